This design comes from an exercise in tuning for small area and a short achievable clock period on the open sky130 flow, not from production work.
Where RTL was checked, it was by simulation tests only, not by an equivalence proof against the original.
Runs are listed by start time; runs that overlapped did not see each other's results, and the first one shown may already differ from the original design.
Some runs may be left out. An edit can pass the tests and still lose a function that they never use.
Only the layout flow was run in runs 13, 14 and 22; the RTL was not checked for function there.
In runs 14 to 22 the design's own scripts or RTL, not TritonCTS, make the clock network.
No driver is modelled on the clock port, so clock power and skew are understated where the tree is cut down; a real chip needs a root buffer or a tree.

==> flow/design.v <==
module spi_slave_interface(MOSI, SS_n, tx_data, tx_valid, clk, rst_n, MISO, rx_data, rx_valid);
	parameter IDLE = 3'b000, CHK_CMD = 3'b001, WRITE = 3'b010, READ_ADD = 3'b011, READ_DATA = 3'b100;
	input MOSI, SS_n, tx_valid, clk, rst_n;
	input [7:0] tx_data;
	output reg MISO, rx_valid;
	output reg [9:0] rx_data;
	reg [2:0] cs, ns;
	reg read;
	reg [3:0] counter;
	always @(posedge clk) begin
		if(~rst_n) begin
			cs <= IDLE;
		end
		else begin
			cs <= ns;
		end
	end
	always @(*) begin
		case(cs)
			IDLE:
				if(SS_n) begin
					ns = IDLE;
				end
				else begin
					ns = CHK_CMD;
				end
			CHK_CMD:
				if(SS_n) begin
					ns = IDLE;
				end
				else if(~SS_n && MOSI && ~read) begin
					ns = READ_ADD;
				end
				else if(~SS_n && MOSI && read) begin
					ns = READ_DATA;
				end
				else begin
					ns = WRITE;
				end
			READ_ADD:
				if(SS_n) begin
					ns = IDLE;
				end
				else begin
					ns = READ_ADD;
				end
			READ_DATA:
				if(SS_n) begin
					ns = IDLE;
				end
				else begin
					ns = READ_DATA;
				end
			WRITE:
				if(SS_n) begin
					ns = IDLE;
				end
				else begin
					ns = WRITE;
				end
			default: ns = IDLE;
		endcase
	end
	always @(posedge clk) begin
		if(~rst_n) begin
			read <= 0;
			MISO <= 0;
			rx_valid <= 0;
			rx_data <= 0;
			counter <= 9;
		end
		else begin
			if(cs == WRITE) begin
				rx_valid <= 0;
				rx_data[counter] <= MOSI;
				counter <= counter -1;
				if(counter == 4'b0000) begin
					rx_valid <= 1;
					counter <= 9;
				end
			end
			else if(cs == READ_ADD) begin
				rx_valid <= 0;
				rx_data[counter] <= MOSI;
				counter <= counter -1;
				if(counter == 4'b0000) begin
					rx_valid <= 1;
					counter <= 9;
					read <= 1;
				end
			end
			else if(cs == READ_DATA) begin
				if(tx_valid) begin
					MISO <= tx_data[counter];
					counter <= counter -1;
					if(counter == 4'b0000) begin
						counter <= 9;
					end
				end
				else begin
					rx_valid <= 0;
					rx_data[counter] <= MOSI;
					counter <= counter -1;
					if(counter == 4'b0000) begin
						rx_valid <= 1;
						counter <= 7;
						read <= 0;
					end
				end
			end
		end
	end
endmodule
module ram(din, rx_valid, clk, rst_n, dout, tx_valid);
	parameter MEM_DEPTH = 256, ADDR_SIZE = 8;
	input [9:0] din;
	input rx_valid, clk, rst_n;
	output [7:0] dout;
	output tx_valid;
	reg [7:0] mem [MEM_DEPTH-1:0];
	reg [ADDR_SIZE-1:0] write_addr, read_addr;
	reg [7:0] dout_r;
	reg tx_valid_r;
	wire rd_cmd = rx_valid && (din[9:8] == 2'b11);
	assign dout = rd_cmd ? mem[read_addr] : dout_r;
	assign tx_valid = rx_valid ? rd_cmd : tx_valid_r;
	always @(posedge clk) begin
		if(rx_valid && (din[9:8] == 2'b01)) begin
			mem[write_addr] <= din[7:0];
		end
	end
	always @(posedge clk) begin
		if(~rst_n) begin
			dout_r <= 0;
			tx_valid_r <= 0;
			write_addr <= 0;
			read_addr <= 0;
		end
		else begin
			if(rx_valid) begin
				if(din[9:8] == 2'b00) begin
					write_addr <= din[7:0];
					tx_valid_r <= 0;
				end
				else if(din[9:8] == 2'b01) begin
					tx_valid_r <= 0;
				end
				else if(din[9:8] == 2'b10) begin
					read_addr <= din[7:0];
					tx_valid_r <= 0;
				end
				else if (din[9:8] == 2'b11) begin
					dout_r <= mem[read_addr];
					tx_valid_r <= 1;
				end
			end
		end
	end
endmodule
module spi(MOSI, SS_n, clk, rst_n, MISO);
	input MOSI, SS_n, clk, rst_n;
	output MISO;
	wire [9:0] rx_data;
	wire rx_valid, tx_valid;
	wire [7:0] tx_data;
	spi_slave_interface slave(.MOSI(MOSI), .SS_n(SS_n), .tx_data(tx_data), .tx_valid(tx_valid), .clk(clk), .rst_n(rst_n), .MISO(MISO), .rx_data(rx_data), .rx_valid(rx_valid));
	ram mem(.din(rx_data), .rx_valid(rx_valid), .clk(clk), .rst_n(rst_n), .dout(tx_data), .tx_valid(tx_valid));
endmodule
==> flow/run.sh <==
#!/bin/bash
# synth_recipe.tcl (not shown) runs the flow's synth.tcl, then flattens the netlist and writes it again
# the make line also repeats each setting of config.mk as NAME=value (left out here)
make -C /OpenROAD-flow-scripts/flow DESIGN_CONFIG=/design/flow/config.mk WORK_HOME=/design/flow/orfs CLKGATE_MAP_FILE= SYNTH_SCRIPT=/design/flow/synth_recipe.tcl finish
==> flow/config.mk <==
export PLATFORM = sky130hd
export DESIGN_NAME = spi
export DESIGN_NICKNAME = spi
export VERILOG_FILES = /design/flow/design.v
export SDC_FILE = /design/flow/constraint.sdc
export NUM_CORES = 4
export LEC_CHECK = 0
export CAP_MARGIN = 20
export CORE_MARGIN = 2
export CORE_UTILIZATION = 40
export SLEW_MARGIN = 20
==> flow/constraint.sdc <==
create_clock -name core_clock -period 5.5 [get_ports {clk}]
set_input_delay 1.1000 -clock core_clock [delete_from_list [all_inputs] [get_ports {clk}]]
set_output_delay 1.1000 -clock core_clock [all_outputs]
set_load 0.01 [all_outputs]
==> results of run 1 <==
==> worst min-delay path, cell delays in order (launching register included) <==
cell and delay [ns]:
sky130_fd_sc_hd__dfxtp_1 0.31, sky130_fd_sc_hd__mux2i_1 0.06, sky130_fd_sc_hd__nor2_1 0.10
==> path summary, 6_finish.rpt <==
path | from | to | depth (start not counted)
max | flip-flop | slave.MISO | 10
min | mem.read_addr[7] | mem.read_addr[7] | 2
max reg2reg | flip-flop | slave.MISO | 10
min reg2reg | mem.read_addr[7] | mem.read_addr[7] | 2
==> routing by layer <==
metal / wire [microns] / vias to the layer above
li1: - / 17500
met3: 21600 / 450
met4: 9420 / 2
met2: 107000 / 2183
met5: 12 / -
met1: 94100 / 23000
==> sequential cells by signal, indices dropped and copies added (netlist names), 3 cells and up, named ones only <==
register / flops
mem.dout_r: 8
slave.rx_data: 10
slave.cs: 3
slave.counter: 4
mem.read_addr: 8
mem.mem: 2048
mem.write_addr: 8
==> synth_stat cells (14+ instances only) <==
cell,count
sky130_fd_sc_hd__buf_6,33
sky130_fd_sc_hd__a211oi_1,14
sky130_fd_sc_hd__dfxtp_1,53
sky130_fd_sc_hd__a221oi_1,15
sky130_fd_sc_hd__buf_8,15
sky130_fd_sc_hd__o22ai_1,62
sky130_fd_sc_hd__o21ai_0,37
sky130_fd_sc_hd__nor3_1,43
sky130_fd_sc_hd__buf_4,36
sky130_fd_sc_hd__mux4_1,27
sky130_fd_sc_hd__nand2_1,107
sky130_fd_sc_hd__mux2i_1,287
sky130_fd_sc_hd__edfxtp_1,2048
sky130_fd_sc_hd__nand4_1,23
sky130_fd_sc_hd__mux4_2,379
sky130_fd_sc_hd__clkbuf_1,79
sky130_fd_sc_hd__nor2_1,367
sky130_fd_sc_hd__nor2b_1,25
sky130_fd_sc_hd__a22oi_1,58
sky130_fd_sc_hd__nand3_1,66
sky130_fd_sc_hd__buf_2,58
sky130_fd_sc_hd__a21oi_1,58
sky130_fd_sc_hd__o221ai_1,52
sky130_fd_sc_hd__inv_1,14
==> metrics by stage <==
stage          worst slack (ns)  instance area, sq um  utilization  hold WS (ns)  std cells
3_3_place_gp              0.477                 85800        0.418         0.479       6753
4_1_cts                    1.17                 92800        0.452         0.511       7151
3_5_place_dp               1.19                 85800        0.418         0.496       6755
6_report                   1.07                 92900        0.453         0.512       7160
2_1_floorplan              1.21                 82800            -         0.459       4187
5_1_grt                   0.992                 92900        0.453         0.530       7158
==> cells by family after synthesis <==
group / after synthesis / share of synthesized area
flops: 2101 / 0.756
simple gates: 706 / 0.0379
mux: 703 / 0.148
compound gates: 399 / 0.0348
buf+inv: 272 / 0.0228
fa+ha+maj: 4 / 0.000605
xor+xnor: 2 / 0.000212
==> cell type report <==
type,count,area [sq um],share of cell area
flip-flops and latches,2101,62600,0.674
multi-input cells,1814,18400,0.198
clock buffers,255,5510,0.0593
well taps,2688,3360,0.0362
repair buffers,143,1510,0.0163
clock inverters,141,1460,0.0158
inverters,16,61.3,0.000660
diodes,2,5.00,0.0000539
==> reports/metrics.csv, run 1 <==
stage,metric,value,unit
worst_setup_path,timing.critical_path.slowest_cell_delay,0.84,ns
sta,rsz0062_at_grt,false,
global_route,grt_pass1_wl,327000,microns
sta,max-slew-margin-rel,0.110,
yosys,yosys.area.top_type,sky130_fd_sc_hd__edfxtp_1,
sta,period_needed,4.43,ns
layout,final_cell_mix,"2,048 x sky130_fd_sc_hd__edfxtp_1, 379 x sky130_fd_sc_hd__mux4_2, 357 x sky130_fd_sc_hd__nor2_1",
place,io_buffer_count,4,
layout,layout.cells.most_common,sky130_fd_sc_hd__edfxtp_1,
global_route,grt_start_max_net_pins,196,
die,io_pins,5,
worst_setup_path,critical_path_peak_fanout,30,
detailed_routing,first_iter_violations,5701,
yosys,synth_async_sr_flop_share,0,
worst_setup_path,critPathBufInv,1,
yosys,cell_types_occupying_the_most_area_after_synthesis,"sky130_fd_sc_hd__edfxtp_1 74%, sky130_fd_sc_hd__mux4_2 10%, sky130_fd_sc_hd__mux2i_1 3.5%",
yosys,post_synth_num_cell_types,81,
clocking,clock-sinks,2101,
place,weighted_congestion_at_the_end_of_routability_driven_global_placement,0.898,
global_route,globalRoute.totalOverflow,0,
detailed_routing,drc_errors,0,
global_route,grt_use_met3,0.0456,
worst_setup_path,crit_required,6.25,ns
yosys,synthesis.yosys.warnings,2,
die,initial_utilization,0.403,
die,dieWidth,459,microns
yosys,post-synth-top-area-fraction,0.743,
global_route,gr-usage-met2,0.336,
sta,timing_max_transition_violations_final,0,
yosys,synth_seq_area_share,0.756,
layout,fillers,17200,
die,design.die.area,211000,sq um
yosys,postSynthCellCount,4187,
clocking,cts_tree,done,
worst_setup_path,cp_top_family,compound AO/OA/AOI/OAI gates,
place,dp.final_hpwl,144000,microns
worst_setup_path,crit_path_end_kind,flip-flop,
layout,syn_to_final_growth,12.3,%
sta,finalSetupTns,0,ns
clocking,cts_buffers,210,
worst_setup_path,crit_slowest_cell,sky130_fd_sc_hd__and2_2,
worst_setup_path,r2r_setup_slack,1.07,ns
clocking,post_cts_resize_count,0,
worst_hold_path,holdCritPathClass,flip-flop to flip-flop,
detailed_routing,route.detailed.wl_per_inst,32.4,microns
clocking,cts.htree.levels,4,
global_route,grt_pass1_vias,41700,
detailed_routing,dr.pass1.iters,6,
sta,worst_slew_pin_slew,1.30,ns
clocking,worstSkewPairLatency,0.87,ns
global_route,number_of_antenna_violations_at_the_first_check_in_global_routing,9,
yosys,yosys_register_bits,2101,
detailed_routing,drt-vias-per-instance,6.02,
clocking,clk_pin_slew_worst_paths,0.06,ns
sta,max_freq,226,MHz
clocking,cts.hold.buffers_added,0,
global_route,overall_global_routing_usage,0.218,
global_route,globalRoute.busiestLayer,met2,
clocking,postCtsSetupBuffers,0,
detailed_routing,postRouteWirelength,232000,microns
yosys,synth.avg_cell_area,19.8,sq um
status,run_status,finished clean,
worst_setup_path,start_kind,flip-flop,
yosys,most_used_flip_flop_cell_after_synthesis,sky130_fd_sc_hd__edfxtp_1,
layout,post_route_cells_drive_above_1_share,0.196,
global_route,gr-usage-met1,0.307,
detailed_routing,postRouteAntennaNets,0,
sta,fin_crit_sh,0.805,
yosys,synth_enable_flop_cells,2048,
clocking,ctsRootBufferMaster,sky130_fd_sc_hd__clkbuf_16,
layout,final_net_count,4294,
yosys,netlist_area,82800,sq um
sta,report.final.hold_viol_count,0,
worst_setup_path,crit_chain,buf_4 -> and2_2 -> a22oi_1 -> a31oi_1 -> a21oi_1 -> o21ai_0 -> nor4_1 -> a211oi_1 -> a21o_1 -> nand4_1,
sta,worst_clock_skew,0.0527,ns
die,placement_rows,166,
sta,timing.final.setup_violations,0,
die,die_height,459,microns
clocking,cts.path.max_buffers,3,
yosys,syn-num-nets,4195,
worst_setup_path,crit_type,flip-flop to flip-flop,
worst_setup_path,crit_arrival,5.18,ns
flow_run,maxcap_violations,0,
die,core-area,205000,sq um
detailed_routing,via_count,43100,
Power of run 1 is not shown: the default activity estimate is doubtful for this run.
==> run 2: changes to the inputs <==
==> flow/design.v (replaced) <==
module spi_slave_interface(MOSI, SS_n, clk, rst_n, MISO, wr_addr, wr_data, rd_addr, rd_data);
	input MOSI, SS_n, clk, rst_n;
	output reg MISO;
	output reg [7:0] wr_addr, wr_data, rd_addr;
	input [7:0] rd_data;
	reg [4:0] cnt;
	reg [8:0] sh;
	reg at11;
	reg [7:0] waddr;
	wire [7:0] byte_in = {sh[6:0], MOSI};
	always @(posedge clk) begin
		sh <= {sh[7:0], MOSI};
		if (~rst_n || SS_n) cnt <= 0;
		else cnt <= cnt + 1'b1;
		at11 <= rst_n && ~SS_n && (cnt == 5'd10);
		MISO <= rd_data[3'd3 - cnt[2:0]];
	end
	always @(posedge clk) begin
		if (~rst_n) waddr <= 0;
		else if (at11 && sh[8:7] == 2'b00) waddr <= byte_in;
	end
	always @(posedge clk) begin
		if (at11 && sh[8:7] == 2'b01) begin
			wr_addr <= waddr;
			wr_data <= byte_in;
		end
		if (at11 && sh[8:7] == 2'b10) rd_addr <= byte_in;
	end
endmodule
module ram(clk, rst_n, wr_addr, wr_data, rd_addr, rd_data);
	input clk, rst_n;
	input [7:0] wr_addr, wr_data, rd_addr;
	output reg [7:0] rd_data;
	reg [2:0] ph;
	reg [7:0] tap;
	wire wr_hit = (ph == wr_addr[2:0]);
	wire rd_hit = (ph - 3'd2 == rd_addr[2:0]);
	always @(posedge clk) begin
		ph <= ph + 1'b1;	 
	end
	genvar j, r;
	generate
		for (j = 0; j < 8; j = j + 1) begin : plane
			wire [31:0] f0;
			for (r = 0; r < 32; r = r + 1) begin : rg
				reg [7:0] f;
				always @(posedge clk) begin
					f[7:1] <= f[6:0];
					f[0] <= (wr_hit && wr_addr[7:3] == r) ? wr_data[j] : f[7];
				end
				assign f0[r] = f[0];
			end
			always @(posedge clk) begin
				tap[j] <= f0[rd_addr[7:3]];
				if (rd_hit) rd_data[j] <= tap[j];
			end
		end
	endgenerate
endmodule
module spi(MOSI, SS_n, clk, rst_n, MISO);
	input MOSI, SS_n, clk, rst_n;
	output MISO;
	wire [7:0] wr_addr, wr_data, rd_addr, rd_data;
	spi_slave_interface slave(.MOSI(MOSI), .SS_n(SS_n), .clk(clk), .rst_n(rst_n), .MISO(MISO),
		.wr_addr(wr_addr), .wr_data(wr_data), .rd_addr(rd_addr), .rd_data(rd_data));
	ram mem(.clk(clk), .rst_n(rst_n), .wr_addr(wr_addr), .wr_data(wr_data), .rd_addr(rd_addr), .rd_data(rd_data));
endmodule
==> run 2 against run 1 <==
Net effect: via count shrank 57%; non-clock buffer count down 122; synthesized cell count is 38% lower; die area fell by 41%; still clean on timing, DRC and antenna; critical path type is now flip-flop to output port; wire length fell by 67%; clock skew is 0.029 ns lower.
==> reports/metrics.csv, run 2 <==
stage,metric,value,unit,change
worst_setup_path,critPathBufInv,1,,unchanged
sta,fin_crit_sh,0.498,,was 0.805
flow_run,maxcap_violations,0,,unchanged
global_route,grt_start_max_net_pins,65,,was 196
clocking,cts.htree.levels,4,,unchanged
die,placement_rows,127,,was 166
global_route,number_of_antenna_violations_at_the_first_check_in_global_routing,5,,was 9
yosys,yosys.cell_count.top_type,sky130_fd_sc_hd__dfxtp_1,,was sky130_fd_sc_hd__edfxtp_1
worst_setup_path,crit_path_end_kind,output port,,was flip-flop
layout,fin_cells,4509,,"was 7,160"
yosys,yosys.area.top_type,sky130_fd_sc_hd__dfxtp_1,,was sky130_fd_sc_hd__edfxtp_1
sta,timing.final.setup_violations,0,,unchanged
place,weighted_congestion_at_the_end_of_routability_driven_global_placement,0.765,,was 0.898
detailed_routing,drt-vias-per-instance,4.08,,was 6.02
die,initial_utilization,0.404,,was 0.403
die,die_height,352,microns,was 459 microns
detailed_routing,dr.pass1.iters,5,,was 6
sta,max-slew-margin-rel,0.275,,was 0.110
worst_setup_path,crit_arrival,1.64,ns,was 5.18 ns
yosys,postSynthCellCount,2614,,"was 4,187"
layout,max_flop_register,mem.plane.rg.f,,was mem.mem
layout,final_util,0.469,,was 0.453
sta,report.final.hold_viol_count,0,,unchanged
clocking,clk_pin_slew_worst_paths,0.06,ns,about the same
detailed_routing,drc_errors,0,,unchanged
clocking,ctsRootBufferMaster,sky130_fd_sc_hd__clkbuf_16,,unchanged
worst_setup_path,crit_chain,clkdlybuf4s50_1,,was buf_4 -> and2_2 -> a22oi_1 -> a31oi_1 -> a21oi_1 -> o21ai_0 -> nor4_1 -> a211oi_1 -> a21o_1 -> nand4_1
clocking,post_cts_resize_count,0,,unchanged
global_route,globalRoute.totalOverflow,0,,unchanged
clocking,cts.path.max_buffers,3,,unchanged
place,dp_worst_setup_slack,2.82,ns,was 1.19 ns
place,dp_cells,4196,,"was 6,755"
clocking,cts.hold.buffers_added,0,,unchanged
layout,number_of_flip_flops_in_the_largest_register,2048,,unchanged
layout,syn_to_final_growth,16.1,%,was 12.3%
detailed_routing,via_count,18400,,"was 43,100"
global_route,overall_global_routing_usage,0.125,,was 0.218
sta,worst_slew_pin_slew,1.09,ns,was 1.30 ns
yosys,ys_top_cells_by_count,"2,083 x sky130_fd_sc_hd__dfxtp_1, 260 x sky130_fd_sc_hd__mux2_2, 82 x sky130_fd_sc_hd__mux4_2",,"was 2,048 x sky130_fd_sc_hd__edfxtp_1, 379 x sky130_fd_sc_hd__mux4_2, 367 x sky130_fd_sc_hd__nor2_1"
detailed_routing,postRouteWirelength,76300,microns,"was 232,000 microns"
status,run_status,finished clean,,unchanged
yosys,post_synth_num_cell_types,32,,was 81
layout,final_net_count,2771,,"was 4,294"
layout,post_route_cells_drive_above_1_share,0.223,,was 0.196
clocking,clock-sinks,2115,,"was 2,101"
die,core-area,120000,sq um,"was 205,000 sq um"
place,dp.final_hpwl,46300,microns,"was 144,000 microns"
yosys,synth_async_sr_flop_share,0,,unchanged
yosys,synthesis.yosys.warnings,2,,unchanged
worst_hold_path,holdCritPathClass,flip-flop to flip-flop,,unchanged
die,dieWidth,352,microns,was 459 microns
worst_setup_path,crit_required,4.40,ns,was 6.25 ns
layout,layout.cells.most_common,sky130_fd_sc_hd__dfxtp_1,,was sky130_fd_sc_hd__edfxtp_1
worst_setup_path,cp_top_family,buffers and inverters,,was compound AO/OA/AOI/OAI gates
clocking,worstSkewPairLatency,0.76,ns,was 0.87 ns
place,io_buffer_count,4,,unchanged
global_route,grt_pass1_wl,117000,microns,"was 327,000 microns"
yosys,netlist_area,48400,sq um,"was 82,800 sq um"
detailed_routing,first_iter_violations,1007,,"was 5,701"
layout,final_cell_mix,"2,083 x sky130_fd_sc_hd__dfxtp_1, 260 x sky130_fd_sc_hd__mux2_2, 187 x sky130_fd_sc_hd__clkbuf_16",,"was 2,048 x sky130_fd_sc_hd__edfxtp_1, 379 x sky130_fd_sc_hd__mux4_2, 357 x sky130_fd_sc_hd__nor2_1"
sta,rsz0062_at_grt,false,,unchanged
worst_setup_path,timing.critical_path.slowest_cell_delay,0.58,ns,was 0.84 ns
worst_setup_path,crit_slowest_cell,sky130_fd_sc_hd__clkdlybuf4s50_1,,was sky130_fd_sc_hd__and2_2
yosys,synth.avg_cell_area,18.5,sq um,was 19.8 sq um
layout,fillers,9958,,"was 17,200"
die,io_pins,5,,unchanged
sta,timing.final.ws_setup,2.76,ns,was 1.07 ns
yosys,most_used_flip_flop_cell_after_synthesis,sky130_fd_sc_hd__dfxtp_1,,was sky130_fd_sc_hd__edfxtp_1
yosys,yosys_register_bits,2115,,"was 2,101"
worst_setup_path,critical_path_peak_fanout,1,,was 30
yosys,cell_types_occupying_the_most_area_after_synthesis,"sky130_fd_sc_hd__dfxtp_1 86%, sky130_fd_sc_hd__mux2_2 6.0%, sky130_fd_sc_hd__mux4_2 3.8%",,"was sky130_fd_sc_hd__edfxtp_1 74%, sky130_fd_sc_hd__mux4_2 10%, sky130_fd_sc_hd__mux2i_1 3.5%"
yosys,post-synth-top-area-fraction,0.861,,was 0.743
sta,period_needed,2.74,ns,was 4.43 ns
sta,worst_clock_skew,0.0237,ns,was 0.0527 ns
clocking,cts_buffers,177,,was 210
sta,max_freq,365,MHz,was 226 MHz
worst_setup_path,crit_type,flip-flop to output port,,was flip-flop to flip-flop
detailed_routing,route.detailed.wl_per_inst,16.9,microns,was 32.4 microns
clocking,postCtsSetupBuffers,0,,unchanged
sta,finalSetupTns,0,ns,unchanged
yosys,syn-num-nets,2621,,"was 4,195"
detailed_routing,postRouteAntennaNets,0,,unchanged
clocking,cts_tree,done,,unchanged
worst_setup_path,start_kind,flip-flop,,unchanged
global_route,grt_pass1_vias,19300,,"was 41,700"
die,design.die.area,124000,sq um,"was 211,000 sq um"
yosys,synth_seq_area_share,0.881,,was 0.756
layout,largestRegisters,"mem.plane.rg.f x2048, slave.sh x9",,"was mem.mem x2048, slave.rx_data x10"
yosys,synth_enable_flop_cells,32,,"was 2,048"
sta,timing_max_transition_violations_final,0,,unchanged
-- run 2: final cells by class --
| class | count | area [sq um] | share of cell area |
|---|---|---|---|
| clock buffer | 260 | 5290 | 0.0942 |
| timing repair buffer | 21 | 168 | 0.00298 |
| antenna | 2 | 5.00 | 0.0000890 |
| multi-input combinational | 447 | 5550 | 0.0988 |
| tap | 1612 | 2020 | 0.0359 |
| sequential | 2115 | 42700 | 0.759 |
| clock inverter | 50 | 513 | 0.00913 |
| inverter | 2 | 7.51 | 0.000134 |
-- run 2: stage by stage --
stage	cell area (sq um)	hold slack (ns)
after floorplan	48400	0.310
after global placement	50400	0.310
after detailed placement	50400	0.312
after CTS	56200	0.310
after global routing	56200	0.318
final	56200	0.317
-- run 2: worst paths after layout --
| kind | from | end | slack (ns) | cells past startpoint |
|---|---|---|---|---|
| worst max-delay path | slave.MISO | MISO | 2.76 | 1 |
| worst min register to register | mem.plane[5].rg[26].f[4] | mem.plane[5].rg[26].f[5] | 0.32 | 0 |
| worst max register to register | slave.rd_addr[4] | mem.tap[7] | 2.85 | 4 |
| worst min-delay path | mem.plane[5].rg[26].f[4] | mem.plane[5].rg[26].f[5] | 0.32 | 0 |
-- run 2: cells by family (layout without fill, tap and decap cells) --
group           Yosys count  after routing  synth area share
compound gates            1              1          0.000103
xor+xnor                 12             12           0.00217
fa+ha+maj                 3              3          0.000775
buf+inv                  52            333           0.00434
flops                  2115           2115             0.881
mux                     355            355             0.101
other cells               0              2                 0
simple gates             76             76            0.0101
-- run 2: metal layers --
metal  track usage  routed length, microns  up-vias
met3        0.0292                    3400      132
met4        0.0476                    1840        0
met2         0.180                   32300      320
met5             0                       0        -
met1         0.181                   38800     9047
li1              -                       -     8909
Power of run 2 is not shown: the default activity estimate is doubtful for this run.
==> run 3: changes to the inputs <==
--- a/flow/config.mk
+++ b/flow/config.mk
@@ -8,4 +8,5 @@
 export CAP_MARGIN = 20
 export CORE_MARGIN = 2
 export CORE_UTILIZATION = 40
+export SETUP_SLACK_MARGIN = 3.5
 export SLEW_MARGIN = 20
==> run 3 against run 2 <==
Net effect: still clean; via count increased by 1.4%; global-route usage is 0.25 points higher; setup slack improved by 0.43 ns; count of clock-buffer cells in the layout shrank 12; maximum frequency increased by 19%; core utilization grew 1.4 points; clock skew fell by 0.0052 ns; critical path depth increased by 4.
==> reports/metrics.csv, run 3 <==
stage,metric,value,unit,change
status,run_status,finished clean,,unchanged
worst_setup_path,crit_type,flip-flop to flip-flop,,was flip-flop to output port
layout,layout.cells.most_common,sky130_fd_sc_hd__dfxtp_1,,unchanged
clocking,cts.path.max_buffers,3,,unchanged
clocking,ctsRootBufferMaster,sky130_fd_sc_hd__clkbuf_16,,unchanged
worst_setup_path,timing.critical_path.slowest_cell_delay,0.59,ns,was 0.58 ns
global_route,overall_global_routing_usage,0.127,,was 0.125
yosys,yosys_register_bits,2115,,unchanged
sta,max-slew-margin-rel,0.256,,was 0.275
worst_setup_path,crit_path_end_kind,flip-flop,,was output port
yosys,netlist_area,48400,sq um,unchanged
detailed_routing,dr.pass1.iters,5,,unchanged
detailed_routing,first_iter_violations,1029,,"was 1,007"
yosys,ys_top_cells_by_count,"2,083 x sky130_fd_sc_hd__dfxtp_1, 260 x sky130_fd_sc_hd__mux2_2, 82 x sky130_fd_sc_hd__mux4_2",,unchanged
die,placement_rows,127,,unchanged
yosys,synth_seq_area_share,0.881,,unchanged
detailed_routing,drc_errors,0,,unchanged
sta,fin_crit_sh,0.419,,was 0.498
die,design.die.area,124000,sq um,unchanged
sta,timing.final.setup_violations,0,,unchanged
global_route,grt_pass1_wl,120000,microns,"was 117,000 microns"
detailed_routing,via_count,18700,,"was 18,400"
die,initial_utilization,0.404,,unchanged
clocking,worstSkewPairLatency,0.77,ns,was 0.76 ns
yosys,post_synth_num_cell_types,32,,unchanged
layout,fillers,9719,,"was 9,958"
worst_setup_path,crit_arrival,2.95,ns,was 1.64 ns
sta,worst_slew_pin_slew,1.12,ns,was 1.09 ns
layout,number_of_flip_flops_in_the_largest_register,2048,,unchanged
clocking,cts_tree,done,,unchanged
worst_setup_path,critPathBufInv,2,,was 1
worst_setup_path,cp_common_cell,sky130_fd_sc_hd__mux4_2,,
clocking,clock-sinks,2115,,unchanged
detailed_routing,route.detailed.wl_per_inst,17.2,microns,was 16.9 microns
global_route,grt_start_max_net_pins,65,,unchanged
yosys,cell_types_occupying_the_most_area_after_synthesis,"sky130_fd_sc_hd__dfxtp_1 86%, sky130_fd_sc_hd__mux2_2 6.0%, sky130_fd_sc_hd__mux4_2 3.8%",,unchanged
detailed_routing,postRouteAntennaNets,0,,unchanged
sta,finalSetupTns,0,ns,unchanged
flow_run,maxcap_violations,0,,unchanged
detailed_routing,drt-vias-per-instance,4.09,,was 4.08
yosys,syn-num-nets,2621,,unchanged
sta,report.final.hold_viol_count,0,,unchanged
layout,post_route_cells_drive_above_1_share,0.254,,was 0.223
global_route,number_of_antenna_violations_at_the_first_check_in_global_routing,2,,was 5
yosys,synthesis.yosys.warnings,2,,unchanged
place,dp.final_hpwl,46100,microns,"was 46,300 microns"
worst_setup_path,crit_chain,buf_6 -> buf_16 -> mux4_2 -> mux4_2 -> mux2_4,,was clkdlybuf4s50_1
sta,timing_max_transition_violations_final,0,,unchanged
clocking,cts_buffers,176,,was 177
yosys,postSynthCellCount,2614,,unchanged
sta,worst_clock_skew,0.0184,ns,was 0.0237 ns
worst_setup_path,start_kind,flip-flop,,unchanged
die,die_height,352,microns,unchanged
sta,max_freq,434,MHz,was 365 MHz
worst_setup_path,cp_top_family,multiplexers,,was buffers and inverters
yosys,synth_async_sr_flop_share,0,,unchanged
yosys,post-synth-top-area-fraction,0.861,,unchanged
yosys,yosys.cell_count.top_type,sky130_fd_sc_hd__dfxtp_1,,unchanged
yosys,yosys.area.top_type,sky130_fd_sc_hd__dfxtp_1,,unchanged
layout,final_cell_mix,"2,080 x sky130_fd_sc_hd__dfxtp_1, 188 x sky130_fd_sc_hd__mux2_2, 182 x sky130_fd_sc_hd__clkbuf_16",,"was 2,083 x sky130_fd_sc_hd__dfxtp_1, 260 x sky130_fd_sc_hd__mux2_2, 187 x sky130_fd_sc_hd__clkbuf_16"
worst_setup_path,critical_path_peak_fanout,8,,was 1
die,core-area,120000,sq um,unchanged
clocking,clk_pin_slew_worst_paths,0.07,ns,was 0.06 ns
layout,max_flop_register,mem.plane.rg.f,,unchanged
place,weighted_congestion_at_the_end_of_routability_driven_global_placement,0.772,,was 0.765
sta,rsz0062_at_grt,true,,was false
die,dieWidth,352,microns,unchanged
yosys,most_used_flip_flop_cell_after_synthesis,sky130_fd_sc_hd__dfxtp_1,,unchanged
layout,largestRegisters,"mem.plane.rg.f x2048, slave.sh x9",,unchanged
sta,period_needed,2.30,ns,was 2.74 ns
global_route,globalRoute.totalOverflow,0,,unchanged
layout,syn_to_final_growth,19.5,%,was 16.1%
yosys,synth.avg_cell_area,18.5,sq um,unchanged
clocking,cts.htree.levels,4,,unchanged
layout,final_net_count,2817,,"was 2,771"
layout,fin_cells,4566,,"was 4,509"
die,io_pins,5,,unchanged
worst_setup_path,crit_required,6.15,ns,was 4.40 ns
detailed_routing,postRouteWirelength,78600,microns,"was 76,300 microns"
global_route,grt_pass1_vias,20000,,"was 19,300"
yosys,synth_enable_flop_cells,32,,unchanged
place,io_buffer_count,4,,unchanged
place,dp_cells,4196,,unchanged
clocking,cts.hold.buffers_added,0,,unchanged
worst_setup_path,crit_slowest_cell,sky130_fd_sc_hd__mux4_2,,was sky130_fd_sc_hd__clkdlybuf4s50_1
worst_hold_path,holdCritPathClass,flip-flop to flip-flop,,unchanged
==> run 3: final timing paths <==
check                           startpoint                  endpoint  slack [ns]  depth (start not counted)
setup reg to reg          slave.rd_addr[4]                mem.tap[7]        3.20                          5
setup / recovery          slave.rd_addr[4]                mem.tap[7]        3.20                          5
hold reg to reg   mem.plane[3].rg[21].f[1]  mem.plane[3].rg[21].f[2]        0.32                          0
hold / removal    mem.plane[3].rg[21].f[1]  mem.plane[3].rg[21].f[2]        0.32                          0
==> run 3: kinds of logic (layout without fill, tap and decap cells) <==
kind of cell             Yosys count  in the layout  synth area share
multiplexers                     355            355             0.101
AO/OA/AOI/OAI                      1              1          0.000103
AND/OR/NAND/NOR                   76             76            0.0101
buffers and inverters             52            390           0.00434
XOR/XNOR                          12             12           0.00217
other                              0              2                 0
adder cells (fa/ha/maj)            3              3          0.000775
flip-flops                      2115           2115             0.881
==> run 3: cell type report <==
cell class / count / area, sq um / area share
flip-flops and latches: 2115 / 42700 / 0.738
multi-input cells: 447 / 6180 / 0.107
clock buffers: 248 / 5160 / 0.0892
well taps: 1612 / 2020 / 0.0349
repair buffers: 68 / 936 / 0.0162
clock inverters: 72 / 877 / 0.0152
inverters: 2 / 7.51 / 0.000130
diodes: 2 / 5.00 / 0.0000865
==> run 3: worst reg2reg max path, stage by stage, from the launching register on <==
cell and delay (ns):
sky130_fd_sc_hd__edfxtp_1 0.42, sky130_fd_sc_hd__buf_6 0.19, sky130_fd_sc_hd__buf_16 0.18, sky130_fd_sc_hd__mux4_2 0.52
sky130_fd_sc_hd__mux4_2 0.59, sky130_fd_sc_hd__mux2_4 0.30
==> run 3: timing repair <==
action | in CTS | in global routing
pin swaps | 18 | 7
setup endpoints to repair | 257 | 241
gates cloned | 3 | 2
gates resized for setup | 128 | 46
setup buffers | 34 | 9
==> run 3: through the flow <==
stage           util  worst slack (ns)  cell area (sq um)  hold WS (ns)
2_1_floorplan      -              3.51              48500         0.310
4_1_cts        0.479              3.14              57500         0.313
6_report       0.482              3.20              57800         0.316
3_5_place_dp   0.420              2.33              50400         0.312
3_3_place_gp   0.420              2.39              50400         0.309
5_1_grt        0.482              3.14              57800         0.320
==> run 3: routing by layer <==
layer,up-vias,track usage,routed length [microns]
met3,133,0.0339,3840
met1,9222,0.180,38900
li1,9000,-,-
met5,-,0,0
met2,312,0.190,34400
met4,0,0.0408,1450
Power of run 3 is not shown: the default activity estimate is doubtful for this run.
==> run 4: changes to the inputs <==
--- a/flow/config.mk
+++ b/flow/config.mk
@@ -8,5 +8,7 @@
 export CAP_MARGIN = 20
 export CORE_MARGIN = 2
 export CORE_UTILIZATION = 40
+export CTS_CLUSTER_DIAMETER = 60
+export CTS_CLUSTER_SIZE = 36
 export SETUP_SLACK_MARGIN = 3.5
 export SLEW_MARGIN = 20
==> run 4 against run 3 <==
Net effect: maximum frequency is 1.4% lower; global-route usage is 0.74 points lower; die area stayed put; flip-flop and latch count stayed put; setup slack worse by 0.033 ns; highest routed layer unchanged; still clean on timing, DRC and antenna; hold slack better by 0.0021 ns; count of clock-buffer cells in the layout is 157 lower; critical path depth is 1 higher; clock skew is 0.0071 ns higher; via count is 4.5% lower; wire length is 4.4% lower.
==> reports/metrics.csv, run 4 <==
stage,metric,value,unit,change
status,run_status,finished clean,,unchanged
place,io_buffer_count,4,,unchanged
detailed_routing,postRouteWirelength,75100,microns,"was 78,600 microns"
detailed_routing,via_count,17800,,"was 18,700"
die,placement_rows,127,,unchanged
yosys,post-synth-top-area-fraction,0.861,,unchanged
clocking,cts.path.max_buffers,3,,unchanged
worst_hold_path,hold-path-cell-count,0,,unchanged
layout,layout.cells.most_common,sky130_fd_sc_hd__dfxtp_1,,unchanged
sta,rsz0062_at_grt,true,,unchanged
layout,fillers,10100,,"was 9,719"
yosys,synth.area.mux_share,0.101,,unchanged
die,die_height,352,microns,unchanged
yosys,synth_enable_flop_cells,32,,unchanged
global_route,grt_pass1_wl,114000,microns,"was 120,000 microns"
detailed_routing,drt-vias-per-instance,4.08,,was 4.09
sta,finalSetupTns,0,ns,unchanged
global_route,number_of_antenna_violations_at_the_first_check_in_global_routing,2,,unchanged
sta,timing.final.setup_violations,0,,unchanged
sta,max-slew-margin-rel,0.253,,was 0.256
layout,post_route_cells_drive_above_1_share,0.209,,was 0.254
yosys,synth.avg_cell_area,18.5,sq um,unchanged
die,core-area,120000,sq um,unchanged
worst_setup_path,crit_arrival,2.90,ns,was 2.95 ns
clocking,ctsRootBufferMaster,sky130_fd_sc_hd__clkbuf_16,,unchanged
clocking,worstSkewPairLatency,0.67,ns,was 0.77 ns
place,dp.final_hpwl,46100,microns,unchanged
yosys,synth_xor_area_frac,0.00217,,unchanged
global_route,grt_pass1_vias,18600,,"was 20,000"
die,design.die.area,124000,sq um,unchanged
sta,worst_slew_pin_slew,1.12,ns,about the same
layout,number_of_flip_flops_in_the_largest_register,2048,,unchanged
global_route,overall_global_routing_usage,0.120,,was 0.127
worst_setup_path,crit_slowest_cell,sky130_fd_sc_hd__mux4_2,,unchanged
yosys,synth_async_sr_flop_share,0,,unchanged
die,io_pins,5,,unchanged
yosys,syn-num-nets,2621,,unchanged
yosys,synthesis.yosys.warnings,2,,unchanged
worst_setup_path,critical_path_peak_fanout,8,,unchanged
clocking,cts_buffers,77,,was 176
yosys,largest_family_of_logic_cells_by_synthesized_area,multiplexers,,unchanged
die,dieWidth,352,microns,unchanged
yosys,yosys.area.top_type,sky130_fd_sc_hd__dfxtp_1,,unchanged
worst_setup_path,crit_type,flip-flop to flip-flop,,unchanged
yosys,adder_cell_share_of_the_synthesized_area,0.000775,,unchanged
place,placed_cell_area,50400,sq um,unchanged
yosys,post_synth_num_cell_types,32,,unchanged
place,weighted_congestion_at_the_end_of_routability_driven_global_placement,0.772,,unchanged
sta,fin_crit_sh,0.425,,was 0.419
worst_setup_path,crit_path_end_kind,flip-flop,,unchanged
layout,syn_to_final_growth,11.8,%,was 19.5%
flow_run,maxcap_violations,0,,unchanged
worst_hold_path,holdCritPathClass,flip-flop to flip-flop,,unchanged
layout,fin_cells,4372,,"was 4,566"
yosys,postSynthCellCount,2614,,unchanged
detailed_routing,dr.pass1.iters,6,,was 5
worst_setup_path,start_kind,flip-flop,,unchanged
yosys,yosys_register_bits,2115,,unchanged
layout,max_flop_register,mem.plane.rg.f,,unchanged
sta,hold-worst-slack,0.318,ns,was 0.316 ns
detailed_routing,first_iter_violations,1131,,"was 1,029"
yosys,synth-simple-area-share,0.0101,,unchanged
yosys,yosys.cell_count.top_type,sky130_fd_sc_hd__dfxtp_1,,unchanged
place,dp_cells,4196,,unchanged
yosys,most_used_flip_flop_cell_after_synthesis,sky130_fd_sc_hd__dfxtp_1,,unchanged
yosys,synth_seq_area_share,0.881,,unchanged
yosys,ys_top_cells_by_count,"2,083 x sky130_fd_sc_hd__dfxtp_1, 260 x sky130_fd_sc_hd__mux2_2, 82 x sky130_fd_sc_hd__mux4_2",,unchanged
global_route,grt_start_max_net_pins,65,,unchanged
yosys,netlist_area,48400,sq um,unchanged
detailed_routing,wl_met2,32200,microns,"was 34,400 microns"
sta,period_needed,2.34,ns,was 2.30 ns
worst_setup_path,crit_required,6.06,ns,was 6.15 ns
layout,final_net_count,2719,,"was 2,817"
clocking,cts_tree,done,,unchanged
detailed_routing,postRouteAntennaNets,0,,unchanged
yosys,cell_types_occupying_the_most_area_after_synthesis,"sky130_fd_sc_hd__dfxtp_1 86%, sky130_fd_sc_hd__mux2_2 6.0%, sky130_fd_sc_hd__mux4_2 3.8%",,unchanged
sta,report.final.hold_viol_count,0,,unchanged
layout,stdcell_area,54100,sq um,"was 57,800 sq um"
detailed_routing,route.detailed.wl_per_inst,17.2,microns,about the same
yosys,synth-compound-area-share,0.000103,,unchanged
global_route,globalRoute.totalOverflow,0,,unchanged
sta,max_freq,428,MHz,was 434 MHz
detailed_routing,dr_wl_met3,2390,microns,was 3840 microns
worst_setup_path,crit_chain,buf_6 -> buf_12 -> buf_12 -> mux4_2 -> mux4_2 -> mux2_4,,was buf_6 -> buf_16 -> mux4_2 -> mux4_2 -> mux2_4
layout,largestRegisters,"mem.plane.rg.f x2048, slave.sh x9",,unchanged
clocking,cts.htree.levels,3,,was 4
clocking,clock-sinks,2115,,unchanged
layout,final_cell_mix,"2,079 x sky130_fd_sc_hd__dfxtp_1, 195 x sky130_fd_sc_hd__mux2_2, 82 x sky130_fd_sc_hd__mux4_2, 82 x sky130_fd_sc_hd__clkbuf_16, 70 x sky130_fd_sc_hd__mux2_4",,"was 2,080 x sky130_fd_sc_hd__dfxtp_1, 188 x sky130_fd_sc_hd__mux2_2, 182 x sky130_fd_sc_hd__clkbuf_16"
detailed_routing,wirelength_met1,39200,microns,"was 38,900 microns"
sta,worst_clock_skew,0.0256,ns,was 0.0184 ns
detailed_routing,drc_errors,0,,unchanged
worst_setup_path,timing.critical_path.slowest_cell_delay,0.58,ns,was 0.59 ns
die,initial_utilization,0.404,,unchanged
sta,timing_max_transition_violations_final,0,,unchanged
worst_setup_path,r2r_cells,6,,was 5
detailed_routing,top_layer_used,met4,,unchanged
clocking,clk_pin_slew_worst_paths,0.12,ns,was 0.07 ns
[run 4: cell counts after synthesis]
Identical to the previous run, type by type.
[run 4: stage by stage]
stage,util,worst slack (ns)
2_1_floorplan,-,3.51
3_3_place_gp,0.420,2.39
3_5_place_dp,0.420,2.33
4_1_cts,0.449,3.18
5_1_grt,0.451,3.14
6_report,0.451,3.16
[run 4: final cells by class]
cell class / instances / area (sq um) / share of cell area
tap: 1612 / 2020 / 0.0373
sequential: 2115 / 42700 / 0.788
antenna: 2 / 5.00 / 0.0000925
clock inverter: 34 / 473 / 0.00874
timing repair buffer: 69 / 875 / 0.0162
inverter: 2 / 7.51 / 0.000139
multi-input combinational: 447 / 6040 / 0.112
clock buffer: 91 / 2050 / 0.0379
[run 4: cells by family after synthesis]
logic type	count (synthesis)
flops	2115
xor+xnor	12
simple gates	76
buf+inv	52
fa+ha+maj	3
compound gates	1
mux	355
[run 4: path summary, 6_finish.rpt]
| kind | from | endpoint | slack (ns) |
|---|---|---|---|
| hold / removal | mem.plane[7].rg[2].f[6] | mem.plane[7].rg[2].f[7] | 0.32 |
| hold reg to reg | mem.plane[7].rg[2].f[6] | mem.plane[7].rg[2].f[7] | 0.32 |
| setup reg to reg | slave.rd_addr[4] | mem.tap[3] | 3.16 |
| setup / recovery | slave.rd_addr[4] | mem.tap[3] | 3.16 |
[run 4: metal layers]
layer / GRT usage / vias to the layer above
li1: - / 8715
met1: 0.180 / 8838
met2: 0.179 / 204
met3: 0.0178 / 72
met4: 0.0354 / 0
met5: 0 / -
[run 4: worst max-delay path, delay by kind of cell (launching register included)]
kind     cells  cell delay (ns)
mux          3             1.44
flops        1             0.40
buf+inv      3             0.38
[run 4: timing repair]
| action | CTS | global route |
|---|---|---|
| setup endpoints to repair | 262 | 218 |
| resized for setup | 115 | 31 |
| pin swaps | 18 | 3 |
| cloned | 3 | 2 |
| hold endpoints to repair | 0 | 0 |
| buffers inserted | 37 | 7 |
| hold buffers | 0 | 0 |
Power of run 4 is not shown: the default activity estimate is doubtful for this run.
==> run 5: changes to the inputs <==
--- a/flow/config.mk
+++ b/flow/config.mk
@@ -8,7 +8,7 @@
 export CAP_MARGIN = 20
 export CORE_MARGIN = 2
 export CORE_UTILIZATION = 40
-export CTS_CLUSTER_DIAMETER = 60
-export CTS_CLUSTER_SIZE = 36
+export CTS_CLUSTER_DIAMETER = 100
+export CTS_CLUSTER_SIZE = 30
 export SETUP_SLACK_MARGIN = 3.5
 export SLEW_MARGIN = 20
==> run 5 against run 4 <==
Net effect: sequential share of layout area rose by 0.21 points; area after synthesis is the same; register-to-register slack better by 0.02 ns; clock skew decreased by 0.0018 ns; critical path type unchanged; hold slack better by 0.0062 ns; still clean.
==> reports/metrics.csv, run 5 <==
stage,metric,value,unit,change
yosys,synth_seq_area_share,0.881,,unchanged
yosys,post_synth_num_cell_types,32,,unchanged
clocking,clk_pin_slew_worst_paths,0.11,ns,was 0.12 ns
detailed_routing,first_iter_violations,1102,,"was 1,131"
global_route,grt_start_max_net_pins,65,,unchanged
layout,number_of_flip_flops_in_the_largest_register,2048,,unchanged
flow_run,maxcap_violations,0,,unchanged
global_route,grt_pass1_wl,114000,microns,about the same
sta,period_needed,2.32,ns,was 2.34 ns
detailed_routing,postRouteAntennaNets,0,,unchanged
clocking,ctsRootBufferMaster,sky130_fd_sc_hd__clkbuf_16,,unchanged
place,io_buffer_count,4,,unchanged
yosys,synth_enable_flop_cells,32,,unchanged
sta,max_freq,431,MHz,was 428 MHz
worst_setup_path,r2r_setup_slack,3.18,ns,was 3.16 ns
sta,timing.final.setup_violations,0,,unchanged
worst_setup_path,worst_r2r_startpoint,slave.rd_addr[4],,unchanged
detailed_routing,drt-vias-per-instance,4.11,,was 4.08
detailed_routing,via_count,17800,,unchanged
place,placed_cell_area,50400,sq um,unchanged
layout,layout.cells.most_common,sky130_fd_sc_hd__dfxtp_1,,unchanged
detailed_routing,dr.pass1.iters,4,,was 6
yosys,synthesis.yosys.warnings,2,,unchanged
clocking,cts_buffers,80,,was 77
layout,post_route_cells_drive_above_1_share,0.202,,was 0.209
worst_setup_path,crit_path_end_kind,flip-flop,,unchanged
yosys,yosys.area.top_type,sky130_fd_sc_hd__dfxtp_1,,unchanged
status,run_status,finished clean,,unchanged
yosys,netlist_area,48400,sq um,unchanged
layout,multiInputGateArea,6200,sq um,was 6040 sq um
sta,worst_clock_skew,0.0238,ns,was 0.0256 ns
place,dp.final_hpwl,46100,microns,unchanged
layout,final_net_count,2730,,"was 2,719"
die,dieWidth,352,microns,unchanged
worst_setup_path,critical_path_peak_fanout,8,,unchanged
worst_setup_path,crit_type,flip-flop to flip-flop,,unchanged
worst_setup_path,timing.critical_path.to,mem.tap[5],,was mem.tap[3]
die,design.die.area,124000,sq um,unchanged
place,weighted_congestion_at_the_end_of_routability_driven_global_placement,0.772,,unchanged
global_route,globalRoute.totalOverflow,0,,unchanged
yosys,yosys.cell_count.top_type,sky130_fd_sc_hd__dfxtp_1,,unchanged
clocking,cts.htree.levels,3,,unchanged
die,placement_rows,127,,unchanged
place,dp_worst_setup_slack,2.33,ns,unchanged
global_route,grt_pass1_vias,18600,,about the same
die,die_height,352,microns,unchanged
layout,fillers,10100,,about the same
worst_setup_path,startpoint_of_the_most_critical_setup_path,slave.rd_addr[4],,unchanged
worst_hold_path,holdCritPathClass,flip-flop to flip-flop,,unchanged
global_route,overall_global_routing_usage,0.120,,about the same
global_route,number_of_antenna_violations_at_the_first_check_in_global_routing,3,,was 2
sta,worst_slew_pin_slew,0.942,ns,was 1.12 ns
yosys,synth.avg_cell_area,18.5,sq um,unchanged
sta,fin_crit_sh,0.422,,was 0.425
sta,hold-worst-slack,0.324,ns,was 0.318 ns
yosys,most_used_flip_flop_cell_after_synthesis,sky130_fd_sc_hd__dfxtp_1,,unchanged
die,io_pins,5,,unchanged
yosys,synth_async_sr_flop_share,0,,unchanged
worst_setup_path,start_kind,flip-flop,,unchanged
yosys,yosys_register_bits,2115,,unchanged
layout,largestRegisters,"mem.plane.rg.f x2048, slave.sh x9",,unchanged
layout,final_cell_mix,"2,080 x sky130_fd_sc_hd__dfxtp_1, 192 x sky130_fd_sc_hd__mux2_2, 83 x sky130_fd_sc_hd__clkbuf_16",,"was 2,079 x sky130_fd_sc_hd__dfxtp_1, 195 x sky130_fd_sc_hd__mux2_2, 82 x sky130_fd_sc_hd__mux4_2, 82 x sky130_fd_sc_hd__clkbuf_16, 70 x sky130_fd_sc_hd__mux2_4"
layout,syn_to_final_growth,11.5,%,was 11.8%
detailed_routing,postRouteWirelength,75200,microns,"was 75,100 microns"
layout,seqCellArea,42700,sq um,about the same
sta,report.final.hold_viol_count,0,,unchanged
sta,timing.final.ws_setup,3.18,ns,was 3.16 ns
sta,finalSetupTns,0,ns,unchanged
yosys,cell_types_occupying_the_most_area_after_synthesis,"sky130_fd_sc_hd__dfxtp_1 86%, sky130_fd_sc_hd__mux2_2 6.0%, sky130_fd_sc_hd__mux4_2 3.8%",,unchanged
clocking,clock-sinks,2115,,unchanged
worst_setup_path,crit_arrival,2.87,ns,was 2.90 ns
clocking,cts_tree,done,,unchanged
clocking,worstSkewPairLatency,0.67,ns,about the same
sta,max-slew-margin-rel,0.372,,was 0.253
layout,stdcell_area,54000,sq um,"was 54,100 sq um"
yosys,postSynthCellCount,2614,,unchanged
yosys,syn-num-nets,2621,,unchanged
yosys,ys_top_cells_by_count,"2,083 x sky130_fd_sc_hd__dfxtp_1, 260 x sky130_fd_sc_hd__mux2_2, 82 x sky130_fd_sc_hd__mux4_2",,unchanged
detailed_routing,drc_errors,0,,unchanged
sta,timing_max_transition_violations_final,0,,unchanged
clocking,cts.path.max_buffers,3,,unchanged
layout,max_flop_register,mem.plane.rg.f,,unchanged
yosys,post-synth-top-area-fraction,0.861,,unchanged
die,core-area,120000,sq um,unchanged
sta,rsz0062_at_grt,true,,unchanged
detailed_routing,route.detailed.wl_per_inst,17.3,microns,was 17.2 microns
worst_setup_path,crit_required,6.05,ns,was 6.06 ns
worst_setup_path,r2r_cells,5,,was 6
die,initial_utilization,0.404,,unchanged
worst_setup_path,rr_endpoint,mem.tap[5],,was mem.tap[3]
## run 5: cell count changes in the layout (fill, tap and decap cells not counted), moves of 4 or more
cell,before,now
sky130_fd_sc_hd__nand2_8,2,12
sky130_fd_sc_hd__nand2_2,9,1
sky130_fd_sc_hd__clkinv_8,7,0
sky130_fd_sc_hd__inv_6,6,0
sky130_fd_sc_hd__buf_6,9,14
sky130_fd_sc_hd__inv_8,6,1
sky130_fd_sc_hd__buf_12,16,20
sky130_fd_sc_hd__clkbuf_1,10,6
## run 5: stage by stage
step | cells | utilization
final | 4343 | 0.450
after global routing | 4342 | 0.450
after CTS | 4326 | 0.446
after detailed placement | 4196 | 0.420
after global placement | 4196 | 0.420
after floorplan | 2614 | -
## run 5: repair_timing
| action | CTS | global route |
|---|---|---|
| setup buffers | 38 | 13 |
| gates resized for setup | 130 | 49 |
| hold buffers | 0 | 0 |
| cloned | 3 | 2 |
| pin swaps | 20 | 10 |
| setup endpoints to repair | 257 | 237 |
## run 5: area by class of cell
cell class / count / area share
clock buffer: 87 / 0.0380
tap: 1612 / 0.0374
timing repair buffer: 77 / 0.0191
antenna: 1 / 0.0000463
inverter: 2 / 0.000139
multi-input combinational: 447 / 0.115
clock inverter: 2 / 0.000348
sequential: 2115 / 0.790
## run 5: cell families (layout without fill, tap and decap cells)
logic type	count (synthesis)	count (layout)	synth area share
multiplexers	355	355	0.101
AND/OR/NAND/NOR	76	76	0.0101
XOR/XNOR	12	12	0.00217
other	0	1	0
buffers and inverters	52	168	0.00434
flip-flops	2115	2115	0.881
adder cells (fa/ha/maj)	3	3	0.000775
AO/OA/AOI/OAI	1	1	0.000103
## run 5: critical path, stage by stage (launching register included)
cell and delay (ns):
sky130_fd_sc_hd__edfxtp_1 0.45, sky130_fd_sc_hd__buf_12 0.15, sky130_fd_sc_hd__buf_12 0.15, sky130_fd_sc_hd__mux4_2 0.56, sky130_fd_sc_hd__mux4_2 0.58, sky130_fd_sc_hd__mux2_4 0.29
## run 5: worst min path at each step
stage | to | slack [ns] | from | cells past startpoint
final | mem.plane[2].rg[18].f[5] | 0.32 | mem.plane[2].rg[18].f[4] | 0
after global routing | mem.plane[7].rg[13].f[6] | 0.33 | mem.plane[7].rg[13].f[5] | 0
after global placement | mem.plane[4].rg[30].f[6] | 0.31 | mem.plane[4].rg[30].f[5] | 0
after floorplan | mem.plane[0].rg[0].f[2] | 0.31 | mem.plane[0].rg[0].f[1] | 0
after CTS | mem.plane[5].rg[24].f[7] | 0.32 | mem.plane[5].rg[24].f[6] | 0
after detailed placement | mem.plane[4].rg[11].f[7] | 0.31 | mem.plane[4].rg[11].f[6] | 0
## run 5: per-layer routing
| layer | share of wire | vias to the layer above | global-route usage |
|---|---|---|---|
| met2 | 0.43 | 218 | 0.180 |
| met5 | 0 | - | 0 |
| met1 | 0.51 | 8831 | 0.180 |
| met3 | 0.041 | 88 | 0.0193 |
| met4 | 0.019 | 0 | 0.0347 |
| li1 | - | 8692 | - |
Power of run 5 is not shown: the default activity estimate is doubtful for this run.
==> run 6: changes to the inputs <==
--- a/flow/design.v
+++ b/flow/design.v
@@ -32,7 +32,7 @@
 	input [7:0] wr_addr, wr_data, rd_addr;
 	output reg [7:0] rd_data;
 	reg [2:0] ph;
-	reg [7:0] tap;
+	reg [1:0] half [0:7];
 	wire wr_hit = (ph == wr_addr[2:0]);
 	wire rd_hit = (ph - 3'd2 == rd_addr[2:0]);
 	always @(posedge clk) begin
@@ -51,8 +51,9 @@
 				assign f0[r] = f[0];
 			end
 			always @(posedge clk) begin
-				tap[j] <= f0[rd_addr[7:3]];
-				if (rd_hit) rd_data[j] <= tap[j];
+				half[j][0] <= f0[{1'b0, rd_addr[6:3]}];
+				half[j][1] <= f0[{1'b1, rd_addr[6:3]}];
+				if (rd_hit) rd_data[j] <= half[j][rd_addr[7]];
 			end
 		end
 	endgenerate
--- a/flow/config.mk
+++ b/flow/config.mk
@@ -7,8 +7,9 @@
 export LEC_CHECK = 0
 export CAP_MARGIN = 20
 export CORE_MARGIN = 2
-export CORE_UTILIZATION = 40
+export CORE_UTILIZATION = 65
 export CTS_CLUSTER_DIAMETER = 100
 export CTS_CLUSTER_SIZE = 30
+export PLACE_DENSITY = 0.75
 export SETUP_SLACK_MARGIN = 3.5
 export SLEW_MARGIN = 20
==> run 6 against run 5 <==
Net effect: hold slack worse by 0.018 ns; area after synthesis up 0.43%; die area down 38%; global-route usage up 7.6 points; highest routed layer unchanged; largest cell class unchanged.
==> reports/metrics.csv, run 6 <==
stage,metric,value,unit,change
layout,final_net_count,2771,,"was 2,730"
worst_setup_path,start_kind,flip-flop,,unchanged
yosys,synth.avg_cell_area,18.2,sq um,was 18.5 sq um
clocking,cts.path.max_buffers,3,,unchanged
clocking,cts_tree,done,,unchanged
die,initial_utilization,0.655,,was 0.404
detailed_routing,drc_errors,0,,unchanged
detailed_routing,via_count,18300,,"was 17,800"
worst_hold_path,timing.hold.worst_endpoint,mem.plane[6].rg[16].f[3],,was mem.plane[2].rg[18].f[5]
clocking,cts.htree.levels,3,,unchanged
die,io_pins,5,,unchanged
clocking,ctsRootBufferMaster,sky130_fd_sc_hd__clkbuf_16,,unchanged
layout,number_of_flip_flops_in_the_largest_register,2048,,unchanged
layout,final_cell_mix,"2,090 x sky130_fd_sc_hd__dfxtp_1, 221 x sky130_fd_sc_hd__mux2_2, 81 x sky130_fd_sc_hd__clkbuf_16",,"was 2,080 x sky130_fd_sc_hd__dfxtp_1, 192 x sky130_fd_sc_hd__mux2_2, 83 x sky130_fd_sc_hd__clkbuf_16"
yosys,netlist_area,48600,sq um,"was 48,400 sq um"
worst_setup_path,r2r_cells,3,,was 5
status,run_status,finished clean,,unchanged
layout,largestRegisters,"mem.plane.rg.f x2048, mem.half x16, slave.sh x9",,"was mem.plane.rg.f x2048, slave.sh x9"
yosys,syn-num-nets,2672,,"was 2,621"
die,design.die.area,77000,sq um,"was 124,000 sq um"
sta,max-slew-margin-rel,0.335,,was 0.372
worst_hold_path,holdCritPathClass,flip-flop to flip-flop,,unchanged
yosys,post_synth_num_cell_types,36,,was 32
worst_setup_path,rr_endpoint,mem.plane[4].rg[16].f[0],,was mem.tap[5]
detailed_routing,postRouteWirelength,76400,microns,"was 75,200 microns"
layout,syn_to_final_growth,9.17,%,was 11.5%
die,placement_rows,100,,was 127
sta,rsz0062_at_grt,true,,unchanged
global_route,number_of_antenna_violations_at_the_first_check_in_global_routing,1,,was 3
global_route,globalRoute.totalOverflow,0,,unchanged
global_route,grt_pass1_vias,19000,,"was 18,600"
worst_setup_path,crit_arrival,2.79,ns,was 2.87 ns
clocking,worstSkewPairLatency,0.67,ns,about the same
place,dp.final_hpwl,43400,microns,"was 46,100 microns"
detailed_routing,dr.pass1.iters,7,,was 4
sta,worst_clock_skew,0.0390,ns,was 0.0238 ns
global_route,grt_pass1_wl,114000,microns,about the same
clocking,cts.hold.buffers_added,0,,unchanged
sta,finalSetupTns,0,ns,unchanged
place,io_buffer_count,4,,unchanged
layout,layout.cells.most_common,sky130_fd_sc_hd__dfxtp_1,,unchanged
worst_setup_path,crit_path_end_kind,flip-flop,,unchanged
die,die_height,278,microns,was 352 microns
global_route,overall_global_routing_usage,0.196,,was 0.120
flow_run,maxcap_violations,0,,unchanged
sta,timing_max_transition_violations_final,0,,unchanged
place,weighted_congestion_at_the_end_of_routability_driven_global_placement,0.754,,was 0.772
worst_setup_path,crit_type,flip-flop to flip-flop,,unchanged
yosys,synth_async_sr_flop_share,0,,unchanged
yosys,cell_types_occupying_the_most_area_after_synthesis,"sky130_fd_sc_hd__dfxtp_1 86%, sky130_fd_sc_hd__mux2_2 6.1%, sky130_fd_sc_hd__mux4_2 3.1%",,"was sky130_fd_sc_hd__dfxtp_1 86%, sky130_fd_sc_hd__mux2_2 6.0%, sky130_fd_sc_hd__mux4_2 3.8%"
sta,report.final.hold_viol_count,0,,unchanged
yosys,post-synth-top-area-fraction,0.861,,about the same
yosys,postSynthCellCount,2665,,"was 2,614"
sta,worst_slew_pin_slew,0.998,ns,was 0.942 ns
yosys,synth_seq_area_share,0.881,,about the same
detailed_routing,first_iter_violations,1136,,"was 1,102"
die,dieWidth,278,microns,was 352 microns
worst_hold_path,hp-start,mem.plane[6].rg[16].f[2],,was mem.plane[2].rg[18].f[4]
worst_setup_path,critical_path_peak_fanout,8,,unchanged
worst_hold_path,hold-path-cell-count,0,,unchanged
yosys,yosys_register_bits,2123,,"was 2,115"
yosys,yosys.area.top_type,sky130_fd_sc_hd__dfxtp_1,,unchanged
worst_setup_path,r2r_setup_slack,3.25,ns,was 3.18 ns
clocking,cts_buffers,80,,unchanged
yosys,synth_enable_flop_cells,32,,unchanged
global_route,grt_start_max_net_pins,33,,was 65
worst_setup_path,worst_r2r_startpoint,slave.wr_addr[7],,was slave.rd_addr[4]
clocking,clock-sinks,2123,,"was 2,115"
detailed_routing,route.detailed.wl_per_inst,20.4,microns,was 17.3 microns
layout,max_flop_register,mem.plane.rg.f,,unchanged
worst_setup_path,crit_required,6.05,ns,about the same
yosys,yosys.cell_count.top_type,sky130_fd_sc_hd__dfxtp_1,,unchanged
sta,max_freq,445,MHz,was 431 MHz
layout,final_util,0.716,,was 0.450
sta,timing.final.setup_violations,0,,unchanged
clocking,clk_pin_slew_worst_paths,0.11,ns,about the same
sta,fin_crit_sh,0.408,,was 0.422
yosys,synthesis.yosys.warnings,3,,was 2
die,core-area,74200,sq um,"was 120,000 sq um"
detailed_routing,postRouteAntennaNets,0,,unchanged
layout,post_route_cells_drive_above_1_share,0.198,,was 0.202
sta,period_needed,2.25,ns,was 2.32 ns
layout,fillers,4300,,"was 10,100"
detailed_routing,drt-vias-per-instance,4.88,,was 4.11
yosys,ys_top_cells_by_count,"2,091 x sky130_fd_sc_hd__dfxtp_1, 264 x sky130_fd_sc_hd__mux2_2, 66 x sky130_fd_sc_hd__mux4_2",,"was 2,083 x sky130_fd_sc_hd__dfxtp_1, 260 x sky130_fd_sc_hd__mux2_2, 82 x sky130_fd_sc_hd__mux4_2"
yosys,most_used_flip_flop_cell_after_synthesis,sky130_fd_sc_hd__dfxtp_1,,unchanged
-- run 6: changes by cell type after synthesis, sizes merged, moves of 4 or more --
cell / before / now
a22oi: 0 / 32
clkbuf: 37 / 41
dfxtp: 2083 / 2091
mux4: 82 / 66
nand2: 20 / 33
nand3: 3 / 8
nor2b: 8 / 15
nor3: 1 / 5
-- run 6: kinds of logic after synthesis --
family | synth area share
buffers and inverters | 0.00443
XOR/XNOR | 0.00208
adder cells (fa/ha/maj) | 0.000772
multiplexers | 0.0936
flip-flops | 0.881
AO/OA/AOI/OAI | 0.00504
AND/OR/NAND/NOR | 0.0135
-- run 6: worst max-delay path by stage --
stage	start	endpoint	slack [ns]	cells after the start
floorplan	slave.wr_addr[1]	mem.plane[0].rg[3].f[0]	3.59	4
global placement	slave.rd_addr[3]	mem.half[0][0]	2.88	4
detailed placement	slave.rd_addr[3]	mem.half[0][0]	2.85	4
CTS	slave.wr_addr[7]	mem.plane[1].rg[20].f[0]	3.27	3
global route	slave.wr_addr[7]	mem.plane[4].rg[16].f[0]	3.16	3
finish	slave.wr_addr[7]	mem.plane[4].rg[16].f[0]	3.25	3
-- run 6: final cells by class --
class / instances / area [sq um] / area share
tap: 969 / 1210 / 0.0228
clock buffer: 87 / 2050 / 0.0386
multi-input combinational: 487 / 6060 / 0.114
clock inverter: 5 / 43.8 / 0.000825
antenna: 2 / 5.00 / 0.0000943
timing repair buffer: 70 / 888 / 0.0167
inverter: 2 / 7.51 / 0.000141
sequential: 2123 / 42800 / 0.807
-- run 6: metrics by stage --
step | hold WS (ns) | setup WS [ns] | std cells | cell area, sq um
2_1_floorplan | 0.310 | 3.59 | 2665 | 48600
3_3_place_gp | 0.309 | 2.88 | 3601 | 49800
3_5_place_dp | 0.312 | 2.85 | 3601 | 49800
4_1_cts | 0.298 | 3.27 | 3727 | 52600
5_1_grt | 0.303 | 3.16 | 3744 | 53100
6_report | 0.306 | 3.25 | 3745 | 53100
-- run 6: critical path, cell delays in order, from the launching register on --
cell	delay, ns
sky130_fd_sc_hd__edfxtp_1	0.64
sky130_fd_sc_hd__nor3b_2	0.53
sky130_fd_sc_hd__nand3_1	0.51
sky130_fd_sc_hd__mux2_2	0.44
-- run 6: per-layer routing --
layer	share of wire	global-route usage	wire, microns
met5	0	0	0
met4	0.017	0.0580	1320
met3	0.042	0.0324	3180
met1	0.48	0.285	37000
met2	0.46	0.307	34900
-- run 6: repair_timing --
item | 4_1_cts | 5_1_grt
resized for setup | 44 | 84
setup buffers | 33 | 16
setup endpoints to repair | 273 | 246
cloned | 1 | 0
pin swaps | 17 | 17
Power of run 6 is not shown: the default activity estimate is doubtful for this run.
==> run 7: changes to the inputs <==
--- a/flow/config.mk
+++ b/flow/config.mk
@@ -7,9 +7,8 @@
 export LEC_CHECK = 0
 export CAP_MARGIN = 20
 export CORE_MARGIN = 2
-export CORE_UTILIZATION = 65
+export CORE_UTILIZATION = 40
 export CTS_CLUSTER_DIAMETER = 100
 export CTS_CLUSTER_SIZE = 30
-export PLACE_DENSITY = 0.75
 export SETUP_SLACK_MARGIN = 3.5
 export SLEW_MARGIN = 20
==> run 7 against run 6 <==
Net effect: still clean on timing, DRC and antenna; sequential share of layout area decreased by 2.0 points; via count down 0.80%; synthesized cell count is the same; core utilization decreased by 26 points; cell area is 2.6% higher; hold slack got worse by 0.0042 ns; die area up 61%; maximum frequency rose by 1.9%; critical path type is now flip-flop to output port.
==> reports/metrics.csv, run 7 <==
stage,metric,value,unit,change
global_route,grt_pass1_wl,117000,microns,"was 114,000 microns"
detailed_routing,postRouteAntennaNets,0,,unchanged
layout,max_flop_register,mem.plane.rg.f,,unchanged
worst_setup_path,crit_chain,buf_6,,was nor3b_2 -> nand3_1 -> mux2_2
place,io_buffer_count,4,,unchanged
layout,multiInputGateArea,6240,sq um,was 6060 sq um
yosys,synth_enable_flop_cells,32,,unchanged
sta,timing.final.setup_violations,0,,unchanged
detailed_routing,first_iter_violations,1103,,"was 1,136"
yosys,cell_types_occupying_the_most_area_after_synthesis,"sky130_fd_sc_hd__dfxtp_1 86%, sky130_fd_sc_hd__mux2_2 6.1%, sky130_fd_sc_hd__mux4_2 3.1%",,unchanged
detailed_routing,drc_errors,0,,unchanged
global_route,globalRoute.totalOverflow,0,,unchanged
die,dieWidth,353,microns,was 278 microns
place,weighted_congestion_at_the_end_of_routability_driven_global_placement,0.732,,was 0.754
worst_setup_path,critical_path_peak_fanout,1,,was 8
global_route,overall_global_routing_usage,0.122,,was 0.196
sta,rsz0062_at_grt,true,,unchanged
sta,worst_slew_pin_slew,0.995,ns,was 0.998 ns
worst_setup_path,timing.critical_path.slowest_cell_delay,0.33,ns,was 0.64 ns
sta,hold-worst-slack,0.302,ns,was 0.306 ns
yosys,yosys.area.top_type,sky130_fd_sc_hd__dfxtp_1,,unchanged
die,initial_utilization,0.404,,was 0.655
yosys,netlist_area,48600,sq um,unchanged
layout,number_of_flip_flops_in_the_largest_register,2048,,unchanged
worst_hold_path,hold-path-cell-count,0,,unchanged
clocking,cts.path.max_buffers,3,,unchanged
layout,post_route_cells_drive_above_1_share,0.206,,was 0.198
worst_setup_path,crit_required,4.40,ns,was 6.05 ns
flow_run,maxcap_violations,0,,unchanged
place,dp.final_hpwl,43800,microns,"was 43,400 microns"
yosys,yosys.cell_count.top_type,sky130_fd_sc_hd__dfxtp_1,,unchanged
worst_setup_path,r2r_setup_slack,3.40,ns,was 3.25 ns
global_route,grt_start_max_net_pins,33,,unchanged
worst_hold_path,timing.hold.worst_endpoint,mem.plane[4].rg[6].f[4],,was mem.plane[6].rg[16].f[3]
clocking,clock-sinks,2123,,unchanged
sta,max_freq,454,MHz,was 445 MHz
worst_setup_path,rr_endpoint,mem.half[0][1],,was mem.plane[4].rg[16].f[0]
detailed_routing,route.detailed.wl_per_inst,17.5,microns,was 20.4 microns
place,placed_cell_area,50600,sq um,"was 49,800 sq um"
sta,worst_clock_skew,0.0433,ns,was 0.0390 ns
die,design.die.area,124000,sq um,"was 77,000 sq um"
worst_setup_path,r2r_cells,6,,was 3
worst_setup_path,crit_slowest_cell,sky130_fd_sc_hd__dfxtp_2,,was sky130_fd_sc_hd__edfxtp_1
clocking,worstSkewPairLatency,0.68,ns,was 0.67 ns
clocking,clk_pin_slew_worst_paths,0.10,ns,was 0.11 ns
sta,finalSetupTns,0,ns,unchanged
worst_setup_path,timing.critical_path.depth,1,,was 3
global_route,grt_pass1_vias,19000,,about the same
layout,layout.cells.most_common,sky130_fd_sc_hd__dfxtp_1,,unchanged
yosys,synth.avg_cell_area,18.2,sq um,unchanged
clocking,ctsRootBufferMaster,sky130_fd_sc_hd__clkbuf_16,,unchanged
worst_hold_path,hp-start,mem.plane[4].rg[6].f[3],,was mem.plane[6].rg[16].f[2]
yosys,synth_seq_area_share,0.881,,unchanged
worst_setup_path,crit_arrival,1.10,ns,was 2.79 ns
yosys,syn-num-nets,2672,,unchanged
yosys,synthesis.yosys.warnings,3,,unchanged
worst_setup_path,critPathBufInv,1,,was 0
die,placement_rows,127,,was 100
layout,seqCellArea,42800,sq um,about the same
clocking,cts_tree,done,,unchanged
sta,max-slew-margin-rel,0.337,,was 0.335
worst_setup_path,crit_path_end_kind,output port,,was flip-flop
detailed_routing,via_count,18100,,"was 18,300"
worst_hold_path,holdCritPathClass,flip-flop to flip-flop,,unchanged
layout,final_cell_mix,"2,088 x sky130_fd_sc_hd__dfxtp_1, 187 x sky130_fd_sc_hd__mux2_2, 85 x sky130_fd_sc_hd__clkbuf_16",,"was 2,090 x sky130_fd_sc_hd__dfxtp_1, 221 x sky130_fd_sc_hd__mux2_2, 81 x sky130_fd_sc_hd__clkbuf_16"
detailed_routing,dr.pass1.iters,4,,was 7
die,core-area,120000,sq um,"was 74,200 sq um"
global_route,number_of_antenna_violations_at_the_first_check_in_global_routing,1,,unchanged
sta,period_needed,2.20,ns,was 2.25 ns
layout,largestRegisters,"mem.plane.rg.f x2048, mem.half x16, slave.sh x9",,unchanged
layout,syn_to_final_growth,12.0,%,was 9.17%
detailed_routing,postRouteWirelength,77100,microns,"was 76,400 microns"
die,io_pins,5,,unchanged
yosys,post-synth-top-area-fraction,0.861,,unchanged
yosys,yosys_register_bits,2123,,unchanged
yosys,ys_top_cells_by_count,"2,091 x sky130_fd_sc_hd__dfxtp_1, 264 x sky130_fd_sc_hd__mux2_2, 66 x sky130_fd_sc_hd__mux4_2",,unchanged
clocking,cts_buffers,81,,was 80
yosys,postSynthCellCount,2665,,unchanged
die,die_height,353,microns,was 278 microns
yosys,post_synth_num_cell_types,36,,unchanged
layout,final_net_count,2793,,"was 2,771"
layout,stdcell_area,54500,sq um,"was 53,100 sq um"
worst_setup_path,worst_r2r_startpoint,slave.rd_addr[3],,was slave.wr_addr[7]
detailed_routing,drt-vias-per-instance,4.11,,was 4.88
worst_setup_path,start_kind,flip-flop,,unchanged
sta,timing_max_transition_violations_final,0,,unchanged
sta,fin_crit_sh,0.401,,was 0.408
layout,fillers,10100,,"was 4,300"
worst_setup_path,cp_top_family,flip-flops,,was simple AND/OR/NAND/NOR gates
status,run_status,finished clean,,unchanged
yosys,synth_async_sr_flop_share,0,,unchanged
clocking,cts.htree.levels,3,,unchanged
yosys,most_used_flip_flop_cell_after_synthesis,sky130_fd_sc_hd__dfxtp_1,,unchanged
sta,report.final.hold_viol_count,0,,unchanged
worst_setup_path,crit_type,flip-flop to output port,,was flip-flop to flip-flop
run 7: repair_timing:
action	in CTS	in global routing
gates resized for setup	87	100
setup endpoints to repair	273	249
hold buffers	0	0
pin swaps	22	22
cloned	3	1
buffers inserted	34	33
run 7: cell families after synthesis:
kind of cell / synth area share
mux: 0.0936
simple gates: 0.0135
fa+ha+maj: 0.000772
buf+inv: 0.00443
flops: 0.881
compound gates: 0.00504
xor+xnor: 0.00208
run 7: layout make-up:
class / instances / share of cell area
Antenna cell: 1 / 0.0000459
Clock buffer: 90 / 0.0390
Clock inverter: 4 / 0.00131
Inverter: 2 / 0.000138
Multi-Input combinational cell: 487 / 0.115
Sequential cell: 2123 / 0.786
Tap cell: 1612 / 0.0370
Timing Repair Buffer: 91 / 0.0217
run 7: worst max path at each step:
stage	to	start	slack, ns
detailed placement	mem.plane[0].rg[0].f[0]	slave.wr_addr[7]	2.58
global placement	mem.plane[3].rg[0].f[0]	slave.wr_addr[7]	2.59
finish	MISO	slave.MISO	3.30
floorplan	mem.plane[0].rg[3].f[0]	slave.wr_addr[1]	3.59
CTS	MISO	slave.MISO	3.23
global route	MISO	slave.MISO	3.24
run 7: metal layers:
layer | share of wire | wire length [microns] | vias to the layer above | global-route usage
met5 | 0 | 0 | - | 0
met4 | 0.022 | 1700 | 0 | 0.0390
met3 | 0.031 | 2360 | 98 | 0.0195
met2 | 0.44 | 34100 | 191 | 0.190
met1 | 0.51 | 39000 | 8970 | 0.175
li1 | - | - | 8884 | -
run 7: metrics by stage:
| stage | util | setup slack [ns] | std cells |
|---|---|---|---|
| after CTS | 0.447 | 3.23 | 4375 |
| after detailed placement | 0.421 | 2.58 | 4244 |
| after floorplan | - | 3.59 | 2665 |
| final | 0.453 | 3.30 | 4410 |
| after global routing | 0.453 | 3.24 | 4409 |
| after global placement | 0.421 | 2.59 | 4244 |
Power of run 7 is not shown: the default activity estimate is doubtful for this run.
==> run 8: changes to the inputs <==
--- a/flow/config.mk
+++ b/flow/config.mk
@@ -10,5 +10,5 @@
 export CORE_UTILIZATION = 40
 export CTS_CLUSTER_DIAMETER = 100
 export CTS_CLUSTER_SIZE = 30
-export SETUP_SLACK_MARGIN = 3.5
+export SETUP_SLACK_MARGIN = 3.2
 export SLEW_MARGIN = 20
==> run 8 against run 7 <==
Net effect: still clean; critical path type is now flip-flop to flip-flop; core utilization fell by 1.1 points; largest cell class unchanged; via count down 1.8%; critical endpoint is now mem.plane[0].rg[13].f[0]; critical path depth grew 3.
==> reports/metrics.csv, run 8 <==
stage,metric,value,unit,change
worst_setup_path,timing.critical_path.slowest_cell_delay,0.52,ns,was 0.33 ns
sta,finalSetupTns,0,ns,unchanged
sta,max-slew-margin-rel,0.272,,was 0.337
place,dp.final_hpwl,43800,microns,unchanged
yosys,ys_top_cells_by_count,"2,091 x sky130_fd_sc_hd__dfxtp_1, 264 x sky130_fd_sc_hd__mux2_2, 66 x sky130_fd_sc_hd__mux4_2",,unchanged
layout,multiInputGateArea,5730,sq um,was 6240 sq um
die,core-area,120000,sq um,unchanged
sta,worst_slew_pin_slew,1.09,ns,was 0.995 ns
worst_setup_path,crit_type,flip-flop to flip-flop,,was flip-flop to output port
worst_hold_path,holdCritPathClass,flip-flop to flip-flop,,unchanged
layout,syn_to_final_growth,9.38,%,was 12.0%
layout,final_cell_mix,"2,091 x sky130_fd_sc_hd__dfxtp_1, 264 x sky130_fd_sc_hd__mux2_2, 84 x sky130_fd_sc_hd__clkbuf_16",,"was 2,088 x sky130_fd_sc_hd__dfxtp_1, 187 x sky130_fd_sc_hd__mux2_2, 85 x sky130_fd_sc_hd__clkbuf_16"
global_route,overall_global_routing_usage,0.119,,was 0.122
clocking,cts_tree,done,,unchanged
yosys,most_used_flip_flop_cell_after_synthesis,sky130_fd_sc_hd__dfxtp_1,,unchanged
sta,fin_crit_sh,0.418,,was 0.401
detailed_routing,postRouteWirelength,74100,microns,"was 77,100 microns"
layout,seqCellArea,42800,sq um,about the same
yosys,cell_types_occupying_the_most_area_after_synthesis,"sky130_fd_sc_hd__dfxtp_1 86%, sky130_fd_sc_hd__mux2_2 6.1%, sky130_fd_sc_hd__mux4_2 3.1%",,unchanged
place,io_buffer_count,4,,unchanged
status,run_status,finished clean,,unchanged
clocking,cts.hold.buffers_added,0,,unchanged
worst_setup_path,crit_required,6.05,ns,was 4.40 ns
yosys,yosys.area.top_type,sky130_fd_sc_hd__dfxtp_1,,unchanged
sta,report.final.hold_viol_count,0,,unchanged
worst_setup_path,cp_top_family,simple AND/OR/NAND/NOR gates,,was flip-flops
yosys,synth_enable_flop_cells,32,,unchanged
global_route,grt_pass1_wl,114000,microns,"was 117,000 microns"
yosys,post-synth-top-area-fraction,0.861,,unchanged
layout,number_of_flip_flops_in_the_largest_register,2048,,unchanged
yosys,yosys_register_bits,2123,,unchanged
detailed_routing,drc_errors,0,,unchanged
clocking,clk_pin_slew_worst_paths,0.11,ns,was 0.10 ns
worst_setup_path,crit_arrival,2.85,ns,was 1.10 ns
yosys,synthesis.yosys.warnings,3,,unchanged
layout,layout.cells.most_common,sky130_fd_sc_hd__dfxtp_1,,unchanged
die,placement_rows,127,,unchanged
detailed_routing,first_iter_violations,948,,"was 1,103"
detailed_routing,drt-vias-per-instance,4.09,,was 4.11
worst_setup_path,crit_slowest_cell,sky130_fd_sc_hd__edfxtp_1,,was sky130_fd_sc_hd__dfxtp_2
yosys,synth_seq_area_share,0.881,,unchanged
clocking,cts_buffers,81,,unchanged
yosys,synth.avg_cell_area,18.2,sq um,unchanged
global_route,globalRoute.totalOverflow,0,,unchanged
global_route,grt_start_max_net_pins,33,,unchanged
worst_setup_path,start_kind,flip-flop,,unchanged
sta,timing_max_transition_violations_final,0,,unchanged
detailed_routing,via_count,17800,,"was 18,100"
clocking,worstSkewPairLatency,0.68,ns,about the same
die,die_height,353,microns,unchanged
yosys,postSynthCellCount,2665,,unchanged
sta,max_freq,435,MHz,was 454 MHz
die,dieWidth,353,microns,unchanged
worst_setup_path,critical_path_peak_fanout,8,,was 1
global_route,number_of_antenna_violations_at_the_first_check_in_global_routing,0,,was 1
clocking,ctsRootBufferMaster,sky130_fd_sc_hd__clkbuf_16,,unchanged
place,weighted_congestion_at_the_end_of_routability_driven_global_placement,0.732,,unchanged
layout,fillers,10300,,"was 10,100"
flow_run,maxcap_violations,0,,unchanged
yosys,syn-num-nets,2672,,unchanged
sta,period_needed,2.30,ns,was 2.20 ns
clocking,cts.htree.levels,3,,unchanged
yosys,post_synth_num_cell_types,36,,unchanged
die,initial_utilization,0.404,,unchanged
yosys,yosys.cell_count.top_type,sky130_fd_sc_hd__dfxtp_1,,unchanged
global_route,grt_pass1_vias,18800,,"was 19,000"
clocking,cts.path.max_buffers,3,,unchanged
detailed_routing,dr.pass1.iters,4,,unchanged
yosys,synth_async_sr_flop_share,0,,unchanged
sta,timing.final.setup_violations,0,,unchanged
die,io_pins,5,,unchanged
sta,worst_clock_skew,0.0435,ns,was 0.0433 ns
die,design.die.area,124000,sq um,unchanged
layout,largestRegisters,"mem.plane.rg.f x2048, mem.half x16, slave.sh x9",,unchanged
layout,max_flop_register,mem.plane.rg.f,,unchanged
detailed_routing,postRouteAntennaNets,0,,unchanged
worst_setup_path,crit_chain,nand2b_1 -> nor2_1 -> nand2_1 -> mux2_2,,was buf_6
worst_setup_path,crit_path_end_kind,flip-flop,,was output port
sta,rsz0062_at_grt,true,,unchanged
worst_setup_path,critPathBufInv,0,,was 1
layout,final_net_count,2738,,"was 2,793"
detailed_routing,route.detailed.wl_per_inst,17.0,microns,was 17.5 microns
layout,post_route_cells_drive_above_1_share,0.178,,was 0.206
clocking,clock-sinks,2123,,unchanged
yosys,netlist_area,48600,sq um,unchanged
[run 8: final cells by class]
type	count	share of cell area
Sequential cell	2123	0.805
Inverter	2	0.000141
Clock inverter	4	0.00134
Tap cell	1612	0.0379
Antenna cell	1	0.0000470
Clock buffer	90	0.0399
Timing Repair Buffer	36	0.00781
Multi-Input combinational cell	487	0.108
[run 8: worst reg2reg max path: stages, from the launching register on]
cell and delay (ns):
sky130_fd_sc_hd__edfxtp_1 0.52, sky130_fd_sc_hd__nand2b_1 0.24, sky130_fd_sc_hd__nor2_1 0.48, sky130_fd_sc_hd__nand2_1 0.52, sky130_fd_sc_hd__mux2_2 0.43
[run 8: per-layer routing]
metal | track usage | vias up | routed length, microns
met5 | 0 | - | 0
met4 | 0.0349 | 0 | 1430
met3 | 0.0196 | 90 | 2270
met2 | 0.187 | 175 | 32900
met1 | 0.171 | 8782 | 37500
li1 | - | 8767 | -
[run 8: worst paths after layout]
check / from / end / slack [ns] / depth (start not counted)
worst max-delay path: slave.wr_addr[4] / mem.plane[0].rg[13].f[0] / 3.20 / 4
worst min-delay path: mem.plane[4].rg[6].f[3] / mem.plane[4].rg[6].f[4] / 0.30 / 0
worst max register to register: slave.wr_addr[4] / mem.plane[0].rg[13].f[0] / 3.20 / 4
worst min register to register: mem.plane[4].rg[6].f[3] / mem.plane[4].rg[6].f[4] / 0.30 / 0
[run 8: logic make-up after synthesis]
group                      after synthesis  share of synthesized area
DFF                                   2123                      0.881
AOI/OAI and AO/OA                       33                    0.00504
muxes                                  339                     0.0936
xor gates and xnor gates                 9                    0.00208
and+or+nand+nor                        103                     0.0135
buffers and inverters                   55                    0.00443
adders and majority gates                3                   0.000772
[run 8: per-stage QoR]
step,util,hold slack [ns],setup slack (ns),instances,instance area [sq um]
finish,0.442,0.302,3.20,4355,53200
floorplan,-,0.310,3.59,2665,48600
global placement,0.421,0.310,2.59,4244,50600
global route,0.442,0.298,3.16,4354,53200
detailed placement,0.421,0.312,2.58,4244,50600
CTS,0.441,0.302,3.05,4348,53000
[run 8: timing repair]
item,in CTS,in global routing
hold endpoints to repair,0,0
gates resized for setup,20,14
setup buffers,10,6
pin swaps,6,5
setup endpoints to repair,246,187
Power of run 8 is not shown: the default activity estimate is doubtful for this run.
==> run 9: changes to the inputs <==
==> flow/design.v (replaced) <==
module spi_slave_interface(MOSI, SS_n, clk, rst_n, MISO, word, waddr, ld_wd, ld_ra, rd_data);
	input MOSI, SS_n, clk, rst_n;
	output reg MISO;
	output [7:0] word;
	output reg [7:0] waddr;
	output ld_wd, ld_ra;
	input [7:0] rd_data;
	reg [4:0] cnt;
	reg [8:0] sh;
	reg at11;
	assign word = {sh[6:0], MOSI};
	assign ld_wd = at11 && sh[8:7] == 2'b01;
	assign ld_ra = at11 && sh[8:7] == 2'b10;
	always @(posedge clk) begin
		sh <= {sh[7:0], MOSI};
		if (~rst_n || SS_n) cnt <= 0;
		else cnt <= cnt + 1'b1;
		at11 <= rst_n && ~SS_n && (cnt == 5'd10);
		MISO <= rd_data[3'd3 - cnt[2:0]];
	end
	always @(posedge clk) begin
		if (~rst_n) waddr <= 0;
		else if (at11 && sh[8:7] == 2'b00) waddr <= word;
	end
endmodule
module ram(clk, word, waddr, ld_wd, ld_ra, rd_data);
	input clk;
	input [7:0] word, waddr;
	input ld_wd, ld_ra;
	output reg [7:0] rd_data;
	reg [7:0] wa, wd, ra;
	reg [3:0] ph;
	reg wr_hit;
	reg [1:0] half [0:7];
	wire [7:0] wa_n = ld_wd ? waddr : wa;
	wire [3:0] ph_rd = ph - 4'd2;
	wire rd_hit = (ph_rd[2:0] == ra[2:0]);
	always @(posedge clk) begin
		ph <= ph + 1'b1;	 
		wa <= wa_n;
		if (ld_wd) wd <= word;
		if (ld_ra) ra <= word;
		wr_hit <= (ph[2:0] + 3'd1 == wa_n[2:0]);
	end
	genvar j, r;
	generate
		for (j = 0; j < 8; j = j + 1) begin : plane
			wire [31:0] f0;
			wire wbit = wd[j] ^ ph[3];
			for (r = 0; r < 32; r = r + 1) begin : rg
				reg [7:0] f;
				always @(posedge clk) begin
					f[7:1] <= f[6:0];
					f[0] <= (wr_hit && wa[7:3] == r) ? wbit : ~f[7];
				end
				assign f0[r] = f[0];
			end
			always @(posedge clk) begin
				half[j][0] <= f0[{1'b0, ra[6:3]}];
				half[j][1] <= f0[{1'b1, ra[6:3]}];
				if (rd_hit) rd_data[j] <= half[j][ra[7]] ^ ph_rd[3];
			end
		end
	endgenerate
endmodule
module spi(MOSI, SS_n, clk, rst_n, MISO);
	input MOSI, SS_n, clk, rst_n;
	output MISO;
	wire [7:0] word, waddr, rd_data;
	wire ld_wd, ld_ra;
	spi_slave_interface slave(.MOSI(MOSI), .SS_n(SS_n), .clk(clk), .rst_n(rst_n), .MISO(MISO),
		.word(word), .waddr(waddr), .ld_wd(ld_wd), .ld_ra(ld_ra), .rd_data(rd_data));
	ram mem(.clk(clk), .word(word), .waddr(waddr), .ld_wd(ld_wd), .ld_ra(ld_ra), .rd_data(rd_data));
endmodule
--- a/flow/config.mk
+++ b/flow/config.mk
@@ -10,5 +10,5 @@
 export CORE_UTILIZATION = 40
 export CTS_CLUSTER_DIAMETER = 100
 export CTS_CLUSTER_SIZE = 30
-export SETUP_SLACK_MARGIN = 3.2
+export SETUP_SLACK_MARGIN = 3.8
 export SLEW_MARGIN = 20
==> run 9 against run 8 <==
Net effect: still clean on timing, DRC and antenna; flip-flop and latch count rose by 2; synthesized cell count up 0.86%; cell count increased by 2.4%; cell area rose by 2.9%; area after synthesis down 0.21%; maximum frequency rose by 3.1%; via count rose by 4.5%.
==> reports/metrics.csv, run 9 <==
stage,metric,value,unit,change
detailed_routing,route.detailed.wl_per_inst,18.6,microns,was 17.0 microns
place,dp.final_hpwl,47200,microns,"was 43,800 microns"
die,dieWidth,352,microns,was 353 microns
worst_setup_path,worst_r2r_startpoint,mem.ra[3],,was slave.wr_addr[4]
die,placement_rows,127,,unchanged
worst_setup_path,timing.critical_path.slowest_cell_delay,0.36,ns,was 0.52 ns
layout,final_cell_mix,"2,094 x sky130_fd_sc_hd__dfxtp_1, 270 x sky130_fd_sc_hd__mux2i_1, 84 x sky130_fd_sc_hd__clkbuf_16",,"was 2,091 x sky130_fd_sc_hd__dfxtp_1, 264 x sky130_fd_sc_hd__mux2_2, 84 x sky130_fd_sc_hd__clkbuf_16"
layout,largestRegisters,"mem.plane.rg.f x2048, mem.half x16, slave.sh x9",,unchanged
layout,max_flop_register,mem.plane.rg.f,,unchanged
status,run_status,finished clean,,unchanged
die,io_pins,5,,unchanged
clocking,clock-sinks,2125,,"was 2,123"
detailed_routing,drt-vias-per-instance,4.18,,was 4.09
layout,fillers,10100,,"was 10,300"
yosys,synth_async_sr_flop_share,0,,unchanged
yosys,synth.avg_cell_area,18.1,sq um,was 18.2 sq um
global_route,number_of_antenna_violations_at_the_first_check_in_global_routing,3,,was 0
sta,worst_slew_pin_slew,0.969,ns,was 1.09 ns
sta,worst_clock_skew,0.0290,ns,was 0.0435 ns
die,core-area,120000,sq um,about the same
clocking,ctsRootBufferMaster,sky130_fd_sc_hd__clkbuf_16,,unchanged
worst_setup_path,critPathBufInv,1,,was 0
detailed_routing,dr.pass1.iters,4,,unchanged
worst_hold_path,holdCritPathClass,flip-flop to flip-flop,,unchanged
sta,timing.final.setup_violations,0,,unchanged
sta,max-slew-margin-rel,0.354,,was 0.272
die,die_height,352,microns,was 353 microns
global_route,overall_global_routing_usage,0.131,,was 0.119
yosys,synth_enable_flop_cells,29,,was 32
worst_setup_path,crit_type,flip-flop to output port,,was flip-flop to flip-flop
layout,multiInputGateArea,6030,sq um,was 5730 sq um
yosys,cell_types_occupying_the_most_area_after_synthesis,"sky130_fd_sc_hd__dfxtp_1 86%, sky130_fd_sc_hd__mux2i_1 5.6%, sky130_fd_sc_hd__mux4_2 3.1%",,"was sky130_fd_sc_hd__dfxtp_1 86%, sky130_fd_sc_hd__mux2_2 6.1%, sky130_fd_sc_hd__mux4_2 3.1%"
worst_setup_path,r2r_setup_slack,3.63,ns,was 3.20 ns
place,io_buffer_count,4,,unchanged
clocking,cts_tree,done,,unchanged
worst_setup_path,crit_required,4.40,ns,was 6.05 ns
worst_setup_path,critical_path_peak_fanout,1,,was 8
yosys,synthesis.yosys.warnings,3,,unchanged
clocking,clk_pin_slew_worst_paths,0.10,ns,was 0.11 ns
global_route,grt_pass1_vias,18900,,"was 18,800"
yosys,yosys.area.top_type,sky130_fd_sc_hd__dfxtp_1,,unchanged
yosys,ys_top_cells_by_count,"2,096 x sky130_fd_sc_hd__dfxtp_1, 272 x sky130_fd_sc_hd__mux2i_1, 66 x sky130_fd_sc_hd__mux4_2",,"was 2,091 x sky130_fd_sc_hd__dfxtp_1, 264 x sky130_fd_sc_hd__mux2_2, 66 x sky130_fd_sc_hd__mux4_2"
clocking,worstSkewPairLatency,0.67,ns,was 0.68 ns
clocking,cts.hold.buffers_added,0,,unchanged
layout,stdcell_area,54700,sq um,"was 53,200 sq um"
detailed_routing,drc_errors,0,,unchanged
worst_setup_path,cp_top_family,flip-flops,,was simple AND/OR/NAND/NOR gates
detailed_routing,first_iter_violations,1261,,was 948
yosys,most_used_flip_flop_cell_after_synthesis,sky130_fd_sc_hd__dfxtp_1,,unchanged
sta,rsz0062_at_grt,true,,unchanged
yosys,netlist_area,48500,sq um,"was 48,600 sq um"
worst_setup_path,startpoint_of_the_most_critical_setup_path,slave.MISO,,was slave.wr_addr[4]
worst_setup_path,crit_chain,buf_6,,was nand2b_1 -> nor2_1 -> nand2_1 -> mux2_2
yosys,synth_seq_area_share,0.883,,was 0.881
sta,report.final.hold_viol_count,0,,unchanged
sta,max_freq,449,MHz,was 435 MHz
yosys,syn-num-nets,2697,,"was 2,672"
clocking,cts.path.max_buffers,3,,unchanged
layout,number_of_flip_flops_in_the_largest_register,2048,,unchanged
worst_setup_path,start_kind,flip-flop,,unchanged
global_route,grt_start_max_net_pins,33,,unchanged
sta,finalSetupTns,0,ns,unchanged
layout,layout.cells.most_common,sky130_fd_sc_hd__dfxtp_1,,unchanged
layout,post_route_cells_drive_above_1_share,0.129,,was 0.178
detailed_routing,postRouteAntennaNets,0,,unchanged
place,placed_cell_area,50600,sq um,about the same
sta,period_needed,2.23,ns,was 2.30 ns
layout,fin_cells,4459,,"was 4,355"
yosys,yosys.cell_count.top_type,sky130_fd_sc_hd__dfxtp_1,,unchanged
yosys,postSynthCellCount,2688,,"was 2,665"
layout,syn_to_final_growth,12.8,%,was 9.38%
sta,timing_max_transition_violations_final,0,,unchanged
global_route,grt_pass1_wl,122000,microns,"was 114,000 microns"
yosys,yosys_register_bits,2125,,"was 2,123"
clocking,cts_buffers,80,,was 81
layout,seqCellArea,42800,sq um,about the same
global_route,globalRoute.totalOverflow,0,,unchanged
detailed_routing,via_count,18600,,"was 17,800"
yosys,post_synth_num_cell_types,39,,was 36
place,dp_cells,4265,,"was 4,244"
clocking,cts.htree.levels,3,,unchanged
layout,final_net_count,2843,,"was 2,738"
worst_setup_path,crit_slowest_cell,sky130_fd_sc_hd__dfxtp_2,,was sky130_fd_sc_hd__edfxtp_1
die,initial_utilization,0.404,,about the same
sta,fin_crit_sh,0.405,,was 0.418
detailed_routing,postRouteWirelength,83100,microns,"was 74,100 microns"
flow_run,maxcap_violations,0,,unchanged
yosys,post-synth-top-area-fraction,0.865,,was 0.861
worst_setup_path,crit_arrival,1.13,ns,was 2.85 ns
worst_hold_path,hp-start,mem.plane[0].rg[17].f[3],,was mem.plane[4].rg[6].f[3]
worst_setup_path,crit_path_end_kind,output port,,was flip-flop
place,weighted_congestion_at_the_end_of_routability_driven_global_placement,0.774,,was 0.732
die,design.die.area,124000,sq um,about the same
run 9: cell types whose count changed after synthesis, sizes merged, moves of 5 or more:
cell,before,now
buf,12,17
dfxtp,2091,2096
mux2,265,4
mux2i,8,272
nand3,8,2
xnor2,4,20
run 9: path summary, 6_finish.rpt:
kind / endpoint / cells past startpoint
setup / recovery: MISO / 1
hold / removal: mem.plane[0].rg[17].f[4] / 0
setup reg to reg: mem.half[6][1] / 8
hold reg to reg: mem.plane[0].rg[17].f[4] / 0
run 9: cell families (layout without fill, tap and decap cells):
logic type                 after synthesis  count (layout)  synth area share
other                                    0               1                 0
buffers and inverters                   63             221           0.00575
xor gates and xnor gates                27              27           0.00503
and+or+nand+nor                         94              94            0.0127
AOI/OAI and AO/OA                       32              32           0.00495
adders and majority gates                5               5           0.00129
muxes                                  342             342            0.0877
DFF                                   2125            2125             0.883
run 9: routing by layer:
layer | global-route usage | part of all wire | vias up
li1 | - | - | 9001
met1 | 0.194 | 0.51 | 9277
met2 | 0.199 | 0.44 | 253
met3 | 0.0216 | 0.036 | 89
met4 | 0.0328 | 0.015 | 0
met5 | 0 | 0 | -
run 9: through the flow:
stage / hold slack [ns] / util / setup WS [ns]
3_3_place_gp: 0.310 / 0.421 / 2.98
6_report: 0.318 / 0.455 / 3.27
5_1_grt: 0.327 / 0.455 / 3.20
2_1_floorplan: 0.310 / - / 3.81
3_5_place_dp: 0.312 / 0.421 / 3.02
4_1_cts: 0.322 / 0.452 / 3.20
run 9: timing repair:
| item | CTS | global route |
|---|---|---|
| gates resized for setup | 111 | 41 |
| endpoints found under the setup margin | 290 | 200 |
| pin swaps | 36 | 32 |
| buffers inserted | 66 | 22 |
| gates cloned | 10 | 1 |
| hold endpoints to repair | 0 | 0 |
run 9: layout make-up:
cell class                      count  area share
Antenna cell                        1   0.0000457
Clock buffer                       91      0.0389
Clock inverter                      3    0.000595
Inverter                            5    0.000343
Multi-Input combinational cell    500       0.110
Sequential cell                  2125       0.783
Tap cell                         1612      0.0369
Timing Repair Buffer              122      0.0302
Power of run 9 is not shown: the default activity estimate is doubtful for this run.
==> run 10: changes to the inputs <==
--- a/flow/config.mk
+++ b/flow/config.mk
@@ -10,5 +10,5 @@
 export CORE_UTILIZATION = 40
 export CTS_CLUSTER_DIAMETER = 100
 export CTS_CLUSTER_SIZE = 30
-export SETUP_SLACK_MARGIN = 3.8
+export SETUP_SLACK_MARGIN = 3.5
 export SLEW_MARGIN = 20
==> run 10 against run 9 <==
Net effect: cell area decreased by 1.9%; flip-flop and latch count did not move; maximum frequency up 0.66%; sequential share of layout area rose by 1.6 points; die area did not move; setup slack better by 0.014 ns; register-to-register slack worse by 0.17 ns; count of clock-buffer cells in the layout fell by 2; critical path depth stayed put; non-clock buffer count is 57 lower; clock skew increased by 0.0083 ns; core utilization down 0.89 points.
==> reports/metrics.csv, run 10 <==
stage,metric,value,unit,change
status,run_status,finished clean,,unchanged
worst_setup_path,rr_endpoint,mem.half[2][1],,was mem.half[6][1]
yosys,synthesis.yosys.warnings,3,,unchanged
layout,max_flop_register,mem.plane.rg.f,,unchanged
sta,worst_slew_pin_slew,0.719,ns,was 0.969 ns
die,core-area,120000,sq um,unchanged
flow_run,maxcap_violations,0,,unchanged
detailed_routing,first_iter_violations,987,,"was 1,261"
worst_setup_path,crit_required,4.40,ns,about the same
layout,multiInputGateArea,5760,sq um,was 6030 sq um
worst_setup_path,timing.critical_path.slowest_cell_delay,0.34,ns,was 0.36 ns
clocking,cts_buffers,81,,was 80
worst_setup_path,crit_arrival,1.11,ns,was 1.13 ns
clocking,cts.htree.levels,3,,unchanged
layout,largestRegisters,"mem.plane.rg.f x2048, mem.half x16, slave.sh x9",,unchanged
worst_hold_path,hold-path-cell-count,0,,unchanged
yosys,post-synth-top-area-fraction,0.865,,unchanged
global_route,globalRoute.totalOverflow,0,,unchanged
detailed_routing,dr.pass1.iters,4,,unchanged
yosys,ys_top_cells_by_count,"2,096 x sky130_fd_sc_hd__dfxtp_1, 272 x sky130_fd_sc_hd__mux2i_1, 66 x sky130_fd_sc_hd__mux4_2",,unchanged
worst_setup_path,crit_type,flip-flop to output port,,unchanged
worst_setup_path,r2r_setup_slack,3.46,ns,was 3.63 ns
global_route,number_of_antenna_violations_at_the_first_check_in_global_routing,0,,was 3
global_route,grt_pass1_wl,116000,microns,"was 122,000 microns"
die,dieWidth,352,microns,unchanged
yosys,cell_types_occupying_the_most_area_after_synthesis,"sky130_fd_sc_hd__dfxtp_1 86%, sky130_fd_sc_hd__mux2i_1 5.6%, sky130_fd_sc_hd__mux4_2 3.1%",,unchanged
yosys,postSynthCellCount,2688,,unchanged
sta,report.final.hold_viol_count,0,,unchanged
global_route,gr-usage-met2,0.190,,was 0.199
yosys,yosys.area.top_type,sky130_fd_sc_hd__dfxtp_1,,unchanged
worst_setup_path,r2r_cells,6,,was 8
worst_setup_path,crit_path_end_kind,output port,,unchanged
detailed_routing,postRouteWirelength,76000,microns,"was 83,100 microns"
die,initial_utilization,0.404,,unchanged
layout,post_route_cells_drive_above_1_share,0.105,,was 0.129
yosys,synth_seq_area_share,0.883,,unchanged
global_route,grt_use_met3,0.0190,,was 0.0216
sta,rsz0062_at_grt,true,,unchanged
global_route,grt_start_max_net_pins,37,,was 33
yosys,syn-num-nets,2697,,unchanged
worst_setup_path,cp_top_family,flip-flops,,unchanged
worst_setup_path,crit_chain,buf_6,,unchanged
layout,syn_to_final_growth,10.6,%,was 12.8%
detailed_routing,drt-vias-per-instance,4.11,,was 4.18
place,io_buffer_count,4,,unchanged
worst_hold_path,hp-start,mem.plane[3].rg[21].f[4],,was mem.plane[0].rg[17].f[3]
die,io_pins,5,,unchanged
global_route,overall_global_routing_usage,0.123,,was 0.131
worst_hold_path,timing.hold.worst_endpoint,mem.plane[3].rg[21].f[5],,was mem.plane[0].rg[17].f[4]
worst_setup_path,crit_slowest_cell,sky130_fd_sc_hd__dfxtp_2,,unchanged
yosys,yosys.cell_count.top_type,sky130_fd_sc_hd__dfxtp_1,,unchanged
worst_setup_path,critical_path_peak_fanout,1,,unchanged
worst_setup_path,start_kind,flip-flop,,unchanged
detailed_routing,postRouteAntennaNets,0,,unchanged
layout,final_net_count,2787,,"was 2,843"
clocking,ctsRootBufferMaster,sky130_fd_sc_hd__clkbuf_16,,unchanged
detailed_routing,drc_errors,0,,unchanged
clocking,clk_pin_slew_worst_paths,0.11,ns,was 0.10 ns
layout,final_util,0.447,,was 0.455
place,dp.final_hpwl,45200,microns,"was 47,200 microns"
sta,worst_clock_skew,0.0373,ns,was 0.0290 ns
layout,final_cell_mix,"2,094 x sky130_fd_sc_hd__dfxtp_1, 272 x sky130_fd_sc_hd__mux2i_1, 83 x sky130_fd_sc_hd__clkbuf_16",,"was 2,094 x sky130_fd_sc_hd__dfxtp_1, 270 x sky130_fd_sc_hd__mux2i_1, 84 x sky130_fd_sc_hd__clkbuf_16"
sta,finalSetupTns,0,ns,unchanged
clocking,clock-sinks,2125,,unchanged
yosys,yosys_register_bits,2125,,unchanged
clocking,cts.hold.buffers_added,0,,unchanged
sta,period_needed,2.21,ns,was 2.23 ns
yosys,post_synth_num_cell_types,39,,unchanged
layout,antenna_cells,0,,was 1
global_route,globalRoute.busiestLayer,met2,,unchanged
layout,layout.cells.most_common,sky130_fd_sc_hd__dfxtp_1,,unchanged
yosys,synth_async_sr_flop_share,0,,unchanged
global_route,grt_pass1_vias,18900,,about the same
worst_setup_path,critPathBufInv,1,,unchanged
sta,fin_crit_sh,0.402,,was 0.405
sta,timing_max_transition_violations_final,0,,unchanged
detailed_routing,via_count,18100,,"was 18,600"
die,placement_rows,127,,unchanged
yosys,synth.avg_cell_area,18.1,sq um,unchanged
worst_setup_path,worst_r2r_startpoint,mem.ra[3],,unchanged
sta,max_freq,452,MHz,was 449 MHz
clocking,cts_tree,done,,unchanged
global_route,gr-usage-met1,0.176,,was 0.194
sta,max-slew-margin-rel,0.518,,was 0.354
yosys,synth_enable_flop_cells,29,,unchanged
clocking,cts.path.max_buffers,3,,unchanged
sta,timing.final.setup_violations,0,,unchanged
yosys,netlist_area,48500,sq um,unchanged
detailed_routing,route.detailed.wl_per_inst,17.3,microns,was 18.6 microns
die,die_height,352,microns,unchanged
place,weighted_congestion_at_the_end_of_routability_driven_global_placement,0.751,,was 0.774
die,design.die.area,124000,sq um,unchanged
yosys,most_used_flip_flop_cell_after_synthesis,sky130_fd_sc_hd__dfxtp_1,,unchanged
worst_hold_path,holdCritPathClass,flip-flop to flip-flop,,unchanged
clocking,worstSkewPairLatency,0.68,ns,was 0.67 ns
layout,number_of_flip_flops_in_the_largest_register,2048,,unchanged
layout,seqCellArea,42800,sq um,unchanged
layout,fillers,10200,,"was 10,100"
[run 10: metrics by stage]
stage / hold slack, ns / cells / setup slack, ns / area (sq um)
after floorplan: 0.310 / 2688 / 3.65 / 48500
after global placement: 0.310 / 4264 / 2.84 / 50500
after detailed placement: 0.312 / 4264 / 2.90 / 50500
after CTS: 0.309 / 4383 / 3.15 / 53300
after global routing: 0.317 / 4402 / 3.23 / 53700
final: 0.310 / 4402 / 3.29 / 53700
[run 10: cells by family after synthesis]
group / count (synthesis) / synth area share
AO/OA/AOI/OAI: 32 / 0.00495
XOR/XNOR: 27 / 0.00503
adder cells (fa/ha/maj): 5 / 0.00129
buffers and inverters: 63 / 0.00575
flip-flops: 2125 / 0.883
multiplexers: 342 / 0.0877
AND/OR/NAND/NOR: 94 / 0.0127
[run 10: final cells by class]
type                    instances  share of cell area
multi-input cells             500               0.107
repair buffers                 65              0.0160
flip-flops and latches       2125               0.798
clock inverters                 6             0.00126
clock buffers                  89              0.0391
inverters                       5            0.000350
well taps                    1612              0.0376
[run 10: worst max-delay path by stage]
| stage | start | to | slack [ns] | cells past startpoint |
|---|---|---|---|---|
| final | slave.MISO | MISO | 3.29 | 1 |
| after global routing | slave.MISO | MISO | 3.23 | 1 |
| after CTS | mem.wa[4] | mem.plane[1].rg[13].f[0] | 3.15 | 3 |
| after detailed placement | mem.ra[3] | mem.half[3][1] | 2.90 | 4 |
| after global placement | mem.ra[3] | mem.half[3][1] | 2.84 | 4 |
| after floorplan | mem.ph[1] | mem.rd_data[0] | 3.65 | 4 |
[run 10: metal layers]
metal  vias to the layer above  part of all wire
met5                         -                 0
met4                         0             0.026
met3                       100             0.025
met2                       165              0.44
met1                      8945              0.51
li1                       8866                 -
[run 10: what timing repair did]
| action | CTS | global route |
|---|---|---|
| buffers inserted | 21 | 19 |
| cloned | 3 | 0 |
| gates resized for setup | 54 | 25 |
| setup endpoints to repair | 269 | 218 |
| pin swaps | 10 | 13 |
Power of run 10 is not shown: the default activity estimate is doubtful for this run.
==> run 11: changes to the inputs <==
==> flow/flow/run.sh (new file) <==
#!/bin/bash
# The standard layout, except that the top of the clock tree is rebuilt after
# CTS: the clock port drives four buffers, one per region of the die, and each
# of those drives the leaf buffers of its region (see retree.tcl). Every tool's
# output goes to a log file of its own in this folder.
set -euo pipefail
R=orfs/results/sky130hd/spi/base
bash standard.sh cts > log_1_std_to_cts.txt 2>&1
cat > retree_run.tcl <<TCL
read_db $R/4_cts.odb
set NQ 4
source flow/retree.tcl
detailed_placement
check_placement
write_db $R/4_cts.odb
TCL
openroad -no_init -exit retree_run.tcl > log_2_retree.txt 2>&1
bash standard.sh finish > log_3_std_finish.txt 2>&1
==> flow/flow/retree.tcl (new file) <==
# Replace the top of the clock tree (the root buffer and the level below it)
# by NQ buffers driven straight from the clock port, each driving the leaf
# buffers of one region of the die.
if {![info exists NQ]} { set NQ 4 }
set block [ord::get_db_block]
set clkport [$block findBTerm clk]
set clknet [$clkport getNet]
proc in_loads {net} {
  set r {}
  foreach it [$net getITerms] { if {[[$it getMTerm] getIoType] eq "INPUT"} { lappend r $it } }
  return $r
}
proc out_of {inst} {
  foreach it [$inst getITerms] { if {[[$it getMTerm] getIoType] eq "OUTPUT"} { return $it } }
  return ""
}
set top {}
set topnets {}
set leaves {}
set dummies {}
foreach r [in_loads $clknet] {
  set ri [$r getInst]
  lappend top $ri
  set rn [[out_of $ri] getNet]
  lappend topnets $rn
  foreach m [in_loads $rn] {
    set mi [$m getInst]
    set mo [out_of $mi]
    if {$mo eq "" || [$mo getNet] eq "NULL"} { lappend dummies $mi; continue }
    lappend top $mi
    set mn [$mo getNet]
    lappend topnets $mn
    foreach l [in_loads $mn] {
      set li [$l getInst]
      set lo [out_of $li]
      if {$lo eq "" || [$lo getNet] eq "NULL"} { lappend dummies $li; continue }
      lappend leaves $l
    }
  }
}
puts "retree: top buffers [llength $top], leaves [llength $leaves], dummy loads [llength $dummies]"
# split the leaves into NQ groups: NQ=4 by the medians of x then y within each half
proc xy {it} { set b [[$it getInst] getBBox]; return [list [expr {([$b xMin]+[$b xMax])/2}] [expr {([$b yMin]+[$b yMax])/2}]] }
proc split2 {its axis} {
  set s [lsort -integer -index 1 [lmap it $its { list $it [lindex [xy $it] $axis] }]]
  set h [expr {[llength $s]/2}]
  return [list [lmap p [lrange $s 0 [expr {$h-1}]] {lindex $p 0}] [lmap p [lrange $s $h end] {lindex $p 0}]]
}
set groups [list $leaves]
set axis 0
while {[llength $groups] < $NQ} {
  set ng {}
  foreach g $groups { foreach h [split2 $g $axis] { lappend ng $h } }
  set groups $ng
  set axis [expr {1-$axis}]
}
# disconnect and remove the old top of the tree
foreach it [concat $leaves] { $it disconnect }
foreach i [concat $top $dummies] { odb::dbInst_destroy $i }
foreach n $topnets { if {[$n getITermCount] == 0 && [$n getBTermCount] == 0} { odb::dbNet_destroy $n } }
set master [[ord::get_db] findMaster sky130_fd_sc_hd__clkbuf_16]
set k 0
foreach g $groups {
  set sx 0; set sy 0
  foreach it $g { lassign [xy $it] x y; incr sx $x; incr sy $y }
  set cx [expr {$sx/[llength $g]}]; set cy [expr {$sy/[llength $g]}]
  set inst [odb::dbInst_create $block $master "clkbuf_region_${k}_clk"]
  $inst setLocation $cx $cy
  $inst setPlacementStatus PLACED
  set net [odb::dbNet_create $block "clknet_region_${k}_clk"]
  $net setSigType CLOCK
  [$inst findITerm A] connect $clknet
  [$inst findITerm X] connect $net
  foreach it $g { $it connect $net }
  puts "retree: region $k: [llength $g] leaves, buffer at [expr {$cx/1000.0}] [expr {$cy/1000.0}]"
  incr k
}
==> flow/standard.sh (new file) <==
#!/bin/bash
# synth_recipe.tcl (not shown) runs the flow's synth.tcl, then flattens the netlist and writes it again
# the make line also repeats each setting of config.mk as NAME=value (left out here)
make -C /OpenROAD-flow-scripts/flow DESIGN_CONFIG=/design/flow/config.mk WORK_HOME=/design/flow/orfs CLKGATE_MAP_FILE= SYNTH_SCRIPT=/design/flow/synth_recipe.tcl "${@:-finish}"
removed: flow/run.sh
==> run 11 against run 10 <==
Net effect: count of clock-buffer cells in the layout down 11; wire length down 0.24%; cell area down 0.40%; critical path depth unchanged; cell count down 0.25%; setup slack better by 0.16 ns.
==> reports/metrics.csv, run 11 <==
stage,metric,value,unit,change
worst_setup_path,r2r_setup_slack,3.48,ns,was 3.46 ns
worst_setup_path,crit_required,4.40,ns,about the same
die,placement_rows,127,,unchanged
detailed_routing,route.detailed.wl_per_inst,17.3,microns,about the same
worst_setup_path,crit_arrival,0.95,ns,was 1.11 ns
worst_setup_path,critical_path_peak_fanout,1,,unchanged
worst_setup_path,crit_path_end_kind,output port,,unchanged
sta,worst_slew_pin_slew,0.715,ns,was 0.719 ns
place,weighted_congestion_at_the_end_of_routability_driven_global_placement,0.751,,unchanged
yosys,yosys.area.top_type,sky130_fd_sc_hd__dfxtp_1,,unchanged
die,core-area,120000,sq um,unchanged
worst_setup_path,start_kind,flip-flop,,unchanged
clocking,cts_tree,done,,unchanged
sta,report.final.hold_viol_count,0,,unchanged
clocking,clk_pin_slew_worst_paths,0.10,ns,was 0.11 ns
clocking,clock-sinks,2125,,unchanged
layout,final_cell_mix,"2,094 x sky130_fd_sc_hd__dfxtp_1, 272 x sky130_fd_sc_hd__mux2i_1, 76 x sky130_fd_sc_hd__clkbuf_16",,"was 2,094 x sky130_fd_sc_hd__dfxtp_1, 272 x sky130_fd_sc_hd__mux2i_1, 83 x sky130_fd_sc_hd__clkbuf_16"
sta,max_freq,487,MHz,was 452 MHz
die,design.die.area,124000,sq um,unchanged
global_route,overall_global_routing_usage,0.121,,was 0.123
layout,final_net_count,2781,,"was 2,787"
clocking,worstSkewPairLatency,0.52,ns,was 0.68 ns
global_route,globalRoute.totalOverflow,0,,unchanged
yosys,ys_top_cells_by_count,"2,096 x sky130_fd_sc_hd__dfxtp_1, 272 x sky130_fd_sc_hd__mux2i_1, 66 x sky130_fd_sc_hd__mux4_2",,unchanged
yosys,yosys_register_bits,2125,,unchanged
worst_hold_path,hold-path-cell-count,0,,unchanged
place,io_buffer_count,4,,unchanged
sta,timing_max_transition_violations_final,0,,unchanged
worst_setup_path,critPathBufInv,1,,unchanged
layout,antenna_cells,0,,unchanged
clocking,ctsRootBufferMaster,sky130_fd_sc_hd__clkbuf_16,,unchanged
yosys,post-synth-top-area-fraction,0.865,,unchanged
layout,final_util,0.445,,was 0.447
layout,layout.cells.most_common,sky130_fd_sc_hd__dfxtp_1,,unchanged
global_route,globalRoute.busiestLayer,met2,,unchanged
yosys,synth_enable_flop_cells,29,,unchanged
yosys,synth_async_sr_flop_share,0,,unchanged
global_route,grt_pass1_wl,116000,microns,about the same
sta,rsz0062_at_grt,true,,unchanged
layout,post_route_cells_drive_above_1_share,0.101,,was 0.105
worst_setup_path,timing.critical_path.slowest_cell_delay,0.34,ns,about the same
global_route,grt_use_met3,0.0179,,was 0.0190
worst_setup_path,crit_type,flip-flop to output port,,unchanged
sta,timing.final.setup_violations,0,,unchanged
place,dp.final_hpwl,45200,microns,unchanged
yosys,postSynthCellCount,2688,,unchanged
layout,largestRegisters,"mem.plane.rg.f x2048, mem.half x16, slave.sh x9",,unchanged
worst_setup_path,timing.critical_path.depth,1,,unchanged
worst_setup_path,crit_slowest_cell,sky130_fd_sc_hd__dfxtp_2,,unchanged
clocking,cts.htree.levels,3,,unchanged
yosys,netlist_area,48500,sq um,unchanged
worst_setup_path,startpoint_of_the_most_critical_setup_path,slave.MISO,,unchanged
yosys,synth_seq_area_share,0.883,,unchanged
yosys,synth.avg_cell_area,18.1,sq um,unchanged
yosys,syn-num-nets,2697,,unchanged
detailed_routing,dr.pass1.iters,4,,unchanged
layout,syn_to_final_growth,10.1,%,was 10.6%
status,run_status,finished clean,,unchanged
worst_setup_path,cp_top_family,flip-flops,,unchanged
sta,max-slew-margin-rel,0.521,,was 0.518
yosys,synthesis.yosys.warnings,3,,unchanged
worst_setup_path,crit_chain,buf_6,,unchanged
die,dieWidth,352,microns,unchanged
worst_hold_path,timing.hold.worst_endpoint,mem.plane[1].rg[23].f[4],,was mem.plane[3].rg[21].f[5]
flow_run,maxcap_violations,0,,unchanged
layout,number_of_flip_flops_in_the_largest_register,2048,,unchanged
die,io_pins,5,,unchanged
detailed_routing,first_iter_violations,1028,,was 987
detailed_routing,via_count,18000,,"was 18,100"
worst_hold_path,hp-start,mem.plane[1].rg[23].f[3],,was mem.plane[3].rg[21].f[4]
layout,fillers,10300,,"was 10,200"
global_route,grt_start_max_net_pins,37,,unchanged
clocking,cts.path.max_buffers,3,,unchanged
clocking,cts_buffers,81,,unchanged
yosys,post_synth_num_cell_types,39,,unchanged
yosys,most_used_flip_flop_cell_after_synthesis,sky130_fd_sc_hd__dfxtp_1,,unchanged
yosys,cell_types_occupying_the_most_area_after_synthesis,"sky130_fd_sc_hd__dfxtp_1 86%, sky130_fd_sc_hd__mux2i_1 5.6%, sky130_fd_sc_hd__mux4_2 3.1%",,unchanged
global_route,grt_pass1_vias,18800,,"was 18,900"
global_route,gr-usage-met1,0.176,,about the same
worst_setup_path,rr_endpoint,mem.half[2][1],,unchanged
detailed_routing,drt-vias-per-instance,4.10,,was 4.11
layout,max_flop_register,mem.plane.rg.f,,unchanged
global_route,gr-usage-met2,0.190,,about the same
yosys,yosys.cell_count.top_type,sky130_fd_sc_hd__dfxtp_1,,unchanged
worst_setup_path,r2r_cells,6,,unchanged
sta,fin_crit_sh,0.373,,was 0.402
die,initial_utilization,0.404,,unchanged
detailed_routing,postRouteWirelength,75900,microns,"was 76,000 microns"
global_route,number_of_antenna_violations_at_the_first_check_in_global_routing,0,,unchanged
detailed_routing,drc_errors,0,,unchanged
clocking,cts.hold.buffers_added,0,,unchanged
sta,worst_clock_skew,0.0312,ns,was 0.0373 ns
die,die_height,352,microns,unchanged
sta,finalSetupTns,0,ns,unchanged
worst_setup_path,worst_r2r_startpoint,mem.ra[3],,unchanged
detailed_routing,postRouteAntennaNets,0,,unchanged
worst_hold_path,holdCritPathClass,flip-flop to flip-flop,,unchanged
sta,period_needed,2.05,ns,was 2.21 ns
[run 11: logic make-up (layout without fill, tap and decap cells)]
group	Yosys count	in the layout	share of synthesized area
flip-flops	2125	2125	0.883
multiplexers	342	342	0.0877
AND/OR/NAND/NOR	94	94	0.0127
buffers and inverters	63	154	0.00575
AO/OA/AOI/OAI	32	32	0.00495
XOR/XNOR	27	27	0.00503
adder cells (fa/ha/maj)	5	5	0.00129
[run 11: per-stage QoR]
stage | setup WS (ns) | hold WS (ns) | area (sq um) | instances
floorplan | 3.65 | 0.310 | 48500 | 2688
global placement | 2.84 | 0.310 | 50500 | 4264
detailed placement | 2.90 | 0.312 | 50500 | 4264
CTS | 3.15 | 0.309 | 53300 | 4383
global route | 3.37 | 0.325 | 53400 | 4391
finish | 3.45 | 0.319 | 53400 | 4391
[run 11: area by class of cell]
cell class / count / area (sq um) / area share
inverter: 5 / 18.8 / 0.000351
clock inverter: 3 / 41.3 / 0.000773
multi-input combinational: 500 / 5740 / 0.107
timing repair buffer: 64 / 862 / 0.0161
buffer: 4 / 100 / 0.00187
tap: 1612 / 2020 / 0.0377
clock buffer: 78 / 1820 / 0.0341
sequential: 2125 / 42800 / 0.802
[run 11: layer usage]
layer	wire [microns]	vias to the layer above
li1	-	8843
met1	38500	8884
met2	33300	164
met3	2060	96
met4	1990	0
met5	0	-
[run 11: worst register-to-register path: stages (launching register included)]
cell                       delay (ns)
sky130_fd_sc_hd__edfxtp_1        0.39
sky130_fd_sc_hd__buf_6           0.11
sky130_fd_sc_hd__buf_12          0.12
sky130_fd_sc_hd__buf_12          0.15
sky130_fd_sc_hd__mux4_2          0.60
sky130_fd_sc_hd__a22oi_2         0.40
sky130_fd_sc_hd__nand2_1         0.13
[run 11: worst max-delay path by stage]
stage	endpoint	slack [ns]
after floorplan	mem.rd_data[0]	3.65
after global placement	mem.half[3][1]	2.84
after detailed placement	mem.half[3][1]	2.90
after CTS	mem.plane[1].rg[13].f[0]	3.15
after global routing	mem.half[0][1]	3.37
final	MISO	3.45
[run 11: repair_timing]
action / 4_1_cts / 5_1_grt
endpoints found under the hold margin: 0 / 0
endpoints found under the setup margin: 269 / 200
resized for setup: 54 / 22
setup buffers: 21 / 18
pin swaps: 10 / 16
cloned: 3 / 0
Power of run 11 is not shown: the default activity estimate is doubtful for this run.
==> run 12: changes to the inputs <==
--- a/flow/config.mk
+++ b/flow/config.mk
@@ -8,7 +8,7 @@
 export CAP_MARGIN = 20
 export CORE_MARGIN = 2
 export CORE_UTILIZATION = 40
-export CTS_CLUSTER_DIAMETER = 100
-export CTS_CLUSTER_SIZE = 30
+export CTS_CLUSTER_DIAMETER = 80
+export CTS_CLUSTER_SIZE = 20
 export SETUP_SLACK_MARGIN = 3.5
 export SLEW_MARGIN = 20
==> run 12 against run 11 <==
Net effect: area after synthesis unchanged; non-clock buffer count up 16; count of clock-buffer cells in the layout up 39; maximum frequency down 2.8%; critical path type unchanged; hold slack better by 0.0027 ns; register-to-register slack worse by 0.07 ns; first-iteration DRC count down 9.2%; die area unchanged; core utilization up 0.84 points; cell count up 1.3%; global-route usage up 0.13 points; sequential share of layout area down 1.5 points.
==> reports/metrics.csv, run 12 <==
stage,metric,value,unit,change
status,run_status,finished clean,,unchanged
detailed_routing,postRouteWirelength,76800,microns,"was 75,900 microns"
yosys,post_synth_num_cell_types,39,,unchanged
detailed_routing,drt-vias-per-instance,4.11,,was 4.10
layout,final_cell_mix,"2,094 x sky130_fd_sc_hd__dfxtp_1, 272 x sky130_fd_sc_hd__mux2i_1, 114 x sky130_fd_sc_hd__clkbuf_16",,"was 2,094 x sky130_fd_sc_hd__dfxtp_1, 272 x sky130_fd_sc_hd__mux2i_1, 76 x sky130_fd_sc_hd__clkbuf_16"
sta,period_needed,2.11,ns,was 2.05 ns
worst_hold_path,hold-path-cell-count,0,,unchanged
yosys,most_used_flip_flop_cell_after_synthesis,sky130_fd_sc_hd__dfxtp_1,,unchanged
die,die_height,352,microns,unchanged
yosys,postSynthCellCount,2688,,unchanged
yosys,yosys_register_bits,2125,,unchanged
sta,max-slew-margin-rel,0.238,,was 0.521
sta,fin_crit_sh,0.384,,was 0.373
worst_setup_path,start_kind,flip-flop,,unchanged
worst_setup_path,r2r_cells,6,,unchanged
clocking,cts_buffers,117,,was 81
clocking,cts.path.max_buffers,3,,unchanged
sta,worst_clock_skew,0.0244,ns,was 0.0312 ns
die,placement_rows,127,,unchanged
global_route,number_of_antenna_violations_at_the_first_check_in_global_routing,0,,unchanged
sta,finalSetupTns,0,ns,unchanged
yosys,synth_seq_area_share,0.883,,unchanged
sta,worst_slew_pin_slew,1.14,ns,was 0.715 ns
worst_setup_path,timing.critical_path.slowest_cell_delay,0.33,ns,was 0.34 ns
layout,largestRegisters,"mem.plane.rg.f x2048, mem.half x16, slave.sh x9",,unchanged
place,io_buffer_count,4,,unchanged
worst_setup_path,worst_r2r_startpoint,mem.ra[3],,unchanged
yosys,syn-num-nets,2697,,unchanged
die,design.die.area,124000,sq um,unchanged
place,dp.final_hpwl,45200,microns,unchanged
flow_run,maxcap_violations,0,,unchanged
layout,post_route_cells_drive_above_1_share,0.116,,was 0.101
worst_setup_path,critPathBufInv,1,,unchanged
worst_setup_path,crit_arrival,1.01,ns,was 0.95 ns
layout,syn_to_final_growth,12.2,%,was 10.1%
die,dieWidth,352,microns,unchanged
die,io_pins,5,,unchanged
sta,timing.final.setup_violations,0,,unchanged
clocking,cts.hold.buffers_added,0,,unchanged
yosys,cell_types_occupying_the_most_area_after_synthesis,"sky130_fd_sc_hd__dfxtp_1 86%, sky130_fd_sc_hd__mux2i_1 5.6%, sky130_fd_sc_hd__mux4_2 3.1%",,unchanged
yosys,yosys.area.top_type,sky130_fd_sc_hd__dfxtp_1,,unchanged
sta,rsz0062_at_grt,true,,unchanged
clocking,clock-sinks,2125,,unchanged
global_route,grt_start_max_net_pins,37,,unchanged
worst_setup_path,crit_path_end_kind,output port,,unchanged
worst_hold_path,holdCritPathClass,flip-flop to flip-flop,,unchanged
detailed_routing,postRouteAntennaNets,0,,unchanged
detailed_routing,drc_errors,0,,unchanged
die,initial_utilization,0.404,,unchanged
global_route,grt_pass1_vias,19300,,"was 18,800"
die,core-area,120000,sq um,unchanged
yosys,yosys.cell_count.top_type,sky130_fd_sc_hd__dfxtp_1,,unchanged
layout,antenna_cells,0,,unchanged
sta,max_freq,473,MHz,was 487 MHz
layout,number_of_flip_flops_in_the_largest_register,2048,,unchanged
worst_setup_path,crit_type,flip-flop to output port,,unchanged
sta,report.final.hold_viol_count,0,,unchanged
yosys,synth.avg_cell_area,18.1,sq um,unchanged
place,weighted_congestion_at_the_end_of_routability_driven_global_placement,0.751,,unchanged
yosys,synth_enable_flop_cells,29,,unchanged
layout,layout.cells.most_common,sky130_fd_sc_hd__dfxtp_1,,unchanged
clocking,ctsRootBufferMaster,sky130_fd_sc_hd__clkbuf_16,,unchanged
worst_hold_path,timing.hold.worst_endpoint,mem.plane[5].rg[16].f[6],,was mem.plane[1].rg[23].f[4]
clocking,cts_tree,done,,unchanged
yosys,synthesis.yosys.warnings,3,,unchanged
worst_setup_path,critical_path_peak_fanout,1,,unchanged
worst_setup_path,r2r_setup_slack,3.41,ns,was 3.48 ns
global_route,overall_global_routing_usage,0.123,,was 0.121
worst_hold_path,hp-start,mem.plane[5].rg[16].f[5],,was mem.plane[1].rg[23].f[3]
detailed_routing,dr.pass1.iters,4,,unchanged
clocking,cts.htree.levels,3,,unchanged
layout,final_net_count,2833,,"was 2,781"
worst_setup_path,crit_chain,buf_6,,unchanged
yosys,netlist_area,48500,sq um,unchanged
worst_setup_path,cp_top_family,flip-flops,,unchanged
yosys,synth_async_sr_flop_share,0,,unchanged
clocking,clk_pin_slew_worst_paths,0.08,ns,was 0.10 ns
detailed_routing,via_count,18300,,"was 18,000"
yosys,ys_top_cells_by_count,"2,096 x sky130_fd_sc_hd__dfxtp_1, 272 x sky130_fd_sc_hd__mux2i_1, 66 x sky130_fd_sc_hd__mux4_2",,unchanged
worst_setup_path,crit_slowest_cell,sky130_fd_sc_hd__dfxtp_2,,unchanged
yosys,post-synth-top-area-fraction,0.865,,unchanged
global_route,grt_pass1_wl,118000,microns,"was 116,000 microns"
clocking,worstSkewPairLatency,0.58,ns,was 0.52 ns
layout,fillers,10200,,"was 10,300"
global_route,globalRoute.totalOverflow,0,,unchanged
sta,timing_max_transition_violations_final,0,,unchanged
layout,max_flop_register,mem.plane.rg.f,,unchanged
detailed_routing,route.detailed.wl_per_inst,17.3,microns,about the same
worst_setup_path,crit_required,4.40,ns,about the same
detailed_routing,first_iter_violations,933,,"was 1,028"
worst_setup_path,rr_endpoint,mem.half[2][1],,unchanged
-- run 12: cell types whose count changed in the layout (fill, tap and decap cells not counted), sizes merged --
cell,delta
clkbuf,+41
buf,+15
bufbuf,-1
clkinv,+1
clkinvlp,+1
-- run 12: final cells by class --
type                            count  area, sq um  share of cell area
Buffer                              4          100             0.00184
Clock buffer                      117         2740              0.0502
Clock inverter                      5         46.3            0.000850
Inverter                            5         18.8            0.000345
Multi-Input combinational cell    500         5730               0.105
Sequential cell                  2125        42800               0.787
Tap cell                         1612         2020              0.0370
Timing Repair Buffer               80          972              0.0179
-- run 12: cell families (layout without fill, tap and decap cells) --
logic type               Yosys count  after routing  synth area share
AO/OA/AOI/OAI                     32             32           0.00495
XOR/XNOR                          27             27           0.00503
adder cells (fa/ha/maj)            5              5           0.00129
buffers and inverters             63            211           0.00575
flip-flops                      2125           2125             0.883
multiplexers                     342            342            0.0877
AND/OR/NAND/NOR                   94             94            0.0127
-- run 12: metal layers --
layer / share of wire / vias to the layer above / global-route usage
met5: 0 / - / 0
met4: 0.029 / 0 / 0.0355
met3: 0.035 / 123 / 0.0202
met2: 0.44 / 202 / 0.190
met1: 0.50 / 8974 / 0.177
li1: - / 8983 / -
-- run 12: repair_timing --
item | in CTS | in global routing
cloned | 2 | 1
hold endpoints to repair | 0 | 0
gates resized for setup | 52 | 20
pin swaps | 17 | 15
endpoints found under the setup margin | 264 | 174
buffers inserted | 23 | 32
-- run 12: how the worst max path moves through the flow --
stage / start / end / slack (ns) / depth (start not counted)
2_1_floorplan: mem.ph[1] / mem.rd_data[0] / 3.65 / 4
3_3_place_gp: mem.ra[3] / mem.half[3][1] / 2.84 / 4
3_5_place_dp: mem.ra[3] / mem.half[3][1] / 2.90 / 4
4_1_cts: mem.wa[4] / mem.plane[7].rg[13].f[0] / 3.16 / 3
5_1_grt: slave.MISO / MISO / 3.34 / 1
6_report: slave.MISO / MISO / 3.39 / 1
-- run 12: stage by stage --
stage | setup WS [ns] | cell area [sq um] | util | hold WS [ns] | std cells
2_1_floorplan | 3.65 | 48500 | - | 0.310 | 2688
3_3_place_gp | 2.84 | 50500 | 0.421 | 0.310 | 4264
3_5_place_dp | 2.90 | 50500 | 0.421 | 0.312 | 4264
4_1_cts | 3.16 | 54200 | 0.451 | 0.307 | 4426
5_1_grt | 3.34 | 54500 | 0.453 | 0.326 | 4448
6_report | 3.39 | 54500 | 0.453 | 0.322 | 4448
Power of run 12 is not shown: the default activity estimate is doubtful for this run.
==> run 13: changes to the inputs <==
--- a/flow/design.v
+++ b/flow/design.v
@@ -32,6 +32,7 @@
 	reg [3:0] ph;
 	reg wr_hit;
 	reg [1:0] half [0:7];
+	reg [3:0] rsel [0:1];
 	wire [7:0] wa_n = ld_wd ? waddr : wa;
 	wire [3:0] ph_rd = ph - 4'd2;
 	wire rd_hit = (ph_rd[2:0] == ra[2:0]);
@@ -40,6 +41,8 @@
 		wa <= wa_n;
 		if (ld_wd) wd <= word;
 		if (ld_ra) ra <= word;
+		rsel[0] <= ra[6:3];
+		rsel[1] <= ra[6:3];
 		wr_hit <= (ph[2:0] + 3'd1 == wa_n[2:0]);
 	end
 	genvar j, r;
@@ -56,8 +59,8 @@
 				assign f0[r] = f[0];
 			end
 			always @(posedge clk) begin
-				half[j][0] <= f0[{1'b0, ra[6:3]}];
-				half[j][1] <= f0[{1'b1, ra[6:3]}];
+				half[j][0] <= f0[{1'b0, rsel[j/4]}];
+				half[j][1] <= f0[{1'b1, rsel[j/4]}];
 				if (rd_hit) rd_data[j] <= half[j][ra[7]] ^ ph_rd[3];
 			end
 		end
--- a/flow/flow/retree.tcl
+++ b/flow/flow/retree.tcl
@@ -2,6 +2,8 @@
 # by NQ buffers driven straight from the clock port, each driving the leaf
 # buffers of one region of the die.
 if {![info exists NQ]} { set NQ 4 }
+if {![info exists REGION_CELL]} { set REGION_CELL {sky130_fd_sc_hd__clkbuf_16 A X} }
+if {![info exists LEAF_CELL]} { set LEAF_CELL {} }
 set block [ord::get_db_block]
 set clkport [$block findBTerm clk]
 set clknet [$clkport getNet]
@@ -58,7 +60,8 @@
 foreach it [concat $leaves] { $it disconnect }
 foreach i [concat $top $dummies] { odb::dbInst_destroy $i }
 foreach n $topnets { if {[$n getITermCount] == 0 && [$n getBTermCount] == 0} { odb::dbNet_destroy $n } }
-set master [[ord::get_db] findMaster sky130_fd_sc_hd__clkbuf_16]
+lassign $REGION_CELL rcell rin rout
+set master [[ord::get_db] findMaster $rcell]
 set k 0
 foreach g $groups {
   set sx 0; set sy 0
@@ -69,9 +72,31 @@
   $inst setPlacementStatus PLACED
   set net [odb::dbNet_create $block "clknet_region_${k}_clk"]
   $net setSigType CLOCK
-  [$inst findITerm A] connect $clknet
-  [$inst findITerm X] connect $net
+  [$inst findITerm $rin] connect $clknet
+  [$inst findITerm $rout] connect $net
   foreach it $g { $it connect $net }
   puts "retree: region $k: [llength $g] leaves, buffer at [expr {$cx/1000.0}] [expr {$cy/1000.0}]"
   incr k
 }
+
+# optionally rebuild the leaf buffers in another cell
+if {[llength $LEAF_CELL]} {
+  lassign $LEAF_CELL lcell lin lout
+  set lm [[ord::get_db] findMaster $lcell]
+  set n 0
+  foreach it $leaves {
+    set old [$it getInst]
+    set in [$it getNet]
+    set out [[out_of $old] getNet]
+    lassign [$old getLocation] x y
+    set nm [$old getName]
+    odb::dbInst_destroy $old
+    set new [odb::dbInst_create $block $lm $nm]
+    $new setLocation $x $y
+    $new setPlacementStatus PLACED
+    [$new findITerm $lin] connect $in
+    [$new findITerm $lout] connect $out
+    incr n
+  }
+  puts "retree: rebuilt $n leaves as $lcell"
+}
--- a/flow/config.mk
+++ b/flow/config.mk
@@ -8,7 +8,7 @@
 export CAP_MARGIN = 20
 export CORE_MARGIN = 2
 export CORE_UTILIZATION = 40
-export CTS_CLUSTER_DIAMETER = 80
-export CTS_CLUSTER_SIZE = 20
+export CTS_CLUSTER_DIAMETER = 100
+export CTS_CLUSTER_SIZE = 30
 export SETUP_SLACK_MARGIN = 3.5
 export SLEW_MARGIN = 20
==> run 13 against run 12 <==
Net effect: still clean; critical path depth is the same; flip-flop and latch count grew 4; first-iteration DRC count grew 7.0%; critical path type unchanged.
==> reports/metrics.csv, run 13 <==
stage,metric,value,unit,change
status,run_status,finished clean,,unchanged
worst_setup_path,timing.critical_path.slowest_cell_delay,0.33,ns,about the same
layout,syn_to_final_growth,9.77,%,was 12.2%
detailed_routing,postRouteAntennaNets,0,,unchanged
detailed_routing,route.detailed.wl_per_inst,17.4,microns,was 17.3 microns
yosys,ys_top_cells_by_count,"2,100 x sky130_fd_sc_hd__dfxtp_1, 272 x sky130_fd_sc_hd__mux2i_1, 66 x sky130_fd_sc_hd__mux4_2",,"was 2,096 x sky130_fd_sc_hd__dfxtp_1, 272 x sky130_fd_sc_hd__mux2i_1, 66 x sky130_fd_sc_hd__mux4_2"
clocking,clk_pin_slew_worst_paths,0.10,ns,was 0.08 ns
clocking,cts.htree.levels,3,,unchanged
layout,final_net_count,2777,,"was 2,833"
worst_hold_path,holdCritPathClass,flip-flop to flip-flop,,unchanged
sta,timing.final.ws_setup,3.44,ns,was 3.39 ns
layout,largestRegisters,"mem.plane.rg.f x2048, mem.half x16, slave.sh x9",,unchanged
place,weighted_congestion_at_the_end_of_routability_driven_global_placement,0.768,,was 0.751
place,dp.final_hpwl,45700,microns,"was 45,200 microns"
die,io_pins,5,,unchanged
worst_setup_path,cp_top_family,flip-flops,,unchanged
layout,fin_cells,4389,,"was 4,448"
worst_setup_path,start_kind,flip-flop,,unchanged
place,io_buffer_count,4,,unchanged
clocking,cts_buffers,82,,was 117
yosys,most_used_flip_flop_cell_after_synthesis,sky130_fd_sc_hd__dfxtp_1,,unchanged
die,die_height,353,microns,was 352 microns
detailed_routing,drt-vias-per-instance,4.14,,was 4.11
die,core-area,120000,sq um,about the same
yosys,netlist_area,48600,sq um,"was 48,500 sq um"
layout,final_cell_mix,"2,096 x sky130_fd_sc_hd__dfxtp_1, 272 x sky130_fd_sc_hd__mux2i_1, 77 x sky130_fd_sc_hd__clkbuf_16",,"was 2,094 x sky130_fd_sc_hd__dfxtp_1, 272 x sky130_fd_sc_hd__mux2i_1, 114 x sky130_fd_sc_hd__clkbuf_16"
sta,period_needed,2.06,ns,was 2.11 ns
yosys,synthesis.yosys.warnings,4,,was 3
detailed_routing,dr.pass1.iters,4,,unchanged
sta,fin_crit_sh,0.375,,was 0.384
sta,timing.final.setup_violations,0,,unchanged
clocking,ctsRootBufferMaster,sky130_fd_sc_hd__clkbuf_16,,unchanged
global_route,overall_global_routing_usage,0.123,,about the same
sta,worst_clock_skew,0.0307,ns,was 0.0244 ns
global_route,globalRoute.totalOverflow,0,,unchanged
worst_setup_path,crit_required,4.40,ns,about the same
yosys,post-synth-top-area-fraction,0.865,,about the same
clocking,cts_tree,done,,unchanged
global_route,number_of_antenna_violations_at_the_first_check_in_global_routing,2,,was 0
detailed_routing,first_iter_violations,998,,was 933
yosys,synth_async_sr_flop_share,0,,unchanged
yosys,synth_seq_area_share,0.883,,about the same
global_route,grt_start_max_net_pins,35,,was 37
worst_setup_path,critPathBufInv,1,,unchanged
yosys,synth.avg_cell_area,18.1,sq um,about the same
yosys,postSynthCellCount,2692,,"was 2,688"
sta,report.final.hold_viol_count,0,,unchanged
yosys,cell_types_occupying_the_most_area_after_synthesis,"sky130_fd_sc_hd__dfxtp_1 86%, sky130_fd_sc_hd__mux2i_1 5.6%, sky130_fd_sc_hd__mux4_2 3.1%",,unchanged
sta,finalSetupTns,0,ns,unchanged
die,dieWidth,353,microns,was 352 microns
global_route,grt_pass1_vias,18800,,"was 19,300"
sta,timing_max_transition_violations_final,0,,unchanged
place,placed_cell_area,50700,sq um,"was 50,500 sq um"
yosys,yosys.area.top_type,sky130_fd_sc_hd__dfxtp_1,,unchanged
worst_setup_path,critical_path_peak_fanout,1,,unchanged
worst_setup_path,crit_arrival,0.96,ns,was 1.01 ns
yosys,post_synth_num_cell_types,39,,unchanged
layout,number_of_flip_flops_in_the_largest_register,2048,,unchanged
layout,max_flop_register,mem.plane.rg.f,,unchanged
place,dp_cells,4271,,"was 4,264"
sta,max-slew-margin-rel,0.361,,was 0.238
layout,post_route_cells_drive_above_1_share,0.0933,,was 0.116
yosys,yosys_register_bits,2129,,"was 2,125"
worst_setup_path,crit_path_end_kind,output port,,unchanged
worst_setup_path,crit_type,flip-flop to output port,,unchanged
global_route,grt_pass1_wl,117000,microns,"was 118,000 microns"
die,placement_rows,127,,unchanged
clocking,cts.path.max_buffers,3,,unchanged
layout,layout.cells.most_common,sky130_fd_sc_hd__dfxtp_1,,unchanged
flow_run,maxcap_violations,0,,unchanged
yosys,syn-num-nets,2701,,"was 2,697"
layout,stdcell_area,53400,sq um,"was 54,500 sq um"
detailed_routing,via_count,18200,,"was 18,300"
die,initial_utilization,0.404,,about the same
sta,rsz0062_at_grt,true,,unchanged
die,design.die.area,124000,sq um,about the same
worst_setup_path,crit_chain,buf_6,,unchanged
detailed_routing,postRouteWirelength,76500,microns,"was 76,800 microns"
yosys,yosys.cell_count.top_type,sky130_fd_sc_hd__dfxtp_1,,unchanged
worst_setup_path,crit_slowest_cell,sky130_fd_sc_hd__dfxtp_2,,unchanged
sta,max_freq,485,MHz,was 473 MHz
layout,antenna_cells,0,,unchanged
clocking,clock-sinks,2129,,"was 2,125"
clocking,cts.hold.buffers_added,0,,unchanged
sta,worst_slew_pin_slew,0.957,ns,was 1.14 ns
yosys,synth_enable_flop_cells,29,,unchanged
place,dp_worst_setup_slack,3.01,ns,was 2.90 ns
detailed_routing,drc_errors,0,,unchanged
clocking,worstSkewPairLatency,0.53,ns,was 0.58 ns
-- run 13: cell count changes in the layout (fill, tap and decap cells not counted), moves of 3 or more --
| cell | previous run | this run |
|---|---|---|
| sky130_fd_sc_hd__clkbuf_16 | 114 | 77 |
| sky130_fd_sc_hd__buf_4 | 46 | 28 |
| sky130_fd_sc_hd__a22oi_1 | 20 | 29 |
| sky130_fd_sc_hd__a22oi_2 | 12 | 3 |
| sky130_fd_sc_hd__buf_6 | 5 | 2 |
| sky130_fd_sc_hd__xnor2_2 | 2 | 5 |
| sky130_fd_sc_hd__xnor2_4 | 6 | 3 |
-- run 13: kinds of logic (layout without fill, tap and decap cells) --
kind of cell    after synthesis  count (layout)  synth area share
flops                      2129            2129             0.883
mux                         342             342            0.0875
simple gates                 94              94            0.0127
buf+inv                      63             148           0.00574
compound gates               32              32           0.00494
xor+xnor                     27              27           0.00502
fa+ha+maj                     5               5           0.00129
-- run 13: worst register-to-register path: cells and delay by family, from the launching register on --
family	cells	cell delay, ns
DFF	1	0.48
muxes	1	0.23
and+or+nand+nor	3	1.15
-- run 13: layout make-up --
cell class | instances | area, sq um
well taps | 1612 | 2020
plain buffers | 4 | 100
flip-flops and latches | 2129 | 42900
clock buffers | 80 | 1850
repair buffers | 55 | 703
inverters | 5 | 18.8
clock inverters | 4 | 96.3
multi-input cells | 500 | 5650
fillers | 10300 | 66900
-- run 13: metal layers --
metal / vias to the layer above / routed length, microns / global-route usage
li1: 8853 / - / -
met1: 9010 / 40000 / 0.184
met2: 187 / 32500 / 0.187
met3: 99 / 2380 / 0.0184
met4: 2 / 1640 / 0.0312
met5: - / 8 / 0
-- run 13: what timing repair did --
action,CTS,global route
pin swaps,11,5
gates resized for setup,26,13
buffers inserted,25,5
setup endpoints to repair,237,87
endpoints found under the hold margin,0,0
-- run 13: through the flow --
stage,hold WS [ns],util
5_1_grt,0.322,0.444
3_5_place_dp,0.312,0.421
6_report,0.314,0.444
2_1_floorplan,0.310,-
4_1_cts,0.320,0.444
3_3_place_gp,0.310,0.421
-- run 13: final timing paths --
check / startpoint / to / slack (ns) / cells past startpoint
worst max-delay path: slave.MISO / MISO / 3.44 / 1
worst min-delay path: mem.plane[6].rg[5].f[4] / mem.plane[6].rg[5].f[5] / 0.31 / 0
worst min register to register: mem.plane[6].rg[5].f[4] / mem.plane[6].rg[5].f[5] / 0.31 / 0
worst max register to register: mem.wa[3] / mem.plane[5].rg[16].f[0] / 3.48 / 4
Power of run 13 is not shown: the default activity estimate is doubtful for this run.
==> run 14: changes to the inputs <==
--- a/flow/flow/run.sh
+++ b/flow/flow/run.sh
@@ -9,6 +9,8 @@
 cat > retree_run.tcl <<TCL
 read_db $R/4_cts.odb
 set NQ 4
+set REGION_CELL {sky130_fd_sc_hd__buf_16 A X}
+set LEAF_CELL {sky130_fd_sc_hd__buf_12 A X}
 source flow/retree.tcl
 detailed_placement
 check_placement
==> run 14 against run 13 <==
Net effect: global-route usage about the same; wire length barely moved; clock skew down 0.00054 ns; sequential share of layout area rose by 0.55 points; first-iteration DRC count stayed put; highest routed layer unchanged; maximum frequency rose by 2.3%; die area unchanged; critical endpoint unchanged; area after synthesis unchanged.
==> reports/metrics.csv, run 14 <==
stage,metric,value,unit,change
status,run_status,finished clean,,unchanged
yosys,cell_types_occupying_the_most_area_after_synthesis,"sky130_fd_sc_hd__dfxtp_1 86%, sky130_fd_sc_hd__mux2i_1 5.6%, sky130_fd_sc_hd__mux4_2 3.1%",,unchanged
worst_setup_path,r2r_setup_slack,3.50,ns,was 3.48 ns
detailed_routing,drc_errors,0,,unchanged
layout,fillers,10300,,about the same
layout,final_cell_mix,"2,096 x sky130_fd_sc_hd__dfxtp_1, 272 x sky130_fd_sc_hd__mux2i_1, 95 x sky130_fd_sc_hd__buf_12",,"was 2,096 x sky130_fd_sc_hd__dfxtp_1, 272 x sky130_fd_sc_hd__mux2i_1, 77 x sky130_fd_sc_hd__clkbuf_16"
worst_hold_path,timing.hold.worst_endpoint,mem.plane[5].rg[9].f[4],,was mem.plane[6].rg[5].f[5]
sta,fin_crit_sh,0.367,,was 0.375
die,die_height,353,microns,unchanged
die,initial_utilization,0.404,,unchanged
global_route,globalRoute.totalOverflow,0,,unchanged
worst_setup_path,startpoint_of_the_most_critical_setup_path,slave.MISO,,unchanged
sta,max-slew-margin-rel,0.351,,was 0.361
clocking,clock-sinks,2129,,unchanged
flow_run,maxcap_violations,0,,unchanged
place,io_buffer_count,4,,unchanged
yosys,syn-num-nets,2701,,unchanged
layout,largestRegisters,"mem.plane.rg.f x2048, mem.half x16, slave.sh x9",,unchanged
sta,max_freq,496,MHz,was 485 MHz
worst_hold_path,hp-start,mem.plane[5].rg[9].f[3],,was mem.plane[6].rg[5].f[4]
yosys,synthesis.yosys.warnings,4,,unchanged
detailed_routing,dr.pass1.iters,5,,was 4
global_route,grt_start_max_net_pins,35,,unchanged
yosys,synth_seq_area_share,0.883,,unchanged
sta,period_needed,2.02,ns,was 2.06 ns
yosys,synth.avg_cell_area,18.1,sq um,unchanged
detailed_routing,postRouteAntennaNets,0,,unchanged
layout,final_net_count,2777,,unchanged
sta,worst_clock_skew,0.0302,ns,was 0.0307 ns
die,core-area,120000,sq um,unchanged
yosys,ys_top_cells_by_count,"2,100 x sky130_fd_sc_hd__dfxtp_1, 272 x sky130_fd_sc_hd__mux2i_1, 66 x sky130_fd_sc_hd__mux4_2",,unchanged
global_route,number_of_antenna_violations_at_the_first_check_in_global_routing,2,,unchanged
worst_setup_path,crit_slowest_cell,sky130_fd_sc_hd__dfxtp_2,,unchanged
layout,layout.cells.most_common,sky130_fd_sc_hd__dfxtp_1,,unchanged
worst_setup_path,rr_endpoint,mem.half[7][1],,was mem.plane[5].rg[16].f[0]
detailed_routing,route.detailed.wl_per_inst,17.4,microns,about the same
yosys,post-synth-top-area-fraction,0.865,,unchanged
worst_setup_path,worst_r2r_startpoint,mem.rsel[0][0],,was mem.wa[3]
worst_setup_path,critical_path_peak_fanout,1,,unchanged
yosys,yosys_register_bits,2129,,unchanged
yosys,post_synth_num_cell_types,39,,unchanged
clocking,worstSkewPairLatency,0.46,ns,was 0.53 ns
die,placement_rows,127,,unchanged
detailed_routing,first_iter_violations,998,,unchanged
worst_hold_path,hold-path-cell-count,0,,unchanged
worst_setup_path,crit_path_end_kind,output port,,unchanged
worst_setup_path,crit_required,4.40,ns,about the same
worst_setup_path,crit_arrival,0.92,ns,was 0.96 ns
place,weighted_congestion_at_the_end_of_routability_driven_global_placement,0.768,,unchanged
global_route,overall_global_routing_usage,0.123,,about the same
layout,number_of_flip_flops_in_the_largest_register,2048,,unchanged
yosys,synth_enable_flop_cells,29,,unchanged
die,io_pins,5,,unchanged
sta,rsz0062_at_grt,true,,unchanged
sta,timing.final.setup_violations,0,,unchanged
sta,finalSetupTns,0,ns,unchanged
layout,antenna_cells,0,,unchanged
die,design.die.area,124000,sq um,unchanged
global_route,grt_pass1_vias,18800,,about the same
worst_hold_path,holdCritPathClass,flip-flop to flip-flop,,unchanged
worst_setup_path,crit_chain,buf_6,,unchanged
worst_setup_path,r2r_cells,4,,unchanged
worst_setup_path,cp_top_family,flip-flops,,unchanged
clocking,cts.hold.buffers_added,0,,unchanged
yosys,synth_async_sr_flop_share,0,,unchanged
yosys,most_used_flip_flop_cell_after_synthesis,sky130_fd_sc_hd__dfxtp_1,,unchanged
layout,post_route_cells_drive_above_1_share,0.0933,,unchanged
sta,worst_slew_pin_slew,0.972,ns,was 0.957 ns
worst_setup_path,timing.critical_path.depth,1,,unchanged
yosys,yosys.area.top_type,sky130_fd_sc_hd__dfxtp_1,,unchanged
yosys,netlist_area,48600,sq um,unchanged
yosys,yosys.cell_count.top_type,sky130_fd_sc_hd__dfxtp_1,,unchanged
detailed_routing,via_count,18000,,"was 18,200"
layout,syn_to_final_growth,9.02,%,was 9.77%
global_route,grt_pass1_wl,117000,microns,about the same
worst_setup_path,start_kind,flip-flop,,unchanged
yosys,postSynthCellCount,2692,,unchanged
sta,timing_max_transition_violations_final,0,,unchanged
clocking,clk_pin_slew_worst_paths,0.11,ns,was 0.10 ns
sta,report.final.hold_viol_count,0,,unchanged
place,dp.final_hpwl,45700,microns,unchanged
detailed_routing,postRouteWirelength,76500,microns,about the same
worst_setup_path,critPathBufInv,1,,unchanged
worst_setup_path,timing.critical_path.slowest_cell_delay,0.33,ns,about the same
layout,max_flop_register,mem.plane.rg.f,,unchanged
die,dieWidth,353,microns,unchanged
worst_setup_path,crit_type,flip-flop to output port,,unchanged
detailed_routing,drt-vias-per-instance,4.10,,was 4.14
-- run 14: logic make-up (layout without fill, tap and decap cells) --
family | after synthesis | in the layout | share of synthesized area
xor+xnor | 27 | 27 | 0.00502
fa+ha+maj | 5 | 5 | 0.00129
compound gates | 32 | 32 | 0.00494
simple gates | 94 | 94 | 0.0127
buf+inv | 63 | 148 | 0.00574
flops | 2129 | 2129 | 0.883
mux | 342 | 342 | 0.0875
-- run 14: how the worst max path moves through the flow --
stage / to / slack (ns)
floorplan: mem.rd_data[0] / 3.65
global placement: mem.half[5][0] / 2.98
detailed placement: mem.half[5][0] / 3.01
CTS: MISO / 3.23
global route: mem.plane[3].rg[28].f[0] / 3.41
finish: MISO / 3.48
-- run 14: area by class of cell --
type	count	area (sq um)	area share
clock inverters	4	96.3	0.00182
well taps	1612	2020	0.0381
flip-flops and latches	2129	42900	0.810
plain buffers	77	1570	0.0297
inverters	5	18.8	0.000354
multi-input cells	500	5640	0.106
repair buffers	55	703	0.0133
clock buffers	7	26.3	0.000496
-- run 14: timing repair --
action                                 in CTS  in global routing
setup endpoints to repair                 237                 94
pin swaps                                  11                  5
buffers inserted                           25                  5
endpoints found under the hold margin       0                  0
gates resized for setup                    26                 12
-- run 14: layer usage --
metal,vias to the layer above,wire (microns),GRT usage
met2,181,32500,0.186
li1,8857,-,-
met3,89,2670,0.0182
met5,-,13,0
met4,2,1510,0.0315
met1,8886,39800,0.185
-- run 14: metrics by stage --
| stage | hold WS [ns] | setup WS [ns] | util | area (sq um) | std cells |
|---|---|---|---|---|---|
| floorplan | 0.310 | 3.65 | - | 48600 | 2692 |
| global placement | 0.310 | 2.98 | 0.421 | 50600 | 4270 |
| detailed placement | 0.312 | 3.01 | 0.421 | 50700 | 4271 |
| CTS | 0.320 | 3.23 | 0.444 | 53400 | 4393 |
| global route | 0.322 | 3.41 | 0.441 | 53000 | 4389 |
| finish | 0.318 | 3.48 | 0.441 | 53000 | 4389 |
Power of run 14 is not shown: the default activity estimate is doubtful for this run.
==> run 15: changes to the inputs <==
==> flow/design.v (replaced) <==
module spi_slave_interface(MOSI, SS_n, clk, rst_n, MISO, word, ld_wa, ld_wd, ld_ra, rd_data);
	input MOSI, SS_n, clk, rst_n;
	output reg MISO;
	output [7:0] word;
	output ld_wa, ld_wd, ld_ra;
	input [7:0] rd_data;
	reg [4:0] cnt;
	reg [8:0] sh;
	reg at11;
	assign word = {sh[6:0], MOSI};
	assign ld_wa = at11 && rst_n && sh[8:7] == 2'b00;
	assign ld_wd = at11 && rst_n && sh[8:7] == 2'b01;
	assign ld_ra = at11 && rst_n && sh[8:7] == 2'b10;
	always @(posedge clk) begin
		sh <= {sh[7:0], MOSI};
		if (~rst_n || SS_n) cnt <= 0;
		else cnt <= cnt + 1'b1;
		at11 <= rst_n && ~SS_n && (cnt == 5'd10);
		MISO <= rd_data[3'd3 - cnt[2:0]];
	end
endmodule
module ram(clk, rst_n, word, ld_wa, ld_wd, ld_ra, rd_data);
	input clk, rst_n;
	input [7:0] word;
	input ld_wa, ld_wd, ld_ra;
	output reg [7:0] rd_data;
	reg [7:0] wa_hi;
	reg [3:0] wa_mid, wr_mid;
	reg [2:0] wa_lo;
	reg wa_zero, wr_on;
	reg [7:0] wd, ra;
	reg [3:0] ph;
	reg [1:0] half [0:7];
	reg [3:0] rsel [0:1];
	wire ld_a = ld_wa || (ld_wd && wa_zero);
	wire [7:0] a_new = ld_wa ? word : 8'd0;
	wire [7:0] wa_hi_n = ld_a ? (8'd1 << a_new[7:5]) : wa_hi;
	wire [3:0] wa_mid_n = ld_a ? (4'd1 << a_new[4:3]) : wa_mid;
	wire [2:0] wa_lo_n = ld_a ? a_new[2:0] : wa_lo;
	wire wr_on_n = ld_wd ? 1'b1 : ld_wa ? 1'b0 : wr_on;
	wire [3:0] ph_rd = ph - 4'd2;
	wire rd_hit = (ph_rd[2:0] == ra[2:0]);
	always @(posedge clk) begin
		ph <= ph + 1'b1;	 
		wa_hi <= wa_hi_n;
		wa_mid <= wa_mid_n;
		wa_lo <= wa_lo_n;
		wr_on <= wr_on_n;
		if (~rst_n) wa_zero <= 1'b1;
		else if (ld_wa || ld_wd) wa_zero <= 1'b0;
		if (ld_wd) wd <= word;
		wr_mid <= (wr_on_n && ph[2:0] + 3'd1 == wa_lo_n) ? wa_mid_n : 4'd0;
		if (ld_ra) ra <= word;
		rsel[0] <= ra[6:3];
		rsel[1] <= ra[6:3];
	end
	genvar j, r;
	generate
		for (j = 0; j < 8; j = j + 1) begin : plane
			wire [31:0] f0;
			wire wbit = wd[j] ^ ph[3];
			for (r = 0; r < 32; r = r + 1) begin : rg
				reg [7:0] f;
				always @(posedge clk) begin
					f[7:1] <= f[6:0];
					f[0] <= (wa_hi[r / 4] && wr_mid[r % 4]) ? wbit : ~f[7];
				end
				assign f0[r] = f[0];
			end
			always @(posedge clk) begin
				half[j][0] <= f0[{1'b0, rsel[j / 4]}];
				half[j][1] <= f0[{1'b1, rsel[j / 4]}];
				if (rd_hit) rd_data[j] <= half[j][ra[7]] ^ ph_rd[3];
			end
		end
	endgenerate
endmodule
module spi(MOSI, SS_n, clk, rst_n, MISO);
	input MOSI, SS_n, clk, rst_n;
	output MISO;
	wire [7:0] word, rd_data;
	wire ld_wa, ld_wd, ld_ra;
	spi_slave_interface slave(.MOSI(MOSI), .SS_n(SS_n), .clk(clk), .rst_n(rst_n), .MISO(MISO),
		.word(word), .ld_wa(ld_wa), .ld_wd(ld_wd), .ld_ra(ld_ra), .rd_data(rd_data));
	ram mem(.clk(clk), .rst_n(rst_n), .word(word), .ld_wa(ld_wa), .ld_wd(ld_wd), .ld_ra(ld_ra), .rd_data(rd_data));
endmodule
==> run 15 against run 14 <==
Net effect: via count increased by 4.4%; first-iteration DRC count increased by 21%; synthesized cell count increased by 9.5%; flip-flop and latch count increased by 4; sequential share of layout area increased by 1.2 points; cell area decreased by 1.2%; hold slack improved by 0.0084 ns; still clean on timing, DRC and antenna; maximum frequency increased by 0.47%; highest routed layer is now met4; critical endpoint unchanged; clock skew decreased by 0.0053 ns; area after synthesis decreased by 0.18%; wire length decreased by 4.5%; critical path depth unchanged.
==> reports/metrics.csv, run 15 <==
stage,metric,value,unit,change
yosys,yosys.area.top_type,sky130_fd_sc_hd__dfxtp_1,,unchanged
worst_setup_path,start_kind,flip-flop,,unchanged
yosys,post-synth-top-area-fraction,0.867,,was 0.865
worst_setup_path,worst_r2r_startpoint,mem.rsel[0][0],,unchanged
sta,worst_clock_skew,0.0249,ns,was 0.0302 ns
global_route,grt_pass1_wl,110000,microns,"was 117,000 microns"
die,dieWidth,352,microns,was 353 microns
worst_setup_path,crit_chain,buf_6,,unchanged
flow_run,maxcap_violations,0,,unchanged
worst_setup_path,rr_endpoint,mem.half[0][0],,was mem.half[7][1]
die,io_pins,5,,unchanged
global_route,number_of_antenna_violations_at_the_first_check_in_global_routing,2,,unchanged
sta,max_freq,498,MHz,was 496 MHz
worst_setup_path,timing.critical_path.slowest_cell_delay,0.33,ns,about the same
die,placement_rows,127,,unchanged
global_route,grt_start_max_net_pins,39,,was 35
global_route,globalRoute.totalOverflow,0,,unchanged
worst_setup_path,crit_arrival,0.91,ns,was 0.92 ns
layout,syn_to_final_growth,7.88,%,was 9.02%
yosys,synth_enable_flop_cells,32,,was 29
yosys,synthesis.yosys.warnings,4,,unchanged
worst_hold_path,timing.hold.worst_endpoint,mem.plane[7].rg[19].f[3],,was mem.plane[5].rg[9].f[4]
worst_setup_path,critPathBufInv,1,,unchanged
sta,rsz0062_at_grt,true,,unchanged
detailed_routing,via_count,18800,,"was 18,000"
clocking,clk_pin_slew_worst_paths,0.12,ns,was 0.11 ns
yosys,most_used_flip_flop_cell_after_synthesis,sky130_fd_sc_hd__dfxtp_1,,unchanged
layout,layout.cells.most_common,sky130_fd_sc_hd__dfxtp_1,,unchanged
die,die_height,352,microns,was 353 microns
detailed_routing,dr.pass1.iters,5,,unchanged
place,io_buffer_count,4,,unchanged
worst_setup_path,cp_top_family,flip-flops,,unchanged
layout,antenna_cells,0,,unchanged
sta,timing_max_transition_violations_final,0,,unchanged
layout,max_flop_register,mem.plane.rg.f,,unchanged
worst_hold_path,hold-path-cell-count,0,,unchanged
clocking,clock-sinks,2133,,"was 2,129"
worst_setup_path,crit_slowest_cell,sky130_fd_sc_hd__dfxtp_2,,unchanged
global_route,grt_pass1_vias,18100,,"was 18,800"
yosys,synth_async_sr_flop_share,0,,unchanged
worst_setup_path,crit_required,4.40,ns,about the same
place,dp.final_hpwl,43600,microns,"was 45,700 microns"
place,weighted_congestion_at_the_end_of_routability_driven_global_placement,0.758,,was 0.768
detailed_routing,drc_errors,0,,unchanged
yosys,yosys.cell_count.top_type,sky130_fd_sc_hd__dfxtp_1,,unchanged
sta,report.final.hold_viol_count,0,,unchanged
layout,final_cell_mix,"2,098 x sky130_fd_sc_hd__dfxtp_1, 264 x sky130_fd_sc_hd__nor2_1, 258 x sky130_fd_sc_hd__a21oi_1",,"was 2,096 x sky130_fd_sc_hd__dfxtp_1, 272 x sky130_fd_sc_hd__mux2i_1, 95 x sky130_fd_sc_hd__buf_12"
yosys,ys_top_cells_by_count,"2,101 x sky130_fd_sc_hd__dfxtp_1, 264 x sky130_fd_sc_hd__nor2_1, 258 x sky130_fd_sc_hd__a21oi_1",,"was 2,100 x sky130_fd_sc_hd__dfxtp_1, 272 x sky130_fd_sc_hd__mux2i_1, 66 x sky130_fd_sc_hd__mux4_2"
yosys,synth.avg_cell_area,16.5,sq um,was 18.1 sq um
worst_hold_path,hp-start,mem.plane[7].rg[19].f[2],,was mem.plane[5].rg[9].f[3]
detailed_routing,drt-vias-per-instance,4.09,,was 4.10
die,initial_utilization,0.404,,about the same
detailed_routing,postRouteAntennaNets,0,,unchanged
layout,final_net_count,2988,,"was 2,777"
global_route,overall_global_routing_usage,0.116,,was 0.123
sta,period_needed,2.01,ns,was 2.02 ns
sta,worst_slew_pin_slew,0.851,ns,was 0.972 ns
sta,fin_crit_sh,0.365,,was 0.367
sta,finalSetupTns,0,ns,unchanged
detailed_routing,postRouteWirelength,73000,microns,"was 76,500 microns"
layout,post_route_cells_drive_above_1_share,0.0636,,was 0.0933
yosys,yosys_register_bits,2133,,"was 2,129"
yosys,post_synth_num_cell_types,43,,was 39
yosys,netlist_area,48500,sq um,"was 48,600 sq um"
layout,largestRegisters,"mem.plane.rg.f x2048, mem.half x16, slave.sh x9",,unchanged
worst_setup_path,crit_type,flip-flop to output port,,unchanged
yosys,syn-num-nets,2958,,"was 2,701"
worst_setup_path,crit_path_end_kind,output port,,unchanged
yosys,cell_types_occupying_the_most_area_after_synthesis,"sky130_fd_sc_hd__dfxtp_1 87%, sky130_fd_sc_hd__a21oi_1 2.7%, sky130_fd_sc_hd__mux4_2 2.3%",,"was sky130_fd_sc_hd__dfxtp_1 86%, sky130_fd_sc_hd__mux2i_1 5.6%, sky130_fd_sc_hd__mux4_2 3.1%"
layout,number_of_flip_flops_in_the_largest_register,2048,,unchanged
detailed_routing,route.detailed.wl_per_inst,15.9,microns,was 17.4 microns
sta,timing.final.setup_violations,0,,unchanged
die,design.die.area,124000,sq um,about the same
worst_setup_path,critical_path_peak_fanout,1,,unchanged
clocking,worstSkewPairLatency,0.48,ns,was 0.46 ns
worst_setup_path,r2r_setup_slack,3.53,ns,was 3.50 ns
yosys,synth_seq_area_share,0.887,,was 0.883
worst_hold_path,holdCritPathClass,flip-flop to flip-flop,,unchanged
detailed_routing,first_iter_violations,1204,,was 998
worst_setup_path,r2r_cells,3,,was 4
status,run_status,finished clean,,unchanged
sta,max-slew-margin-rel,0.431,,was 0.351
die,core-area,120000,sq um,about the same
yosys,postSynthCellCount,2949,,"was 2,692"
[run 15: timing repair]
action,4_1_cts,5_1_grt
hold buffers,0,0
resized for setup,18,20
buffers inserted,9,5
endpoints found under the setup margin,111,54
gates cloned,0,1
pin swaps,4,6
[run 15: logic make-up after synthesis]
logic type / count (synthesis) / share of synthesized area
DFF: 2133 / 0.887
and+or+nand+nor: 333 / 0.0275
AOI/OAI and AO/OA: 271 / 0.0287
muxes: 91 / 0.0424
buffers and inverters: 90 / 0.00874
xor gates and xnor gates: 26 / 0.00469
adders and majority gates: 5 / 0.00129
[run 15: worst max path at each step]
stage / startpoint / to / slack [ns] / depth (start not counted)
2_1_floorplan: rst_n / mem.wr_mid[1] / 3.25 / 6
3_3_place_gp: rst_n / mem.wr_mid[1] / 2.32 / 6
3_5_place_dp: rst_n / mem.wr_mid[0] / 2.30 / 6
4_1_cts: slave.MISO / MISO / 3.24 / 1
5_1_grt: slave.MISO / MISO / 3.44 / 1
6_report: slave.MISO / MISO / 3.49 / 1
[run 15: routing by layer]
metal,wire [microns],track usage,vias to the layer above,part of all wire
li1,-,-,9519,-
met1,39200,0.179,9003,0.54
met2,30000,0.171,189,0.41
met3,2250,0.0179,100,0.031
met4,1520,0.0253,0,0.021
met5,0,0,-,0
[run 15: cell type report]
cell class | instances | area (sq um)
fill | 10600 | 67800
sequential | 2133 | 43000
multi-input combinational | 726 | 5260
tap | 1612 | 2020
buffer | 76 | 1550
timing repair buffer | 34 | 377
clock buffer | 8 | 40.0
clock inverter | 3 | 32.5
inverter | 8 | 30.0
[run 15: through the flow]
stage / util / hold slack, ns / std cells / worst slack [ns] / cell area [sq um]
3_5_place_dp: 0.420 / 0.312 / 4498 / 2.30 / 50500
3_3_place_gp: 0.420 / 0.310 / 4498 / 2.32 / 50500
6_report: 0.436 / 0.326 / 4600 / 3.49 / 52300
5_1_grt: 0.436 / 0.332 / 4600 / 3.44 / 52300
2_1_floorplan: - / 0.310 / 2949 / 3.25 / 48500
4_1_cts: 0.440 / 0.316 / 4605 / 3.24 / 52800
Power of run 15 is not shown: the default activity estimate is doubtful for this run.
==> run 16: changes to the inputs <==
--- a/flow/config.mk
+++ b/flow/config.mk
@@ -7,7 +7,7 @@
 export LEC_CHECK = 0
 export CAP_MARGIN = 20
 export CORE_MARGIN = 2
-export CORE_UTILIZATION = 40
+export CORE_UTILIZATION = 60
 export CTS_CLUSTER_DIAMETER = 100
 export CTS_CLUSTER_SIZE = 30
 export SETUP_SLACK_MARGIN = 3.5
==> run 16 against run 15 <==
Net effect: critical path depth unchanged; global-route usage increased by 7.3 points; cell count decreased by 12%; hold slack got worse by 0.022 ns; largest cell class unchanged.
==> reports/metrics.csv, run 16 <==
stage,metric,value,unit,change
clocking,worstSkewPairLatency,0.47,ns,was 0.48 ns
yosys,cell_types_occupying_the_most_area_after_synthesis,"sky130_fd_sc_hd__dfxtp_1 87%, sky130_fd_sc_hd__a21oi_1 2.7%, sky130_fd_sc_hd__mux4_2 2.3%",,unchanged
worst_setup_path,crit_arrival,0.91,ns,about the same
global_route,number_of_antenna_violations_at_the_first_check_in_global_routing,4,,was 2
yosys,syn-num-nets,2958,,unchanged
worst_setup_path,timing.critical_path.slowest_cell_delay,0.34,ns,was 0.33 ns
yosys,postSynthCellCount,2949,,unchanged
yosys,yosys.area.top_type,sky130_fd_sc_hd__dfxtp_1,,unchanged
worst_setup_path,critPathBufInv,1,,unchanged
worst_setup_path,cp_top_family,flip-flops,,unchanged
yosys,ys_top_cells_by_count,"2,101 x sky130_fd_sc_hd__dfxtp_1, 264 x sky130_fd_sc_hd__nor2_1, 258 x sky130_fd_sc_hd__a21oi_1",,unchanged
detailed_routing,route.detailed.wl_per_inst,19.4,microns,was 15.9 microns
flow_run,maxcap_violations,0,,unchanged
sta,timing.final.setup_violations,0,,unchanged
die,dieWidth,288,microns,was 352 microns
sta,report.final.hold_viol_count,0,,unchanged
layout,antenna_cells,0,,unchanged
layout,max_flop_register,mem.plane.rg.f,,unchanged
sta,period_needed,2.01,ns,about the same
worst_setup_path,crit_chain,buf_6,,unchanged
global_route,globalRoute.totalOverflow,0,,unchanged
yosys,yosys.cell_count.top_type,sky130_fd_sc_hd__dfxtp_1,,unchanged
worst_hold_path,holdCritPathClass,flip-flop to flip-flop,,unchanged
place,weighted_congestion_at_the_end_of_routability_driven_global_placement,0.774,,was 0.758
yosys,synthesis.yosys.warnings,4,,unchanged
detailed_routing,dr.pass1.iters,5,,unchanged
yosys,post-synth-top-area-fraction,0.867,,unchanged
yosys,post_synth_num_cell_types,43,,unchanged
sta,timing_max_transition_violations_final,0,,unchanged
detailed_routing,via_count,19200,,"was 18,800"
clocking,cts.hold.buffers_added,0,,unchanged
layout,final_net_count,2997,,"was 2,988"
die,placement_rows,104,,was 127
global_route,grt_start_max_net_pins,33,,was 39
layout,layout.cells.most_common,sky130_fd_sc_hd__dfxtp_1,,unchanged
worst_setup_path,crit_required,4.40,ns,about the same
global_route,overall_global_routing_usage,0.189,,was 0.116
layout,number_of_flip_flops_in_the_largest_register,2048,,unchanged
worst_setup_path,crit_path_end_kind,output port,,unchanged
yosys,most_used_flip_flop_cell_after_synthesis,sky130_fd_sc_hd__dfxtp_1,,unchanged
sta,fin_crit_sh,0.366,,was 0.365
global_route,grt_pass1_wl,116000,microns,"was 110,000 microns"
yosys,synth.avg_cell_area,16.5,sq um,unchanged
die,io_pins,5,,unchanged
yosys,netlist_area,48500,sq um,unchanged
yosys,synth_enable_flop_cells,32,,unchanged
yosys,synth_async_sr_flop_share,0,,unchanged
global_route,grt_pass1_vias,18700,,"was 18,100"
clocking,clock-sinks,2133,,unchanged
die,core-area,80300,sq um,"was 120,000 sq um"
detailed_routing,postRouteWirelength,78800,microns,"was 73,000 microns"
die,design.die.area,83200,sq um,"was 124,000 sq um"
sta,max-slew-margin-rel,0.442,,was 0.431
clocking,clk_pin_slew_worst_paths,0.11,ns,was 0.12 ns
status,run_status,finished clean,,unchanged
die,initial_utilization,0.604,,was 0.404
worst_setup_path,start_kind,flip-flop,,unchanged
worst_setup_path,crit_slowest_cell,sky130_fd_sc_hd__dfxtp_2,,unchanged
layout,post_route_cells_drive_above_1_share,0.0675,,was 0.0636
sta,worst_clock_skew,0.0267,ns,was 0.0249 ns
detailed_routing,first_iter_violations,1154,,"was 1,204"
sta,worst_slew_pin_slew,0.834,ns,was 0.851 ns
detailed_routing,drc_errors,0,,unchanged
worst_setup_path,crit_type,flip-flop to output port,,unchanged
layout,syn_to_final_growth,6.74,%,was 7.88%
layout,largestRegisters,"mem.plane.rg.f x2048, mem.half x16, slave.sh x9",,unchanged
place,io_buffer_count,4,,unchanged
place,dp.final_hpwl,45900,microns,"was 43,600 microns"
sta,finalSetupTns,0,ns,unchanged
detailed_routing,postRouteAntennaNets,0,,unchanged
yosys,yosys_register_bits,2133,,unchanged
worst_setup_path,critical_path_peak_fanout,1,,unchanged
yosys,synth_seq_area_share,0.887,,unchanged
die,die_height,288,microns,was 352 microns
layout,final_cell_mix,"2,097 x sky130_fd_sc_hd__dfxtp_1, 264 x sky130_fd_sc_hd__nor2_1, 258 x sky130_fd_sc_hd__a21oi_1",,"was 2,098 x sky130_fd_sc_hd__dfxtp_1, 264 x sky130_fd_sc_hd__nor2_1, 258 x sky130_fd_sc_hd__a21oi_1"
sta,rsz0062_at_grt,true,,unchanged
sta,max_freq,496,MHz,was 498 MHz
detailed_routing,drt-vias-per-instance,4.74,,was 4.09
==> run 16: cell counts after synthesis <==
Identical to the previous run, type by type.
==> run 16: kinds of logic after synthesis <==
logic type	count (synthesis)	share of synthesized area
buf+inv	90	0.00874
simple gates	333	0.0275
fa+ha+maj	5	0.00129
mux	91	0.0424
compound gates	271	0.0287
flops	2133	0.887
xor+xnor	26	0.00469
==> run 16: final timing paths <==
| check | startpoint | to | slack, ns | cells past startpoint |
|---|---|---|---|---|
| setup / recovery | slave.MISO | MISO | 3.49 | 1 |
| hold / removal | mem.plane[7].rg[13].f[4] | mem.plane[7].rg[13].f[5] | 0.30 | 0 |
| setup reg to reg | mem.rsel[0][0] | mem.half[3][0] | 3.50 | 4 |
| hold reg to reg | mem.plane[7].rg[13].f[4] | mem.plane[7].rg[13].f[5] | 0.30 | 0 |
==> run 16: routing by layer <==
metal	global-route usage	vias to the layer above	wire length [microns]
met1	0.303	9312	41700
met3	0.0303	103	3260
met2	0.266	290	32000
li1	-	9525	-
met4	0.0501	0	1780
met5	0	-	0
==> run 16: timing repair <==
action | in CTS | in global routing
gates cloned | 0 | 4
pin swaps | 5 | 6
buffers inserted | 19 | 2
setup endpoints to repair | 120 | 128
gates resized for setup | 17 | 24
==> run 16: area by class of cell <==
type                            instances  area (sq um)
Sequential cell                      2133         43000
Clock inverter                          1          30.0
Multi-Input combinational cell        726          5270
Clock buffer                            6          22.5
Fill cell                            5637         28500
Inverter                                8          30.0
Tap cell                             1060          1330
Timing Repair Buffer                   43           531
Buffer                                 76          1550
==> run 16: per-stage QoR <==
stage	hold WS, ns	util	area [sq um]	worst slack, ns	cells
floorplan	0.310	-	48500	3.25	2949
global placement	0.310	0.620	49800	2.45	3945
detailed placement	0.312	0.620	49800	2.38	3945
CTS	0.307	0.650	52200	3.25	4057
global route	0.300	0.645	51800	3.40	4053
finish	0.304	0.645	51800	3.49	4053
Power of run 16 is not shown: the default activity estimate is doubtful for this run.
==> run 17: changes to the inputs <==
--- a/flow/flow/run.sh
+++ b/flow/flow/run.sh
@@ -1,7 +1,8 @@
 #!/bin/bash
 # The standard layout, except that the top of the clock tree is rebuilt after
 # CTS: the clock port drives four buffers, one per region of the die, and each
-# of those drives the leaf buffers of its region (see retree.tcl). Every tool's
+# of those drives the leaf buffers of its region (see retree.tcl); and mux4_1
+# cells become mux4_2, which is smaller. Every tool's
 # output goes to a log file of its own in this folder.
 set -euo pipefail
 R=orfs/results/sky130hd/spi/base
@@ -12,6 +13,13 @@
 set REGION_CELL {sky130_fd_sc_hd__buf_16 A X}
 set LEAF_CELL {sky130_fd_sc_hd__buf_12 A X}
 source flow/retree.tcl
+# mux4_2 has the pins and function of mux4_1 in less area (and more drive)
+set m2 [[ord::get_db] findMaster sky130_fd_sc_hd__mux4_2]
+set nswap 0
+foreach inst [[ord::get_db_block] getInsts] {
+  if {[[\$inst getMaster] getName] eq "sky130_fd_sc_hd__mux4_1"} { \$inst swapMaster \$m2; incr nswap }
+}
+puts "swapped \$nswap mux4_1 to mux4_2"
 detailed_placement
 check_placement
 write_db $R/4_cts.odb
--- a/flow/config.mk
+++ b/flow/config.mk
@@ -7,7 +7,7 @@
 export LEC_CHECK = 0
 export CAP_MARGIN = 20
 export CORE_MARGIN = 2
-export CORE_UTILIZATION = 60
+export CORE_UTILIZATION = 40
 export CTS_CLUSTER_DIAMETER = 100
 export CTS_CLUSTER_SIZE = 30
 export SETUP_SLACK_MARGIN = 3.5
==> run 17 against run 16 <==
Net effect: still clean; core utilization is 21 points lower; first-iteration DRC count is 2.8% higher; die area is 49% higher; hold slack better by 0.022 ns; maximum frequency is 0.37% higher; area after synthesis stayed put; register-to-register slack better by 0.05 ns; synthesized cell count stayed put; flip-flop and latch count stayed put; global-route usage is 7.2 points lower; cell count is 13% higher; wire length is 7.4% lower.
==> reports/metrics.csv, run 17 <==
stage,metric,value,unit,change
worst_setup_path,start_kind,flip-flop,,unchanged
yosys,yosys.cell_count.top_type,sky130_fd_sc_hd__dfxtp_1,,unchanged
flow_run,maxcap_violations,0,,unchanged
detailed_routing,dr.pass1.iters,5,,unchanged
yosys,postSynthCellCount,2949,,unchanged
sta,worst_clock_skew,0.0259,ns,was 0.0267 ns
worst_setup_path,critical_path_peak_fanout,1,,unchanged
clocking,clk_pin_slew_worst_paths,0.12,ns,was 0.11 ns
global_route,grt_pass1_vias,18100,,"was 18,700"
layout,antenna_cells,0,,unchanged
die,dieWidth,352,microns,was 288 microns
sta,report.final.hold_viol_count,0,,unchanged
sta,worst_slew_pin_slew,0.908,ns,was 0.834 ns
layout,max_flop_register,mem.plane.rg.f,,unchanged
die,design.die.area,124000,sq um,"was 83,200 sq um"
layout,multiInputGateArea,5150,sq um,was 5270 sq um
sta,period_needed,2.01,ns,about the same
yosys,syn-num-nets,2958,,unchanged
yosys,synth_seq_area_share,0.887,,unchanged
sta,max_freq,498,MHz,was 496 MHz
detailed_routing,drt-vias-per-instance,4.09,,was 4.74
die,die_height,352,microns,was 288 microns
worst_setup_path,critPathBufInv,1,,unchanged
sta,max-slew-margin-rel,0.393,,was 0.442
worst_setup_path,timing.critical_path.slowest_cell_delay,0.33,ns,was 0.34 ns
worst_setup_path,crit_required,4.40,ns,about the same
global_route,grt_pass1_wl,110000,microns,"was 116,000 microns"
layout,post_route_cells_drive_above_1_share,0.0736,,was 0.0675
worst_setup_path,cp_top_family,flip-flops,,unchanged
layout,seqCellArea,43000,sq um,about the same
global_route,number_of_antenna_violations_at_the_first_check_in_global_routing,2,,was 4
sta,finalSetupTns,0,ns,unchanged
die,io_pins,5,,unchanged
yosys,synthesis.yosys.warnings,4,,unchanged
clocking,clock-sinks,2133,,unchanged
place,dp_worst_setup_slack,2.30,ns,was 2.38 ns
worst_setup_path,crit_path_end_kind,output port,,unchanged
worst_setup_path,worst_r2r_startpoint,mem.wr_mid[1],,was mem.rsel[0][0]
detailed_routing,first_iter_violations,1186,,"was 1,154"
detailed_routing,drc_errors,0,,unchanged
detailed_routing,postRouteAntennaNets,0,,unchanged
yosys,synth_async_sr_flop_share,0,,unchanged
yosys,ys_top_cells_by_count,"2,101 x sky130_fd_sc_hd__dfxtp_1, 264 x sky130_fd_sc_hd__nor2_1, 258 x sky130_fd_sc_hd__a21oi_1",,unchanged
status,run_status,finished clean,,unchanged
yosys,post_synth_num_cell_types,43,,unchanged
layout,final_cell_mix,"2,098 x sky130_fd_sc_hd__dfxtp_1, 264 x sky130_fd_sc_hd__nor2_1, 258 x sky130_fd_sc_hd__a21oi_1",,"was 2,097 x sky130_fd_sc_hd__dfxtp_1, 264 x sky130_fd_sc_hd__nor2_1, 258 x sky130_fd_sc_hd__a21oi_1"
layout,number_of_flip_flops_in_the_largest_register,2048,,unchanged
sta,hold-worst-slack,0.326,ns,was 0.304 ns
yosys,most_used_flip_flop_cell_after_synthesis,sky130_fd_sc_hd__dfxtp_1,,unchanged
clocking,worstSkewPairLatency,0.48,ns,was 0.47 ns
detailed_routing,route.detailed.wl_per_inst,15.9,microns,was 19.4 microns
detailed_routing,via_count,18800,,"was 19,200"
worst_setup_path,crit_chain,buf_6,,unchanged
sta,fin_crit_sh,0.365,,was 0.366
sta,timing_max_transition_violations_final,0,,unchanged
worst_setup_path,crit_slowest_cell,sky130_fd_sc_hd__dfxtp_2,,unchanged
yosys,synth.avg_cell_area,16.5,sq um,unchanged
worst_hold_path,holdCritPathClass,flip-flop to flip-flop,,unchanged
place,dp.final_hpwl,43600,microns,"was 45,900 microns"
die,core-area,120000,sq um,"was 80,300 sq um"
clocking,cts.hold.buffers_added,0,,unchanged
global_route,overall_global_routing_usage,0.116,,was 0.189
global_route,globalRoute.totalOverflow,0,,unchanged
yosys,netlist_area,48500,sq um,unchanged
global_route,grt_start_max_net_pins,39,,was 33
yosys,yosys.area.top_type,sky130_fd_sc_hd__dfxtp_1,,unchanged
worst_setup_path,startpoint_of_the_most_critical_setup_path,slave.MISO,,unchanged
layout,fillers,10600,,"was 5,637"
layout,final_util,0.435,,was 0.645
layout,final_net_count,2988,,"was 2,997"
yosys,post-synth-top-area-fraction,0.867,,unchanged
layout,syn_to_final_growth,7.63,%,was 6.74%
worst_setup_path,crit_type,flip-flop to output port,,unchanged
sta,rsz0062_at_grt,true,,unchanged
yosys,cell_types_occupying_the_most_area_after_synthesis,"sky130_fd_sc_hd__dfxtp_1 87%, sky130_fd_sc_hd__a21oi_1 2.7%, sky130_fd_sc_hd__mux4_2 2.3%",,unchanged
yosys,synth_enable_flop_cells,32,,unchanged
worst_setup_path,crit_arrival,0.91,ns,about the same
die,initial_utilization,0.404,,was 0.604
worst_hold_path,hp-start,mem.plane[7].rg[19].f[2],,was mem.plane[7].rg[13].f[4]
place,io_buffer_count,4,,unchanged
place,weighted_congestion_at_the_end_of_routability_driven_global_placement,0.758,,was 0.774
yosys,yosys_register_bits,2133,,unchanged
sta,timing.final.ws_setup,3.49,ns,about the same
die,placement_rows,127,,was 104
layout,layout.cells.most_common,sky130_fd_sc_hd__dfxtp_1,,unchanged
sta,timing.final.setup_violations,0,,unchanged
detailed_routing,postRouteWirelength,73000,microns,"was 78,800 microns"
layout,largestRegisters,"mem.plane.rg.f x2048, mem.half x16, slave.sh x9",,unchanged
==> run 17: cell counts after synthesis <==
No cell type changed its count.
==> run 17: cell type report <==
class	count	share of cell area
tap	1612	0.0386
buffer	76	0.0297
sequential	2133	0.824
clock buffer	8	0.000767
multi-input combinational	726	0.0986
inverter	8	0.000575
timing repair buffer	34	0.00704
clock inverter	3	0.000623
==> run 17: logic make-up after synthesis <==
logic type | count (synthesis) | share of synthesized area
buf+inv | 90 | 0.00874
simple gates | 333 | 0.0275
compound gates | 271 | 0.0287
xor+xnor | 26 | 0.00469
mux | 91 | 0.0424
flops | 2133 | 0.887
fa+ha+maj | 5 | 0.00129
==> run 17: metal layers <==
layer	vias up	wire (microns)	global-route usage
li1	9493	-	-
met1	9010	39400	0.180
met2	196	29900	0.171
met3	98	2120	0.0168
met4	0	1490	0.0249
met5	-	0	0
==> run 17: final timing paths <==
| check | end | slack (ns) | cells past startpoint |
|---|---|---|---|
| worst max-delay path | MISO | 3.49 | 1 |
| worst min-delay path | mem.plane[7].rg[19].f[3] | 0.33 | 0 |
| worst max register to register | mem.plane[6].rg[9].f[0] | 3.55 | 2 |
| worst min register to register | mem.plane[7].rg[19].f[3] | 0.33 | 0 |
==> run 17: timing repair <==
action                                  4_1_cts  5_1_grt
setup buffers                                 9        5
gates resized for setup                      18       18
endpoints found under the setup margin      111       49
pin swaps                                     4        6
cloned                                        0        1
==> run 17: stage by stage <==
step                      area (sq um)  cells
final                            52200   4600
after global routing             52200   4600
after CTS                        52800   4605
after detailed placement         50500   4498
after global placement           50500   4498
after floorplan                  48500   2949
Power of run 17 is not shown: the default activity estimate is doubtful for this run.
==> run 18: changes to the inputs <==
--- a/flow/config.mk
+++ b/flow/config.mk
@@ -10,5 +10,5 @@
 export CORE_UTILIZATION = 40
 export CTS_CLUSTER_DIAMETER = 100
 export CTS_CLUSTER_SIZE = 30
-export SETUP_SLACK_MARGIN = 3.5
+export SETUP_SLACK_MARGIN = 3.6
 export SLEW_MARGIN = 20
==> run 18 against run 17 <==
Net effect: wire length is 2.6% higher; clock skew is 0.023 ns higher; register-to-register slack got worse by 0.05 ns; critical path depth rose by 4; area after synthesis stayed put; largest cell class unchanged; hold slack lost 0.013 ns; non-clock buffer count increased by 18; setup slack better by 0.0067 ns.
==> reports/metrics.csv, run 18 <==
stage,metric,value,unit,change
status,run_status,finished clean,,unchanged
sta,fin_crit_sh,0.364,,was 0.365
sta,worst_slew_pin_slew,0.787,ns,was 0.908 ns
yosys,synth_seq_area_share,0.887,,unchanged
yosys,yosys.cell_count.top_type,sky130_fd_sc_hd__dfxtp_1,,unchanged
sta,period_needed,2.00,ns,was 2.01 ns
detailed_routing,dr.pass1.iters,5,,unchanged
yosys,synthesis.yosys.warnings,4,,unchanged
layout,syn_to_final_growth,8.54,%,was 7.63%
global_route,number_of_antenna_violations_at_the_first_check_in_global_routing,1,,was 2
worst_setup_path,crit_arrival,2.36,ns,was 0.91 ns
yosys,synth_enable_flop_cells,32,,unchanged
place,dp.final_hpwl,44300,microns,"was 43,600 microns"
layout,layout.cells.most_common,sky130_fd_sc_hd__dfxtp_1,,unchanged
yosys,most_used_flip_flop_cell_after_synthesis,sky130_fd_sc_hd__dfxtp_1,,unchanged
yosys,post_synth_num_cell_types,43,,unchanged
detailed_routing,drt-vias-per-instance,4.13,,was 4.09
clocking,worstSkewPairLatency,0.49,ns,was 0.48 ns
yosys,largest_family_of_logic_cells_by_synthesized_area,multiplexers,,unchanged
yosys,synth_xor_area_frac,0.00469,,unchanged
sta,hold-worst-slack,0.313,ns,was 0.326 ns
place,weighted_congestion_at_the_end_of_routability_driven_global_placement,0.724,,was 0.758
yosys,synth.avg_cell_area,16.5,sq um,unchanged
detailed_routing,drc_errors,0,,unchanged
yosys,post-synth-top-area-fraction,0.867,,unchanged
worst_setup_path,crit_chain,buf_6 -> buf_12 -> buf_16 -> mux4_2 -> mux4_2,,was buf_6
worst_hold_path,hp-start,mem.plane[0].rg[24].f[6],,was mem.plane[7].rg[19].f[2]
sta,finalSetupTns,0,ns,unchanged
die,design.die.area,124000,sq um,unchanged
yosys,ys_top_cells_by_count,"2,101 x sky130_fd_sc_hd__dfxtp_1, 264 x sky130_fd_sc_hd__nor2_1, 258 x sky130_fd_sc_hd__a21oi_1",,unchanged
layout,final_net_count,3006,,"was 2,988"
die,io_pins,5,,unchanged
yosys,synth_async_sr_flop_share,0,,unchanged
worst_hold_path,hold-path-cell-count,0,,unchanged
clocking,clk_pin_slew_worst_paths,0.12,ns,about the same
global_route,overall_global_routing_usage,0.119,,was 0.116
yosys,adder_cell_share_of_the_synthesized_area,0.00129,,unchanged
global_route,grt_start_max_net_pins,33,,was 39
worst_setup_path,cp_common_cell,sky130_fd_sc_hd__mux4_2,,
worst_setup_path,timing.critical_path.slowest_cell_delay,0.56,ns,was 0.33 ns
layout,max_flop_register,mem.plane.rg.f,,unchanged
sta,rsz0062_at_grt,true,,unchanged
worst_setup_path,crit_required,5.86,ns,was 4.40 ns
die,placement_rows,127,,unchanged
worst_setup_path,r2r_cells,5,,was 2
yosys,synth-compound-area-share,0.0287,,unchanged
worst_setup_path,r2r_setup_slack,3.50,ns,was 3.55 ns
sta,worst_clock_skew,0.0486,ns,was 0.0259 ns
yosys,postSynthCellCount,2949,,unchanged
layout,final_cell_mix,"2,099 x sky130_fd_sc_hd__dfxtp_1, 264 x sky130_fd_sc_hd__nor2_1, 258 x sky130_fd_sc_hd__a21oi_1",,"was 2,098 x sky130_fd_sc_hd__dfxtp_1, 264 x sky130_fd_sc_hd__nor2_1, 258 x sky130_fd_sc_hd__a21oi_1"
place,dp_worst_setup_slack,2.29,ns,was 2.30 ns
detailed_routing,first_iter_violations,1263,,"was 1,186"
yosys,synth-simple-area-share,0.0275,,unchanged
yosys,synth.area.mux_share,0.0424,,unchanged
die,core-area,120000,sq um,unchanged
detailed_routing,postRouteWirelength,74900,microns,"was 73,000 microns"
layout,antenna_cells,0,,unchanged
worst_setup_path,worst_r2r_startpoint,mem.rsel[0][0],,was mem.wr_mid[1]
layout,number_of_flip_flops_in_the_largest_register,2048,,unchanged
yosys,syn-num-nets,2958,,unchanged
sta,max_freq,500,MHz,was 498 MHz
worst_setup_path,crit_type,flip-flop to flip-flop,,was flip-flop to output port
die,die_height,352,microns,unchanged
place,dp_cells,4497,,"was 4,498"
worst_setup_path,crit_path_end_kind,flip-flop,,was output port
detailed_routing,route.detailed.wl_per_inst,16.2,microns,was 15.9 microns
worst_setup_path,start_kind,flip-flop,,unchanged
yosys,netlist_area,48500,sq um,unchanged
worst_hold_path,holdCritPathClass,flip-flop to flip-flop,,unchanged
global_route,grt_pass1_wl,112000,microns,"was 110,000 microns"
sta,timing.final.setup_violations,0,,unchanged
sta,timing.final.ws_setup,3.50,ns,was 3.49 ns
worst_setup_path,crit_slowest_cell,sky130_fd_sc_hd__mux4_2,,was sky130_fd_sc_hd__dfxtp_2
sta,max-slew-margin-rel,0.474,,was 0.393
sta,report.final.hold_viol_count,0,,unchanged
flow_run,maxcap_violations,0,,unchanged
die,dieWidth,352,microns,unchanged
layout,fin_cells,4618,,"was 4,600"
die,initial_utilization,0.404,,unchanged
place,io_buffer_count,4,,unchanged
global_route,grt_pass1_vias,18100,,about the same
yosys,cell_types_occupying_the_most_area_after_synthesis,"sky130_fd_sc_hd__dfxtp_1 87%, sky130_fd_sc_hd__a21oi_1 2.7%, sky130_fd_sc_hd__mux4_2 2.3%",,unchanged
global_route,globalRoute.totalOverflow,0,,unchanged
yosys,yosys.area.top_type,sky130_fd_sc_hd__dfxtp_1,,unchanged
worst_setup_path,startpoint_of_the_most_critical_setup_path,mem.rsel[0][0],,was slave.MISO
layout,largestRegisters,"mem.plane.rg.f x2048, mem.half x16, slave.sh x9",,unchanged
yosys,yosys_register_bits,2133,,unchanged
detailed_routing,via_count,19100,,"was 18,800"
detailed_routing,postRouteAntennaNets,0,,unchanged
sta,timing_max_transition_violations_final,0,,unchanged
clocking,clock-sinks,2133,,unchanged
layout,post_route_cells_drive_above_1_share,0.0842,,was 0.0736
worst_setup_path,critical_path_peak_fanout,5,,was 1
## run 18: cell counts after synthesis
No cell type changed its count.
## run 18: final cells by class
| class | instances | area (sq um) |
|---|---|---|
| multi-input cells | 726 | 5210 |
| fillers | 10500 | 67500 |
| plain buffers | 77 | 1570 |
| inverters | 8 | 30.0 |
| repair buffers | 51 | 719 |
| clock inverters | 4 | 63.8 |
| clock buffers | 7 | 26.3 |
| flip-flops and latches | 2133 | 43000 |
| well taps | 1612 | 2020 |
## run 18: final timing paths
kind | end
worst max register to register | mem.half[4][0]
worst min-delay path | mem.plane[0].rg[24].f[7]
worst min register to register | mem.plane[0].rg[24].f[7]
worst max-delay path | mem.half[4][0]
## run 18: critical path, delay by kind of cell (launching register included)
| kind | cells | cell delay [ns] |
|---|---|---|
| buffers and inverters | 3 | 0.40 |
| DFF | 1 | 0.41 |
| muxes | 2 | 1.05 |
## run 18: routing by layer
metal / vias to the layer above / global-route usage / routed length, microns
met3: 94 / 0.0194 / 2380
met4: 0 / 0.0268 / 1530
met1: 9262 / 0.185 / 40500
met2: 217 / 0.171 / 30500
li1: 9518 / - / -
met5: - / 0 / 0
## run 18: logic make-up after synthesis
family | after synthesis
AOI/OAI and AO/OA | 271
xor gates and xnor gates | 26
adders and majority gates | 5
buffers and inverters | 90
DFF | 2133
muxes | 91
and+or+nand+nor | 333
## run 18: what timing repair did
item                                    4_1_cts  5_1_grt
cloned                                        5        1
pin swaps                                     7        5
gates resized for setup                      53       25
hold buffers                                  0        0
endpoints found under the setup margin      148      114
setup buffers                                22        5
## run 18: through the flow
stage	instance area (sq um)	util
global placement	50500	0.420
floorplan	48500	-
finish	52700	0.438
detailed placement	50500	0.420
global route	52700	0.438
CTS	53200	0.443
Power of run 18 is not shown: the default activity estimate is doubtful for this run.
==> run 19: changes to the inputs <==
--- a/flow/config.mk
+++ b/flow/config.mk
@@ -7,8 +7,8 @@
 export LEC_CHECK = 0
 export CAP_MARGIN = 20
 export CORE_MARGIN = 2
-export CORE_UTILIZATION = 40
+export CORE_UTILIZATION = 46
 export CTS_CLUSTER_DIAMETER = 100
 export CTS_CLUSTER_SIZE = 30
-export SETUP_SLACK_MARGIN = 3.6
+export SETUP_SLACK_MARGIN = 3.5
 export SLEW_MARGIN = 20
==> run 19 against run 18 <==
Net effect: still clean; hold slack lost 0.0078 ns; wire length grew 3.5%; die area decreased by 13%; critical path type unchanged.
==> reports/metrics.csv, run 19 <==
stage,metric,value,unit,change
status,run_status,finished clean,,unchanged
sta,report.final.hold_viol_count,0,,unchanged
layout,antenna_cells,0,,unchanged
yosys,synth.area.mux_share,0.0424,,unchanged
yosys,cell_types_occupying_the_most_area_after_synthesis,"sky130_fd_sc_hd__dfxtp_1 87%, sky130_fd_sc_hd__a21oi_1 2.7%, sky130_fd_sc_hd__mux4_2 2.3%",,unchanged
detailed_routing,via_count,19200,,"was 19,100"
detailed_routing,postRouteWirelength,77500,microns,"was 74,900 microns"
sta,max-slew-margin-rel,0.364,,was 0.474
die,dieWidth,329,microns,was 352 microns
yosys,ys_top_cells_by_count,"2,101 x sky130_fd_sc_hd__dfxtp_1, 264 x sky130_fd_sc_hd__nor2_1, 258 x sky130_fd_sc_hd__a21oi_1",,unchanged
worst_setup_path,crit_type,flip-flop to flip-flop,,unchanged
worst_setup_path,r2r_cells,3,,was 5
detailed_routing,postRouteAntennaNets,0,,unchanged
worst_setup_path,timing.critical_path.slowest_cell_delay,0.76,ns,was 0.56 ns
detailed_routing,first_iter_violations,1479,,"was 1,263"
place,weighted_congestion_at_the_end_of_routability_driven_global_placement,0.817,,was 0.724
die,die_height,329,microns,was 352 microns
yosys,yosys_register_bits,2133,,unchanged
sta,finalSetupTns,0,ns,unchanged
die,core-area,105000,sq um,"was 120,000 sq um"
detailed_routing,drc_errors,0,,unchanged
worst_setup_path,start_kind,flip-flop,,unchanged
yosys,synth-simple-area-share,0.0275,,unchanged
worst_setup_path,timing.critical_path.depth,3,,was 5
layout,layout.cells.most_common,sky130_fd_sc_hd__dfxtp_1,,unchanged
worst_setup_path,critPathBufInv,0,,was 3
worst_setup_path,rr_endpoint,mem.plane[3].rg[26].f[0],,was mem.half[4][0]
layout,post_route_cells_drive_above_1_share,0.0737,,was 0.0842
sta,rsz0062_at_grt,true,,unchanged
die,design.die.area,108000,sq um,"was 124,000 sq um"
sta,timing_max_transition_violations_final,0,,unchanged
yosys,synth_seq_area_share,0.887,,unchanged
global_route,overall_global_routing_usage,0.143,,was 0.119
die,placement_rows,119,,was 127
worst_setup_path,crit_path_end_kind,flip-flop,,unchanged
sta,timing.final.setup_violations,0,,unchanged
yosys,synth.avg_cell_area,16.5,sq um,unchanged
yosys,largest_family_of_logic_cells_by_synthesized_area,multiplexers,,unchanged
place,dp.final_hpwl,45600,microns,"was 44,300 microns"
clocking,clk_pin_slew_worst_paths,0.11,ns,was 0.12 ns
global_route,globalRoute.totalOverflow,0,,unchanged
detailed_routing,route.detailed.wl_per_inst,17.7,microns,was 16.2 microns
yosys,synth_xor_area_frac,0.00469,,unchanged
yosys,yosys.area.top_type,sky130_fd_sc_hd__dfxtp_1,,unchanged
sta,max_freq,493,MHz,was 500 MHz
worst_setup_path,crit_required,5.84,ns,was 5.86 ns
worst_setup_path,r2r_setup_slack,3.47,ns,was 3.50 ns
global_route,number_of_antenna_violations_at_the_first_check_in_global_routing,0,,was 1
yosys,most_used_flip_flop_cell_after_synthesis,sky130_fd_sc_hd__dfxtp_1,,unchanged
layout,number_of_flip_flops_in_the_largest_register,2048,,unchanged
yosys,post-synth-top-area-fraction,0.867,,unchanged
yosys,synth-compound-area-share,0.0287,,unchanged
worst_setup_path,startpoint_of_the_most_critical_setup_path,mem.wr_mid[2],,was mem.rsel[0][0]
layout,largestRegisters,"mem.plane.rg.f x2048, mem.half x16, slave.sh x9",,unchanged
yosys,syn-num-nets,2958,,unchanged
worst_setup_path,cp_top_family,simple AND/OR/NAND/NOR gates,,was multiplexers
yosys,postSynthCellCount,2949,,unchanged
worst_setup_path,crit_slowest_cell,sky130_fd_sc_hd__dfxtp_1,,was sky130_fd_sc_hd__mux4_2
global_route,grt_pass1_wl,117000,microns,"was 112,000 microns"
yosys,synth_async_sr_flop_share,0,,unchanged
yosys,post_synth_num_cell_types,43,,unchanged
sta,worst_clock_skew,0.0309,ns,was 0.0486 ns
worst_setup_path,critical_path_peak_fanout,16,,was 5
place,io_buffer_count,4,,unchanged
layout,syn_to_final_growth,7.08,%,was 8.54%
die,io_pins,5,,unchanged
clocking,worstSkewPairLatency,0.47,ns,was 0.49 ns
worst_setup_path,crit_arrival,2.37,ns,was 2.36 ns
sta,period_needed,2.03,ns,was 2.00 ns
yosys,netlist_area,48500,sq um,unchanged
flow_run,maxcap_violations,0,,unchanged
yosys,synth_enable_flop_cells,32,,unchanged
worst_hold_path,holdCritPathClass,flip-flop to flip-flop,,unchanged
layout,final_net_count,2988,,"was 3,006"
layout,final_cell_mix,"2,098 x sky130_fd_sc_hd__dfxtp_1, 264 x sky130_fd_sc_hd__nor2_1, 258 x sky130_fd_sc_hd__a21oi_1",,"was 2,099 x sky130_fd_sc_hd__dfxtp_1, 264 x sky130_fd_sc_hd__nor2_1, 258 x sky130_fd_sc_hd__a21oi_1"
die,initial_utilization,0.462,,was 0.404
worst_setup_path,worst_r2r_startpoint,mem.wr_mid[2],,was mem.rsel[0][0]
global_route,grt_start_max_net_pins,33,,unchanged
sta,fin_crit_sh,0.369,,was 0.364
layout,max_flop_register,mem.plane.rg.f,,unchanged
sta,worst_slew_pin_slew,0.952,ns,was 0.787 ns
yosys,adder_cell_share_of_the_synthesized_area,0.00129,,unchanged
yosys,yosys.cell_count.top_type,sky130_fd_sc_hd__dfxtp_1,,unchanged
detailed_routing,dr.pass1.iters,7,,was 5
clocking,clock-sinks,2133,,unchanged
yosys,synthesis.yosys.warnings,4,,unchanged
global_route,grt_pass1_vias,19100,,"was 18,100"
detailed_routing,drt-vias-per-instance,4.38,,was 4.13
worst_setup_path,timing.critical_path.to,mem.plane[3].rg[26].f[0],,was mem.half[4][0]
worst_setup_path,crit_chain,nand2_1 -> nor2_1 -> a21oi_1,,was buf_6 -> buf_12 -> buf_16 -> mux4_2 -> mux4_2
[run 19: cell counts after synthesis]
No cell type changed its count.
[run 19: kinds of logic after synthesis]
family	count (synthesis)
buf+inv	90
simple gates	333
compound gates	271
mux	91
flops	2133
xor+xnor	26
fa+ha+maj	5
[run 19: final cells by class]
| type | instances | area (sq um) |
|---|---|---|
| Tap cell | 1391 | 1740 |
| Clock buffer | 6 | 22.5 |
| Multi-Input combinational cell | 726 | 5160 |
| Clock inverter | 1 | 30.0 |
| Fill cell | 8546 | 53000 |
| Buffer | 76 | 1550 |
| Inverter | 8 | 30.0 |
| Sequential cell | 2133 | 43000 |
| Timing Repair Buffer | 34 | 388 |
[run 19: worst min path at each step]
| stage | startpoint | endpoint | slack, ns | depth (start not counted) |
|---|---|---|---|---|
| 2_1_floorplan | mem.plane[0].rg[0].f[1] | mem.plane[0].rg[0].f[2] | 0.31 | 0 |
| 3_3_place_gp | mem.plane[6].rg[6].f[5] | mem.plane[6].rg[6].f[6] | 0.31 | 0 |
| 3_5_place_dp | mem.plane[0].rg[10].f[1] | mem.plane[0].rg[10].f[2] | 0.31 | 0 |
| 4_1_cts | mem.plane[2].rg[9].f[2] | mem.plane[2].rg[9].f[3] | 0.31 | 0 |
| 5_1_grt | mem.plane[2].rg[8].f[4] | mem.plane[2].rg[8].f[5] | 0.31 | 0 |
| 6_report | mem.plane[2].rg[9].f[2] | mem.plane[2].rg[9].f[3] | 0.30 | 0 |
[run 19: stage by stage]
step	area, sq um	util	hold WS, ns	instances	worst slack, ns
3_3_place_gp	50200	0.478	0.309	4275	2.40
3_5_place_dp	50200	0.478	0.312	4275	2.26
5_1_grt	52000	0.495	0.309	4375	3.44
6_report	52000	0.495	0.305	4375	3.47
4_1_cts	52500	0.500	0.310	4380	3.24
2_1_floorplan	48500	-	0.310	2949	3.25
[run 19: timing repair]
action / 4_1_cts / 5_1_grt
endpoints found under the setup margin: 80 / 35
resized for setup: 16 / 17
pin swaps: 3 / 4
hold buffers: 0 / 0
buffers inserted: 11 / 5
gates cloned: 0 / 1
[run 19: per-layer routing]
layer	up-vias	GRT usage	routed length, microns
met5	-	0	0
met4	0	0.0370	1860
met3	111	0.0201	2630
met2	251	0.213	33000
met1	9325	0.220	40100
li1	9479	-	-
Power of run 19 is not shown: the default activity estimate is doubtful for this run.
==> run 20: changes to the inputs <==
--- a/flow/config.mk
+++ b/flow/config.mk
@@ -7,8 +7,8 @@
 export LEC_CHECK = 0
 export CAP_MARGIN = 20
 export CORE_MARGIN = 2
-export CORE_UTILIZATION = 46
-export CTS_CLUSTER_DIAMETER = 100
+export CORE_UTILIZATION = 40
+export CTS_CLUSTER_DIAMETER = 70
 export CTS_CLUSTER_SIZE = 30
 export SETUP_SLACK_MARGIN = 3.5
 export SLEW_MARGIN = 20
==> run 20 against run 19 <==
Net effect: still clean on timing, DRC and antenna; first-iteration DRC count shrank 20%; global-route usage shrank 2.6 points; cell count grew 5.5%; maximum frequency grew 1.1%; wire length shrank 5.3%; non-clock buffer count grew 8; cell area grew 1.0%; register-to-register slack gained 0.05 ns; synthesized cell count is the same; via count shrank 1.8%; sequential share of layout area shrank 0.84 points; area after synthesis is the same.
==> reports/metrics.csv, run 20 <==
stage,metric,value,unit,change
worst_setup_path,crit_arrival,0.91,ns,was 2.37 ns
layout,final_net_count,2996,,"was 2,988"
worst_hold_path,holdCritPathClass,flip-flop to flip-flop,,unchanged
sta,worst_slew_pin_slew,0.857,ns,was 0.952 ns
sta,max-slew-margin-rel,0.427,,was 0.364
sta,timing.final.setup_violations,0,,unchanged
clocking,clock-sinks,2133,,unchanged
die,die_height,352,microns,was 329 microns
worst_setup_path,r2r_setup_slack,3.52,ns,was 3.47 ns
global_route,grt_start_max_net_pins,39,,was 33
layout,syn_to_final_growth,8.18,%,was 7.08%
global_route,grt_pass1_wl,111000,microns,"was 117,000 microns"
yosys,postSynthCellCount,2949,,unchanged
global_route,number_of_antenna_violations_at_the_first_check_in_global_routing,4,,was 0
yosys,synth_seq_area_share,0.887,,unchanged
die,design.die.area,124000,sq um,"was 108,000 sq um"
sta,timing_max_transition_violations_final,0,,unchanged
detailed_routing,postRouteWirelength,73400,microns,"was 77,500 microns"
die,io_pins,5,,unchanged
place,io_buffer_count,4,,unchanged
yosys,synth_async_sr_flop_share,0,,unchanged
die,core-area,120000,sq um,"was 105,000 sq um"
yosys,post-synth-top-area-fraction,0.867,,unchanged
yosys,ys_top_cells_by_count,"2,101 x sky130_fd_sc_hd__dfxtp_1, 264 x sky130_fd_sc_hd__nor2_1, 258 x sky130_fd_sc_hd__a21oi_1",,unchanged
yosys,synth_xor_area_frac,0.00469,,unchanged
yosys,yosys_register_bits,2133,,unchanged
place,dp.final_hpwl,43600,microns,"was 45,600 microns"
clocking,clk_pin_slew_worst_paths,0.11,ns,about the same
detailed_routing,drc_errors,0,,unchanged
sta,fin_crit_sh,0.365,,was 0.369
yosys,largest_family_of_logic_cells_by_synthesized_area,multiplexers,,unchanged
layout,max_flop_register,mem.plane.rg.f,,unchanged
sta,report.final.hold_viol_count,0,,unchanged
detailed_routing,dr.pass1.iters,4,,was 7
detailed_routing,postRouteAntennaNets,0,,unchanged
die,placement_rows,127,,was 119
detailed_routing,route.detailed.wl_per_inst,15.9,microns,was 17.7 microns
layout,final_cell_mix,"2,098 x sky130_fd_sc_hd__dfxtp_1, 264 x sky130_fd_sc_hd__nor2_1, 258 x sky130_fd_sc_hd__a21oi_1",,unchanged
yosys,most_used_flip_flop_cell_after_synthesis,sky130_fd_sc_hd__dfxtp_1,,unchanged
clocking,worstSkewPairLatency,0.49,ns,was 0.47 ns
detailed_routing,drt-vias-per-instance,4.08,,was 4.38
layout,antenna_cells,0,,unchanged
status,run_status,finished clean,,unchanged
worst_setup_path,crit_type,flip-flop to output port,,was flip-flop to flip-flop
global_route,globalRoute.totalOverflow,0,,unchanged
yosys,yosys.cell_count.top_type,sky130_fd_sc_hd__dfxtp_1,,unchanged
sta,rsz0062_at_grt,true,,unchanged
yosys,synthesis.yosys.warnings,4,,unchanged
yosys,cell_types_occupying_the_most_area_after_synthesis,"sky130_fd_sc_hd__dfxtp_1 87%, sky130_fd_sc_hd__a21oi_1 2.7%, sky130_fd_sc_hd__mux4_2 2.3%",,unchanged
yosys,synth_enable_flop_cells,32,,unchanged
flow_run,maxcap_violations,0,,unchanged
worst_setup_path,start_kind,flip-flop,,unchanged
detailed_routing,via_count,18800,,"was 19,200"
yosys,yosys.area.top_type,sky130_fd_sc_hd__dfxtp_1,,unchanged
yosys,netlist_area,48500,sq um,unchanged
global_route,overall_global_routing_usage,0.117,,was 0.143
layout,largestRegisters,"mem.plane.rg.f x2048, mem.half x16, slave.sh x9",,unchanged
clocking,cts.hold.buffers_added,0,,unchanged
yosys,synth-compound-area-share,0.0287,,unchanged
yosys,post_synth_num_cell_types,43,,unchanged
place,weighted_congestion_at_the_end_of_routability_driven_global_placement,0.758,,was 0.817
worst_setup_path,crit_path_end_kind,output port,,was flip-flop
yosys,synth.avg_cell_area,16.5,sq um,unchanged
worst_setup_path,cp_top_family,flip-flops,,was simple AND/OR/NAND/NOR gates
worst_setup_path,critPathBufInv,1,,was 0
yosys,synth.area.mux_share,0.0424,,unchanged
global_route,grt_pass1_vias,18200,,"was 19,100"
yosys,adder_cell_share_of_the_synthesized_area,0.00129,,unchanged
worst_setup_path,crit_slowest_cell,sky130_fd_sc_hd__dfxtp_2,,was sky130_fd_sc_hd__dfxtp_1
sta,period_needed,2.01,ns,was 2.03 ns
yosys,synth-simple-area-share,0.0275,,unchanged
die,initial_utilization,0.404,,was 0.462
die,dieWidth,352,microns,was 329 microns
worst_setup_path,critical_path_peak_fanout,1,,was 16
sta,finalSetupTns,0,ns,unchanged
worst_setup_path,crit_required,4.40,ns,was 5.84 ns
detailed_routing,first_iter_violations,1190,,"was 1,479"
layout,layout.cells.most_common,sky130_fd_sc_hd__dfxtp_1,,unchanged
sta,worst_clock_skew,0.0304,ns,was 0.0309 ns
layout,post_route_cells_drive_above_1_share,0.0793,,was 0.0737
sta,max_freq,498,MHz,was 493 MHz
layout,number_of_flip_flops_in_the_largest_register,2048,,unchanged
worst_setup_path,timing.critical_path.slowest_cell_delay,0.33,ns,was 0.76 ns
yosys,syn-num-nets,2958,,unchanged
worst_setup_path,crit_chain,buf_6,,was nand2_1 -> nor2_1 -> a21oi_1
run 20: cell type report:
class / instances / area (sq um)
fillers: 10600 / 67600
flip-flops and latches: 2133 / 43000
multi-input cells: 726 / 5150
well taps: 1612 / 2020
plain buffers: 79 / 1610
repair buffers: 39 / 450
clock inverters: 10 / 128
clock buffers: 8 / 70.1
inverters: 8 / 30.0
run 20: cell families after synthesis:
logic type,count (synthesis)
flip-flops,2133
AND/OR/NAND/NOR,333
AO/OA/AOI/OAI,271
multiplexers,91
buffers and inverters,90
XOR/XNOR,26
adder cells (fa/ha/maj),5
run 20: what timing repair did:
action	4_1_cts	5_1_grt
pin swaps	6	4
setup endpoints to repair	114	31
gates cloned	1	0
gates resized for setup	21	16
setup buffers	15	4
run 20: worst reg2reg max path, delay by kind of cell, from the launching register on:
kind,cells,cell delay (ns)
buffers and inverters,2,0.33
DFF,1,0.44
muxes,2,1.09
run 20: routing by layer:
layer,vias to the layer above,GRT usage,share of wire
met4,0,0.0268,0.021
met3,99,0.0188,0.031
met2,189,0.172,0.41
met1,9021,0.180,0.54
met5,-,0,0
li1,9514,-,-
run 20: worst paths after layout:
check        cells after the start                     from                      end
min reg2reg                      0  mem.plane[0].rg[7].f[2]  mem.plane[0].rg[7].f[3]
max reg2reg                      4           mem.rsel[0][0]           mem.half[2][0]
min                              0  mem.plane[0].rg[7].f[2]  mem.plane[0].rg[7].f[3]
max                              1               slave.MISO                     MISO
run 20: per-stage QoR:
stage          instance area, sq um  hold WS (ns)   util  setup WS [ns]  cells
3_5_place_dp                  50500         0.312  0.420           2.30   4498
2_1_floorplan                 48500         0.310      -           3.25   2949
6_report                      52500         0.310  0.437           3.49   4615
4_1_cts                       53100         0.309  0.442           3.23   4620
5_1_grt                       52500         0.309  0.437           3.45   4615
3_3_place_gp                  50500         0.310  0.420           2.32   4498
Power of run 20 is not shown: the default activity estimate is doubtful for this run.
==> run 21: changes to the inputs <==
--- a/flow/flow/run.sh
+++ b/flow/flow/run.sh
@@ -1,7 +1,8 @@
 #!/bin/bash
 # The standard layout, except that the top of the clock tree is rebuilt after
 # CTS: the clock port drives four buffers, one per region of the die, and each
-# of those drives the leaf buffers of its region (see retree.tcl); and mux4_1
+# of those drives the leaf buffers of its region, and the dummy loads CTS added
+# to balance the leaf nets are removed (see retree.tcl); and mux4_1
 # cells become mux4_2, which is smaller. Every tool's
 # output goes to a log file of its own in this folder.
 set -euo pipefail
--- a/flow/flow/retree.tcl
+++ b/flow/flow/retree.tcl
@@ -100,3 +100,22 @@
   }
   puts "retree: rebuilt $n leaves as $lcell"
 }
+
+# remove the dummy loads CTS hung on the leaf nets to balance them: cells whose
+# only input is on a clock net and whose output drives nothing
+set nd 0
+foreach inst [$block getInsts] {
+  set o [out_of $inst]
+  if {$o eq ""} { continue }
+  set on [$o getNet]
+  if {$on ne "NULL" && [$on getITermCount] > 1} { continue }
+  set ins {}
+  foreach it [$inst getITerms] { if {[[$it getMTerm] getIoType] eq "INPUT" && [$it getNet] ne "NULL"} { lappend ins $it } }
+  if {[llength $ins] != 1} { continue }
+  if {[[[lindex $ins 0] getNet] getSigType] ne "CLOCK"} { continue }
+  [lindex $ins 0] disconnect
+  if {$on ne "NULL"} { $o disconnect; if {[$on getITermCount] == 0 && [$on getBTermCount] == 0} { odb::dbNet_destroy $on } }
+  odb::dbInst_destroy $inst
+  incr nd
+}
+puts "retree: removed $nd dummy loads"
--- a/flow/config.mk
+++ b/flow/config.mk
@@ -8,7 +8,7 @@
 export CAP_MARGIN = 20
 export CORE_MARGIN = 2
 export CORE_UTILIZATION = 40
-export CTS_CLUSTER_DIAMETER = 70
+export CTS_CLUSTER_DIAMETER = 100
 export CTS_CLUSTER_SIZE = 30
 export SETUP_SLACK_MARGIN = 3.5
 export SLEW_MARGIN = 20
==> run 21 against run 20 <==
Net effect: still clean on timing, DRC and antenna; critical path depth stayed put; via count decreased by 0.20%; clock skew barely moved; hold slack got worse by 0.017 ns; register-to-register slack improved by 0.04 ns; global-route usage shrank 0.087 points; flip-flop and latch count stayed put; wire length shrank 0.49%; maximum frequency is 0.55% higher; sequential share of layout area up 0.54 points; cell area is 0.65% lower; highest routed layer unchanged.
==> reports/metrics.csv, run 21 <==
stage,metric,value,unit,change
status,run_status,finished clean,,unchanged
detailed_routing,postRouteWirelength,73100,microns,"was 73,400 microns"
layout,final_cell_mix,"2,098 x sky130_fd_sc_hd__dfxtp_1, 264 x sky130_fd_sc_hd__nor2_1, 258 x sky130_fd_sc_hd__a21oi_1",,unchanged
yosys,cell_types_occupying_the_most_area_after_synthesis,"sky130_fd_sc_hd__dfxtp_1 87%, sky130_fd_sc_hd__a21oi_1 2.7%, sky130_fd_sc_hd__mux4_2 2.3%",,unchanged
yosys,synth_async_sr_flop_share,0,,unchanged
yosys,netlist_area,48500,sq um,unchanged
worst_setup_path,crit_chain,buf_6,,unchanged
die,core-area,120000,sq um,unchanged
worst_setup_path,crit_path_end_kind,output port,,unchanged
layout,multiInputGateArea,5150,sq um,about the same
sta,timing_max_transition_violations_final,0,,unchanged
worst_setup_path,crit_slowest_cell,sky130_fd_sc_hd__dfxtp_2,,unchanged
detailed_routing,via_count,18800,,about the same
global_route,number_of_antenna_violations_at_the_first_check_in_global_routing,2,,was 4
sta,worst_clock_skew,0.0308,ns,was 0.0304 ns
detailed_routing,postRouteAntennaNets,0,,unchanged
layout,final_net_count,2988,,"was 2,996"
worst_hold_path,holdCritPathClass,flip-flop to flip-flop,,unchanged
die,io_pins,5,,unchanged
flow_run,maxcap_violations,0,,unchanged
sta,max_freq,501,MHz,was 498 MHz
layout,max_flop_register,mem.plane.rg.f,,unchanged
layout,syn_to_final_growth,7.47,%,was 8.18%
sta,finalSetupTns,0,ns,unchanged
clocking,clk_pin_slew_worst_paths,0.11,ns,about the same
sta,rsz0062_at_grt,true,,unchanged
sta,max-slew-margin-rel,0.401,,was 0.427
layout,fillers,10600,,about the same
die,die_height,352,microns,unchanged
layout,largestRegisters,"mem.plane.rg.f x2048, mem.half x16, slave.sh x9",,unchanged
layout,antenna_cells,0,,unchanged
layout,seqCellArea,43000,sq um,unchanged
yosys,yosys.cell_count.top_type,sky130_fd_sc_hd__dfxtp_1,,unchanged
layout,number_of_flip_flops_in_the_largest_register,2048,,unchanged
global_route,grt_pass1_vias,18100,,"was 18,200"
die,placement_rows,127,,unchanged
yosys,synth.avg_cell_area,16.5,sq um,unchanged
global_route,grt_start_max_net_pins,39,,unchanged
place,io_buffer_count,4,,unchanged
clocking,worstSkewPairLatency,0.47,ns,was 0.49 ns
die,dieWidth,352,microns,unchanged
clocking,clock-sinks,2133,,unchanged
worst_setup_path,crit_arrival,0.90,ns,was 0.91 ns
worst_setup_path,start_kind,flip-flop,,unchanged
worst_setup_path,critical_path_peak_fanout,1,,unchanged
layout,post_route_cells_drive_above_1_share,0.0722,,was 0.0793
sta,report.final.hold_viol_count,0,,unchanged
sta,worst_slew_pin_slew,0.896,ns,was 0.857 ns
sta,timing.final.setup_violations,0,,unchanged
detailed_routing,dr.pass1.iters,5,,was 4
yosys,synth_seq_area_share,0.887,,unchanged
yosys,yosys.area.top_type,sky130_fd_sc_hd__dfxtp_1,,unchanged
global_route,globalRoute.totalOverflow,0,,unchanged
clocking,cts.hold.buffers_added,0,,unchanged
yosys,post_synth_num_cell_types,43,,unchanged
yosys,post-synth-top-area-fraction,0.867,,unchanged
yosys,synthesis.yosys.warnings,4,,unchanged
sta,fin_crit_sh,0.363,,was 0.365
global_route,overall_global_routing_usage,0.116,,was 0.117
place,dp.final_hpwl,43600,microns,unchanged
yosys,syn-num-nets,2958,,unchanged
worst_setup_path,crit_type,flip-flop to output port,,unchanged
detailed_routing,route.detailed.wl_per_inst,15.9,microns,about the same
worst_setup_path,crit_required,4.40,ns,about the same
worst_setup_path,cp_top_family,flip-flops,,unchanged
die,design.die.area,124000,sq um,unchanged
detailed_routing,drt-vias-per-instance,4.09,,was 4.08
yosys,yosys_register_bits,2133,,unchanged
layout,layout.cells.most_common,sky130_fd_sc_hd__dfxtp_1,,unchanged
worst_setup_path,critPathBufInv,1,,unchanged
sta,period_needed,2.00,ns,was 2.01 ns
yosys,synth_enable_flop_cells,32,,unchanged
die,initial_utilization,0.404,,unchanged
global_route,grt_pass1_wl,110000,microns,"was 111,000 microns"
detailed_routing,drc_errors,0,,unchanged
detailed_routing,first_iter_violations,1193,,"was 1,190"
worst_setup_path,timing.critical_path.slowest_cell_delay,0.33,ns,about the same
yosys,most_used_flip_flop_cell_after_synthesis,sky130_fd_sc_hd__dfxtp_1,,unchanged
yosys,postSynthCellCount,2949,,unchanged
place,weighted_congestion_at_the_end_of_routability_driven_global_placement,0.758,,unchanged
yosys,ys_top_cells_by_count,"2,101 x sky130_fd_sc_hd__dfxtp_1, 264 x sky130_fd_sc_hd__nor2_1, 258 x sky130_fd_sc_hd__a21oi_1",,unchanged
run 21: cell counts after synthesis:
Identical to the previous run, type by type.
run 21: worst paths after layout:
check | slack, ns | endpoint | depth (start not counted) | from
worst max-delay path | 3.50 | MISO | 1 | slave.MISO
worst min register to register | 0.29 | mem.plane[3].rg[17].f[7] | 0 | mem.plane[3].rg[17].f[6]
worst max register to register | 3.56 | mem.half[6][1] | 4 | mem.rsel[0][0]
worst min-delay path | 0.29 | mem.plane[3].rg[17].f[7] | 0 | mem.plane[3].rg[17].f[6]
run 21: per-layer routing:
metal  global-route usage  up-vias  share of wire  wire length (microns)
li1                     -     9486              -                      -
met1                0.180     8997           0.54                  39200
met2                0.171      208           0.41                  30100
met3               0.0168       95          0.030                   2220
met4               0.0249        0          0.020                   1470
met5                    0        -              0                      0
run 21: cell families (layout without fill, tap and decap cells):
kind of cell    after synthesis  count (layout)  share of synthesized area
flops                      2133            2133                      0.887
simple gates                333             333                     0.0275
compound gates              271             271                     0.0287
mux                          91              91                     0.0424
buf+inv                      90             118                    0.00874
xor+xnor                     26              26                    0.00469
fa+ha+maj                     5               5                    0.00129
run 21: what timing repair did:
item                       in CTS  in global routing
setup endpoints to repair     111                 49
gates resized for setup        18                 17
pin swaps                       4                  6
buffers inserted                9                  5
gates cloned                    0                  1
run 21: layout make-up:
| cell class | instances | share of cell area |
|---|---|---|
| buffer | 76 | 0.0298 |
| tap | 1612 | 0.0387 |
| sequential | 2133 | 0.825 |
| multi-input combinational | 726 | 0.0987 |
| inverter | 8 | 0.000576 |
| timing repair buffer | 34 | 0.00705 |
run 21: stage by stage:
| stage | hold slack, ns | setup WS [ns] | area (sq um) | utilization | std cells |
|---|---|---|---|---|---|
| final | 0.293 | 3.50 | 52100 | 0.434 | 4589 |
| after global placement | 0.310 | 2.32 | 50500 | 0.420 | 4498 |
| after floorplan | 0.310 | 3.25 | 48500 | - | 2949 |
| after global routing | 0.302 | 3.45 | 52100 | 0.434 | 4589 |
| after CTS | 0.316 | 3.24 | 52800 | 0.440 | 4605 |
| after detailed placement | 0.312 | 2.30 | 50500 | 0.420 | 4498 |
Power of run 21 is not shown: the default activity estimate is doubtful for this run.
==> run 22: changes to the inputs <==
--- a/flow/design.v
+++ b/flow/design.v
@@ -28,7 +28,7 @@
 	reg [3:0] wa_mid, wr_mid;
 	reg [2:0] wa_lo;
 	reg wa_zero, wr_on;
-	reg [7:0] wd, ra;
+	reg [7:0] wb, ra;
 	reg [3:0] ph;
 	reg [1:0] half [0:7];
 	reg [3:0] rsel [0:1];
@@ -48,7 +48,8 @@
 		wr_on <= wr_on_n;
 		if (~rst_n) wa_zero <= 1'b1;
 		else if (ld_wa || ld_wd) wa_zero <= 1'b0;
-		if (ld_wd) wd <= word;
+		if (ld_wd) wb <= word ^ {8{ph[3] ^ (ph[2:0] == 3'd7)}};
+		else if (ph[2:0] == 3'd7) wb <= ~wb;
 		wr_mid <= (wr_on_n && ph[2:0] + 3'd1 == wa_lo_n) ? wa_mid_n : 4'd0;
 		if (ld_ra) ra <= word;
 		rsel[0] <= ra[6:3];
@@ -58,12 +59,11 @@
 	generate
 		for (j = 0; j < 8; j = j + 1) begin : plane
 			wire [31:0] f0;
-			wire wbit = wd[j] ^ ph[3];
 			for (r = 0; r < 32; r = r + 1) begin : rg
 				reg [7:0] f;
 				always @(posedge clk) begin
 					f[7:1] <= f[6:0];
-					f[0] <= (wa_hi[r / 4] && wr_mid[r % 4]) ? wbit : ~f[7];
+					f[0] <= (wa_hi[r / 4] && wr_mid[r % 4]) ? wb[j] : ~f[7];
 				end
 				assign f0[r] = f[0];
 			end
==> run 22 against run 21 <==
Net effect: wire length increased by 1.3%; hold slack got worse by 0.051 ns; critical path type unchanged; cell count increased by 0.24%; maximum frequency about the same; area after synthesis about the same; critical path depth unchanged; largest cell class unchanged; core utilization decreased by 0.057 points; clock skew increased by 0.037 ns.
==> reports/metrics.csv, run 22 <==
stage,metric,value,unit,change
sta,rsz0062_at_grt,true,,unchanged
place,weighted_congestion_at_the_end_of_routability_driven_global_placement,0.756,,was 0.758
layout,max_flop_register,mem.plane.rg.f,,unchanged
sta,worst_clock_skew,0.0681,ns,was 0.0308 ns
global_route,globalRoute.totalOverflow,0,,unchanged
worst_setup_path,critical_path_peak_fanout,1,,unchanged
layout,fin_cells,4600,,"was 4,589"
detailed_routing,via_count,19000,,"was 18,800"
place,dp_cells,4510,,"was 4,498"
sta,period_needed,2.00,ns,about the same
worst_setup_path,crit_path_end_kind,output port,,unchanged
die,core-area,120000,sq um,unchanged
detailed_routing,dr.pass1.iters,6,,was 5
sta,report.final.hold_viol_count,0,,unchanged
yosys,yosys.area.top_type,sky130_fd_sc_hd__dfxtp_1,,unchanged
layout,final_cell_mix,"2,098 x sky130_fd_sc_hd__dfxtp_1, 273 x sky130_fd_sc_hd__nor2_1, 264 x sky130_fd_sc_hd__a21oi_1",,"was 2,098 x sky130_fd_sc_hd__dfxtp_1, 264 x sky130_fd_sc_hd__nor2_1, 258 x sky130_fd_sc_hd__a21oi_1"
yosys,yosys.cell_count.top_type,sky130_fd_sc_hd__dfxtp_1,,unchanged
worst_setup_path,timing.critical_path.depth,1,,unchanged
status,run_status,finished clean,,unchanged
sta,timing.final.setup_violations,0,,unchanged
worst_setup_path,cp_top_family,flip-flops,,unchanged
die,placement_rows,127,,unchanged
worst_setup_path,crit_required,4.40,ns,about the same
layout,largestRegisters,"mem.plane.rg.f x2048, mem.half x16, slave.sh x9",,unchanged
detailed_routing,postRouteAntennaNets,0,,unchanged
place,dp_worst_setup_slack,2.11,ns,was 2.30 ns
yosys,synth_enable_flop_cells,32,,unchanged
worst_setup_path,crit_arrival,0.90,ns,about the same
die,dieWidth,352,microns,about the same
detailed_routing,top_layer_used,met4,,unchanged
detailed_routing,dr_wl_met3,3240,microns,was 2220 microns
global_route,grt_pass1_wl,111000,microns,"was 110,000 microns"
yosys,syn-num-nets,2983,,"was 2,958"
detailed_routing,wl_met2,30700,microns,"was 30,100 microns"
global_route,number_of_antenna_violations_at_the_first_check_in_global_routing,0,,was 2
layout,final_net_count,2998,,"was 2,988"
clocking,worstSkewPairLatency,0.46,ns,was 0.47 ns
yosys,synth.avg_cell_area,16.3,sq um,was 16.5 sq um
clocking,cts.hold.buffers_added,0,,unchanged
layout,seqCellArea,43000,sq um,unchanged
die,io_pins,5,,unchanged
detailed_routing,drt-vias-per-instance,4.13,,was 4.09
sta,fin_crit_sh,0.363,,about the same
yosys,synthesis.yosys.warnings,4,,unchanged
yosys,most_used_flip_flop_cell_after_synthesis,sky130_fd_sc_hd__dfxtp_1,,unchanged
worst_setup_path,r2r_cells,4,,unchanged
die,initial_utilization,0.404,,about the same
detailed_routing,first_iter_violations,1277,,"was 1,193"
worst_setup_path,critPathBufInv,1,,unchanged
detailed_routing,postRouteWirelength,74000,microns,"was 73,100 microns"
detailed_routing,route.detailed.wl_per_inst,16.1,microns,was 15.9 microns
sta,timing.final.ws_setup,3.50,ns,about the same
sta,max_freq,501,MHz,about the same
layout,layout.cells.most_common,sky130_fd_sc_hd__dfxtp_1,,unchanged
worst_setup_path,crit_chain,buf_2,,was buf_6
worst_setup_path,start_kind,flip-flop,,unchanged
yosys,yosys_register_bits,2133,,unchanged
yosys,synth_seq_area_share,0.887,,about the same
place,dp.final_hpwl,43100,microns,"was 43,600 microns"
flow_run,maxcap_violations,0,,unchanged
layout,post_route_cells_drive_above_1_share,0.0683,,was 0.0722
global_route,grt_start_max_net_pins,34,,was 39
place,io_buffer_count,4,,unchanged
clocking,clock-sinks,2133,,unchanged
sta,max-slew-margin-rel,0.357,,was 0.401
yosys,synth_async_sr_flop_share,0,,unchanged
detailed_routing,wirelength_met1,38100,microns,"was 39,200 microns"
layout,syn_to_final_growth,7.38,%,was 7.47%
yosys,ys_top_cells_by_count,"2,101 x sky130_fd_sc_hd__dfxtp_1, 274 x sky130_fd_sc_hd__nor2_1, 264 x sky130_fd_sc_hd__a21oi_1",,"was 2,101 x sky130_fd_sc_hd__dfxtp_1, 264 x sky130_fd_sc_hd__nor2_1, 258 x sky130_fd_sc_hd__a21oi_1"
sta,worst_slew_pin_slew,0.962,ns,was 0.896 ns
yosys,post-synth-top-area-fraction,0.867,,about the same
yosys,cell_types_occupying_the_most_area_after_synthesis,"sky130_fd_sc_hd__dfxtp_1 87%, sky130_fd_sc_hd__mux4_2 3.8%, sky130_fd_sc_hd__a21oi_1 2.7%",,"was sky130_fd_sc_hd__dfxtp_1 87%, sky130_fd_sc_hd__a21oi_1 2.7%, sky130_fd_sc_hd__mux4_2 2.3%"
worst_setup_path,crit_type,flip-flop to output port,,unchanged
layout,multiInputGateArea,5140,sq um,was 5150 sq um
yosys,netlist_area,48500,sq um,about the same
layout,number_of_flip_flops_in_the_largest_register,2048,,unchanged
worst_hold_path,holdCritPathClass,flip-flop to flip-flop,,unchanged
worst_setup_path,timing.critical_path.slowest_cell_delay,0.31,ns,was 0.33 ns
sta,timing_max_transition_violations_final,0,,unchanged
layout,fillers,10600,,about the same
die,design.die.area,124000,sq um,about the same
worst_setup_path,crit_slowest_cell,sky130_fd_sc_hd__dfxtp_1,,was sky130_fd_sc_hd__dfxtp_2
detailed_routing,drc_errors,0,,unchanged
clocking,clk_pin_slew_worst_paths,0.11,ns,about the same
sta,finalSetupTns,0,ns,unchanged
yosys,post_synth_num_cell_types,40,,was 43
yosys,postSynthCellCount,2973,,"was 2,949"
global_route,overall_global_routing_usage,0.118,,was 0.116
die,die_height,352,microns,about the same
worst_hold_path,hold-path-cell-count,0,,unchanged
global_route,grt_pass1_vias,17700,,"was 18,100"
==> run 22: changes by cell type after synthesis, sizes merged, moves of 3 or more <==
cell    change
a21oi       +6
and4        -4
clkbuf      +6
nor2       +10
nor4b       +3
xnor2       +9
xor2        -8
==> run 22: cell type report <==
| type | count | share of cell area |
|---|---|---|
| inverters | 9 | 0.000649 |
| repair buffers | 26 | 0.00569 |
| well taps | 1612 | 0.0387 |
| diodes | 2 | 0.0000961 |
| flip-flops and latches | 2133 | 0.826 |
| plain buffers | 76 | 0.0298 |
| multi-input cells | 742 | 0.0987 |
==> run 22: logic make-up (layout without fill, tap and decap cells) <==
group | after synthesis | count (layout) | synth area share
muxes | 91 | 91 | 0.0400
AOI/OAI and AO/OA | 275 | 275 | 0.0294
adders and majority gates | 6 | 6 | 0.00155
buffers and inverters | 98 | 111 | 0.00877
xor gates and xnor gates | 27 | 27 | 0.00519
and+or+nand+nor | 343 | 343 | 0.0280
DFF | 2133 | 2133 | 0.887
other | 0 | 2 | 0
==> run 22: routing by layer <==
metal | track usage | vias to the layer above
met1 | 0.179 | 9065
met3 | 0.0168 | 124
met4 | 0.0338 | 0
met5 | 0 | -
li1 | - | 9522
met2 | 0.174 | 277
==> run 22: final timing paths <==
kind                                                 end  slack (ns)                startpoint
worst max-delay path                                MISO        3.50                slave.MISO
worst min-delay path            mem.plane[0].rg[15].f[3]        0.24  mem.plane[0].rg[15].f[2]
worst max register to register            mem.half[4][1]        3.57            mem.rsel[0][0]
worst min register to register  mem.plane[0].rg[15].f[3]        0.24  mem.plane[0].rg[15].f[2]
==> run 22: through the flow <==
stage,hold WS [ns],utilization,area [sq um]
4_1_cts,0.301,0.438,52600
3_5_place_dp,0.312,0.418,50300
6_report,0.243,0.433,52100
3_3_place_gp,0.309,0.418,50300
5_1_grt,0.242,0.433,52100
2_1_floorplan,0.310,-,48500
==> run 22: repair_timing <==
item                       4_1_cts  5_1_grt
setup endpoints to repair       68       34
pin swaps                        1        5
setup buffers                    8        4
gates resized for setup         12       15
Power of run 22 is not shown: the default activity estimate is doubtful for this run.

[re-timing with driven ports]
The results above use ideal ports. As a check the final layouts listed here were re-extracted and re-timed, cells and wires unchanged.
Step 1: set_driving_cell puts a clkbuf_16 on clk and a buf_2 on each other input, an assumption about the parent block.
Step 2 moves the port delays by t, midway between the first and last clock arrival at a register: inputs arrive t later, outputs are due t later. That takes back most of the time a late clock gives input paths.
Three values: ideal, step 1, step 2; two values: the first two.
run	shift t [ns]	setup slack, ns	worst hold slack (ns)	clock arrival spread, ns	worst slew at a driven data input, ns
run 1	0.939	1.074 / 1.074 / 1.074	0.512 / 0.512 / 0.512	0.055 / 0.055	0.04
run 2	0.812	2.764 / 2.703 / 2.849	0.317 / 0.317 / 0.317	0.028 / 0.028	0.03
run 3	0.824	3.198 / 3.152 / 3.132	0.316 / 0.316 / 0.316	0.022 / 0.023	0.03
run 4	0.728	3.164 / 3.164 / 3.111	0.318 / 0.318 / 0.318	0.030 / 0.030	0.03
run 5	0.728	3.181 / 3.181 / 3.139	0.324 / 0.324 / 0.324	0.024 / 0.024	0.03
run 6	0.716	3.254 / 3.254 / 3.191	0.306 / 0.306 / 0.306	0.039 / 0.039	0.12
run 7	0.723	3.295 / 3.224 / 3.091	0.302 / 0.302 / 0.302	0.058 / 0.058	0.04
run 8	0.721	3.203 / 3.203 / 3.142	0.302 / 0.302 / 0.302	0.058 / 0.058	0.04
run 9	0.722	3.272 / 3.207 / 3.204	0.318 / 0.318 / 0.318	0.033 / 0.033	0.04
run 10	0.719	3.287 / 3.225 / 3.265	0.310 / 0.310 / 0.310	0.047 / 0.046	0.03
run 11	0.643	3.448 / 3.311 / 3.254	0.319 / 0.319 / 0.319	0.036 / 0.036	0.03
run 12	0.711	3.388 / 3.248 / 3.237	0.322 / 0.322 / 0.322	0.026 / 0.026	0.03
run 13	0.647	3.438 / 3.296 / 3.176	0.314 / 0.314 / 0.314	0.057 / 0.057	0.08
run 14	0.617	3.484 / 3.327 / 3.150	0.318 / 0.318 / 0.318	0.055 / 0.056	0.08
run 15	0.623	3.493 / 3.339 / 2.988	0.326 / 0.326 / 0.326	0.025 / 0.025	0.08
run 16	0.623	3.486 / 3.322 / 2.989	0.304 / 0.304 / 0.304	0.039 / 0.038	0.12
run 17	0.623	3.493 / 3.339 / 2.972	0.326 / 0.326 / 0.326	0.026 / 0.026	0.08
run 18	0.621	3.500 / 3.372 / 3.028	0.313 / 0.313 / 0.313	0.049 / 0.050	0.08
run 19	0.615	3.471 / 3.340 / 2.993	0.305 / 0.305 / 0.305	0.041 / 0.040	0.06
run 20	0.621	3.493 / 3.338 / 2.979	0.310 / 0.310 / 0.310	0.039 / 0.040	0.08
run 21	0.611	3.504 / 3.350 / 2.999	0.293 / 0.293 / 0.293	0.042 / 0.041	0.08
run 22	0.588	3.503 / 3.354 / 3.033	0.243 / 0.243 / 0.243	0.087 / 0.088	0.04
After both steps setup and hold are still met in every run listed. The setup slack of run 17, which loses most, moves by -0.154 ns with the drivers and by -0.521 ns with both steps.
